Source: an optimization exercise on an open RTL-to-GDS flow (aim: small area and a short achievable clock period). Production flows keep margins and buffers that such runs may drop. At most, simulation tests tie the RTL to the original design; equivalence was not proved. The runs stand in the order in which they began. Some may have run side by side, so a run need not build on the results above it, and the first need not be the original design. The series may have gaps, and a smaller design here may also do less where the tests do not look. Function not checked in run 2: the RTL went through the layout flow alone. The clock cells of runs 7 to 14 come from the design's own scripts or RTL, not from TritonCTS. No driver is modelled on the clock port, so clock power and skew are understated where the tree is cut down; a real chip needs a root buffer or a tree.

[flow/config.mk]
export PLATFORM = sky130hd
export DESIGN_NAME = uart_wb
export DESIGN_NICKNAME = uart_wb
export VERILOG_FILES = /design/flow/design.v
export SDC_FILE = /design/flow/constraint.sdc
export NUM_CORES = 4
export LEC_CHECK = 0
export CAP_MARGIN = 20
export CORE_MARGIN = 2
export CORE_UTILIZATION = 40
export SLEW_MARGIN = 20
[flow/design.v]
`default_nettype none
module glitch_filter #(
	parameter integer L = 4,
	parameter RST_VAL = 1'b1,
	parameter integer WITH_SYNCHRONIZER = 1,
	parameter integer WITH_SAMP_COND = 0,
	parameter integer WITH_EVT_COND = 0
)(
	input wire  in,
	input wire  samp_cond,	 
	input wire  evt_cond,	 
	output wire val,
	output reg  rise,
	output reg  fall,
	input  wire clk,
	input  wire rst
);
	wire [L-1:0] all_zero;
	wire [L-1:0] all_one;
	wire [L-1:0] all_rst;
	wire samp_cond_i = WITH_SAMP_COND ? samp_cond : 1'b1;
	wire evt_cond_i  = WITH_EVT_COND  ? evt_cond  : 1'b1;
	reg    [1:0] sync;
	reg          state;
	reg  [L-1:0] cnt;
	reg  [L-1:0] cnt_move;
	wire cnt_is_all_zero;
	wire cnt_is_all_one;
	assign all_zero = { L{1'b0} };
	assign all_one  = { L{1'b1} };
	assign all_rst  = { L{RST_VAL} };
	if (WITH_SYNCHRONIZER)
		always @(posedge clk)
			sync <= { sync[0], in };
	else
		always @(*)
			sync = { in, in };
	always @(*)
	begin
		cnt_move = all_zero;
		if (samp_cond_i & sync[1] & ~cnt_is_all_one)
			cnt_move = 1;
		else if (samp_cond_i & ~sync[1] & ~cnt_is_all_zero)
			cnt_move = -1;
	end
	always @(posedge clk)
		if (rst)
			cnt <= all_rst;
		else
			cnt <= cnt + cnt_move;
	assign cnt_is_all_zero = (cnt == all_zero);
	assign cnt_is_all_one  = (cnt == all_one);
	always @(posedge clk)
		if (rst)
			state <= RST_VAL;
		else begin
			if (state & cnt_is_all_zero)
				state <= 1'b0;
			else if (~state & cnt_is_all_one)
				state <= 1'b1;
			else
				state <= state;
		end
	assign val = state;
	always @(posedge clk)
	begin
		if (~evt_cond_i) begin
			rise <= 1'b0;
			fall <= 1'b0;
		end else begin
			rise <= ~state & cnt_is_all_one;
			fall <=  state & cnt_is_all_zero;
		end
	end
endmodule  
`default_nettype none
module uart_rx #(
	parameter integer DIV_WIDTH = 8,
	parameter integer GLITCH_FILTER = 2
)(
	input  wire rx,
	output wire [7:0] data,
	output reg  stb,
	input  wire [DIV_WIDTH-1:0] div,	 
	input  wire clk,
	input  wire rst
);
	wire rx_val;
	wire rx_fall;
	wire go, done, ce;
	reg  active;
	reg [DIV_WIDTH:0] div_cnt;
	reg [4:0] bit_cnt;
	reg [8:0] shift;
	generate
		if (GLITCH_FILTER > 0)
			glitch_filter #(
				.L(GLITCH_FILTER),
				.RST_VAL(1'b1),
				.WITH_SYNCHRONIZER(1)
			) gf_I (
				.in(rx),
				.val(rx_val),
				.rise(),
				.fall(rx_fall),
				.clk(clk),
				.rst(rst)
			);
		else begin
			reg [1:0] rx_sync;
			reg rx_fd;
			always @(posedge clk)
			begin
				rx_sync <= { rx_sync[0], rx };
				rx_fd   <= rx_sync[1] & ~rx_sync[0];
			end
			assign rx_fall = rx_fd;
			assign rx_val  = rx_sync[1];
		end
	endgenerate
	assign go = rx_fall & ~active;
	assign done = ce & bit_cnt[4];
	always @(posedge clk or posedge rst)
		if (rst)
			active <= 1'b0;
		else
			active <= (active & ~done) | go;
	always @(posedge clk)
		if (~active)
			div_cnt <= { 2'b00, div[DIV_WIDTH-1:1] } - 1;
		else if (div_cnt[DIV_WIDTH])
			div_cnt <= { 1'b0, div };
		else
			div_cnt <= div_cnt - 1;
	assign ce = div_cnt[DIV_WIDTH];
	always @(posedge clk)
		if (~active)
			bit_cnt <= 5'h08;
		else if (ce)
			bit_cnt <= bit_cnt - 1;
	always @(posedge clk)
		if (ce)
			shift <= { rx_val, shift[8:1] };
	assign data = shift[7:0];
	always @(posedge clk)
		stb <= ce & bit_cnt[4] & rx_val;
endmodule  
`default_nettype none
module uart_tx #(
	parameter integer DIV_WIDTH = 8
)(
	output wire tx,
	input  wire [7:0] data,
	input  wire valid,
	output reg  ack,
	input  wire [DIV_WIDTH-1:0] div,	 
	input  wire clk,
	input  wire rst
);
	wire go, done, ce;
	reg  active;
	reg [9:0] shift;
	reg [DIV_WIDTH:0] div_cnt;
	reg [4:0] bit_cnt;
	assign go = valid & ~active;
	assign done = ce & bit_cnt[4];
	always @(posedge clk or posedge rst)
		if (rst)
			active <= 1'b0;
		else
			active <= (active & ~done) | go;
	always @(posedge clk)
		if (~active | div_cnt[DIV_WIDTH])
			div_cnt <= { 1'b0, div };
		else
			div_cnt <= div_cnt - 1;
	assign ce = div_cnt[DIV_WIDTH];
	always @(posedge clk)
		if (~active)
			bit_cnt <= 5'h08;
		else if (ce)
			bit_cnt <= bit_cnt - 1;
	always @(posedge clk or posedge rst)
		if (rst)
			shift <= 10'h3ff;
		else if (go)
			shift <= { 1'b1, data, 1'b0 };
		else if (ce)
			shift <= { 1'b1, shift[9:1] };
	always @(posedge clk)
		ack <= go;
	assign tx = shift[0];
endmodule  
`default_nettype none
module ram_sdp #(
	parameter integer AWIDTH = 9,
	parameter integer DWIDTH = 8
)(
	input  wire [AWIDTH-1:0] wr_addr,
	input  wire [DWIDTH-1:0] wr_data,
	input  wire wr_ena,
	input  wire [AWIDTH-1:0] rd_addr,
	output reg  [DWIDTH-1:0] rd_data,
	input  wire rd_ena,
	input  wire clk
);
	(* no_rw_check *)
	reg [DWIDTH-1:0] ram [(1<<AWIDTH)-1:0];
	always @(posedge clk)
	begin
		if (rd_ena)
			rd_data <= ram[rd_addr];
		if (wr_ena)
			ram[wr_addr] <= wr_data;
	end
endmodule  
`default_nettype none
module fifo_sync_ram #(
	parameter integer DEPTH = 256,
	parameter integer WIDTH = 16
)(
	input  wire [WIDTH-1:0] wr_data,
	input  wire wr_ena,
	output wire wr_full,
	output wire [WIDTH-1:0] rd_data,
	input  wire rd_ena,
	output wire rd_empty,
	input  wire clk,
	input  wire rst
);
	localparam AWIDTH = $clog2(DEPTH);
	reg  [AWIDTH-1:0] ram_wr_addr;
	wire [ WIDTH-1:0] ram_wr_data;
	wire ram_wr_ena;
	reg  [AWIDTH-1:0] ram_rd_addr;
	wire [ WIDTH-1:0] ram_rd_data;
	wire ram_rd_ena;
	reg  [AWIDTH:0] level;
	(* keep="true" *) wire lvl_dec;
	(* keep="true" *) wire lvl_mov;
	wire lvl_empty;
	wire full_nxt;
	reg  full;
	reg  rd_valid;
	always @(posedge clk or posedge rst)
		if (rst)
			level <= {(AWIDTH+1){1'b1}};
		else
			level <= level + { {AWIDTH{lvl_dec}}, lvl_mov };
	assign lvl_dec = ram_rd_ena & ~ram_wr_ena;
	assign lvl_mov = ram_rd_ena ^  ram_wr_ena;
	assign lvl_empty = level[AWIDTH];
	assign full_nxt = level == { 1'b0, {(AWIDTH-2){1'b1}}, 2'b01 };
	always @(posedge clk or posedge rst)
		if (rst)
			full <= 1'b0;
		else
			full <= (full | (wr_ena & ~rd_ena & full_nxt)) & ~(rd_ena & ~wr_ena);
	assign wr_full = full;
	always @(posedge clk or posedge rst)
		if (rst)
			ram_wr_addr <= 0;
		else if (ram_wr_ena)
			ram_wr_addr <= ram_wr_addr + 1;
	assign ram_wr_data = wr_data;
	assign ram_wr_ena  = wr_ena;
	always @(posedge clk or posedge rst)
		if (rst)
			ram_rd_addr <= 0;
		else if (ram_rd_ena)
			ram_rd_addr <= ram_rd_addr + 1;
	assign ram_rd_ena = (rd_ena | ~rd_valid) & ~lvl_empty;
	always @(posedge clk or posedge rst)
		if (rst)
			rd_valid <= 1'b0;
		else if (rd_ena | ~rd_valid)
			rd_valid <= ~lvl_empty;
	assign rd_data = ram_rd_data;
	assign rd_empty = ~rd_valid;
	ram_sdp #(
		.AWIDTH(AWIDTH),
		.DWIDTH(WIDTH)
	) ram_I (
		.wr_addr(ram_wr_addr),
		.wr_data(ram_wr_data),
		.wr_ena(ram_wr_ena),
		.rd_addr(ram_rd_addr),
		.rd_data(ram_rd_data),
		.rd_ena(ram_rd_ena),
		.clk(clk)
	);
endmodule  
`default_nettype none
module uart_wb #(
	parameter integer DIV_WIDTH = 8,
	parameter integer DW = 16
)(
	output wire uart_tx,
	input  wire uart_rx,
	input  wire [1:0]    wb_addr,
	output wire [DW-1:0] wb_rdata,
	input  wire [DW-1:0] wb_wdata,
	input  wire          wb_we,
	input  wire          wb_cyc,
	output wire          wb_ack,
	input  wire clk,
	input  wire rst
);
	wire [ 7:0] urf_wdata;
	wire        urf_wren;
	wire        urf_full;
	wire [ 7:0] urf_rdata;
	wire        urf_rden;
	wire        urf_empty;
	reg         urf_overflow;
	wire        urf_overflow_clr;
	wire [ 7:0] utf_wdata;
	wire        utf_wren;
	wire        utf_full;
	wire [ 7:0] utf_rdata;
	wire        utf_rden;
	wire        utf_empty;
	wire [ 7:0] uart_tx_data;
	wire        uart_tx_valid;
	wire        uart_tx_ack;
	wire [ 7:0] uart_rx_data;
	wire        uart_rx_stb;
	reg  [DIV_WIDTH-1:0] uart_div;
	wire          ub_rdata_rst;
	reg  [DW-1:0] ub_rdata;
	reg           ub_rd_data;
	reg           ub_rd_ctrl;
	reg           ub_wr_data;
	reg           ub_wr_div;
	reg           ub_ack;
	uart_tx #(
		.DIV_WIDTH(DIV_WIDTH)
	) uart_tx_I (
		.data(uart_tx_data),
		.valid(uart_tx_valid),
		.ack(uart_tx_ack),
		.tx(uart_tx),
		.div(uart_div),
		.clk(clk),
		.rst(rst)
	);
	fifo_sync_ram #(
		.DEPTH(128),
		.WIDTH(8)
	) uart_tx_fifo_I (
		.wr_data(utf_wdata),
		.wr_ena(utf_wren),
		.wr_full(utf_full),
		.rd_data(utf_rdata),
		.rd_ena(utf_rden),
		.rd_empty(utf_empty),
		.clk(clk),
		.rst(rst)
	);
	assign uart_tx_data  =  utf_rdata;
	assign uart_tx_valid = ~utf_empty;
	assign utf_rden      =  uart_tx_ack;
	uart_rx #(
		.DIV_WIDTH(DIV_WIDTH),
		.GLITCH_FILTER(2)
	) uart_rx_I (
		.rx(uart_rx),
		.data(uart_rx_data),
		.stb(uart_rx_stb),
		.div(uart_div),
		.clk(clk),
		.rst(rst)
	);
	fifo_sync_ram #(
		.DEPTH(128),
		.WIDTH(8)
	) uart_rx_fifo_I (
		.wr_data(urf_wdata),
		.wr_ena(urf_wren),
		.wr_full(urf_full),
		.rd_data(urf_rdata),
		.rd_ena(urf_rden),
		.rd_empty(urf_empty),
		.clk(clk),
		.rst(rst)
	);
	assign urf_wdata = uart_rx_data;
	assign urf_wren  = uart_rx_stb & ~urf_full;
	always @(posedge clk or posedge rst)
		if (rst)
			urf_overflow <= 1'b0;
		else
			urf_overflow <= (urf_overflow & ~urf_overflow_clr) | (uart_rx_stb & urf_full);
	always @(posedge clk)
		if (ub_ack) begin
			ub_rd_data <= 1'b0;
			ub_rd_ctrl <= 1'b0;
			ub_wr_data <= 1'b0;
			ub_wr_div  <= 1'b0;
		end else begin
			ub_rd_data <= ~wb_we & wb_cyc & (wb_addr == 2'b00);
			ub_rd_ctrl <= ~wb_we & wb_cyc & (wb_addr == 2'b01);
			ub_wr_data <=  wb_we & wb_cyc & (wb_addr == 2'b00) & ~utf_full;
			ub_wr_div  <=  wb_we & wb_cyc & (wb_addr == 2'b01);
		end
	always @(posedge clk)
		if (ub_ack)
			ub_ack <= 1'b0;
		else
			ub_ack <= wb_cyc & (~wb_we | (wb_addr == 2'b01) | ~utf_full);
	assign ub_rdata_rst = ub_ack | wb_we | ~wb_cyc;
	always @(posedge clk)
		if (ub_rdata_rst)
			ub_rdata <= { DW{1'b0} };
		else
			ub_rdata <= wb_addr[0] ?
				{ urf_empty, urf_overflow, utf_empty, utf_full, { (DW-DIV_WIDTH-4){1'b0} }, uart_div } :
				{ urf_empty, { (DW-9){1'b0} }, urf_rdata };
	always @(posedge clk)
		if (ub_wr_div)
			uart_div <= wb_wdata[DIV_WIDTH-1:0];
	assign utf_wdata = wb_wdata[7:0];
	assign utf_wren  = ub_wr_data;
	assign urf_rden  = ub_rd_data & ~ub_rdata[DW-1];
	assign urf_overflow_clr = ub_rd_ctrl & ub_rdata[DW-2];
	assign wb_rdata = ub_rdata;
	assign wb_ack = ub_ack;
endmodule  
[flow/constraint.sdc]
create_clock -name core_clock -period 4.0 [get_ports {clk}]
set_input_delay 0.8000 -clock core_clock [delete_from_list [all_inputs] [get_ports {clk}]]
set_output_delay 0.8000 -clock core_clock [all_outputs]
set_load 0.01 [all_outputs]
[flow/run.sh]
#!/bin/bash
# synth_recipe.tcl (not shown) runs the flow's synth.tcl, then flattens the netlist and writes it again
# the make line also repeats each setting of config.mk as NAME=value (left out here)
make -C /OpenROAD-flow-scripts/flow DESIGN_CONFIG=/design/flow/config.mk WORK_HOME=/design/flow/orfs CLKGATE_MAP_FILE= SYNTH_SCRIPT=/design/flow/synth_recipe.tcl finish
==> metrics.yaml, run 1 <==
run_status:
  status: "timing/DRC/antenna clean"
finish:
  seqCellArea_sq_um: 65100
  nFillCells: 18057
  final_cells: 7702
  drive_above_1_share_pct: 21.9
  syn_to_final_growth_pct: 13.7
  nets: 4738
  final_cell_mix: "2,081 x edfxtp_1, 382 x mux4_2, 314 x nor2_1, 275 x mux2i_1, 265 x buf_4"
  multi_input_area_sq_um: 19200
  final_common_cell: "edfxtp_1"
sta:
  slew_headroom_pct: 25.9
  skew_ns: 0.0229
  rsz0062_at_grt: "no"
  setup-tns-final_ns: 0
  min_period_ns: 3.49
  slew_viol_final: 0
  max_freq_mhz: 287
  final-setup-viol-count: 0
  timing.final.crit_share_pct: 87.2
  worstMarginPinSlew_ns: 1.11
  hold_viol: 0
global_route:
  grt_max_degree: 130
  antenna_found_initial: 2
  grt_usage_pct: 18.9
  grt_pass1_vias: 43164
  grt-ovfl-total: 0
  grt_pass1_wl_um: 303000
synthesis:
  synth_top_area_share_pct: 72.8
  syn-cell-area_sq_um: 85800
  synthCells: 4394
  synthArstFlopShare_pct: 2.73
  ys_top_cells_by_area: "edfxtp_1 73%, mux4_2 10%, mux2i_1 3.2%"
  ys.flop_type: "edfxtp_1"
  ys_ff_latch: 2194
  synth-edff-count: 2081
  ys_types: 77
  ys_seq_area_share_pct: 75.8
  synth_top_area_cell: "edfxtp_1"
  postSynthAreaPerCell_sq_um: 19.5
  yosys_warnings: 6
clock_network:
  cts.sinks: 2194
  cts_buffer_depth: 3
  cts_setup_buffers: 0
  cts_made_buffers: 208
  cts_root_buf: "clkbuf_16"
  htreeDepth: 4
  clk_pin_slew_worst_paths_ns: 0.06
  hold_buffers: 0
  cts_resized: 0
  tritoncts: "built"
  clk_latency_ns: 0.83
placement:
  place_congestion: 0.842
  dpl.hpwl_um: 127000
  io_buffers: 28
  dp_cells: 7314
floorplanning:
  die_area_sq_um: 218000
  io-pin-count: 41
  die_h_um: 467
  core_area_sq_um: 214000
  start_util_pct: 40.1
  rows: 170
  die_w_um: 467
critical_path:
  cp-start-kind: "flip-flop"
  path_max_fanout: 29
  r2r_end: "uart_tx_fifo_I.ram_I.rd_data[3]"
  critPathKind: "reg2reg"
  crit_path_end_kind: "flip-flop"
  r2r_start: "uart_tx_fifo_I.ram_rd_addr[0]"
  reg2reg_depth: 9
  cp.arrival_ns: 4.05
  required_ns: 4.56
  reg2reg_setup_slack_ns: 0.51
run:
  drv_cap: 0
min_path:
  worstHoldStart: "uart_rx_I.genblk1.gf_I.sync[0]"
  hold_path.class: "reg2reg"
  min_path_cells: 0
  min_to: "uart_rx_I.genblk1.gf_I.sync[1]"
routing:
  vias: 43149
  wl_per_cell_um: 27.0
  wirelength_um: 208000
  ant_nets: 0
  viasPerCell: 5.60
  drc: 0
  drtPass1Iterations: 9
  drtIter0Drc: 4597
## worst max-delay path by stage
stage,depth (start not counted),to,slack [ns],startpoint
after detailed placement,9,uart_tx_fifo_I.ram_I.rd_data[3],0.49,uart_tx_fifo_I.ram_rd_addr[0]
after CTS,9,uart_tx_fifo_I.ram_I.rd_data[3],0.47,uart_tx_fifo_I.ram_rd_addr[0]
final,9,uart_tx_fifo_I.ram_I.rd_data[3],0.51,uart_tx_fifo_I.ram_rd_addr[0]
after floorplan,10,uart_rx_fifo_I.level[7],0.94,ub_rdata[15]
after global routing,9,uart_tx_fifo_I.ram_I.rd_data[3],0.33,uart_tx_fifo_I.ram_rd_addr[0]
after global placement,9,uart_tx_fifo_I.ram_I.rd_data[3],0.52,uart_tx_fifo_I.ram_rd_addr[0]
## per-stage QoR
| step | utilization, % | hold WS [ns] | instance area, sq um | setup slack [ns] |
|---|---|---|---|---|
| floorplan | - | 0.310 | 85800 | 0.936 |
| global placement | 42.4 | 0.317 | 90800 | 0.521 |
| detailed placement | 42.4 | 0.314 | 90800 | 0.491 |
| CTS | 45.6 | 0.291 | 97500 | 0.471 |
| global route | 45.6 | 0.339 | 97500 | 0.327 |
| finish | 45.6 | 0.336 | 97500 | 0.511 |
## worst max-delay path, cell delays in order, from the launching register on
cell and delay (ns):
dfrtp_4 0.93, buf_12 0.29, buf_12 0.21, buf_12 0.17, mux4_2 0.51, mux2i_1 0.38, nor2_1 0.15, a211oi_1 0.21
a211oi_1 0.13, o32a_1 0.23
## registers in the layout (all words and copies together) (netlist names), 8 cells and up
| signal | cells |
|---|---|
| uart_rx_fifo_I.level | 8 |
| uart_rx_fifo_I.ram_I.ram | 1024 |
| uart_tx_I.div_cnt | 9 |
| uart_rx_fifo_I.ram_I.rd_data | 8 |
| uart_div | 8 |
| uart_rx_I.shift | 9 |
| uart_tx_I.shift | 9 |
| uart_tx_fifo_I.level | 8 |
| uart_tx_fifo_I.ram_I.rd_data | 8 |
| uart_tx_fifo_I.ram_I.ram | 1024 |
| ub_rdata | 12 |
| uart_rx_I.div_cnt | 9 |
## cell families (layout without fill, tap and decap cells)
logic type                 count (synthesis)  count (layout)  synth area share, %
AOI/OAI and AO/OA                        460             460                 3.86
and+or+nand+nor                          694             694                 3.59
xor gates and xnor gates                  63              63                0.643
adders and majority gates                 28              28                0.426
muxes                                    688             688                 13.8
buffers and inverters                    266             732                 1.84
DFF                                     2194            2194                 75.8
other                                      1               5              0.00437
## layout make-up
cell class	instances	area share (%)
inverters	25	0.0975
clock buffers	273	5.79
flip-flops and latches	2194	66.7
diodes	1	0.00257
repair buffers	321	2.96
multi-input cells	1937	19.7
well taps	2838	3.64
clock inverters	113	1.10
## synthesized netlist by cell type, drive strengths merged (6+ instances only)
cell type and number:
clkbuf 82, nand2 167, a221oi 21, mux2 22, a22oi 71, o32a 15, dfxtp 53, o22ai 57
or2 6, buf 159, mux4 391, ha 26, a211oi 46, a21oi 72, o21ai 38, a31oi 19
xor2 21, nor3 28, inv 25, a21boi 8, o211ai 9, a2111oi 19, nand2b 23, mux2i 275
a22o 21, and2 15, dfrtp 35, o221ai 34, and3 10, nor2b 31, nand4 19, nand3 46
xnor2 42, nor2 319, nor4 6, dfstp 25, edfxtp 2081
## per-layer routing
metal | wire, um | share of wire, % | track usage (%)
met5 | 13 | 0.0063 | 0
met4 | 6390 | 3.1 | 5.85
met3 | 13600 | 6.6 | 3.36
met2 | 100000 | 48 | 30.3
met1 | 87800 | 42 | 26.2
Power of run 1 is not shown: the default activity estimate is doubtful for this run.
==> run 2: changes to the inputs <==
--- a/flow/design.v
+++ b/flow/design.v
@@ -198,3 +198,3 @@
 )(
-	input  wire [AWIDTH-1:0] wr_addr,
+	output reg  [AWIDTH-1:0] wr_addr,
 	input  wire [DWIDTH-1:0] wr_data,
@@ -202,15 +202,16 @@
 	input  wire [AWIDTH-1:0] rd_addr,
-	output reg  [DWIDTH-1:0] rd_data,
-	input  wire rd_ena,
-	input  wire clk
+	output wire [DWIDTH-1:0] rd_data,
+	input  wire clk,
+	input  wire rst
 );
-	(* no_rw_check *)
 	reg [DWIDTH-1:0] ram [(1<<AWIDTH)-1:0];
+	always @(posedge clk or posedge rst)
+		if (rst)
+			wr_addr <= 0;
+		else if (wr_ena)
+			wr_addr <= wr_addr + 1;
 	always @(posedge clk)
-	begin
-		if (rd_ena)
-			rd_data <= ram[rd_addr];
 		if (wr_ena)
 			ram[wr_addr] <= wr_data;
-	end
+	assign rd_data = ram[rd_addr];
 endmodule  
@@ -219,3 +220,4 @@
 	parameter integer DEPTH = 256,
-	parameter integer WIDTH = 16
+	parameter integer WIDTH = 16,
+	parameter integer WR_REG = 0
 )(
@@ -231,3 +233,3 @@
 	localparam AWIDTH = $clog2(DEPTH);
-	reg  [AWIDTH-1:0] ram_wr_addr;
+	wire [AWIDTH-1:0] ram_wr_addr;
 	wire [ WIDTH-1:0] ram_wr_data;
@@ -235,8 +237,7 @@
 	reg  [AWIDTH-1:0] ram_rd_addr;
-	wire [ WIDTH-1:0] ram_rd_data;
-	wire ram_rd_ena;
 	reg  [AWIDTH:0] level;
-	(* keep="true" *) wire lvl_dec;
-	(* keep="true" *) wire lvl_mov;
+	wire lvl_dec;
+	wire lvl_mov;
 	wire lvl_empty;
+	wire lvl_rd;
 	wire full_nxt;
@@ -249,4 +250,5 @@
 			level <= level + { {AWIDTH{lvl_dec}}, lvl_mov };
-	assign lvl_dec = ram_rd_ena & ~ram_wr_ena;
-	assign lvl_mov = ram_rd_ena ^  ram_wr_ena;
+	assign lvl_rd  = (rd_ena | ~rd_valid) & ~lvl_empty;
+	assign lvl_dec = lvl_rd & ~wr_ena;
+	assign lvl_mov = lvl_rd ^  wr_ena;
 	assign lvl_empty = level[AWIDTH];
@@ -261,15 +263,2 @@
 		if (rst)
-			ram_wr_addr <= 0;
-		else if (ram_wr_ena)
-			ram_wr_addr <= ram_wr_addr + 1;
-	assign ram_wr_data = wr_data;
-	assign ram_wr_ena  = wr_ena;
-	always @(posedge clk or posedge rst)
-		if (rst)
-			ram_rd_addr <= 0;
-		else if (ram_rd_ena)
-			ram_rd_addr <= ram_rd_addr + 1;
-	assign ram_rd_ena = (rd_ena | ~rd_valid) & ~lvl_empty;
-	always @(posedge clk or posedge rst)
-		if (rst)
 			rd_valid <= 1'b0;
@@ -277,4 +266,26 @@
 			rd_valid <= ~lvl_empty;
-	assign rd_data = ram_rd_data;
 	assign rd_empty = ~rd_valid;
+	generate
+		if (WR_REG) begin
+			reg              wr_ena_r;
+			reg  [WIDTH-1:0] wr_data_r;
+			always @(posedge clk or posedge rst)
+				if (rst)
+					wr_ena_r <= 1'b0;
+				else
+					wr_ena_r <= wr_ena;
+			always @(posedge clk)
+				wr_data_r <= wr_data;
+			assign ram_wr_ena  = wr_ena_r;
+			assign ram_wr_data = wr_data_r;
+		end else begin
+			assign ram_wr_ena  = wr_ena;
+			assign ram_wr_data = wr_data;
+		end
+	endgenerate
+	always @(posedge clk or posedge rst)
+		if (rst)
+			ram_rd_addr <= 0;
+		else if (rd_ena)
+			ram_rd_addr <= ram_rd_addr + 1;
 	ram_sdp #(
@@ -287,5 +298,5 @@
 		.rd_addr(ram_rd_addr),
-		.rd_data(ram_rd_data),
-		.rd_ena(ram_rd_ena),
-		.clk(clk)
+		.rd_data(rd_data),
+		.clk(clk),
+		.rst(rst)
 	);
@@ -348,3 +359,4 @@
 		.DEPTH(128),
-		.WIDTH(8)
+		.WIDTH(8),
+		.WR_REG(1)
 	) uart_tx_fifo_I (
==> metrics.yaml, run 2 <==
placement:
  io_buffers: 28  # unchanged
  dp_cells: 7116  # -2.7%
  place_congestion: 0.840  # -0.30%
  dpl.hpwl_um: 124000  # -2.5%
synthesis:
  synth_common_cells: "2,065 x edfxtp_1, 453 x mux4_2, 321 x nor2_1"
  syn-cell-area_sq_um: 85600  # -0.20%
  synth_top_area_share_pct: 72.4  # -0.41 points
  synthCells: 4343  # -1.2%
  synth_top_area_cell: "edfxtp_1"
  ys.flop_type: "edfxtp_1"
  yosys_warnings: 7  # +1
  synthArstFlopShare_pct: 2.79  # +0.054 points
  ys_ff_latch: 2187  # -0.32%
  ys_seq_area_share_pct: 75.7  # -0.19 points
  synth-edff-count: 2065  # -0.77%
  synth_most_common_cell: "edfxtp_1"
  ys_types: 77  # unchanged
  ys_top_cells_by_area: "edfxtp_1 72%, mux4_2 12%, mux2i_1 2.5%"
  postSynthAreaPerCell_sq_um: 19.7  # +0.97%
critical_path:
  critPathKind: "reg2reg"
  reg2reg_setup_slack_ns: 0.64  # +0.13 ns
  reg2reg_depth: 7  # -2
  cp.arrival_ns: 4.11  # +0.06 ns
  crit_path_end_kind: "flip-flop"
  path_max_fanout: 19  # -34%
  r2r_end: "ub_rdata[2]"
  r2r_start: "uart_rx_fifo_I.ram_rd_addr[0]"
  required_ns: 4.75  # +0.19 ns
  cp-start-kind: "flip-flop"
clock_network:
  cts_resized: 0  # unchanged
  cts_setup_buffers: 0  # unchanged
  hold_buffers: 0  # unchanged
  cts_root_buf: "clkbuf_16"
  htreeDepth: 4  # unchanged
  clk_latency_ns: 0.87  # +0.04 ns
  cts.sinks: 2187  # -0.32%
  cts_made_buffers: 216  # +3.8%
  cts_buffer_depth: 3  # unchanged
  tritoncts: "built"
  clk_pin_slew_worst_paths_ns: 0.06  # about the same
sta:
  hold_viol: 0  # unchanged
  slew_viol_final: 0  # unchanged
  rsz0062_at_grt: "no"
  timing.final.crit_share_pct: 84.0  # -3.3 points
  skew_ns: 0.0865  # +0.0636 ns
  max_freq_mhz: 298  # +3.9%
  setup-tns-final_ns: 0  # unchanged
  min_period_ns: 3.36  # -0.131 ns
  slew_headroom_pct: 25.2  # -0.71 points
  worstMarginPinSlew_ns: 1.12  # +0.00811 ns
  final-setup-viol-count: 0  # unchanged
routing:
  viasPerCell: 5.59  # -0.25%
  ant_nets: 0  # unchanged
  drc: 0  # unchanged
  wl_per_cell_um: 26.5  # -1.8%
  drtPass1Iterations: 6  # -3
  wirelength_um: 199000  # -4.2%
  vias: 42000  # -2.7%
  drtIter0Drc: 4218  # -8.2%
floorplanning:
  rows: 169  # -0.59%
  io-pin-count: 41  # unchanged
  die_h_um: 467  # -0.10%
  start_util_pct: 40.3  # +0.20 points
  die_w_um: 467  # -0.10%
  core_area_sq_um: 213000  # -0.69%
  die_area_sq_um: 218000  # -0.20%
run_status:
  status: "timing/DRC/antenna clean"
finish:
  final_util_pct: 45.6  # about the same
  reg.largest.list: "uart_rx_fifo_I.ram_I.ram x1024, uart_tx_fifo_I.ram_I.ram x1024, ub_rdata x12"
  final_common_cell: "edfxtp_1"
  syn_to_final_growth_pct: 13.1
  nets: 4557  # -3.8%
  drive_above_1_share_pct: 21.4  # -0.51 points
  final_cells: 7516  # -2.4%
  final_cell_mix: "2,065 x edfxtp_1, 453 x mux4_2, 321 x nor2_1, 217 x clkbuf_16, 215 x mux2i_1"
global_route:
  grt_pass1_vias: 42112  # -2.4%
  grt_pass1_wl_um: 292000  # -3.6%
  grt_max_degree: 130  # unchanged
  grt_usage_pct: 18.2  # -0.68 points
  grt-ovfl-total: 0  # unchanged
  antenna_found_initial: 4  # +2
min_path:
  hold_path.class: "in2async"
run:
  drv_cap: 0  # unchanged
[run 2: how the worst max path moves through the flow]
stage | startpoint | endpoint | slack (ns)
2_1_floorplan | uart_tx_I.ack | uart_tx_fifo_I.level[6] | 1.42
3_3_place_gp | uart_rx_fifo_I.ram_rd_addr[0] | ub_rdata[3] | 0.70
3_5_place_dp | uart_rx_fifo_I.ram_rd_addr[0] | ub_rdata[3] | 0.67
4_1_cts | uart_rx_fifo_I.ram_rd_addr[0] | ub_rdata[3] | 0.67
5_1_grt | uart_rx_fifo_I.ram_rd_addr[0] | ub_rdata[3] | 0.49
6_report | uart_rx_fifo_I.ram_rd_addr[0] | ub_rdata[2] | 0.64
[run 2: cell type report]
cell class	count	area [sq um]
repair buffers	199	1940
clock inverters	121	1240
diodes	1	2.50
fillers	17809	116000
clock buffers	275	5760
multi-input cells	1878	19400
inverters	34	129
well taps	2821	3530
flip-flops and latches	2187	64800
[run 2: per-stage QoR]
| step | worst slack [ns] | cell area [sq um] | hold slack, ns |
|---|---|---|---|
| CTS | 0.666 | 96800 | 0.214 |
| floorplan | 1.42 | 85600 | 0.310 |
| global placement | 0.696 | 89800 | 0.319 |
| finish | 0.642 | 96900 | 0.279 |
| global route | 0.490 | 96900 | 0.267 |
| detailed placement | 0.673 | 89800 | 0.330 |
[run 2: cell families after synthesis]
kind of cell / Yosys count / share of synthesized area (%)
AND/OR/NAND/NOR: 686 / 3.59
adder cells (fa/ha/maj): 18 / 0.263
buffers and inverters: 281 / 1.70
flip-flops: 2187 / 75.7
multiplexers: 687 / 14.8
XOR/XNOR: 71 / 0.726
AO/OA/AOI/OAI: 412 / 3.30
other: 1 / 0.00438
[run 2: critical path: stages, from the launching register on]
cell and delay, ns:
dfrtp_4 0.71, buf_12 0.27, buf_12 0.20, mux4_2 0.52
mux4_2 0.52, mux2i_1 0.50, nand2_1 0.18, a32o_1 0.29
[run 2: per-layer routing]
layer	GRT usage (%)	routed length, um	vias to the layer above
met5	0	7	-
met4	4.61	4280	2
met3	3.55	14000	285
met1	26.0	86500	22254
li1	-	-	18047
met2	28.6	94300	1412
Power of run 2 is not shown: the default activity estimate is doubtful for this run.
==> run 3: changes to the inputs <==
--- a/flow/design.v
+++ b/flow/design.v
@@ -83,2 +83,3 @@
 	output reg  stb,
+	output wire stb_nxt,	 
 	input  wire [DIV_WIDTH-1:0] div,	 
@@ -144,4 +145,5 @@
 	assign data = shift[7:0];
+	assign stb_nxt = ce & bit_cnt[4] & rx_val;
 	always @(posedge clk)
-		stb <= ce & bit_cnt[4] & rx_val;
+		stb <= stb_nxt;
 endmodule  
@@ -155,2 +157,3 @@
 	output reg  ack,
+	output wire ack_nxt,	 
 	input  wire [DIV_WIDTH-1:0] div,	 
@@ -191,3 +194,12 @@
 		ack <= go;
-	assign tx = shift[0];
+	assign ack_nxt = go;
+	reg tx_q;
+	always @(posedge clk)
+		if (rst)
+			tx_q <= 1'b1;
+		else if (go)
+			tx_q <= 1'b0;
+		else if (ce)
+			tx_q <= shift[1];
+	assign tx = tx_q;
 endmodule  
@@ -195,10 +207,11 @@
 module ram_sdp #(
-	parameter integer AWIDTH = 9,
-	parameter integer DWIDTH = 8
+	parameter integer AWIDTH = 7,
+	parameter integer DWIDTH = 8,
+	parameter integer LWIDTH = 5
 )(
-	output reg  [AWIDTH-1:0] wr_addr,
 	input  wire [DWIDTH-1:0] wr_data,
 	input  wire wr_ena,
-	input  wire [AWIDTH-1:0] rd_addr,
-	output wire [DWIDTH-1:0] rd_data,
+	input  wire wr_keep,	 
+	output reg  [DWIDTH-1:0] rd_data,
+	input  wire rd_ena_nxt,
 	input  wire clk,
@@ -206,12 +219,60 @@
 );
-	reg [DWIDTH-1:0] ram [(1<<AWIDTH)-1:0];
+	localparam integer N  = 1 << AWIDTH;
+	localparam integer NL = 1 << LWIDTH;
+	localparam integer NG = N / NL;
+	reg  [7:0] wr_l;
+	reg  [N/8-1:0] wr_h;
+	reg  [NL-1:0] rd_l_nxt;		 
+	reg  [NG-1:0] rd_h_nxt;		 
+	reg  [NG-1:0] rd_h;			 
+	reg  [N*DWIDTH-1:0]  store;
+	reg  [NG*DWIDTH-1:0] grp;
 	always @(posedge clk or posedge rst)
-		if (rst)
-			wr_addr <= 0;
-		else if (wr_ena)
-			wr_addr <= wr_addr + 1;
-	always @(posedge clk)
-		if (wr_ena)
-			ram[wr_addr] <= wr_data;
-	assign rd_data = ram[rd_addr];
+		if (rst) begin
+			wr_l <= 1;
+			wr_h <= 1;
+		end else if (wr_ena) begin
+			wr_l <= { wr_l[6:0], wr_l[7] };
+			if (wr_l[7])
+				wr_h <= { wr_h[N/8-2:0], wr_h[N/8-1] };
+		end
+	genvar r;
+	generate
+		for (r=0; r<N; r=r+1) begin
+			wire row_ld   =  wr_ena  &  wr_l[r % 8] & wr_h[r / 8];
+			wire row_keep =  wr_keep | ~wr_l[r % 8] | ~wr_h[r / 8];
+			always @(posedge clk)
+				store[r*DWIDTH+:DWIDTH] <=
+					({DWIDTH{row_ld}}   & wr_data) |
+					({DWIDTH{row_keep}} & store[r*DWIDTH+:DWIDTH]);
+		end
+	endgenerate
+	always @(posedge clk or posedge rst)
+		if (rst) begin
+			rd_l_nxt <= 1;
+			rd_h_nxt <= 1;
+			rd_h     <= 1;
+		end else begin
+			if (rd_ena_nxt) begin
+				rd_l_nxt <= { rd_l_nxt[NL-2:0], rd_l_nxt[NL-1] };
+				if (rd_l_nxt[NL-1])
+					rd_h_nxt <= { rd_h_nxt[NG-2:0], rd_h_nxt[NG-1] };
+			end
+			rd_h <= rd_h_nxt;
+		end
+	integer g, i;
+	reg [DWIDTH-1:0] sel;
+	always @(posedge clk)
+		for (g=0; g<NG; g=g+1) begin
+			sel = 0;
+			for (i=0; i<NL; i=i+1)
+				sel = sel | ({DWIDTH{rd_l_nxt[i]}} & store[(g*NL+i)*DWIDTH+:DWIDTH]);
+			grp[g*DWIDTH+:DWIDTH] <= sel;
+		end
+	always @(*)
+	begin
+		rd_data = 0;
+		for (g=0; g<NG; g=g+1)
+			rd_data = rd_data | ({DWIDTH{rd_h[g]}} & grp[g*DWIDTH+:DWIDTH]);
+	end
 endmodule  
@@ -220,4 +281,3 @@
 	parameter integer DEPTH = 256,
-	parameter integer WIDTH = 16,
-	parameter integer WR_REG = 0
+	parameter integer WIDTH = 16
 )(
@@ -225,5 +285,8 @@
 	input  wire wr_ena,
+	input  wire wr_keep,	 
 	output wire wr_full,
+	output wire wr_full_nxt,	 
 	output wire [WIDTH-1:0] rd_data,
 	input  wire rd_ena,
+	input  wire rd_ena_nxt,
 	output wire rd_empty,
@@ -233,6 +296,2 @@
 	localparam AWIDTH = $clog2(DEPTH);
-	wire [AWIDTH-1:0] ram_wr_addr;
-	wire [ WIDTH-1:0] ram_wr_data;
-	wire ram_wr_ena;
-	reg  [AWIDTH-1:0] ram_rd_addr;
 	reg  [AWIDTH:0] level;
@@ -243,4 +302,13 @@
 	wire full_nxt;
+	wire full_d;
 	reg  full;
 	reg  rd_valid;
+	reg [AWIDTH:0] level_inc;
+	reg [AWIDTH:0] level_dec;
+	integer k;
+	always @(*)
+		for (k=0; k<=AWIDTH; k=k+1) begin
+			level_inc[k] = level[k] ^ ((level & ((1 << k) - 1)) == ((1 << k) - 1));
+			level_dec[k] = level[k] ^ ((level & ((1 << k) - 1)) == 0);
+		end
 	always @(posedge clk or posedge rst)
@@ -248,4 +316,4 @@
 			level <= {(AWIDTH+1){1'b1}};
-		else
-			level <= level + { {AWIDTH{lvl_dec}}, lvl_mov };
+		else if (lvl_mov)
+			level <= lvl_dec ? level_dec : level_inc;
 	assign lvl_rd  = (rd_ena | ~rd_valid) & ~lvl_empty;
@@ -259,4 +327,6 @@
 		else
-			full <= (full | (wr_ena & ~rd_ena & full_nxt)) & ~(rd_ena & ~wr_ena);
+			full <= full_d;
+	assign full_d = (full | (wr_ena & ~rd_ena & full_nxt)) & ~(rd_ena & ~wr_ena);
 	assign wr_full = full;
+	assign wr_full_nxt = full_d;
 	always @(posedge clk or posedge rst)
@@ -267,25 +337,2 @@
 	assign rd_empty = ~rd_valid;
-	generate
-		if (WR_REG) begin
-			reg              wr_ena_r;
-			reg  [WIDTH-1:0] wr_data_r;
-			always @(posedge clk or posedge rst)
-				if (rst)
-					wr_ena_r <= 1'b0;
-				else
-					wr_ena_r <= wr_ena;
-			always @(posedge clk)
-				wr_data_r <= wr_data;
-			assign ram_wr_ena  = wr_ena_r;
-			assign ram_wr_data = wr_data_r;
-		end else begin
-			assign ram_wr_ena  = wr_ena;
-			assign ram_wr_data = wr_data;
-		end
-	endgenerate
-	always @(posedge clk or posedge rst)
-		if (rst)
-			ram_rd_addr <= 0;
-		else if (rd_ena)
-			ram_rd_addr <= ram_rd_addr + 1;
 	ram_sdp #(
@@ -294,7 +341,7 @@
 	) ram_I (
-		.wr_addr(ram_wr_addr),
-		.wr_data(ram_wr_data),
-		.wr_ena(ram_wr_ena),
-		.rd_addr(ram_rd_addr),
+		.wr_data(wr_data),
+		.wr_ena(wr_ena),
+		.wr_keep(wr_keep),
 		.rd_data(rd_data),
+		.rd_ena_nxt(rd_ena_nxt),
 		.clk(clk),
@@ -322,4 +369,7 @@
 	wire        urf_full;
+	wire        urf_full_nxt;
+	wire        urf_wkeep;
 	wire [ 7:0] urf_rdata;
 	wire        urf_rden;
+	wire        urf_rden_nxt;
 	wire        urf_empty;
@@ -330,4 +380,6 @@
 	wire        utf_full;
+	wire        utf_wkeep;
 	wire [ 7:0] utf_rdata;
 	wire        utf_rden;
+	wire        utf_rden_nxt;
 	wire        utf_empty;
@@ -336,4 +388,6 @@
 	wire        uart_tx_ack;
+	wire        uart_tx_ack_nxt;
 	wire [ 7:0] uart_rx_data;
 	wire        uart_rx_stb;
+	wire        uart_rx_stb_nxt;
 	reg  [DIV_WIDTH-1:0] uart_div;
@@ -352,2 +406,3 @@
 		.ack(uart_tx_ack),
+		.ack_nxt(uart_tx_ack_nxt),
 		.tx(uart_tx),
@@ -359,4 +414,3 @@
 		.DEPTH(128),
-		.WIDTH(8),
-		.WR_REG(1)
+		.WIDTH(8)
 	) uart_tx_fifo_I (
@@ -364,5 +418,8 @@
 		.wr_ena(utf_wren),
+		.wr_keep(utf_wkeep),
 		.wr_full(utf_full),
+		.wr_full_nxt(),
 		.rd_data(utf_rdata),
 		.rd_ena(utf_rden),
+		.rd_ena_nxt(utf_rden_nxt),
 		.rd_empty(utf_empty),
@@ -374,2 +431,3 @@
 	assign utf_rden      =  uart_tx_ack;
+	assign utf_rden_nxt  =  uart_tx_ack_nxt;
 	uart_rx #(
@@ -381,2 +439,3 @@
 		.stb(uart_rx_stb),
+		.stb_nxt(uart_rx_stb_nxt),
 		.div(uart_div),
@@ -391,5 +450,8 @@
 		.wr_ena(urf_wren),
+		.wr_keep(urf_wkeep),
 		.wr_full(urf_full),
+		.wr_full_nxt(urf_full_nxt),
 		.rd_data(urf_rdata),
 		.rd_ena(urf_rden),
+		.rd_ena_nxt(urf_rden_nxt),
 		.rd_empty(urf_empty),
@@ -399,3 +461,14 @@
 	assign urf_wdata = uart_rx_data;
-	assign urf_wren  = uart_rx_stb & ~urf_full;
+	reg urf_wren_r;
+	reg urf_wkeep_r;
+	always @(posedge clk or posedge rst)
+		if (rst) begin
+			urf_wren_r  <= 1'b0;
+			urf_wkeep_r <= 1'b1;
+		end else begin
+			urf_wren_r  <=  (uart_rx_stb_nxt & ~urf_full_nxt);
+			urf_wkeep_r <= ~(uart_rx_stb_nxt & ~urf_full_nxt);
+		end
+	assign urf_wren  = urf_wren_r;
+	assign urf_wkeep = urf_wkeep_r;
 	always @(posedge clk or posedge rst)
@@ -417,2 +490,9 @@
 		end
+	reg ub_wr_keep;
+	always @(posedge clk)
+		if (ub_ack)
+			ub_wr_keep <= 1'b1;
+		else
+			ub_wr_keep <= ~(wb_we & wb_cyc & (wb_addr == 2'b00) & ~utf_full);
+	assign utf_wkeep = ub_wr_keep;
 	always @(posedge clk)
@@ -435,3 +515,7 @@
 	assign utf_wren  = ub_wr_data;
-	assign urf_rden  = ub_rd_data & ~ub_rdata[DW-1];
+	reg urf_rden_r;
+	always @(posedge clk)
+		urf_rden_r <= urf_rden_nxt;
+	assign urf_rden  = urf_rden_r;
+	assign urf_rden_nxt = ~ub_ack & ~wb_we & wb_cyc & (wb_addr == 2'b00) & ~urf_empty;
 	assign urf_overflow_clr = ub_rd_ctrl & ub_rdata[DW-2];
--- a/flow/config.mk
+++ b/flow/config.mk
@@ -10,2 +10,5 @@
 export CORE_UTILIZATION = 40
+export CTS_CLUSTER_DIAMETER = 80
+export CTS_CLUSTER_SIZE = 20
+export SETUP_SLACK_MARGIN = 1.9
 export SLEW_MARGIN = 20
==> metrics.yaml, run 3 <==
synthesis:
  yosys_warnings: 6  # -1
  synthCells: 7587  # +75%
  synth_top_area_share_pct: 51.4  # -21 points
  ys_seq_area_share_pct: 56.9  # -19 points
  ys_ff_latch: 2345  # +7.2%
  postSynthAreaPerCell_sq_um: 11.1  # -44%
  ys_types: 60  # -22%
  ys_top_cells_by_area: "dfxtp_1 51%, a22o_1 21%, a22oi_1 9.4%"
  synth_top_area_cell: "dfxtp_1"
  synth_most_common_cell: "dfxtp_1"
  syn-cell-area_sq_um: 84400  # -1.5%
  synthArstFlopShare_pct: 6.87  # +4.1 points
  synth_common_cells: "2,167 x dfxtp_1, 2,053 x a22o_1, 1,052 x a22oi_1"
  ys.flop_type: "dfxtp_1"
  synth-edff-count: 17  # -99%
global_route:
  grt_pass1_vias: 68975  # +64%
  grt_max_degree: 81  # -38%
  grt-ovfl-total: 0  # unchanged
  grt_usage_pct: 36.1  # +18 points
  antenna_found_initial: 23  # +19
  grt_pass1_wl_um: 557000  # +91%
routing:
  wl_per_cell_um: 39.9  # +51%
  drc: 0  # unchanged
  vias: 75166  # +79%
  drtPass1Iterations: 7  # +1
  wirelength_um: 407000  # +100%
  drtIter0Drc: 15542  # +270%
  viasPerCell: 7.38  # +32%
  ant_nets: 0  # unchanged
placement:
  place_congestion: 0.984  # +17%
  dp_cells: 9839  # +38%
  io_buffers: 28  # unchanged
  dp_slack_ns: 0.847  # +0.174 ns
  place_area_sq_um: 87300  # -2.8%
  dpl.hpwl_um: 244000  # +97%
min_path:
  min_to: "uart_rx_I.genblk1.gf_I.sync[1]"
  hold_path.class: "reg2reg"
  worstHoldStart: "uart_rx_I.genblk1.gf_I.sync[0]"
  min_path_cells: 0
finish:
  design_area_sq_um: 93500  # -3.4%
  reg.largest.list: "uart_rx_fifo_I.ram_I.store x1024, uart_tx_fifo_I.ram_I.store x1024"
  nets: 7348  # +61%
  final_common_cell: "dfxtp_1"
  drive_above_1_share_pct: 13.0  # -8.4 points
  syn_to_final_growth_pct: 10.8
  final_cell_mix: "2,154 x dfxtp_1, 2,053 x a22o_1, 1,015 x a22oi_1, 430 x nand2_1, 344 x buf_4"
  final_cells: 10191  # +36%
  nFillCells: 19170  # +7.6%
critical_path:
  r2r_end: "uart_tx_fifo_I.ram_I.store[839]"
  cp-start-kind: "flip-flop"
  cp.arrival_ns: 2.99  # -1.12 ns
  critPathKind: "reg2reg"
  path_max_fanout: 30  # +11
  required_ns: 4.74  # about the same
  r2r_start: "uart_tx_fifo_I.ram_I.wr_h[13]"
  reg2reg_depth: 2  # -5
  crit_path_end_kind: "flip-flop"
  reg2reg_setup_slack_ns: 1.76  # +1.11 ns
floorplanning:
  die_area_sq_um: 215000  # -1.5%
  start_util_pct: 40.3  # -0.042 points
  core_area_sq_um: 210000  # -1.4%
  io-pin-count: 41  # unchanged
  rows: 168  # -0.59%
  die_w_um: 463  # -0.74%
  die_h_um: 463  # -0.74%
clock_network:
  cts_buffer_depth: 3  # unchanged
  cts_root_buf: "clkbuf_16"
  clk_pin_slew_worst_paths_ns: 0.09  # +0.03 ns
  clk_latency_ns: 0.85  # -0.02 ns
  tritoncts: "built"
  cts.sinks: 2345  # +7.2%
  cts_made_buffers: 135  # -38%
  hold_buffers: 0  # unchanged
  htreeDepth: 4  # unchanged
sta:
  hold_viol: 0  # unchanged
  min_period_ns: 2.24  # -1.11 ns
  slew_viol_final: 0  # unchanged
  final-setup-viol-count: 0  # unchanged
  setup-tns-final_ns: 0  # unchanged
  worstMarginPinSlew_ns: 1.14  # +0.0198 ns
  timing.final.crit_share_pct: 56.1  # -28 points
  skew_ns: 0.0285  # -0.0581 ns
  setup_slack_ns: 1.76  # +1.11 ns
  rsz0062_at_grt: "yes"
  slew_headroom_pct: 24.2  # -1.0 points
  max_freq_mhz: 446  # +50%
run_status:
  status: "timing/DRC/antenna clean"
run:
  drv_cap: 0  # unchanged
==> run 3: changes by cell type in the layout (fill, tap and decap cells not counted), sizes merged, moves of 212 or more <==
cell	delta
a22o	+2050
a22oi	+1029
buf	+277
dfxtp	+2106
edfxtp	-2048
mux2i	-212
mux4	-458
nand2	+318
nand4	+246
nor2	-291
==> run 3: cell families after synthesis <==
| group | count (synthesis) | share of synthesized area, % |
|---|---|---|
| other | 1 | 0.00444 |
| DFF | 2345 | 56.9 |
| buffers and inverters | 899 | 4.14 |
| AOI/OAI and AO/OA | 3189 | 31.3 |
| xor gates and xnor gates | 42 | 0.436 |
| and+or+nand+nor | 1045 | 6.38 |
| adders and majority gates | 8 | 0.119 |
| muxes | 58 | 0.770 |
==> run 3: final cells by class <==
type	instances	area [sq um]	area share, %
timing repair buffer	463	4340	4.64
multi-input combinational	4346	33400	35.8
clock buffer	184	3790	4.06
inverter	26	101	0.108
tap	2805	3510	3.75
clock inverter	1	11.3	0.0120
antenna	21	52.6	0.0562
sequential	2345	48300	51.6
==> run 3: repair_timing <==
item	CTS	global route
pin swaps	10	22
buffers inserted	121	25
gates cloned	0	0
endpoints found under the setup margin	1937	280
resized for setup	241	84
==> run 3: per-stage QoR <==
step                      hold WS (ns)  utilization, %
after detailed placement         0.320            41.6
after global routing             0.353            44.6
final                            0.344            44.6
after global placement           0.319            41.6
after floorplan                  0.310               -
after CTS                        0.348            44.3
==> run 3: critical path: stages, from the launching register on <==
cell	delay, ns
dfrtp_2	0.95
nand2_1	0.72
a22o_1	0.44
==> run 3: how the worst max path moves through the flow <==
| stage | from | depth (start not counted) | endpoint | slack, ns |
|---|---|---|---|---|
| 2_1_floorplan | rst | 2 | uart_rx_I.genblk1.gf_I.state | 0.62 |
| 3_3_place_gp | wb_wdata[7] | 3 | uart_tx_fifo_I.ram_I.store[671] | 0.89 |
| 3_5_place_dp | wb_wdata[7] | 3 | uart_tx_fifo_I.ram_I.store[95] | 0.85 |
| 4_1_cts | uart_tx_I.tx_q | 1 | uart_tx | 1.70 |
| 5_1_grt | uart_tx_I.tx_q | 1 | uart_tx | 1.75 |
| 6_report | uart_tx_fifo_I.ram_I.wr_h[13] | 2 | uart_tx_fifo_I.ram_I.store[839] | 1.76 |
==> run 3: layer usage <==
metal / up-vias / GRT usage, % / routed length, um
li1: 28875 / - / -
met1: 37402 / 47.6 / 152000
met2: 7327 / 47.8 / 156000
met3: 1532 / 17.2 / 72200
met4: 30 / 19.3 / 25700
met5: - / 0.401 / 384
Power of run 3 is not shown: the default activity estimate is doubtful for this run.
==> run 4: changes to the inputs <==
--- a/flow/design.v
+++ b/flow/design.v
@@ -213,3 +213,2 @@
 	input  wire wr_ena,
-	input  wire wr_keep,	 
 	output reg  [DWIDTH-1:0] rd_data,
@@ -240,10 +239,6 @@
 	generate
-		for (r=0; r<N; r=r+1) begin
-			wire row_ld   =  wr_ena  &  wr_l[r % 8] & wr_h[r / 8];
-			wire row_keep =  wr_keep | ~wr_l[r % 8] | ~wr_h[r / 8];
+		for (r=0; r<N; r=r+1)
 			always @(posedge clk)
-				store[r*DWIDTH+:DWIDTH] <=
-					({DWIDTH{row_ld}}   & wr_data) |
-					({DWIDTH{row_keep}} & store[r*DWIDTH+:DWIDTH]);
-		end
+				if (wr_ena & wr_l[r % 8] & wr_h[r / 8])
+					store[r*DWIDTH+:DWIDTH] <= wr_data;
 	endgenerate
@@ -285,3 +280,2 @@
 	input  wire wr_ena,
-	input  wire wr_keep,	 
 	output wire wr_full,
@@ -343,3 +337,2 @@
 		.wr_ena(wr_ena),
-		.wr_keep(wr_keep),
 		.rd_data(rd_data),
@@ -370,3 +363,2 @@
 	wire        urf_full_nxt;
-	wire        urf_wkeep;
 	wire [ 7:0] urf_rdata;
@@ -380,3 +372,2 @@
 	wire        utf_full;
-	wire        utf_wkeep;
 	wire [ 7:0] utf_rdata;
@@ -418,3 +409,2 @@
 		.wr_ena(utf_wren),
-		.wr_keep(utf_wkeep),
 		.wr_full(utf_full),
@@ -450,3 +440,2 @@
 		.wr_ena(urf_wren),
-		.wr_keep(urf_wkeep),
 		.wr_full(urf_full),
@@ -462,13 +451,8 @@
 	reg urf_wren_r;
-	reg urf_wkeep_r;
 	always @(posedge clk or posedge rst)
-		if (rst) begin
-			urf_wren_r  <= 1'b0;
-			urf_wkeep_r <= 1'b1;
-		end else begin
-			urf_wren_r  <=  (uart_rx_stb_nxt & ~urf_full_nxt);
-			urf_wkeep_r <= ~(uart_rx_stb_nxt & ~urf_full_nxt);
-		end
+		if (rst)
+			urf_wren_r <= 1'b0;
+		else
+			urf_wren_r <= uart_rx_stb_nxt & ~urf_full_nxt;
 	assign urf_wren  = urf_wren_r;
-	assign urf_wkeep = urf_wkeep_r;
 	always @(posedge clk or posedge rst)
@@ -490,9 +474,2 @@
 		end
-	reg ub_wr_keep;
-	always @(posedge clk)
-		if (ub_ack)
-			ub_wr_keep <= 1'b1;
-		else
-			ub_wr_keep <= ~(wb_we & wb_cyc & (wb_addr == 2'b00) & ~utf_full);
-	assign utf_wkeep = ub_wr_keep;
 	always @(posedge clk)
--- a/flow/config.mk
+++ b/flow/config.mk
@@ -9,5 +9,5 @@
 export CORE_MARGIN = 2
-export CORE_UTILIZATION = 40
-export CTS_CLUSTER_DIAMETER = 80
-export CTS_CLUSTER_SIZE = 20
+export CORE_UTILIZATION = 50
+export CTS_CLUSTER_DIAMETER = 90
+export CTS_CLUSTER_SIZE = 28
 export SETUP_SLACK_MARGIN = 1.9
==> metrics.yaml, run 4 <==
run_status:
  status: "timing/DRC/antenna clean"
finish:
  reg.largest.list: "uart_rx_fifo_I.ram_I.store x1024, uart_tx_fifo_I.ram_I.store x1024"
  final_common_cell: "edfxtp_1"
  seqCellArea_sq_um: 68600  # +42%
  drive_above_1_share_pct: 11.9  # -1.1 points
  nets: 4907  # -33%
  multi_input_area_sq_um: 14800  # -56%
  final_cell_mix: "2,065 x edfxtp_1, 1,045 x a22oi_1, 257 x nand4_1, 219 x nand2_1, 198 x and3_1"
  nFillCells: 13021  # -32%
  syn_to_final_growth_pct: 8.65
sta:
  worstMarginPinSlew_ns: 1.02  # -0.113 ns
  slew_viol_final: 0  # unchanged
  slew_headroom_pct: 31.7  # +7.5 points
  setup-tns-final_ns: 0  # unchanged
  min_period_ns: 2.15  # -0.0932 ns
  rsz0062_at_grt: "yes"
  timing.final.crit_share_pct: 53.8  # -2.3 points
  hold_viol: 0  # unchanged
  final-setup-viol-count: 0  # unchanged
  max_freq_mhz: 465  # +4.3%
  hold_ws_ns: 0.340  # -0.00347 ns
  skew_ns: 0.0338  # +0.00532 ns
synthesis:
  ys_seq_area_share_pct: 81.0  # +24 points
  ys_types: 53  # -12%
  yosys_warnings: 6  # unchanged
  ys_ff_latch: 2343  # -0.085%
  synth_common_cells: "2,065 x edfxtp_1, 1,056 x a22oi_1, 322 x clkbuf_1"
  ys_top_cells_by_area: "edfxtp_1 73%, a22oi_1 9.4%, dfrtp_1 3.7%"
  postSynthAreaPerCell_sq_um: 17.4  # +56%
  ys.flop_type: "edfxtp_1"
  synth-edff-count: 2065  # +2,048
  synthCells: 4861  # -36%
  syn-cell-area_sq_um: 84400  # about the same
  synth_top_area_cell: "edfxtp_1"
  synthArstFlopShare_pct: 6.83  # -0.037 points
  synth_top_area_share_pct: 73.5  # +22 points
  synth_most_common_cell: "edfxtp_1"
routing:
  drc: 0  # unchanged
  drtIter0Drc: 7778  # -50%
  viasPerCell: 6.80  # -7.8%
  drtPass1Iterations: 7  # unchanged
  ant_nets: 0  # unchanged
  vias: 48740  # -35%
  wirelength_um: 261000  # -36%
  wl_per_cell_um: 36.4  # -8.7%
placement:
  place_congestion: 0.858  # -13%
  io_buffers: 28  # unchanged
  dpl.hpwl_um: 151000  # -38%
critical_path:
  critPathKind: "reg2out"
  critPathBufInv: 1  # +1
  cp.arrival_ns: 1.35  # -1.64 ns
  cpMaxStageDelayCell: "dfxtp_4"
  cpLargestDelayFamily: "flip-flops"
  reg2reg_setup_slack_ns: 1.86  # +0.10 ns
  worst_path_largest_cell_delay_ns: 0.46  # -0.49 ns
  cp-start-kind: "flip-flop"
  required_ns: 3.20  # -1.54 ns
  path_cells: "buf_6"
  crit_path_end_kind: "output pin"
  path_max_fanout: 1  # -97%
clock_network:
  cts_buffer_depth: 3  # unchanged
  clk_pin_slew_worst_paths_ns: 0.11  # +0.02 ns
  cts.sinks: 2343  # -0.085%
  cts_made_buffers: 93  # -31%
  clk_latency_ns: 0.78  # -0.07 ns
  tritoncts: "built"
  cts_root_buf: "clkbuf_16"
  htreeDepth: 3  # -1
min_path:
  hold_path.class: "reg2reg"
floorplanning:
  io-pin-count: 41  # unchanged
  start_util_pct: 50.4  # +10 points
  rows: 150  # -11%
  die_w_um: 415  # -10%
  core_area_sq_um: 167000  # -20%
  die_h_um: 415  # -10%
  die_area_sq_um: 172000  # -20%
run:
  drv_cap: 0  # unchanged
global_route:
  grt_max_degree: 130  # +60%
  grt_pass1_wl_um: 360000  # -35%
  grt-ovfl-total: 0  # unchanged
  grt_usage_pct: 29.7  # -6.4 points
  grt_pass1_vias: 45695  # -34%
  antenna_found_initial: 8  # -65%
[run 4: what timing repair did]
action | in CTS | in global routing
buffers inserted | 112 | 8
gates resized for setup | 204 | 50
endpoints found under the setup margin | 1060 | 318
cloned | 0 | 1
pin swaps | 19 | 11
hold buffers | 0 | 0
endpoints found under the hold margin | 0 | 0
[run 4: final cells by class]
class,instances,area share [%]
Timing Repair inverter,1,0.00546
Tap cell,2204,3.01
Inverter,25,0.110
Clock buffer,168,2.87
Sequential cell,2343,74.8
Timing Repair Buffer,262,2.89
Multi-Input combinational cell,2150,16.2
Clock inverter,8,0.119
Antenna cell,3,0.00819
[run 4: cells by family (layout without fill, tap and decap cells)]
family          after synthesis  after routing  synth area share (%)
flops                      2343           2343                  81.0
compound gates             1174           1174                  10.3
simple gates                895            895                  6.05
buf+inv                     371            464                  1.68
xor+xnor                     42             42                 0.436
mux                          27             27                 0.356
fa+ha+maj                     8              8                 0.119
other cells                   1              7               0.00444
[run 4: path summary, 6_finish.rpt]
check | start | end | cells after the start
worst max-delay path | ub_rdata[7] | wb_rdata[7] | 1
worst min-delay path | uart_rx_I.genblk1.gf_I.sync[0] | uart_rx_I.genblk1.gf_I.sync[1] | 0
worst max register to register | uart_rx_fifo_I.ram_I.rd_l_nxt[22] | uart_rx_fifo_I.ram_I.grp[17] | 4
worst min register to register | uart_rx_I.genblk1.gf_I.sync[0] | uart_rx_I.genblk1.gf_I.sync[1] | 0
max in group asynchronous | rst | uart_rx_fifo_I.ram_I.rd_l_nxt[14] | 3
min in group asynchronous | rst | uart_tx_fifo_I.ram_I.wr_h[11] | 2
[run 4: metrics by stage]
stage | cells | worst slack (ns) | utilization (%) | cell area, sq um
floorplan | 4864 | 0.635 | - | 84500
CTS | 7151 | 1.79 | 54.7 | 91500
global placement | 6863 | 1.24 | 52.1 | 87200
global route | 7161 | 1.83 | 54.8 | 91700
finish | 7164 | 1.85 | 54.8 | 91700
detailed placement | 6863 | 1.20 | 52.1 | 87200
[run 4: layer usage]
metal	GRT usage [%]	wire length (um)
met3	4.29	22700
met4	10.6	11000
met2	49.8	129000
met5	0	67
met1	39.7	98700
[run 4: worst register-to-register path: cells and delay by family, from the launching register on]
family                 cells  cell delay [ns]
AO/OA/AOI/OAI              1             0.22
buffers and inverters      1             0.25
flip-flops                 1             0.57
AND/OR/NAND/NOR            2             1.00
Power of run 4 is not shown: the default activity estimate is doubtful for this run.
==> run 5: changes to the inputs <==
--- a/flow/design.v
+++ b/flow/design.v
@@ -213,2 +213,3 @@
 	input  wire wr_ena,
+	input  wire wr_keep,	 
 	output reg  [DWIDTH-1:0] rd_data,
@@ -237,8 +238,14 @@
 		end
+	wire [N/8-1:0] grp_ld   = {(N/8){wr_ena}}  &  wr_h;
+	wire [N/8-1:0] grp_keep = {(N/8){wr_keep}} | ~wr_h;
 	genvar r;
 	generate
-		for (r=0; r<N; r=r+1)
+		for (r=0; r<N; r=r+1) begin
+			wire row_ld   = grp_ld[r / 8]   &  wr_l[r % 8];
+			wire row_keep = grp_keep[r / 8] | ~wr_l[r % 8];
 			always @(posedge clk)
-				if (wr_ena & wr_l[r % 8] & wr_h[r / 8])
-					store[r*DWIDTH+:DWIDTH] <= wr_data;
+				store[r*DWIDTH+:DWIDTH] <=
+					({DWIDTH{row_ld}}   & wr_data) |
+					({DWIDTH{row_keep}} & store[r*DWIDTH+:DWIDTH]);
+		end
 	endgenerate
@@ -280,2 +287,3 @@
 	input  wire wr_ena,
+	input  wire wr_keep,	 
 	output wire wr_full,
@@ -337,2 +345,3 @@
 		.wr_ena(wr_ena),
+		.wr_keep(wr_keep),
 		.rd_data(rd_data),
@@ -363,2 +372,3 @@
 	wire        urf_full_nxt;
+	wire        urf_wkeep;
 	wire [ 7:0] urf_rdata;
@@ -372,2 +382,3 @@
 	wire        utf_full;
+	wire        utf_wkeep;
 	wire [ 7:0] utf_rdata;
@@ -409,2 +420,3 @@
 		.wr_ena(utf_wren),
+		.wr_keep(utf_wkeep),
 		.wr_full(utf_full),
@@ -440,2 +452,3 @@
 		.wr_ena(urf_wren),
+		.wr_keep(urf_wkeep),
 		.wr_full(urf_full),
@@ -451,8 +464,13 @@
 	reg urf_wren_r;
+	reg urf_wkeep_r;
 	always @(posedge clk or posedge rst)
-		if (rst)
-			urf_wren_r <= 1'b0;
-		else
-			urf_wren_r <= uart_rx_stb_nxt & ~urf_full_nxt;
+		if (rst) begin
+			urf_wren_r  <= 1'b0;
+			urf_wkeep_r <= 1'b1;
+		end else begin
+			urf_wren_r  <=  (uart_rx_stb_nxt & ~urf_full_nxt);
+			urf_wkeep_r <= ~(uart_rx_stb_nxt & ~urf_full_nxt);
+		end
 	assign urf_wren  = urf_wren_r;
+	assign urf_wkeep = urf_wkeep_r;
 	always @(posedge clk or posedge rst)
@@ -474,2 +492,9 @@
 		end
+	reg ub_wr_keep;
+	always @(posedge clk)
+		if (ub_ack)
+			ub_wr_keep <= 1'b1;
+		else
+			ub_wr_keep <= ~(wb_we & wb_cyc & (wb_addr == 2'b00) & ~utf_full);
+	assign utf_wkeep = ub_wr_keep;
 	always @(posedge clk)
==> metrics.yaml, run 5 <==
run_status:
  status: "timing/DRC/antenna clean"
sta:
  skew_ns: 0.0457  # +0.0120 ns
  min_period_ns: 2.20  # +0.0522 ns
  worstMarginPinSlew_ns: 1.05  # +0.0250 ns
  slew_viol_final: 0  # unchanged
  rsz0062_at_grt: "yes"
  final-setup-viol-count: 0  # unchanged
  hold_viol: 0  # unchanged
  setup-tns-final_ns: 0  # unchanged
  slew_headroom_pct: 29.9  # -1.8 points
  max_freq_mhz: 454  # -2.4%
  timing.final.crit_share_pct: 55.1  # +1.3 points
synthesis:
  synth_top_area_cell: "dfxtp_1"
  syn-cell-area_sq_um: 85000  # +0.67%
  synthCells: 9501  # +95%
  synth-edff-count: 17  # -99%
  ys_top_cells_by_area: "dfxtp_1 51%, o21ai_0 11%, nand2_1 10%"
  synthArstFlopShare_pct: 6.87  # +0.037 points
  ys.flop_type: "dfxtp_1"
  ys_seq_area_share_pct: 56.4  # -25 points
  synth_top_area_share_pct: 51.0  # -22 points
  yosys_warnings: 6  # unchanged
  synth_most_common_cell: "nand2_1"
  synth_common_cells: "2,283 x nand2_1, 2,167 x dfxtp_1, 1,815 x o21ai_0"
  ys_ff_latch: 2345  # +0.085%
  ys_types: 55  # +3.8%
  postSynthAreaPerCell_sq_um: 8.94  # -48%
routing:
  wl_met2_um: 142000  # +10%
  routed-wl-met3_um: 48000  # +110%
  viasPerCell: 6.61  # -2.8%
  wirelength_um: 349000  # +34%
  wl_met1_um: 145000  # +46%
  top_layer: "met5"
  ant_nets: 0  # unchanged
  vias: 75168  # +54%
  wl_per_cell_um: 30.7  # -16%
  drc: 0  # unchanged
  drtPass1Iterations: 9  # +2
  drtIter0Drc: 11911  # +53%
placement:
  io_buffers: 28  # unchanged
  place_area_sq_um: 86400  # -0.97%
  dpl.hpwl_um: 218000  # +44%
  place_congestion: 0.952  # +11%
  dp_cells: 11029  # +61%
clock_network:
  clk_latency_ns: 0.79  # about the same
  cts_root_buf: "clkbuf_16"
  tritoncts: "built"
  hold_buffers: 0  # unchanged
  cts_made_buffers: 100  # +7.5%
  htreeDepth: 3  # unchanged
  cts_buffer_depth: 3  # unchanged
  cts.sinks: 2345  # +0.085%
  clk_pin_slew_worst_paths_ns: 0.11  # about the same
global_route:
  grt_pass1_wl_um: 494000  # +37%
  grt_pass1_vias: 67674  # +48%
  antenna_found_initial: 15  # +7
  grt_usage_pct: 38.7  # +9.0 points
  grt_max_degree: 94  # -28%
  grt-ovfl-total: 0  # unchanged
finish:
  nets: 9116  # +86%
  reg.largest.list: "uart_rx_fifo_I.ram_I.store x1024, uart_tx_fifo_I.ram_I.store x1024"
  syn_to_final_growth_pct: 9.24
  final_cell_mix: "2,263 x nand2_1, 2,153 x dfxtp_1, 1,815 x o21ai_0, 903 x a22oi_1, 261 x a22o_1"
  drive_above_1_share_pct: 12.5  # +0.63 points
  nFillCells: 15322  # +18%
  design_area_sq_um: 92800  # +1.2%
  final_util_pct: 54.9  # +0.11 points
  final_cells: 11367  # +59%
  final_common_cell: "nand2_1"
floorplanning:
  start_util_pct: 50.3  # -0.17 points
  core_area_sq_um: 169000  # +1.0%
  rows: 151  # +0.67%
  die_h_um: 416  # +0.33%
  die_area_sq_um: 173000  # +0.66%
  die_w_um: 416  # +0.33%
  io-pin-count: 41  # unchanged
critical_path:
  critPathKind: "reg2reg"
  cp-start-kind: "flip-flop"
  cp.arrival_ns: 2.86  # +1.51 ns
  crit_path_end_kind: "flip-flop"
  cpMaxStageDelayCell: "dfrtp_4"
  reg2reg_setup_slack_ns: 1.80  # -0.06 ns
  required_ns: 4.65  # +1.45 ns
  path_cells: "buf_6 > buf_12 > a22oi_1 > nand4_1 > or4_1"
  path_max_fanout: 11  # +10
  worst_path_largest_cell_delay_ns: 0.55  # +0.09 ns
run:
  drv_cap: 0  # unchanged
min_path:
  hold_path.class: "reg2reg"
## run 5: cell types whose count changed in the layout (fill, tap and decap cells not counted), moves of 34 or more
| cell | previous run | this run |
|---|---|---|
| a21o_1 | 34 | 0 |
| a22o_1 | 1 | 261 |
| a22oi_1 | 1045 | 903 |
| a22oi_2 | 11 | 149 |
| and3_1 | 198 | 14 |
| and3_2 | 63 | 7 |
| buf_12 | 34 | 69 |
| clkbuf_1 | 74 | 19 |
| dfrtp_1 | 69 | 26 |
| dfxtp_1 | 106 | 2153 |
| edfxtp_1 | 2065 | 17 |
| nand2_1 | 219 | 2263 |
| o21ai_0 | 25 | 1815 |
| or2_2 | 2 | 228 |
## run 5: repair_timing
item | 4_1_cts | 5_1_grt
pin swaps | 31 | 50
setup buffers | 126 | 46
gates resized for setup | 333 | 103
cloned | 0 | 0
setup endpoints to repair | 2036 | 391
## run 5: path summary, 6_finish.rpt
check | from | to | cells past startpoint
worst max-delay path | uart_tx_fifo_I.ram_I.rd_l_nxt[30] | uart_tx_fifo_I.ram_I.grp[1] | 5
worst min-delay path | uart_rx_I.genblk1.gf_I.sync[0] | uart_rx_I.genblk1.gf_I.sync[1] | 0
worst max register to register | uart_tx_fifo_I.ram_I.rd_l_nxt[30] | uart_tx_fifo_I.ram_I.grp[1] | 5
worst min register to register | uart_rx_I.genblk1.gf_I.sync[0] | uart_rx_I.genblk1.gf_I.sync[1] | 0
max in group asynchronous | rst | uart_rx_fifo_I.ram_I.rd_l_nxt[12] | 3
min in group asynchronous | rst | uart_tx_fifo_I.full | 2
## run 5: per-layer routing
metal  vias to the layer above  GRT usage (%)
met5                         -              0
met4                         8           15.0
met3                       810           10.5
met2                      4994           54.3
met1                     36881           56.2
li1                      32475              -
## run 5: logic make-up after synthesis
| group | count (synthesis) | share of synthesized area [%] |
|---|---|---|
| muxes | 58 | 0.763 |
| adders and majority gates | 8 | 0.118 |
| AOI/OAI and AO/OA | 3189 | 23.1 |
| other | 1 | 0.00441 |
| DFF | 2345 | 56.4 |
| xor gates and xnor gates | 42 | 0.433 |
| and+or+nand+nor | 2957 | 15.1 |
| buffers and inverters | 901 | 4.03 |
## run 5: through the flow
| stage | setup slack (ns) | hold slack [ns] |
|---|---|---|
| 2_1_floorplan | 0.621 | 0.310 |
| 3_3_place_gp | 0.882 | 0.323 |
| 3_5_place_dp | 0.877 | 0.315 |
| 4_1_cts | 1.68 | 0.344 |
| 5_1_grt | 1.83 | 0.346 |
| 6_report | 1.80 | 0.341 |
## run 5: area by class of cell
type	instances	area, sq um	share of cell area (%)
clock inverter	34	379	0.408
inverter	27	113	0.121
timing repair buffer	353	3830	4.13
clock buffer	126	2720	2.92
sequential	2345	48300	52.0
tap	2218	2780	2.99
antenna	6	15.0	0.0162
multi-input combinational	6258	34700	37.4
## run 5: worst max-delay path, delay by kind of cell (launching register included)
family                 cells  cell delay (ns)
AOI/OAI and AO/OA          1             0.36
and+or+nand+nor            2             0.75
buffers and inverters      2             0.41
DFF                        1             0.55
Power of run 5 is not shown: the default activity estimate is doubtful for this run.
==> run 6: changes to the inputs <==
--- a/flow/design.v
+++ b/flow/design.v
@@ -213,3 +213,2 @@
 	input  wire wr_ena,
-	input  wire wr_keep,	 
 	output reg  [DWIDTH-1:0] rd_data,
@@ -238,14 +237,8 @@
 		end
-	wire [N/8-1:0] grp_ld   = {(N/8){wr_ena}}  &  wr_h;
-	wire [N/8-1:0] grp_keep = {(N/8){wr_keep}} | ~wr_h;
 	genvar r;
 	generate
-		for (r=0; r<N; r=r+1) begin
-			wire row_ld   = grp_ld[r / 8]   &  wr_l[r % 8];
-			wire row_keep = grp_keep[r / 8] | ~wr_l[r % 8];
+		for (r=0; r<N; r=r+1)
 			always @(posedge clk)
-				store[r*DWIDTH+:DWIDTH] <=
-					({DWIDTH{row_ld}}   & wr_data) |
-					({DWIDTH{row_keep}} & store[r*DWIDTH+:DWIDTH]);
-		end
+				if (wr_ena & wr_l[r % 8] & wr_h[r / 8])
+					store[r*DWIDTH+:DWIDTH] <= wr_data;
 	endgenerate
@@ -287,3 +280,2 @@
 	input  wire wr_ena,
-	input  wire wr_keep,	 
 	output wire wr_full,
@@ -345,3 +337,2 @@
 		.wr_ena(wr_ena),
-		.wr_keep(wr_keep),
 		.rd_data(rd_data),
@@ -372,3 +363,2 @@
 	wire        urf_full_nxt;
-	wire        urf_wkeep;
 	wire [ 7:0] urf_rdata;
@@ -382,3 +372,2 @@
 	wire        utf_full;
-	wire        utf_wkeep;
 	wire [ 7:0] utf_rdata;
@@ -420,3 +409,2 @@
 		.wr_ena(utf_wren),
-		.wr_keep(utf_wkeep),
 		.wr_full(utf_full),
@@ -452,3 +440,2 @@
 		.wr_ena(urf_wren),
-		.wr_keep(urf_wkeep),
 		.wr_full(urf_full),
@@ -464,13 +451,8 @@
 	reg urf_wren_r;
-	reg urf_wkeep_r;
 	always @(posedge clk or posedge rst)
-		if (rst) begin
-			urf_wren_r  <= 1'b0;
-			urf_wkeep_r <= 1'b1;
-		end else begin
-			urf_wren_r  <=  (uart_rx_stb_nxt & ~urf_full_nxt);
-			urf_wkeep_r <= ~(uart_rx_stb_nxt & ~urf_full_nxt);
-		end
+		if (rst)
+			urf_wren_r <= 1'b0;
+		else
+			urf_wren_r <= uart_rx_stb_nxt & ~urf_full_nxt;
 	assign urf_wren  = urf_wren_r;
-	assign urf_wkeep = urf_wkeep_r;
 	always @(posedge clk or posedge rst)
@@ -492,9 +474,2 @@
 		end
-	reg ub_wr_keep;
-	always @(posedge clk)
-		if (ub_ack)
-			ub_wr_keep <= 1'b1;
-		else
-			ub_wr_keep <= ~(wb_we & wb_cyc & (wb_addr == 2'b00) & ~utf_full);
-	assign utf_wkeep = ub_wr_keep;
 	always @(posedge clk)
--- a/flow/config.mk
+++ b/flow/config.mk
@@ -9,5 +9,6 @@
 export CORE_MARGIN = 2
-export CORE_UTILIZATION = 50
+export CORE_UTILIZATION = 60
 export CTS_CLUSTER_DIAMETER = 90
 export CTS_CLUSTER_SIZE = 28
+export PLACE_DENSITY = 0.72
 export SETUP_SLACK_MARGIN = 1.9
==> metrics.yaml, run 6 <==
run_status:
  status: "timing/DRC/antenna clean"
floorplanning:
  io-pin-count: 41  # unchanged
  die_h_um: 379  # -8.9%
  die_w_um: 379  # -8.9%
  start_util_pct: 60.5  # +10 points
  die_area_sq_um: 144000  # -17%
  rows: 137  # -9.3%
  core_area_sq_um: 140000  # -17%
sta:
  final-setup-viol-count: 0  # unchanged
  slew_headroom_pct: 25.1  # -4.8 points
  slew_viol_final: 0  # unchanged
  rsz0062_at_grt: "yes"
  min_period_ns: 2.20  # -0.00722 ns
  skew_ns: 0.0432  # -0.00256 ns
  timing.final.crit_share_pct: 54.9  # -0.18 points
  worstMarginPinSlew_ns: 1.12  # +0.0736 ns
  setup-tns-final_ns: 0  # unchanged
  hold_viol: 0  # unchanged
  max_freq_mhz: 455  # +0.33%
routing:
  top_layer: "met5"
  wl_met1_um: 87800  # -39%
  wirelength_um: 247000  # -29%
  routed-wl-met3_um: 40100  # -16%
  drtIter0Drc: 9899  # -17%
  wl_met2_um: 109000  # -23%
  drc: 0  # unchanged
  wl_per_cell_um: 36.3  # +18%
  vias: 49908  # -34%
  drtPass1Iterations: 10  # +1
  ant_nets: 0  # unchanged
  viasPerCell: 7.34  # +11%
critical_path:
  required_ns: 4.64  # about the same
  cpMaxStageDelayCell: "dfrtp_1"
  path_cells: "nand2_1 > a21o_1"
  critPathKind: "reg2reg"
  path_max_fanout: 18  # +7
  worst_path_largest_cell_delay_ns: 0.89  # +0.34 ns
  cp.arrival_ns: 2.84  # -0.02 ns
  critPathBufInv: 0  # -2
  path_depth: 2  # -3
  crit_path_end_kind: "flip-flop"
  cpLargestDelayFamily: "flip-flops"
  reg2reg_depth: 2  # -3
  cp-start-kind: "flip-flop"
finish:
  final_common_cell: "edfxtp_1"
  final_cell_mix: "2,065 x edfxtp_1, 1,050 x a22oi_1, 257 x nand4_1, 245 x and3_1, 220 x nand2_1"
  nFillCells: 9273  # -39%
  nets: 4873  # -47%
  drive_above_1_share_pct: 9.91  # -2.6 points
  syn_to_final_growth_pct: 7.50
  reg.largest.list: "uart_rx_fifo_I.ram_I.store x1024, uart_tx_fifo_I.ram_I.store x1024"
synthesis:
  syn-cell-area_sq_um: 84400  # -0.66%
  yosys_warnings: 6  # unchanged
  ys.flop_type: "edfxtp_1"
  synth_top_area_share_pct: 73.5  # +22 points
  synthCells: 4861  # -49%
  synth_common_cells: "2,065 x edfxtp_1, 1,056 x a22oi_1, 322 x clkbuf_1"
  synthArstFlopShare_pct: 6.83  # -0.037 points
  postSynthAreaPerCell_sq_um: 17.4  # +94%
  ys_seq_area_share_pct: 81.0  # +25 points
  ys_top_cells_by_area: "edfxtp_1 73%, a22oi_1 9.4%, dfrtp_1 3.7%"
  synth_most_common_cell: "edfxtp_1"
  synth_top_area_cell: "edfxtp_1"
  ys_types: 53  # -3.6%
  ys_ff_latch: 2343  # -0.085%
  synth-edff-count: 2065  # +2,048
clock_network:
  tritoncts: "built"
  cts_made_buffers: 93  # -7.0%
  cts.sinks: 2343  # -0.085%
  hold_buffers: 0  # unchanged
  cts_buffer_depth: 3  # unchanged
  clk_pin_slew_worst_paths_ns: 0.10  # about the same
  clk_latency_ns: 0.77  # -0.02 ns
  htreeDepth: 3  # unchanged
  cts_root_buf: "clkbuf_16"
global_route:
  grt_pass1_wl_um: 342000  # -31%
  antenna_found_initial: 2  # -13
  grt-ovfl-total: 0  # unchanged
  grt_usage_pct: 34.0  # -4.7 points
  grt_max_degree: 130  # +38%
  grt_pass1_vias: 46109  # -32%
run:
  drv_cap: 0  # unchanged
placement:
  dpl.hpwl_um: 144000  # -34%
  place_congestion: 0.916  # -3.7%
  io_buffers: 28  # unchanged
min_path:
  min_path_cells: 0  # unchanged
  hold_path.class: "reg2reg"
==> run 6: cell count changes after synthesis, sizes merged, moves of 12 or more <==
cell	delta
nand2	-2063
and3	+240
edfxtp	+2048
clkbuf	-516
o21ai	-1790
dfxtp	-2049
a22o	-260
or2	-227
buf	-12
mux2	-30
a21o	+34
==> run 6: logic make-up after synthesis <==
logic type                 count (synthesis)  synth area share [%]
muxes                                     27                 0.356
xor gates and xnor gates                  42                 0.436
AOI/OAI and AO/OA                       1174                  10.3
adders and majority gates                  8                 0.119
DFF                                     2343                  81.0
and+or+nand+nor                          895                  6.05
other                                      1               0.00444
buffers and inverters                    371                  1.68
==> run 6: area by class of cell <==
type | instances | area, sq um | area share [%]
diodes | 2 | 5.00 | 0.00551
clock buffers | 171 | 2710 | 2.98
clock inverters | 5 | 50.0 | 0.0551
inverters | 25 | 97.6 | 0.108
multi-input cells | 2150 | 14700 | 16.2
flip-flops and latches | 2343 | 68600 | 75.6
well taps | 1876 | 2350 | 2.59
repair buffers | 229 | 2250 | 2.48
==> run 6: worst paths after layout <==
path | start | endpoint | slack (ns)
hold reg to reg | uart_rx_I.genblk1.gf_I.sync[0] | uart_rx_I.genblk1.gf_I.sync[1] | 0.34
min in group asynchronous | rst | uart_tx_fifo_I.ram_I.rd_l_nxt[30] | 0.48
setup reg to reg | uart_rx_fifo_I.ram_I.wr_l[7] | uart_rx_fifo_I.ram_I.wr_h[14] | 1.80
hold / removal | uart_rx_I.genblk1.gf_I.sync[0] | uart_rx_I.genblk1.gf_I.sync[1] | 0.34
max in group asynchronous | rst | uart_rx_fifo_I.ram_I.rd_l_nxt[23] | 2.68
setup / recovery | uart_rx_fifo_I.ram_I.wr_l[7] | uart_rx_fifo_I.ram_I.wr_h[14] | 1.80
==> run 6: what timing repair did <==
| action | 4_1_cts | 5_1_grt |
|---|---|---|
| gates resized for setup | 171 | 25 |
| pin swaps | 9 | 10 |
| setup endpoints to repair | 867 | 53 |
| buffers inserted | 58 | 21 |
==> run 6: per-stage QoR <==
step	area, sq um	util, %	hold WS [ns]	cells	setup slack (ns)
after global routing	90700	65.0	0.350	6799	1.86
after detailed placement	86800	62.2	0.316	6544	0.942
after CTS	90400	64.8	0.348	6778	1.84
after global placement	86800	62.2	0.320	6542	0.970
after floorplan	84500	-	0.310	4864	0.635
final	90800	65.0	0.342	6801	1.80
==> run 6: routing by layer <==
metal | track usage (%) | vias to the layer above
met5 | 0 | -
met4 | 12.4 | 2
met3 | 8.82 | 605
met2 | 49.9 | 4481
met1 | 49.6 | 25128
li1 | - | 19692
Power of run 6 is not shown: the default activity estimate is doubtful for this run.
==> run 7: changes to the inputs <==
==> flow/flow/run.sh (new file) <==
#!/bin/bash
# Layout flow: the standard flow (standard.sh), except for the clock
# tree. In a copy of the ORFS scripts, cts.tcl builds the clock tree with
# flow/mycts.tcl (the clock port feeds one root buffer per quarter of the
# die, each root feeds the leaf buffers of its quarter, each leaf buffer a
# cluster of nearby flip-flops) in place of clock_tree_synthesis; all the
# rest of the cts step (timing repair, placement legalization) and every
# other step are ORFS's own, unchanged.
set -euo pipefail
W=$PWD
rm -rf "$W/orfs_scripts"
cp -r "$FLOW_HOME/scripts" "$W/orfs_scripts"
python3 - "$W/orfs_scripts/cts.tcl" <<'PY'
import sys
p = sys.argv[1]
s = open(p).read()
old = "log_cmd clock_tree_synthesis {*}$cts_args\n"
assert s.count(old) == 1, "cts.tcl: clock_tree_synthesis call not found"
s = s.replace(old, "source $::env(MYCTS_TCL)\nset_propagated_clock [all_clocks]\n")
open(p, "w").write(s)
PY
export SCRIPTS_DIR="$W/orfs_scripts"
export MYCTS_TCL="$W/flow/mycts.tcl"
export MYCTS_LEAF=26
export MYCTS_SUB=1
bash standard.sh finish > "$W/flow_make.log" 2>&1
==> flow/flow/mycts.tcl (new file) <==
# Hand-built clock tree: the clock port feeds 4 root buffers (one per
# quarter of the die); each root feeds the leaf buffers of its quarter; each
# leaf buffer feeds a cluster of about MYCTS_LEAF flip-flops close together;
# with MYCTS_SUB set, each root feeds 4 sub-roots that feed the leaves
# (the quarter is cut in columns along x, each column in runs along y).
proc mycts_build {} {
  set block [ord::get_db_block]
  set db [ord::get_db]
  set buf [$db findMaster sky130_fd_sc_hd__clkbuf_16]
  set leaf_size [expr {[info exists ::env(MYCTS_LEAF)] ? $::env(MYCTS_LEAF) : 24}]
  set clk_net [$block findNet clk]
  # sinks: the instance pins on the clock net
  set sinks {}
  foreach it [$clk_net getITerms] {
    set inst [$it getInst]
    set bb [$inst getBBox]
    lappend sinks [list $it [expr {([$bb xMin]+[$bb xMax])/2}] [expr {([$bb yMin]+[$bb yMax])/2}]]
  }
  set n [llength $sinks]
  set die [$block getDieArea]
  set cx [expr {([$die xMin]+[$die xMax])/2}]
  set cy [expr {([$die yMin]+[$die yMax])/2}]
  # 4 regions: quadrants
  set regions {{} {} {} {}}
  foreach s $sinks {
    set q [expr {([lindex $s 1] >= $cx ? 1 : 0) + ([lindex $s 2] >= $cy ? 2 : 0)}]
    lset regions $q [concat [lindex $regions $q] [list $s]]
  }
  set li 0
  set ri 0
  foreach reg $regions {
    set m [llength $reg]
    if {$m == 0} continue
    # leaf clusters: strips along x, then runs along y inside each strip
    set nleaf [expr {int(ceil(double($m) / $leaf_size))}]
    set ncol [expr {max(1, int(round(sqrt($nleaf))))}]
    set bycol [lsort -integer -index 1 $reg]
    set percol [expr {int(ceil(double($m) / $ncol))}]
    set leaves {}
    for {set c 0} {$c < $ncol} {incr c} {
      set col [lrange $bycol [expr {$c*$percol}] [expr {($c+1)*$percol-1}]]
      if {[llength $col] == 0} continue
      set col [lsort -integer -index 2 $col]
      set k [expr {int(ceil(double([llength $col]) / $leaf_size))}]
      set per [expr {int(ceil(double([llength $col]) / $k))}]
      for {set j 0} {$j < $k} {incr j} {
        set cl [lrange $col [expr {$j*$per}] [expr {($j+1)*$per-1}]]
        if {[llength $cl] == 0} continue
        set sx 0; set sy 0
        foreach s $cl { incr sx [lindex $s 1]; incr sy [lindex $s 2] }
        set x [expr {$sx / [llength $cl]}]; set y [expr {$sy / [llength $cl]}]
        set inst [odb::dbInst_create $block $buf "clkbuf_leaf_$li"]
        $inst setLocation $x $y
        $inst setPlacementStatus PLACED
        set net [odb::dbNet_create $block "clknet_leaf_$li"]
        $net setSigType CLOCK
        foreach s $cl { set it [lindex $s 0]; $it disconnect; $it connect $net }
        [$inst findITerm X] connect $net
        lappend leaves [list $inst $x $y]
        incr li
      }
    }
    # root of the region, with MYCTS_SUB sub-roots in between (the leaves
    # split in 2 by x, then each half in 2 by y)
    set groups [list $leaves]
    if {[info exists ::env(MYCTS_SUB)] && $::env(MYCTS_SUB) > 0} {
      set byx [lsort -integer -index 1 $leaves]
      set h [expr {[llength $byx] / 2}]
      set groups {}
      foreach half [list [lrange $byx 0 [expr {$h-1}]] [lrange $byx $h end]] {
        set byy [lsort -integer -index 2 $half]
        set h2 [expr {[llength $byy] / 2}]
        foreach g [list [lrange $byy 0 [expr {$h2-1}]] [lrange $byy $h2 end]] {
          if {[llength $g]} { lappend groups $g }
        }
      }
    }
    set tops {}
    set si 0
    foreach g $groups {
      if {[llength $groups] == 1} { lappend tops {*}$g; break }
      set sx 0; set sy 0
      foreach l $g { incr sx [lindex $l 1]; incr sy [lindex $l 2] }
      set x [expr {$sx / [llength $g]}]; set y [expr {$sy / [llength $g]}]
      set sub [odb::dbInst_create $block $buf "clkbuf_sub_${ri}_$si"]
      $sub setLocation $x $y
      $sub setPlacementStatus PLACED
      set snet [odb::dbNet_create $block "clknet_sub_${ri}_$si"]
      $snet setSigType CLOCK
      [$sub findITerm X] connect $snet
      foreach l $g { [[lindex $l 0] findITerm A] connect $snet }
      lappend tops [list $sub $x $y]
      incr si
    }
    set sx 0; set sy 0
    foreach l $tops { incr sx [lindex $l 1]; incr sy [lindex $l 2] }
    set x [expr {$sx / [llength $tops]}]; set y [expr {$sy / [llength $tops]}]
    set root [odb::dbInst_create $block $buf "clkbuf_root_$ri"]
    $root setLocation $x $y
    $root setPlacementStatus PLACED
    set rnet [odb::dbNet_create $block "clknet_root_$ri"]
    $rnet setSigType CLOCK
    [$root findITerm X] connect $rnet
    foreach l $tops { [[lindex $l 0] findITerm A] connect $rnet }
    [$root findITerm A] connect $clk_net
    incr ri
  }
  puts "mycts: $n sinks, $li leaf buffers, $ri root buffers"
}
mycts_build
==> flow/standard.sh (new file) <==
#!/bin/bash
# synth_recipe.tcl (not shown) runs the flow's synth.tcl, then flattens the netlist and writes it again
# the make line also repeats each setting of config.mk as NAME=value (left out here)
make -C /OpenROAD-flow-scripts/flow DESIGN_CONFIG=/design/flow/config.mk WORK_HOME=/design/flow/orfs CLKGATE_MAP_FILE= SYNTH_SCRIPT=/design/flow/synth_recipe.tcl "${@:-finish}"
--- a/flow/config.mk
+++ b/flow/config.mk
@@ -9,6 +9,5 @@
 export CORE_MARGIN = 2
-export CORE_UTILIZATION = 60
+export CORE_UTILIZATION = 50
 export CTS_CLUSTER_DIAMETER = 90
 export CTS_CLUSTER_SIZE = 28
-export PLACE_DENSITY = 0.72
 export SETUP_SLACK_MARGIN = 1.9
removed: flow/run.sh
==> metrics.yaml, run 7 <==
routing:
  viasPerCell: 6.85  # -6.7%
  vias: 48636  # -2.5%
  ant_nets: 0  # unchanged
  drtPass1Iterations: 6  # -4
  wirelength_um: 261000  # +5.7%
  drc: 0  # unchanged
  drtIter0Drc: 8004  # -19%
  wl_per_cell_um: 36.7  # +1.2%
global_route:
  grt_usage_pct: 29.4  # -4.6 points
  grt_max_degree: 130  # unchanged
  grt_pass1_vias: 45857  # -0.55%
  grt-ovfl-total: 0  # unchanged
  grt_pass1_wl_um: 359000  # +4.9%
  antenna_found_initial: 3  # +1
finish:
  drive_above_1_share_pct: 12.1  # +2.2 points
  design_area_sq_um: 92000  # +1.4%
  final_cell_mix: "2,065 x edfxtp_1, 1,046 x a22oi_1, 257 x nand4_1, 218 x nand2_1, 196 x and3_1"
  syn_to_final_growth_pct: 9.02
  final_util_pct: 55.0  # -10 points
  nets: 4931  # +1.2%
  reg.largest.list: "uart_rx_fifo_I.ram_I.store x1024, uart_tx_fifo_I.ram_I.store x1024"
  final_cells: 7105  # +4.5%
  final_common_cell: "edfxtp_1"
sta:
  max_freq_mhz: 468  # +2.8%
  worstMarginPinSlew_ns: 1.13  # +0.0109 ns
  slew_viol_final: 0  # unchanged
  setup-tns-final_ns: 0  # unchanged
  timing.final.crit_share_pct: 53.4  # -1.5 points
  skew_ns: 0.0811  # +0.0379 ns
  slew_headroom_pct: 24.4  # -0.73 points
  rsz0062_at_grt: "no"
  min_period_ns: 2.14  # -0.0588 ns
  final-setup-viol-count: 0  # unchanged
  hold_viol: 0  # unchanged
placement:
  dp_cells: 6863  # +4.9%
  dpl.hpwl_um: 151000  # +5.3%
  io_buffers: 28  # unchanged
  place_congestion: 0.858  # -6.4%
  place_area_sq_um: 87200  # +0.43%
floorplanning:
  start_util_pct: 50.4  # -10 points
  die_w_um: 415  # +9.4%
  die_h_um: 415  # +9.4%
  rows: 150  # +9.5%
  die_area_sq_um: 172000  # +20%
  io-pin-count: 41  # unchanged
  core_area_sq_um: 167000  # +20%
run:
  drv_cap: 0  # unchanged
min_path:
  hold_path.class: "reg2reg"
synthesis:
  postSynthAreaPerCell_sq_um: 17.4  # unchanged
  synthCells: 4861  # unchanged
  synth_top_area_cell: "edfxtp_1"
  ys_types: 53  # unchanged
  synth_most_common_cell: "edfxtp_1"
  ys_seq_area_share_pct: 81.0  # unchanged
  ys_top_cells_by_area: "edfxtp_1 73%, a22oi_1 9.4%, dfrtp_1 3.7%"
  synthArstFlopShare_pct: 6.83  # unchanged
  yosys_warnings: 6  # unchanged
  synth_common_cells: "2,065 x edfxtp_1, 1,056 x a22oi_1, 322 x clkbuf_1"
  synth_top_area_share_pct: 73.5  # unchanged
  ys.flop_type: "edfxtp_1"
  synth-edff-count: 2065  # unchanged
  ys_ff_latch: 2343  # unchanged
  syn-cell-area_sq_um: 84400  # unchanged
critical_path:
  crit_path_end_kind: "flip-flop"
  cpMaxStageDelayCell: "dfrtp_1"
  cp.arrival_ns: 2.34  # -0.50 ns
  critPathBufInv: 0  # unchanged
  critPathKind: "reg2reg"
  cp-start-kind: "flip-flop"
  path_max_fanout: 18  # unchanged
  path_cells: "and3_1"
  required_ns: 4.21  # -0.43 ns
  worst_path_largest_cell_delay_ns: 0.99  # +0.10 ns
  cpLargestDelayFamily: "flip-flops"
clock_network:
  clk_latency_ns: 0.60  # -0.17 ns
  clk_pin_slew_worst_paths_ns: 0.09  # about the same
run_status:
  status: "timing/DRC/antenna clean"
run 7: area by class of cell:
type | instances | area (sq um)
Timing Repair Buffer | 256 | 2610
Inverter | 25 | 101
Multi-Input combinational cell | 2150 | 14800
Sequential cell | 2343 | 68600
Fill cell | 12967 | 75400
Buffer | 123 | 3080
Timing Repair inverter | 1 | 5.00
Tap cell | 2204 | 2760
Antenna cell | 3 | 7.51
run 7: stage by stage:
| step | hold slack [ns] | setup slack [ns] |
|---|---|---|
| after CTS | 0.338 | 1.86 |
| after global placement | 0.310 | 1.24 |
| after detailed placement | 0.316 | 1.20 |
| final | 0.336 | 1.86 |
| after floorplan | 0.310 | 0.635 |
| after global routing | 0.351 | 1.90 |
run 7: logic make-up (layout without fill, tap and decap cells):
family	after synthesis	in the layout	share of synthesized area (%)
fa+ha+maj	8	8	0.119
xor+xnor	42	42	0.436
buf+inv	371	405	1.68
other cells	1	7	0.00444
compound gates	1174	1174	10.3
mux	27	27	0.356
flops	2343	2343	81.0
simple gates	895	895	6.05
run 7: path summary, 6_finish.rpt:
check | from | slack (ns) | endpoint | cells past startpoint
max in group asynchronous | rst | 2.23 | uart_rx_fifo_I.ram_I.wr_h[3] | 3
min in group asynchronous | rst | 0.70 | uart_tx_fifo_I.ram_I.wr_h[5] | 2
worst min-delay path | uart_rx_I.genblk1.gf_I.sync[0] | 0.34 | uart_rx_I.genblk1.gf_I.sync[1] | 0
worst max-delay path | uart_tx_fifo_I.ram_I.wr_l[5] | 1.86 | uart_tx_fifo_I.ram_I.store[429] | 1
worst max register to register | uart_tx_fifo_I.ram_I.wr_l[5] | 1.86 | uart_tx_fifo_I.ram_I.store[429] | 1
worst min register to register | uart_rx_I.genblk1.gf_I.sync[0] | 0.34 | uart_rx_I.genblk1.gf_I.sync[1] | 0
run 7: per-layer routing:
metal  global-route usage [%]  vias to the layer above  routed length, um
met5                        0                        -                 14
met4                     10.5                        2              11300
met3                     3.65                      505              23400
met2                     49.2                     2966             128000
met1                     39.9                    25414              98400
li1                         -                    19749                  -
run 7: repair_timing:
action	in CTS	in global routing
pin swaps	13	12
setup buffers	101	14
setup endpoints to repair	1199	322
hold buffers	0	0
gates resized for setup	176	56
cloned	0	1
hold endpoints to repair	0	0
Power of run 7 is not shown: the default activity estimate is doubtful for this run.
==> run 8: changes to the inputs <==
--- a/flow/design.v
+++ b/flow/design.v
@@ -213,2 +213,3 @@
 	input  wire wr_ena,
+	input  wire wr_ena_nxt,	 
 	output reg  [DWIDTH-1:0] rd_data,
@@ -222,2 +223,3 @@
 	reg  [7:0] wr_l;
+	reg  [7:0] wr_le;
 	reg  [N/8-1:0] wr_h;
@@ -227,10 +229,14 @@
 	reg  [N*DWIDTH-1:0]  store;
-	reg  [NG*DWIDTH-1:0] grp;
+	reg  [NG*DWIDTH-1:0] grp_a;
+	reg  [NG*DWIDTH-1:0] grp_b;
+	wire [7:0] wr_l_nxt = wr_ena ? { wr_l[6:0], wr_l[7] } : wr_l;
 	always @(posedge clk or posedge rst)
 		if (rst) begin
-			wr_l <= 1;
-			wr_h <= 1;
-		end else if (wr_ena) begin
-			wr_l <= { wr_l[6:0], wr_l[7] };
-			if (wr_l[7])
+			wr_l  <= 1;
+			wr_h  <= 1;
+			wr_le <= 0;
+		end else begin
+			wr_l  <= wr_l_nxt;
+			wr_le <= wr_ena_nxt ? wr_l_nxt : 8'h00;
+			if (wr_ena & wr_l[7])
 				wr_h <= { wr_h[N/8-2:0], wr_h[N/8-1] };
@@ -241,3 +247,3 @@
 			always @(posedge clk)
-				if (wr_ena & wr_l[r % 8] & wr_h[r / 8])
+				if (wr_le[r % 8] & wr_h[r / 8])
 					store[r*DWIDTH+:DWIDTH] <= wr_data;
@@ -258,9 +264,13 @@
 	integer g, i;
-	reg [DWIDTH-1:0] sel;
+	reg [DWIDTH-1:0] sel_a, sel_b;
 	always @(posedge clk)
 		for (g=0; g<NG; g=g+1) begin
-			sel = 0;
-			for (i=0; i<NL; i=i+1)
-				sel = sel | ({DWIDTH{rd_l_nxt[i]}} & store[(g*NL+i)*DWIDTH+:DWIDTH]);
-			grp[g*DWIDTH+:DWIDTH] <= sel;
+			sel_a = 0;
+			sel_b = 0;
+			for (i=0; i<NL/2; i=i+1) begin
+				sel_a = sel_a | ({DWIDTH{rd_l_nxt[i]}}      & store[(g*NL+i)*DWIDTH+:DWIDTH]);
+				sel_b = sel_b | ({DWIDTH{rd_l_nxt[NL/2+i]}} & store[(g*NL+NL/2+i)*DWIDTH+:DWIDTH]);
+			end
+			grp_a[g*DWIDTH+:DWIDTH] <= sel_a;
+			grp_b[g*DWIDTH+:DWIDTH] <= sel_b;
 		end
@@ -270,3 +280,3 @@
 		for (g=0; g<NG; g=g+1)
-			rd_data = rd_data | ({DWIDTH{rd_h[g]}} & grp[g*DWIDTH+:DWIDTH]);
+			rd_data = rd_data | ({DWIDTH{rd_h[g]}} & (grp_a[g*DWIDTH+:DWIDTH] | grp_b[g*DWIDTH+:DWIDTH]));
 	end
@@ -280,2 +290,3 @@
 	input  wire wr_ena,
+	input  wire wr_ena_nxt,	 
 	output wire wr_full,
@@ -337,2 +348,3 @@
 		.wr_ena(wr_ena),
+		.wr_ena_nxt(wr_ena_nxt),
 		.rd_data(rd_data),
@@ -363,2 +375,3 @@
 	wire        urf_full_nxt;
+	wire        urf_wren_nxt;
 	wire [ 7:0] urf_rdata;
@@ -372,2 +385,3 @@
 	wire        utf_full;
+	wire        utf_wren_nxt;
 	wire [ 7:0] utf_rdata;
@@ -409,2 +423,3 @@
 		.wr_ena(utf_wren),
+		.wr_ena_nxt(utf_wren_nxt),
 		.wr_full(utf_full),
@@ -440,2 +455,3 @@
 		.wr_ena(urf_wren),
+		.wr_ena_nxt(urf_wren_nxt),
 		.wr_full(urf_full),
@@ -455,4 +471,5 @@
 		else
-			urf_wren_r <= uart_rx_stb_nxt & ~urf_full_nxt;
+			urf_wren_r <= urf_wren_nxt;
 	assign urf_wren  = urf_wren_r;
+	assign urf_wren_nxt = uart_rx_stb_nxt & ~urf_full_nxt;
 	always @(posedge clk or posedge rst)
@@ -491,2 +508,3 @@
 	assign utf_wdata = wb_wdata[7:0];
+	assign utf_wren_nxt = ~ub_ack & wb_we & wb_cyc & (wb_addr == 2'b00) & ~utf_full;
 	assign utf_wren  = ub_wr_data;
==> flow/flow/run.sh (replaced) <==
#!/bin/bash
# Layout flow: the standard flow (standard.sh) on a copy of the ORFS
# scripts with two changes:
# - cts.tcl builds the clock tree with flow/mycts.tcl (the clock port feeds
#   one root buffer per quarter of the die, each root 4 sub-roots, each
#   sub-root the leaf buffers of its part, each leaf buffer a cluster of
#   nearby flip-flops) in place of clock_tree_synthesis;
# - cts.tcl and global_route.tcl repair timing twice: first with the output
#   ports' output delay set to 0 (the paths to the outputs mostly depend on
#   the clock tree, and the repair otherwise stops at them), then, with the
#   constraint's output delay set back, as ORFS does.
# Every other step is ORFS's own. Each step's log is in orfs/logs/, make's
# output in flow_make.log.
set -euo pipefail
W=$PWD
rm -rf "$W/orfs_scripts"
cp -r "$FLOW_HOME/scripts" "$W/orfs_scripts"
grep '^set_output_delay' "$W/constraint.sdc" > "$W/output_delay.sdc"
python3 - "$W/orfs_scripts" <<'PY'
import sys
d = sys.argv[1]
relaxed = ("set_output_delay 0 -clock [all_clocks] [all_outputs]\n  repair_timing_helper\n"
           "  source $::env(MY_OUTPUT_DELAY_SDC)\n  repair_timing_helper\n")
p = d + "/cts.tcl"
s = open(p).read()
old = "log_cmd clock_tree_synthesis {*}$cts_args\n"
assert s.count(old) == 1, "cts.tcl: clock_tree_synthesis call not found"
s = s.replace(old, "source $::env(MYCTS_TCL)\nset_propagated_clock [all_clocks]\n")
old = "  repair_timing_helper\n"
assert s.count(old) == 1, "cts.tcl: repair_timing_helper call not found"
s = s.replace(old, "  " + relaxed)
open(p, "w").write(s)
p = d + "/global_route.tcl"
s = open(p).read()
old = "    repair_timing_helper\n"
assert s.count(old) == 1, "global_route.tcl: repair_timing_helper call not found"
s = s.replace(old, "    " + relaxed.replace("\n  ", "\n    "))
open(p, "w").write(s)
PY
export SCRIPTS_DIR="$W/orfs_scripts"
export MYCTS_TCL="$W/flow/mycts.tcl"
export MY_OUTPUT_DELAY_SDC="$W/output_delay.sdc"
export MYCTS_LEAF=26
export MYCTS_SUB=1
bash standard.sh finish > "$W/flow_make.log" 2>&1
==> metrics.yaml, run 8 <==
synthesis:
  synthArstFlopShare_pct: 7.26  # +0.43 points
  synth-edff-count: 2065  # unchanged
  ys.flop_type: "edfxtp_1"
  syn-cell-area_sq_um: 86400  # +2.3%
  synth_most_common_cell: "edfxtp_1"
  synthCells: 4791  # -1.4%
  synth_top_area_cell: "edfxtp_1"
  ys_types: 56  # +5.7%
  yosys_warnings: 6  # unchanged
  ys_top_cells_by_area: "edfxtp_1 72%, a22o_1 5.2%, a221oi_1 5.2%"
  synth_top_area_share_pct: 71.8  # -1.7 points
  ys_ff_latch: 2423  # +3.4%
  synth_common_cells: "2,065 x edfxtp_1, 513 x a22o_1, 512 x a221oi_1"
  ys_seq_area_share_pct: 81.2  # +0.11 points
  postSynthAreaPerCell_sq_um: 18.0  # +3.8%
sta:
  timing.final.crit_share_pct: 53.5  # about the same
  worstMarginPinSlew_ns: 1.14  # +0.00455 ns
  max_freq_mhz: 468  # about the same
  min_period_ns: 2.14  # +0.00104 ns
  setup_slack_ns: 1.86  # -0.00104 ns
  slew_viol_final: 0  # unchanged
  setup-tns-final_ns: 0  # unchanged
  hold_viol: 0  # unchanged
  final-setup-viol-count: 0  # unchanged
  slew_headroom_pct: 24.1  # -0.30 points
  rsz0062_at_grt: "yes"
  skew_ns: 0.0728  # -0.00828 ns
critical_path:
  path_max_fanout: 17  # -1
  required_ns: 4.26  # +0.05 ns
  cp.arrival_ns: 2.40  # +0.06 ns
  reg2reg_setup_slack_ns: 1.86  # about the same
  reg2reg_depth: 4  # +3
  cp-start-kind: "flip-flop"
  r2r_start: "uart_rx_fifo_I.ram_I.rd_l_nxt[29]"
  cp-endpoint: "uart_rx_fifo_I.ram_I.grp_b[15]"
  critPathKind: "reg2reg"
  cp-startpoint: "uart_rx_fifo_I.ram_I.rd_l_nxt[29]"
  r2r_end: "uart_rx_fifo_I.ram_I.grp_b[15]"
  crit_path_end_kind: "flip-flop"
clock_network:
  clk_pin_slew_worst_paths_ns: 0.10  # about the same
  clk_latency_ns: 0.59  # about the same
finish:
  final_cell_mix: "2,065 x edfxtp_1, 513 x a22o_1, 508 x a221oi_1, 262 x and2_1, 219 x nand2_1"
  final_common_cell: "edfxtp_1"
  nFillCells: 13476  # +3.9%
  syn_to_final_growth_pct: 7.38
  drive_above_1_share_pct: 8.69  # -3.4 points
  reg.largest.list: "uart_rx_fifo_I.ram_I.store x1024, uart_tx_fifo_I.ram_I.store x1024"
  nets: 4795  # -2.8%
placement:
  dp_slack_ns: 1.08  # -0.122 ns
  place_congestion: 0.829  # -3.4%
  io_buffers: 28  # unchanged
  dpl.hpwl_um: 137000  # -9.3%
routing:
  ant_nets: 0  # unchanged
  drtPass1Iterations: 8  # +2
  viasPerCell: 6.43  # -6.0%
  wl_per_cell_um: 32.1  # -13%
  vias: 45510  # -6.4%
  drtIter0Drc: 5098  # -36%
  drc: 0  # unchanged
  wirelength_um: 227000  # -13%
global_route:
  antenna_found_initial: 0  # -3
  grt_pass1_wl_um: 325000  # -9.5%
  grt_pass1_vias: 44209  # -3.6%
  grt-ovfl-total: 0  # unchanged
  grt_max_degree: 130  # unchanged
  grt_usage_pct: 25.4  # -4.0 points
run_status:
  status: "timing/DRC/antenna clean"
floorplanning:
  start_util_pct: 50.4  # -0.072 points
  io-pin-count: 41  # unchanged
  die_w_um: 420  # +1.1%
  rows: 152  # +1.3%
  core_area_sq_um: 172000  # +2.5%
  die_area_sq_um: 176000  # +2.3%
  die_h_um: 420  # +1.1%
min_path:
  min_path_cells: 0  # unchanged
  hold_path.class: "reg2reg"
run:
  drv_cap: 0  # unchanged
==> run 8: cell count changes after synthesis, moves of 56 or more <==
cell	before	now
a221oi_1	0	512
a22o_1	1	513
a22oi_1	1056	0
and2_1	7	262
and3_1	261	3
dfxtp_1	118	182
nand4_1	257	139
o21ai_0	25	81
or4_1	68	2
==> run 8: final cells by class <==
| type | instances | area, sq um | share of cell area, % |
|---|---|---|---|
| diodes | 2 | 5.00 | 0.00540 |
| multi-input cells | 2026 | 15000 | 16.2 |
| inverters | 31 | 120 | 0.129 |
| repair buffers | 157 | 1430 | 1.54 |
| plain buffers | 125 | 3130 | 3.37 |
| flip-flops and latches | 2423 | 70200 | 75.6 |
| well taps | 2310 | 2890 | 3.12 |
==> run 8: critical path, cell delays in order, from the launching register on <==
cell and delay, ns:
dfrtp_2 0.61, buf_4 0.28, a22o_1 0.21, a221oi_1 0.28, nand4_1 0.48
==> run 8: per-stage QoR <==
step	instance area (sq um)	std cells	hold slack [ns]	utilization (%)
global placement	89500	6941	0.315	52.2
floorplan	86400	4794	0.310	-
global route	92800	7072	0.349	54.1
finish	92800	7074	0.336	54.1
detailed placement	89500	6941	0.314	52.2
CTS	92700	7067	0.339	54.0
==> run 8: how the worst min path moves through the flow <==
stage	from	to	slack, ns
2_1_floorplan	uart_rx_I.genblk1.gf_I.sync[0]	uart_rx_I.genblk1.gf_I.sync[1]	0.31
3_3_place_gp	uart_rx_I.genblk1.gf_I.sync[0]	uart_rx_I.genblk1.gf_I.sync[1]	0.31
3_5_place_dp	uart_rx_I.genblk1.gf_I.sync[0]	uart_rx_I.genblk1.gf_I.sync[1]	0.31
4_1_cts	uart_rx_I.genblk1.gf_I.sync[0]	uart_rx_I.genblk1.gf_I.sync[1]	0.34
5_1_grt	uart_rx_I.genblk1.gf_I.sync[0]	uart_rx_I.genblk1.gf_I.sync[1]	0.35
6_report	uart_rx_I.genblk1.gf_I.sync[0]	uart_rx_I.genblk1.gf_I.sync[1]	0.34
==> run 8: metal layers <==
metal	wire length [um]	share of wire [%]	track usage, %
met1	93300	41	35.9
met2	112000	49	42.8
met3	14300	6.3	2.24
met4	7150	3.2	6.48
met5	0	0	0
==> run 8: logic make-up (layout without fill, tap and decap cells) <==
group / count (synthesis) / in the layout / synth area share, %
other cells: 1 / 6 / 0.00434
simple gates: 742 / 742 / 4.64
mux: 66 / 66 / 0.844
flops: 2423 / 2423 / 81.2
compound gates: 1166 / 1166 / 11.3
xor+xnor: 40 / 40 / 0.406
buf+inv: 345 / 313 / 1.53
fa+ha+maj: 8 / 8 / 0.116
==> run 8: what timing repair did <==
action / 4_1_cts / 5_1_grt
hold buffers: 0 / 0
setup buffers: 1 / 5
pin swaps: 2 / 8
cloned: 0 / 0
endpoints found under the setup margin: 135 / 48
gates resized for setup: 50 / 22
Power of run 8 is not shown: the default activity estimate is doubtful for this run.
==> run 9: changes to the inputs <==
--- a/flow/flow/run.sh
+++ b/flow/flow/run.sh
@@ -11,3 +11,4 @@
 #   constraint's output delay set back, as ORFS does.
-# Every other step is ORFS's own. Each step's log is in orfs/logs/, make's
+# The timing repair may also resize cells to another footprint
+# (MATCH_CELL_FOOTPRINT=0). Every other step is ORFS's own. Each step's log is in orfs/logs/, make's
 # output in flow_make.log.
@@ -44,2 +45,3 @@
 export MYCTS_SUB=1
-bash standard.sh finish > "$W/flow_make.log" 2>&1
+# (on make's command line: the platform's config.mk sets it to 1)
+bash standard.sh MATCH_CELL_FOOTPRINT=0 finish > "$W/flow_make.log" 2>&1
==> metrics.yaml, run 9 <==
run_status:
  status: "timing/DRC/antenna clean"
routing:
  vias: 45564  # +0.12%
  drc: 0  # unchanged
  drtIter0Drc: 5049  # -0.96%
  drtPass1Iterations: 6  # -2
  ant_nets: 0  # unchanged
  wl_per_cell_um: 32.1  # about the same
  viasPerCell: 6.44  # +0.15%
  wirelength_um: 227000  # about the same
sta:
  hold_viol: 0  # unchanged
  final-setup-viol-count: 0  # unchanged
  worstMarginPinSlew_ns: 1.14  # +0.00230 ns
  min_period_ns: 2.12  # -0.0154 ns
  skew_ns: 0.0750  # +0.00222 ns
  rsz0062_at_grt: "yes"
  slew_headroom_pct: 23.9  # -0.15 points
  max_freq_mhz: 471  # +0.73%
  slew_viol_final: 0  # unchanged
  timing.final.crit_share_pct: 53.1  # -0.39 points
  setup-tns-final_ns: 0  # unchanged
critical_path:
  reg2reg_setup_slack_ns: 1.88  # +0.02 ns
  cp.arrival_ns: 2.58  # +0.18 ns
  r2r_start: "uart_tx_fifo_I.ram_I.rd_l_nxt[0]"
  r2r_end: "uart_tx_fifo_I.ram_I.grp_a[11]"
  cp-start-kind: "flip-flop"
  cp-endpoint: "uart_tx_fifo_I.ram_I.grp_a[11]"
  crit_path_end_kind: "flip-flop"
  reg2reg_depth: 4  # unchanged
  cp-startpoint: "uart_tx_fifo_I.ram_I.rd_l_nxt[0]"
  path_max_fanout: 22  # +5
  critPathKind: "reg2reg"
  required_ns: 4.46  # +0.20 ns
finish:
  syn_to_final_growth_pct: 7.44  # about the same
  seqCellArea_sq_um: 70200  # about the same
  reg.largest.list: "uart_rx_fifo_I.ram_I.store x1024, uart_tx_fifo_I.ram_I.store x1024"
  final_common_cell: "edfxtp_1"
  design_area_sq_um: 92800  # about the same
  final_cell_mix: "2,065 x edfxtp_1, 513 x a22o_1, 508 x a221oi_1, 262 x and2_1, 219 x nand2_1"
  nets: 4795  # unchanged
  nFillCells: 13465  # -0.082%
  multi_input_area_sq_um: 15000  # unchanged
  drive_above_1_share_pct: 8.65  # -0.042 points
  diodes: 0  # -2
synthesis:
  synth.area.mux_share_pct: 0.844  # unchanged
  synth_fa_ha_area_share_pct: 0.116  # unchanged
  synth-edff-count: 2065  # unchanged
  syn-cell-area_sq_um: 86400  # unchanged
  synth-simple-area-share_pct: 4.64  # unchanged
  synthArstFlopShare_pct: 7.26  # unchanged
  postSynthAreaPerCell_sq_um: 18.0  # unchanged
  synth_top_family_by_area: "compound AO/OA/AOI/OAI gates"
  ys_top_cells_by_area: "edfxtp_1 72%, a22o_1 5.2%, a221oi_1 5.2%"
  yosys_warnings: 6  # unchanged
  synth_compound_area_share_pct: 11.3  # unchanged
  synth_xor_area_share_pct: 0.406  # unchanged
  ys_types: 56  # unchanged
  ys_ff_latch: 2423  # unchanged
  synthCells: 4791  # unchanged
  ys.flop_type: "edfxtp_1"
  synth_top_area_share_pct: 71.8  # unchanged
  synth_most_common_cell: "edfxtp_1"
  synth_common_cells: "2,065 x edfxtp_1, 513 x a22o_1, 512 x a221oi_1"
  synth_top_area_cell: "edfxtp_1"
  ys_seq_area_share_pct: 81.2  # unchanged
clock_network:
  clk_latency_ns: 0.59  # about the same
  clk_pin_slew_worst_paths_ns: 0.09  # about the same
global_route:
  grt_pass1_vias: 44213  # +0.0090%
  grt_pass1_wl_um: 325000  # about the same
  grt-ovfl-total: 0  # unchanged
  grt_usage_pct: 25.4  # about the same
  grt_max_degree: 130  # unchanged
  antenna_found_initial: 0  # unchanged
floorplanning:
  die_area_sq_um: 176000  # unchanged
  die_w_um: 420  # unchanged
  rows: 152  # unchanged
  core_area_sq_um: 172000  # unchanged
  io-pin-count: 41  # unchanged
  start_util_pct: 50.4  # unchanged
  die_h_um: 420  # unchanged
placement:
  place_congestion: 0.829  # unchanged
  dpl.hpwl_um: 137000  # unchanged
  place_area_sq_um: 89500  # unchanged
  io_buffers: 28  # unchanged
run:
  drv_cap: 0  # unchanged
min_path:
  hold_path.class: "reg2reg"
[run 9: worst min path at each step]
stage                                   startpoint                              to  slack (ns)  cells past startpoint
finish              uart_rx_I.genblk1.gf_I.sync[0]  uart_rx_I.genblk1.gf_I.sync[1]        0.34                      0
detailed placement  uart_rx_I.genblk1.gf_I.sync[0]  uart_rx_I.genblk1.gf_I.sync[1]        0.31                      0
global placement    uart_rx_I.genblk1.gf_I.sync[0]  uart_rx_I.genblk1.gf_I.sync[1]        0.31                      0
CTS                 uart_rx_I.genblk1.gf_I.sync[0]  uart_rx_I.genblk1.gf_I.sync[1]        0.34                      0
floorplan           uart_rx_I.genblk1.gf_I.sync[0]  uart_rx_I.genblk1.gf_I.sync[1]        0.31                      0
global route        uart_rx_I.genblk1.gf_I.sync[0]  uart_rx_I.genblk1.gf_I.sync[1]        0.35                      0
[run 9: repair_timing]
| item | CTS | global route |
|---|---|---|
| buffers inserted | 1 | 5 |
| endpoints found under the setup margin | 135 | 48 |
| resized for setup | 49 | 18 |
| pin swaps | 2 | 8 |
| hold buffers | 0 | 0 |
[run 9: cells by family (layout without fill, tap and decap cells)]
family | Yosys count | count (layout)
mux | 66 | 66
simple gates | 742 | 742
fa+ha+maj | 8 | 8
buf+inv | 345 | 313
flops | 2423 | 2423
xor+xnor | 40 | 40
other cells | 1 | 4
compound gates | 1166 | 1166
[run 9: worst max-delay path, cell delays in order (launching register included)]
cell and delay (ns):
dfstp_2 1.03, buf_4 0.35, a22o_1 0.21, a221oi_1 0.06, nand4_1 0.32
[run 9: cell type report]
type                    instances  area share (%)
plain buffers                 125            3.37
inverters                      31           0.129
multi-input cells            2026            16.2
flip-flops and latches       2423            75.6
well taps                    2310            3.11
repair buffers                157            1.59
[run 9: per-stage QoR]
| step | utilization, % | hold WS, ns | cells | setup WS [ns] |
|---|---|---|---|---|
| after floorplan | - | 0.310 | 4794 | 0.401 |
| after global placement | 52.2 | 0.315 | 6941 | 1.09 |
| after detailed placement | 52.2 | 0.314 | 6941 | 1.08 |
| after CTS | 54.0 | 0.339 | 7067 | 1.90 |
| after global routing | 54.1 | 0.349 | 7072 | 1.91 |
| final | 54.1 | 0.336 | 7072 | 1.88 |
[run 9: per-layer routing]
metal	GRT usage (%)	wire length (um)	share of wire (%)	vias to the layer above
met5	0	0	0	-
li1	-	-	-	19329
met3	2.24	14200	6.3	301
met4	6.48	7120	3.1	0
met2	42.8	112000	49	1804
met1	35.9	93700	41	24130
Power of run 9 is not shown: the default activity estimate is doubtful for this run.
==> run 10: changes to the inputs <==
==> flow/design.v: back to that of run 4 <==
==> metrics.yaml, run 10 <==
floorplanning:
  die_area_sq_um: 172000  # -2.3%
  io-pin-count: 41  # unchanged
  core_area_sq_um: 167000  # -2.4%
  start_util_pct: 50.4  # +0.072 points
  die_w_um: 415  # -1.1%
  rows: 150  # -1.3%
  die_h_um: 415  # -1.1%
run:
  drv_cap: 0  # unchanged
critical_path:
  required_ns: 4.21  # -0.25 ns
  critPathBufInv: 0  # -1
  r2r_end: "uart_rx_fifo_I.ram_I.store[980]"
  reg2reg_depth: 1  # -3
  cp-start-kind: "flip-flop"
  critPathKind: "reg2reg"
  reg2reg_setup_slack_ns: 1.78  # -0.10 ns
  cp.arrival_ns: 2.43  # -0.15 ns
  worst_path_largest_cell_delay_ns: 0.95  # -0.08 ns
  cpLargestDelayFamily: "flip-flops"
  crit_path_end_kind: "flip-flop"
  cpMaxStageDelayCell: "dfrtp_1"
  path_max_fanout: 18  # -18%
  path_cells: "and3_1"
  r2r_start: "uart_rx_fifo_I.ram_I.wr_l[2]"
global_route:
  grt_pass1_wl_um: 365000  # +12%
  antenna_found_initial: 4  # +4
  grt_usage_pct: 29.9  # +4.5 points
  grt_pass1_vias: 46299  # +4.7%
  grt-ovfl-total: 0  # unchanged
  grt_max_degree: 130  # unchanged
synthesis:
  synthCells: 4861  # +1.5%
  synth_xor_area_share_pct: 0.436  # +0.030 points
  synth_top_family_by_area: "compound AO/OA/AOI/OAI gates"
  synth_top_area_share_pct: 73.5  # +1.7 points
  synth_fa_ha_area_share_pct: 0.119  # +0.0027 points
  synth.area.mux_share_pct: 0.356  # -0.49 points
  synth_top_area_cell: "edfxtp_1"
  postSynthAreaPerCell_sq_um: 17.4  # -3.7%
  synth_common_cells: "2,065 x edfxtp_1, 1,056 x a22oi_1, 322 x clkbuf_1"
  yosys_warnings: 6  # unchanged
  ys_top_cells_by_area: "edfxtp_1 73%, a22oi_1 9.4%, dfrtp_1 3.7%"
  ys_seq_area_share_pct: 81.0  # -0.11 points
  synth-edff-count: 2065  # unchanged
  ys.flop_type: "edfxtp_1"
  ys_types: 53  # -5.4%
  synth_most_common_cell: "edfxtp_1"
  ys_ff_latch: 2343  # -3.3%
  synth_compound_area_share_pct: 10.3  # -1.0 points
  synth-simple-area-share_pct: 6.05  # +1.4 points
  synthArstFlopShare_pct: 6.83  # -0.43 points
  syn-cell-area_sq_um: 84400  # -2.3%
finish:
  final_cell_mix: "2,065 x edfxtp_1, 1,045 x a22oi_1, 257 x nand4_1, 218 x nand2_1, 181 x and3_1"
  final_common_cell: "edfxtp_1"
  nets: 4939  # +3.0%
  drive_above_1_share_pct: 12.5  # +3.8 points
  reg.largest.list: "uart_rx_fifo_I.ram_I.store x1024, uart_tx_fifo_I.ram_I.store x1024"
  final_cells: 7117  # +0.64%
  syn_to_final_growth_pct: 9.42
  final_util_pct: 55.2  # +1.1 points
placement:
  place_congestion: 0.857  # +3.4%
  dpl.hpwl_um: 150000  # +9.6%
  dp_cells: 6860  # -1.2%
  io_buffers: 28  # unchanged
  dp_slack_ns: 1.17  # +0.0934 ns
clock_network:
  hold_buffers: 0  # unchanged
  clk_pin_slew_worst_paths_ns: 0.09  # about the same
  clk_latency_ns: 0.60  # about the same
routing:
  wirelength_um: 266000  # +17%
  drc: 0  # unchanged
  ant_nets: 0  # unchanged
  drtPass1Iterations: 6  # unchanged
  wl_per_cell_um: 37.3  # +16%
  vias: 48834  # +7.2%
  drtIter0Drc: 7174  # +42%
  viasPerCell: 6.86  # +6.5%
sta:
  hold_viol: 0  # unchanged
  setup-tns-final_ns: 0  # unchanged
  worstMarginPinSlew_ns: 1.02  # -0.117 ns
  skew_ns: 0.0877  # +0.0127 ns
  min_period_ns: 2.22  # +0.0955 ns
  max_freq_mhz: 451  # -4.3%
  setup_slack_ns: 1.78  # -0.0955 ns
  timing.final.crit_share_pct: 55.5  # +2.4 points
  final-setup-viol-count: 0  # unchanged
  slew_viol_final: 0  # unchanged
  slew_headroom_pct: 31.7  # +7.8 points
  rsz0062_at_grt: "yes"
min_path:
  worstHoldStart: "uart_rx_I.genblk1.gf_I.sync[0]"
  hold_path.class: "reg2reg"
  min_to: "uart_rx_I.genblk1.gf_I.sync[1]"
  min_path_cells: 0  # unchanged
run_status:
  status: "timing/DRC/antenna clean"
-- run 10: cell types whose count changed after synthesis, sizes merged, moves of 25 or more --
cell / change
nand4: +118
o21ai: -56
a21o: +33
a221oi: -512
clkbuf: +25
mux2: -31
or4: +67
a22o: -512
dfxtp: -64
and2: -255
a22oi: +1056
and3: +258
-- run 10: routing by layer --
metal	track usage (%)	part of all wire [%]
met1	40.3	37
met2	49.9	49
met3	3.78	9.2
met4	11.6	4.7
met5	0	0.010
-- run 10: per-stage QoR --
step | cell area [sq um] | hold WS, ns
2_1_floorplan | 84400 | 0.310
3_3_place_gp | 87100 | 0.316
3_5_place_dp | 87200 | 0.313
4_1_cts | 92100 | 0.337
5_1_grt | 92400 | 0.350
6_report | 92400 | 0.339
-- run 10: kinds of logic (layout without fill, tap and decap cells) --
family                     Yosys count  count (layout)
DFF                               2343            2343
AOI/OAI and AO/OA                 1174            1174
and+or+nand+nor                    895             895
buffers and inverters              371             413
xor gates and xnor gates            42              42
muxes                               27              27
adders and majority gates            8               8
other                                1              11
-- run 10: how the worst max path moves through the flow --
stage / from / end / slack, ns / cells past startpoint
finish: uart_rx_fifo_I.ram_I.wr_l[2] / uart_rx_fifo_I.ram_I.store[980] / 1.78 / 1
global route: wb_we / uart_rx_fifo_I.ram_I.rd_l_nxt[8] / 1.86 / 9
CTS: uart_tx_fifo_I.ram_I.rd_l_nxt[0] / uart_tx_fifo_I.ram_I.grp[13] / 1.90 / 4
detailed placement: wb_we / uart_rx_fifo_I.ram_I.rd_h_nxt[2] / 1.17 / 8
global placement: wb_we / uart_rx_fifo_I.ram_I.rd_h_nxt[1] / 1.21 / 8
floorplan: rst / uart_rx_I.genblk1.gf_I.state / 0.63 / 2
-- run 10: repair_timing --
item	in CTS	in global routing
buffers inserted	120	7
hold endpoints to repair	0	0
endpoints found under the setup margin	1204	332
pin swaps	14	11
resized for setup	177	65
cloned	1	1
-- run 10: area by class of cell --
class | instances | area (sq um)
Buffer | 120 | 3000
Timing Repair Buffer | 266 | 2990
Sequential cell | 2343 | 68600
Multi-Input combinational cell | 2150 | 14900
Fill cell | 13005 | 75000
Tap cell | 2204 | 2760
Antenna cell | 7 | 17.5
Inverter | 25 | 101
Timing Repair inverter | 2 | 10.0
Power of run 10 is not shown: the default activity estimate is doubtful for this run.
==> run 11: changes to the inputs <==
==> flow/design.v: back to that of run 8 <==
--- a/flow/config.mk
+++ b/flow/config.mk
@@ -12,3 +12,3 @@
 export CTS_CLUSTER_SIZE = 28
-export SETUP_SLACK_MARGIN = 1.9
+export SETUP_SLACK_MARGIN = 2.1
 export SLEW_MARGIN = 20
==> metrics.yaml, run 11 <==
synthesis:
  ys.flop_type: "edfxtp_1"
  syn-cell-area_sq_um: 86400  # +2.3%
  ys_top_cells_by_area: "edfxtp_1 72%, a22o_1 5.2%, a221oi_1 5.2%"
  yosys_warnings: 6  # unchanged
  synthArstFlopShare_pct: 7.26  # +0.43 points
  synth_most_common_cell: "edfxtp_1"
  synth_top_area_cell: "edfxtp_1"
  ys_seq_area_share_pct: 81.2  # +0.11 points
  synth_top_area_share_pct: 71.8  # -1.7 points
  postSynthAreaPerCell_sq_um: 18.0  # +3.8%
  synth-edff-count: 2065  # unchanged
  ys_ff_latch: 2423  # +3.4%
  ys_types: 56  # +5.7%
  synthCells: 4791  # -1.4%
  synth_common_cells: "2,065 x edfxtp_1, 513 x a22o_1, 512 x a221oi_1"
floorplanning:
  die_area_sq_um: 176000  # +2.3%
  core_area_sq_um: 172000  # +2.5%
  die_w_um: 420  # +1.1%
  start_util_pct: 50.4  # -0.072 points
  rows: 152  # +1.3%
  die_h_um: 420  # +1.1%
  io-pin-count: 41  # unchanged
routing:
  drtPass1Iterations: 6  # unchanged
  viasPerCell: 6.44  # -6.1%
  wl_per_cell_um: 32.1  # -14%
  ant_nets: 0  # unchanged
  wirelength_um: 228000  # -14%
  vias: 45773  # -6.3%
  drtIter0Drc: 5160  # -28%
  drc: 0  # unchanged
finish:
  drive_above_1_share_pct: 11.2  # -1.3 points
  design_area_sq_um: 93500  # +1.2%
  nFillCells: 13384  # +2.9%
  final_cell_mix: "2,065 x edfxtp_1, 513 x a22o_1, 470 x a221oi_1, 262 x and2_1, 217 x nand2_1"
  multi_input_area_sq_um: 15300  # +2.9%
  final_util_pct: 54.5  # -0.67 points
  syn_to_final_growth_pct: 8.24
  final_common_cell: "edfxtp_1"
  reg.largest.list: "uart_rx_fifo_I.ram_I.store x1024, uart_tx_fifo_I.ram_I.store x1024"
  final_cells: 7106  # -0.15%
  nets: 4828  # -2.2%
  seqCellArea_sq_um: 70300  # +2.4%
sta:
  slew_headroom_pct: 27.7  # -4.1 points
  final-setup-viol-count: 0  # unchanged
  worstMarginPinSlew_ns: 1.08  # +0.0611 ns
  setup-tns-final_ns: 0  # unchanged
  max_freq_mhz: 514  # +14%
  skew_ns: 0.0735  # -0.0142 ns
  slew_viol_final: 0  # unchanged
  timing.final.crit_share_pct: 48.6  # -6.8 points
  hold_viol: 0  # unchanged
  rsz0062_at_grt: "yes"
  min_period_ns: 1.95  # -0.272 ns
global_route:
  antenna_found_initial: 0  # -4
  grt_max_degree: 130  # unchanged
  grt_pass1_vias: 44480  # -3.9%
  grt_pass1_wl_um: 326000  # -11%
  grt-ovfl-total: 0  # unchanged
  grt_usage_pct: 25.5  # -4.4 points
placement:
  dp_cells: 6941  # +1.2%
  place_congestion: 0.829  # -3.3%
  dpl.hpwl_um: 137000  # -8.8%
  io_buffers: 28  # unchanged
  place_area_sq_um: 89500  # +2.6%
critical_path:
  required_ns: 4.33  # +0.12 ns
  critPathBufInv: 1  # +1
  cp.arrival_ns: 2.28  # -0.15 ns
  critPathKind: "reg2reg"
  cpLargestDelayFamily: "flip-flops"
  path_max_fanout: 16  # -2
  crit_path_end_kind: "flip-flop"
  cpMaxStageDelayCell: "dfrtp_4"
  worst_path_largest_cell_delay_ns: 0.63  # -0.32 ns
  cp-start-kind: "flip-flop"
  path_cells: "buf_4 > a22o_1 > a221oi_1 > nand4_1"
min_path:
  hold_path.class: "reg2reg"
clock_network:
  clk_pin_slew_worst_paths_ns: 0.09  # about the same
  clk_latency_ns: 0.59  # about the same
run:
  drv_cap: 0  # unchanged
run_status:
  status: "timing/DRC/antenna clean"
run 11: routing by layer:
layer	track usage, %	vias up	part of all wire, %
met4	6.58	0	3.2
met1	35.8	24158	41
met3	2.32	319	6.6
met2	43.2	1870	49
met5	0	-	0
li1	-	19426	-
run 11: logic make-up (layout without fill, tap and decap cells):
| logic type | count (synthesis) | after routing | synth area share (%) |
|---|---|---|---|
| muxes | 66 | 66 | 0.844 |
| and+or+nand+nor | 742 | 742 | 4.64 |
| xor gates and xnor gates | 40 | 40 | 0.406 |
| buffers and inverters | 345 | 346 | 1.53 |
| DFF | 2423 | 2423 | 81.2 |
| other | 1 | 5 | 0.00434 |
| AOI/OAI and AO/OA | 1166 | 1166 | 11.3 |
| adders and majority gates | 8 | 8 | 0.116 |
run 11: final timing paths:
kind,from,endpoint,slack [ns],depth (start not counted)
setup / recovery,uart_tx_fifo_I.ram_I.rd_l_nxt[14],uart_tx_fifo_I.ram_I.grp_a[11],2.05,4
hold / removal,uart_rx_I.genblk1.gf_I.sync[0],uart_rx_I.genblk1.gf_I.sync[1],0.34,0
setup reg to reg,uart_tx_fifo_I.ram_I.rd_l_nxt[14],uart_tx_fifo_I.ram_I.grp_a[11],2.05,4
hold reg to reg,uart_rx_I.genblk1.gf_I.sync[0],uart_rx_I.genblk1.gf_I.sync[1],0.34,0
min in group asynchronous,rst,urf_overflow,0.88,3
max in group asynchronous,rst,uart_rx_fifo_I.ram_I.rd_l_nxt[26],2.53,3
run 11: repair_timing:
action	in CTS	in global routing
hold buffers	0	0
buffers inserted	28	11
cloned	0	0
pin swaps	27	10
setup endpoints to repair	2006	81
resized for setup	196	31
run 11: cell type report:
cell class | instances | area share [%]
sequential | 2423 | 75.1
multi-input combinational | 2026 | 16.4
buffer | 125 | 3.35
tap | 2310 | 3.09
timing repair buffer | 190 | 1.93
inverter | 31 | 0.128
antenna | 1 | 0.00268
run 11: stage by stage:
step           setup WS (ns)  hold slack [ns]
2_1_floorplan          0.401            0.310
4_1_cts                 1.91            0.339
6_report                2.05            0.336
5_1_grt                 1.98            0.349
3_3_place_gp            1.09            0.315
3_5_place_dp            1.08            0.314
run 11: worst reg2reg max path, cell delays in order, from the launching register on:
cell and delay [ns]:
dfrtp_4 0.63, buf_4 0.27, a22o_1 0.25, a221oi_1 0.21
nand4_1 0.34
Power of run 11 is not shown: the default activity estimate is doubtful for this run.
==> run 12: changes to the inputs <==
--- a/flow/config.mk
+++ b/flow/config.mk
@@ -12,3 +12,3 @@
 export CTS_CLUSTER_SIZE = 28
-export SETUP_SLACK_MARGIN = 2.1
+export SETUP_SLACK_MARGIN = 2.3
 export SLEW_MARGIN = 20
==> metrics.yaml, run 12 <==
routing:
  routed-wl-met3_um: 16300  # +7.9%
  drtIter0Drc: 5377  # +4.2%
  viasPerCell: 6.46  # +0.27%
  wirelength_um: 236000  # +3.5%
  drtPass1Iterations: 7  # +1
  wl_met2_um: 117000  # +3.5%
  top_layer: "met5"
  wl_met1_um: 95100  # +2.2%
  ant_nets: 0  # unchanged
  wl_per_cell_um: 32.7  # +1.6%
  vias: 46747  # +2.1%
  drc: 0  # unchanged
critical_path:
  worst_path_largest_cell_delay_ns: 0.46  # -0.17 ns
  reg2reg_setup_slack_ns: 2.06  # about the same
  reg2reg_depth: 7  # +3
  cp.arrival_ns: 2.46  # +0.18 ns
  cp-startpoint: "urf_rden_r"
  cpMaxStageDelayCell: "or4b_4"
  crit_path_end_kind: "flip-flop"
  cp-start-kind: "flip-flop"
  r2r_end: "uart_rx_fifo_I.level[6]"
  path_max_fanout: 4  # -12
  required_ns: 4.53  # +0.20 ns
  cp-endpoint: "uart_rx_fifo_I.level[6]"
  critPathKind: "reg2reg"
  r2r_start: "urf_rden_r"
  path_cells: "inv_2 > a21oi_2 > ha_2 > or4b_4 > o32a_1 > nor2_1 > xor2_1"
min_path:
  hold_path.class: "reg2reg"
sta:
  worstMarginPinSlew_ns: 0.975  # -0.110 ns
  max_freq_mhz: 516  # +0.42%
  slew_viol_final: 0  # unchanged
  setup-tns-final_ns: 0  # unchanged
  rsz0062_at_grt: "yes"
  hold_ws_ns: 0.336  # -0.0000190 ns
  final-setup-viol-count: 0  # unchanged
  hold_viol: 0  # unchanged
  slew_headroom_pct: 35.0  # +7.3 points
  skew_ns: 0.0719  # -0.00161 ns
  min_period_ns: 1.94  # -0.00810 ns
  timing.final.crit_share_pct: 48.4  # -0.20 points
finish:
  final_common_cell: "edfxtp_1"
  nFillCells: 13047  # -2.5%
  final_cells: 7238  # +1.9%
  syn_to_final_growth_pct: 12.1
  final_cell_mix: "2,065 x edfxtp_1, 512 x a22o_1, 313 x a221oi_1, 216 x nand2_1, 190 x a221oi_2"
  drive_above_1_share_pct: 19.5  # +8.3 points
  design_area_sq_um: 96800  # +3.6%
  reg.largest.list: "uart_rx_fifo_I.ram_I.store x1024, uart_tx_fifo_I.ram_I.store x1024"
  nets: 4959  # +2.7%
synthesis:
  postSynthAreaPerCell_sq_um: 18.0  # unchanged
  syn-cell-area_sq_um: 86400  # unchanged
  synth.area.mux_share_pct: 0.844  # unchanged
  yosys_warnings: 6  # unchanged
  synth_top_area_share_pct: 71.8  # unchanged
  ys.flop_type: "edfxtp_1"
  synth_fa_ha_area_share_pct: 0.116  # unchanged
  synth_top_family_by_area: "compound AO/OA/AOI/OAI gates"
  synth_common_cells: "2,065 x edfxtp_1, 513 x a22o_1, 512 x a221oi_1"
  synth-edff-count: 2065  # unchanged
  synth_xor_area_share_pct: 0.406  # unchanged
  synth_most_common_cell: "edfxtp_1"
  ys_ff_latch: 2423  # unchanged
  synthArstFlopShare_pct: 7.26  # unchanged
  synth-simple-area-share_pct: 4.64  # unchanged
  ys_types: 56  # unchanged
  ys_top_cells_by_area: "edfxtp_1 72%, a22o_1 5.2%, a221oi_1 5.2%"
  synthCells: 4791  # unchanged
  ys_seq_area_share_pct: 81.2  # unchanged
  synth_top_area_cell: "edfxtp_1"
  synth_compound_area_share_pct: 11.3  # unchanged
global_route:
  antenna_found_initial: 5  # +5
  grt_max_degree: 130  # unchanged
  grt_pass1_vias: 45347  # +1.9%
  grt_pass1_wl_um: 335000  # +2.6%
  grt-ovfl-total: 0  # unchanged
  grt_usage_pct: 26.3  # +0.79 points
clock_network:
  hold_buffers: 0  # unchanged
  clk_pin_slew_worst_paths_ns: 0.09  # about the same
  clk_latency_ns: 0.59  # about the same
placement:
  dp_cells: 6941  # unchanged
  io_buffers: 28  # unchanged
  place_congestion: 0.829  # unchanged
  place_area_sq_um: 89500  # unchanged
  dpl.hpwl_um: 137000  # unchanged
floorplanning:
  rows: 152  # unchanged
  start_util_pct: 50.4  # unchanged
  die_area_sq_um: 176000  # unchanged
  die_w_um: 420  # unchanged
  core_area_sq_um: 172000  # unchanged
  die_h_um: 420  # unchanged
  io-pin-count: 41  # unchanged
run_status:
  status: "timing/DRC/antenna clean"
run:
  drv_cap: 0  # unchanged
==> run 12: layout make-up <==
type | instances | area (sq um) | area share [%]
Antenna cell | 2 | 5.00 | 0.00517
Buffer | 125 | 3130 | 3.23
Inverter | 31 | 123 | 0.127
Multi-Input combinational cell | 2027 | 16600 | 17.2
Sequential cell | 2423 | 70300 | 72.6
Tap cell | 2310 | 2890 | 2.99
Timing Repair Buffer | 320 | 3730 | 3.85
==> run 12: cell families (layout without fill, tap and decap cells) <==
group	after synthesis	in the layout
and+or+nand+nor	742	743
DFF	2423	2423
other	1	6
buffers and inverters	345	476
adders and majority gates	8	8
AOI/OAI and AO/OA	1166	1166
xor gates and xnor gates	40	40
muxes	66	66
==> run 12: worst min-delay path by stage <==
stage,from,endpoint,depth (start not counted)
after global routing,uart_rx_I.genblk1.gf_I.sync[0],uart_rx_I.genblk1.gf_I.sync[1],0
after CTS,uart_rx_I.genblk1.gf_I.sync[0],uart_rx_I.genblk1.gf_I.sync[1],0
final,uart_rx_I.genblk1.gf_I.sync[0],uart_rx_I.genblk1.gf_I.sync[1],0
after detailed placement,uart_rx_I.genblk1.gf_I.sync[0],uart_rx_I.genblk1.gf_I.sync[1],0
after floorplan,uart_rx_I.genblk1.gf_I.sync[0],uart_rx_I.genblk1.gf_I.sync[1],0
after global placement,uart_rx_I.genblk1.gf_I.sync[0],uart_rx_I.genblk1.gf_I.sync[1],0
==> run 12: per-stage QoR <==
step	util (%)	setup slack [ns]
floorplan	-	0.401
global placement	52.2	1.09
detailed placement	52.2	1.08
CTS	55.7	2.07
global route	56.4	1.98
finish	56.4	2.06
==> run 12: layer usage <==
layer  global-route usage [%]  vias up
li1                         -    19708
met1                     36.8    24639
met2                     44.3     2047
met3                     2.54      349
met4                     7.41        4
met5                        0        -
==> run 12: critical path, delay by kind of cell (launching register included) <==
family	cells	cell delay (ns)
buf+inv	1	0.05
compound gates	2	0.44
flops	1	0.41
simple gates	2	0.59
xor+xnor	1	0.17
fa+ha+maj	1	0.20
==> run 12: timing repair <==
action,4_1_cts,5_1_grt
gates resized for setup,509,167
gates cloned,10,5
pin swaps,74,72
endpoints found under the setup margin,2416,325
setup buffers,124,31
Power of run 12 is not shown: the default activity estimate is doubtful for this run.
==> run 13: changes to the inputs <==
--- a/flow/flow/run.sh
+++ b/flow/flow/run.sh
@@ -5,4 +5,4 @@
 #   one root buffer per quarter of the die, each root 4 sub-roots, each
-#   sub-root the leaf buffers of its part, each leaf buffer a cluster of
-#   nearby flip-flops) in place of clock_tree_synthesis;
+#   sub-root the leaf buffers (clkbuf_8) of its part, each leaf buffer a
+#   cluster of about 16 nearby flip-flops) in place of clock_tree_synthesis;
 # - cts.tcl and global_route.tcl repair timing twice: first with the output
@@ -43,3 +43,4 @@
 export MY_OUTPUT_DELAY_SDC="$W/output_delay.sdc"
-export MYCTS_LEAF=26
+export MYCTS_LEAF=16
+export MYCTS_LEAF_BUF=sky130_fd_sc_hd__clkbuf_8
 export MYCTS_SUB=1
--- a/flow/flow/mycts.tcl
+++ b/flow/flow/mycts.tcl
@@ -3,3 +3,4 @@
 # leaf buffer feeds a cluster of about MYCTS_LEAF flip-flops close together;
-# with MYCTS_SUB set, each root feeds 4 sub-roots that feed the leaves
+# with MYCTS_SUB set, each root feeds 4 sub-roots that feed the leaves;
+# the leaf buffers are MYCTS_LEAF_BUF cells (clkbuf_16 by default)
 # (the quarter is cut in columns along x, each column in runs along y).
@@ -9,2 +10,4 @@
   set buf [$db findMaster sky130_fd_sc_hd__clkbuf_16]
+  set leaf_buf $buf
+  if {[info exists ::env(MYCTS_LEAF_BUF)]} { set leaf_buf [$db findMaster $::env(MYCTS_LEAF_BUF)] }
   set leaf_size [expr {[info exists ::env(MYCTS_LEAF)] ? $::env(MYCTS_LEAF) : 24}]
@@ -51,3 +54,3 @@
         set x [expr {$sx / [llength $cl]}]; set y [expr {$sy / [llength $cl]}]
-        set inst [odb::dbInst_create $block $buf "clkbuf_leaf_$li"]
+        set inst [odb::dbInst_create $block $leaf_buf "clkbuf_leaf_$li"]
         $inst setLocation $x $y
--- a/flow/config.mk
+++ b/flow/config.mk
@@ -12,3 +12,3 @@
 export CTS_CLUSTER_SIZE = 28
-export SETUP_SLACK_MARGIN = 2.3
+export SETUP_SLACK_MARGIN = 2.1
 export SLEW_MARGIN = 20
==> metrics.yaml, run 13 <==
run_status:
  status: "timing/DRC/antenna clean"
floorplanning:
  rows: 152  # unchanged
  die_h_um: 420  # unchanged
  io-pin-count: 41  # unchanged
  die_w_um: 420  # unchanged
  start_util_pct: 50.4  # unchanged
  die_area_sq_um: 176000  # unchanged
  core_area_sq_um: 172000  # unchanged
global_route:
  grt_pass1_wl_um: 329000  # -1.8%
  grt-ovfl-total: 0  # unchanged
  grt_pass1_vias: 45014  # -0.73%
  grt_max_degree: 130  # unchanged
  grt_usage_pct: 25.7  # -0.58 points
  antenna_found_initial: 0  # -5
synthesis:
  synthCells: 4791  # unchanged
  ys_seq_area_share_pct: 81.2  # unchanged
  ys_top_cells_by_area: "edfxtp_1 72%, a22o_1 5.2%, a221oi_1 5.2%"
  synth_top_area_cell: "edfxtp_1"
  ys_ff_latch: 2423  # unchanged
  synth_common_cells: "2,065 x edfxtp_1, 513 x a22o_1, 512 x a221oi_1"
  synth_most_common_cell: "edfxtp_1"
  ys.flop_type: "edfxtp_1"
  ys_types: 56  # unchanged
  synth_top_area_share_pct: 71.8  # unchanged
  postSynthAreaPerCell_sq_um: 18.0  # unchanged
  synthArstFlopShare_pct: 7.26  # unchanged
  yosys_warnings: 6  # unchanged
  syn-cell-area_sq_um: 86400  # unchanged
  synth-edff-count: 2065  # unchanged
critical_path:
  critPathBufInv: 2  # +1
  path_max_fanout: 4  # unchanged
  required_ns: 4.51  # -0.02 ns
  cpLargestDelayFamily: "simple AND/OR/NAND/NOR gates"
  worst_path_largest_cell_delay_ns: 0.45  # about the same
  path_cells: "buf_12 > inv_2 > ha_4 > or4b_4 > o32a_1 > nor2_1 > xor2_1"
  critPathKind: "reg2reg"
  cp-start-kind: "flip-flop"
  cpMaxStageDelayCell: "or4b_4"
  cp.arrival_ns: 2.48  # +0.02 ns
  crit_path_end_kind: "flip-flop"
finish:
  final_cell_mix: "2,065 x edfxtp_1, 513 x a22o_1, 469 x a221oi_1, 262 x and2_1, 216 x nand2_1"
  final_common_cell: "edfxtp_1"
  drive_above_1_share_pct: 12.6  # -6.9 points
  nFillCells: 13440  # +3.0%
  nets: 4901  # -1.2%
  final_cells: 7179  # -0.82%
  final_util_pct: 54.4  # -2.0 points
  syn_to_final_growth_pct: 8.02
  reg.largest.list: "uart_rx_fifo_I.ram_I.store x1024, uart_tx_fifo_I.ram_I.store x1024"
placement:
  io_buffers: 28  # unchanged
  dp_cells: 6941  # unchanged
  dpl.hpwl_um: 137000  # unchanged
  place_congestion: 0.829  # unchanged
routing:
  drtPass1Iterations: 8  # +1
  wirelength_um: 231000  # -2.4%
  vias: 46034  # -1.5%
  drc: 0  # unchanged
  ant_nets: 0  # unchanged
  wl_per_cell_um: 32.1  # -1.6%
  viasPerCell: 6.41  # -0.72%
  drtIter0Drc: 5308  # -1.3%
clock_network:
  clk_pin_slew_worst_paths_ns: 0.09  # about the same
  clk_latency_ns: 0.60  # about the same
  hold_buffers: 0  # unchanged
sta:
  hold_viol: 0  # unchanged
  final-setup-viol-count: 0  # unchanged
  max_freq_mhz: 507  # -1.7%
  min_period_ns: 1.97  # +0.0336 ns
  timing.final.crit_share_pct: 49.3  # +0.84 points
  worstMarginPinSlew_ns: 1.09  # +0.120 ns
  slew_headroom_pct: 27.0  # -8.0 points
  slew_viol_final: 0  # unchanged
  rsz0062_at_grt: "yes"
  setup-tns-final_ns: 0  # unchanged
  skew_ns: 0.0764  # +0.00460 ns
min_path:
  hold_path.class: "reg2reg"
run:
  drv_cap: 0  # unchanged
-- run 13: cell counts after synthesis --
No cell type changed its count.
-- run 13: layer usage --
metal	part of all wire, %	vias to the layer above	track usage [%]
met3	6.8	324	2.52
met1	41	24224	36.1
met5	0	-	0
met2	50	1984	43.4
li1	-	19502	-
met4	3.0	0	6.61
-- run 13: final timing paths --
kind	start	endpoint	slack (ns)	cells past startpoint
worst max-delay path	urf_wren_r	uart_rx_fifo_I.level[6]	2.03	7
worst min-delay path	uart_rx_I.genblk1.gf_I.sync[0]	uart_rx_I.genblk1.gf_I.sync[1]	0.34	0
worst max register to register	urf_wren_r	uart_rx_fifo_I.level[6]	2.03	7
worst min register to register	uart_rx_I.genblk1.gf_I.sync[0]	uart_rx_I.genblk1.gf_I.sync[1]	0.34	0
max in group asynchronous	rst	uart_rx_fifo_I.ram_I.rd_l_nxt[26]	2.55	3
min in group asynchronous	rst	urf_overflow	0.89	3
-- run 13: cell families after synthesis --
| logic type | after synthesis | synth area share [%] |
|---|---|---|
| DFF | 2423 | 81.2 |
| AOI/OAI and AO/OA | 1166 | 11.3 |
| and+or+nand+nor | 742 | 4.64 |
| buffers and inverters | 345 | 1.53 |
| muxes | 66 | 0.844 |
| xor gates and xnor gates | 40 | 0.406 |
| adders and majority gates | 8 | 0.116 |
| other | 1 | 0.00434 |
-- run 13: cell type report --
type | count | area (sq um) | share of cell area [%]
Timing Repair Buffer | 200 | 1900 | 2.04
Buffer | 188 | 2810 | 3.01
Multi-Input combinational cell | 2026 | 15300 | 16.4
Inverter | 31 | 120 | 0.129
Antenna cell | 1 | 2.50 | 0.00268
Sequential cell | 2423 | 70300 | 75.3
Tap cell | 2310 | 2890 | 3.10
-- run 13: repair_timing --
item / in CTS / in global routing
setup buffers: 30 / 19
hold endpoints to repair: 0 / 0
setup endpoints to repair: 2022 / 89
resized for setup: 195 / 32
pin swaps: 28 / 15
cloned: 0 / 0
-- run 13: stage by stage --
step	instance area (sq um)	hold slack [ns]	worst slack, ns
floorplan	86400	0.310	0.401
global route	93300	0.349	1.97
global placement	89500	0.315	1.09
detailed placement	89500	0.314	1.08
CTS	93000	0.341	1.90
finish	93300	0.337	2.03
Power of run 13 is not shown: the default activity estimate is doubtful for this run.
==> run 14: changes to the inputs <==
--- a/flow/flow/run.sh
+++ b/flow/flow/run.sh
@@ -5,4 +5,4 @@
 #   one root buffer per quarter of the die, each root 4 sub-roots, each
-#   sub-root the leaf buffers (clkbuf_8) of its part, each leaf buffer a
-#   cluster of about 16 nearby flip-flops) in place of clock_tree_synthesis;
+#   sub-root the leaf buffers of its part, each leaf buffer a cluster of
+#   nearby flip-flops) in place of clock_tree_synthesis;
 # - cts.tcl and global_route.tcl repair timing twice: first with the output
@@ -43,4 +43,3 @@
 export MY_OUTPUT_DELAY_SDC="$W/output_delay.sdc"
-export MYCTS_LEAF=16
-export MYCTS_LEAF_BUF=sky130_fd_sc_hd__clkbuf_8
+export MYCTS_LEAF=26
 export MYCTS_SUB=1
--- a/flow/flow/mycts.tcl
+++ b/flow/flow/mycts.tcl
@@ -3,4 +3,3 @@
 # leaf buffer feeds a cluster of about MYCTS_LEAF flip-flops close together;
-# with MYCTS_SUB set, each root feeds 4 sub-roots that feed the leaves;
-# the leaf buffers are MYCTS_LEAF_BUF cells (clkbuf_16 by default)
+# with MYCTS_SUB set, each root feeds 4 sub-roots that feed the leaves
 # (the quarter is cut in columns along x, each column in runs along y).
@@ -10,4 +9,2 @@
   set buf [$db findMaster sky130_fd_sc_hd__clkbuf_16]
-  set leaf_buf $buf
-  if {[info exists ::env(MYCTS_LEAF_BUF)]} { set leaf_buf [$db findMaster $::env(MYCTS_LEAF_BUF)] }
   set leaf_size [expr {[info exists ::env(MYCTS_LEAF)] ? $::env(MYCTS_LEAF) : 24}]
@@ -54,3 +51,3 @@
         set x [expr {$sx / [llength $cl]}]; set y [expr {$sy / [llength $cl]}]
-        set inst [odb::dbInst_create $block $leaf_buf "clkbuf_leaf_$li"]
+        set inst [odb::dbInst_create $block $buf "clkbuf_leaf_$li"]
         $inst setLocation $x $y
--- a/flow/config.mk
+++ b/flow/config.mk
@@ -12,3 +12,3 @@
 export CTS_CLUSTER_SIZE = 28
-export SETUP_SLACK_MARGIN = 2.1
+export SETUP_SLACK_MARGIN = 2.2
 export SLEW_MARGIN = 20
==> metrics.yaml, run 14 <==
run_status:
  status: "timing/DRC/antenna clean"
sta:
  min_period_ns: 1.94  # -0.0278 ns
  timing.final.crit_share_pct: 48.6  # -0.69 points
  worstMarginPinSlew_ns: 1.13  # +0.0376 ns
  skew_ns: 0.0770  # +0.000556 ns
  max_freq_mhz: 514  # +1.4%
  hold_viol: 0  # unchanged
  final-setup-viol-count: 0  # unchanged
  setup-tns-final_ns: 0  # unchanged
  hold_ws_ns: 0.336  # -0.000209 ns
  slew_headroom_pct: 24.5  # -2.5 points
  rsz0062_at_grt: "yes"
  slew_viol_final: 0  # unchanged
synthesis:
  synth_compound_area_share_pct: 11.3  # unchanged
  ys_seq_area_share_pct: 81.2  # unchanged
  synth_most_common_cell: "edfxtp_1"
  synth_common_cells: "2,065 x edfxtp_1, 513 x a22o_1, 512 x a221oi_1"
  synth_xor_area_share_pct: 0.406  # unchanged
  ys.flop_type: "edfxtp_1"
  synth_top_area_share_pct: 71.8  # unchanged
  synth_top_area_cell: "edfxtp_1"
  synth_fa_ha_area_share_pct: 0.116  # unchanged
  synth.area.mux_share_pct: 0.844  # unchanged
  ys_ff_latch: 2423  # unchanged
  syn-cell-area_sq_um: 86400  # unchanged
  ys_types: 56  # unchanged
  synth-simple-area-share_pct: 4.64  # unchanged
  synthCells: 4791  # unchanged
  ys_top_cells_by_area: "edfxtp_1 72%, a22o_1 5.2%, a221oi_1 5.2%"
  synth-edff-count: 2065  # unchanged
  synthArstFlopShare_pct: 7.26  # unchanged
  postSynthAreaPerCell_sq_um: 18.0  # unchanged
  yosys_warnings: 6  # unchanged
  synth_top_family_by_area: "compound AO/OA/AOI/OAI gates"
clock_network:
  clk_latency_ns: 0.59  # about the same
  clk_pin_slew_worst_paths_ns: 0.09  # about the same
  hold_buffers: 0  # unchanged
critical_path:
  critPathKind: "reg2reg"
  reg2reg_depth: 7  # unchanged
  r2r_end: "uart_rx_fifo_I.level[6]"
  cp.arrival_ns: 2.47  # about the same
  r2r_start: "urf_rden_r"
  crit_path_end_kind: "flip-flop"
  cp-start-kind: "flip-flop"
  reg2reg_setup_slack_ns: 2.06  # +0.03 ns
  required_ns: 4.52  # about the same
  path_max_fanout: 4  # unchanged
floorplanning:
  die_w_um: 420  # unchanged
  die_area_sq_um: 176000  # unchanged
  rows: 152  # unchanged
  die_h_um: 420  # unchanged
  start_util_pct: 50.4  # unchanged
  io-pin-count: 41  # unchanged
  core_area_sq_um: 172000  # unchanged
routing:
  drtIter0Drc: 5460  # +2.9%
  viasPerCell: 6.42  # +0.17%
  ant_nets: 0  # unchanged
  drtPass1Iterations: 6  # -2
  drc: 0  # unchanged
  vias: 46041  # +0.015%
  wl_per_cell_um: 32.3  # +0.57%
  wirelength_um: 232000  # +0.42%
placement:
  dpl.hpwl_um: 137000  # unchanged
  place_congestion: 0.829  # unchanged
  io_buffers: 28  # unchanged
finish:
  final_util_pct: 55.1  # +0.70 points
  seqCellArea_sq_um: 70300  # about the same
  drive_above_1_share_pct: 13.4  # +0.83 points
  reg.largest.list: "uart_rx_fifo_I.ram_I.store x1024, uart_tx_fifo_I.ram_I.store x1024"
  final_common_cell: "edfxtp_1"
  final_cell_mix: "2,065 x edfxtp_1, 513 x a22o_1, 442 x a221oi_1, 255 x and2_1, 216 x nand2_1"
  syn_to_final_growth_pct: 9.42
  nFillCells: 13287  # -1.1%
  multi_input_area_sq_um: 15600  # +1.7%
  nets: 4889  # -0.24%
min_path:
  min_to: "uart_rx_I.genblk1.gf_I.sync[1]"
  worstHoldStart: "uart_rx_I.genblk1.gf_I.sync[0]"
  min_path_cells: 0  # unchanged
  hold_path.class: "reg2reg"
global_route:
  grt_max_degree: 130  # unchanged
  grt-ovfl-total: 0  # unchanged
  antenna_found_initial: 1  # +1
  grt_pass1_vias: 44793  # -0.49%
  grt_usage_pct: 25.9  # +0.17 points
  grt_pass1_wl_um: 330000  # +0.43%
run:
  drv_cap: 0  # unchanged
-- run 14: worst max path at each step --
stage / start / end / slack (ns)
after floorplan: rst / uart_rx_I.genblk1.gf_I.state / 0.40
after global routing: urf_rden_r / uart_rx_fifo_I.level[7] / 1.98
after CTS: urf_rden_r / uart_rx_fifo_I.level[6] / 2.07
after global placement: wb_we / uart_rx_fifo_I.ram_I.rd_l_nxt[1] / 1.09
after detailed placement: wb_we / uart_rx_fifo_I.ram_I.rd_l_nxt[2] / 1.08
final: urf_rden_r / uart_rx_fifo_I.level[6] / 2.06
-- run 14: cell families after synthesis --
family	count (synthesis)
and+or+nand+nor	742
adders and majority gates	8
buffers and inverters	345
DFF	2423
other	1
xor gates and xnor gates	40
AOI/OAI and AO/OA	1166
muxes	66
-- run 14: layout make-up --
cell class / instances / share of cell area (%)
timing repair buffer: 250 / 2.63
buffer: 125 / 3.31
sequential: 2423 / 74.4
antenna: 2 / 0.00530
inverter: 31 / 0.130
multi-input combinational: 2027 / 16.5
tap: 2310 / 3.06
-- run 14: per-stage QoR --
step                      area (sq um)  std cells  setup slack, ns
after floorplan                  86400       4794            0.401
after global placement           89500       6941             1.09
after detailed placement         89500       6941             1.08
after CTS                        94200       7148             2.07
after global routing             94500       7166             1.98
final                            94500       7168             2.06
-- run 14: metal layers --
metal | global-route usage [%] | up-vias | share of wire (%)
met4 | 6.84 | 0 | 3.3
met3 | 2.42 | 328 | 6.8
met2 | 43.6 | 2004 | 49
met1 | 36.4 | 24169 | 41
li1 | - | 19540 | -
met5 | 0 | - | 0
-- run 14: repair_timing --
action | 4_1_cts | 5_1_grt
pin swaps | 41 | 27
endpoints found under the setup margin | 2279 | 129
resized for setup | 286 | 52
cloned | 2 | 0
setup buffers | 80 | 18
-- run 14: critical path, cell delays in order, from the launching register on --
cell	delay [ns]
dfxtp_4	0.42
inv_2	0.05
a21oi_2	0.11
ha_2	0.20
or4b_4	0.46
o32a_1	0.33
nor2_1	0.13
xor2_1	0.17
Power of run 14 is not shown: the default activity estimate is doubtful for this run.

==> port drivers added, routing unchanged <==
Ports are ideal in the flow. The routed layouts listed here were re-timed in OpenROAD.
Step 1 (the two cells are an assumption about what drives the block):
set clk [get_ports {clk}]
set_driving_cell -lib_cell sky130_fd_sc_hd__clkbuf_16 $clk
set_driving_cell -lib_cell sky130_fd_sc_hd__buf_2 [delete_from_list [all_inputs] $clk]
Step 2 moves the port delays by t, midway between the first and last clock arrival at a register: inputs arrive t later, outputs are due t later. That takes back most of the time a late clock gives input paths.
Three values: ideal, step 1, step 2; two values: the first two.
run | shift t [ns] | setup slack, ns | worst hold slack (ns) | clock arrival spread, ns | worst data-port slew with drivers (ns)
run 1 | 0.901 | 0.511 / 0.511 / 0.511 | 0.336 / 0.291 / 0.336 | 0.030 / 0.029 | 0.08
run 2 | 0.915 | 0.642 / 0.642 / 0.642 | 0.279 / 0.220 / 0.346 | 0.094 / 0.094 | 0.09
run 3 | 0.924 | 1.756 / 1.696 / 0.971 | 0.344 / 0.344 / 0.344 | 0.033 / 0.032 | 0.05
run 4 | 0.845 | 1.849 / 1.764 / 1.151 | 0.340 / 0.340 / 0.340 | 0.039 / 0.039 | 0.03
run 5 | 0.864 | 1.797 / 1.760 / 1.289 | 0.341 / 0.341 / 0.341 | 0.052 / 0.052 | 0.04
run 6 | 0.830 | 1.804 / 1.804 / 1.210 | 0.342 / 0.342 / 0.342 | 0.047 / 0.047 | 0.04
run 7 | 0.736 | 1.863 / 1.740 / 1.397 | 0.336 / 0.336 / 0.336 | 0.086 / 0.085 | 0.03
run 8 | 0.733 | 1.862 / 1.764 / 1.388 | 0.336 / 0.336 / 0.336 | 0.075 / 0.076 | 0.07
run 9 | 0.730 | 1.877 / 1.789 / 1.399 | 0.336 / 0.336 / 0.336 | 0.078 / 0.079 | 0.07
run 10 | 0.736 | 1.782 / 1.782 / 1.392 | 0.339 / 0.339 / 0.339 | 0.093 / 0.093 | 0.04
run 11 | 0.734 | 2.054 / 1.896 / 1.563 | 0.336 / 0.336 / 0.336 | 0.079 / 0.079 | 0.07
run 12 | 0.744 | 2.062 / 1.925 / 1.788 | 0.336 / 0.336 / 0.336 | 0.078 / 0.077 | 0.07
run 13 | 0.744 | 2.029 / 1.877 / 1.597 | 0.337 / 0.337 / 0.337 | 0.076 / 0.077 | 0.07
run 14 | 0.742 | 2.056 / 1.926 / 1.646 | 0.336 / 0.336 / 0.336 | 0.079 / 0.079 | 0.07
After both steps setup and hold are still met in every run listed. For run 3, which loses most, drivers alone change the setup slack by -0.060 ns; drivers and shift together by -0.785 ns.
